This design comes from an exercise in tuning for small area, a short achievable clock period and few clock cycles per item on the open sky130 flow, not from production work. The RTL was checked by simulation tests, not by an equivalence proof against the original design. Runs are listed by start time; runs that overlapped did not see each other's results, and the first one shown may already differ from the original design. The series may have gaps, and a smaller design here may also do less where the tests do not look.

==> flow/design.v <==
module JAM (
input CLK,
input RST,
output reg [2:0] W,
output reg [2:0] J,
input [6:0] Cost,
output reg [3:0] MatchCount,
output reg [9:0] MinCost,
output reg Valid );
parameter GETDATA = 3'b000;
parameter CALCULATE = 3'b001;
parameter NEXTORDER = 3'b010;
parameter NEXTORDER2 = 3'b011;
parameter NEXTORDER3 = 3'b100;
reg finish_getdata, finish_nextorder, start_getdata;
reg [2:0] state, nextState, step;
reg [2:0] order_pointer, exchange_position, start_pointer;
reg [9:0] adder1, adder2;
reg [2:0] order [0:7];
reg [6:0] tab [0:7];
wire order_less_than_post;
wire [2:0] aim_number;
wire [9:0] total_cost;
assign aim_number = order[start_pointer - 1];
assign order_less_than_post = order[order_pointer] < order[order_pointer + 1];
assign total_cost = adder1 + adder2;
always@(negedge CLK)begin
	finish_getdata <= 0;
	if(RST)begin
		W <= 0;
		J <= 0;
	end
	else if(state == GETDATA)begin
		if(W == 7 && J == 7)begin
			W <= 0;
			J <= 0;
			finish_getdata <= 1;
		end
		else begin
			J <= J + 1;
			W <= W + 1;
		end
		tab[J] <= Cost;
	end
	else if(state == NEXTORDER2 && order_pointer == 0)begin
		W <= start_pointer - 1;
		J <= order[exchange_position];
	end
	else if(start_getdata == 1)begin
		tab[W] <= Cost;
		W <= W + 1;
		J <= order[W + 1];
	end
	else begin
		W <= W;
		J <= J;
	end
end
always@(posedge CLK)begin
	if(RST)
		state <= 0;
	else
		state <= nextState;
end
always@(state, finish_getdata, finish_nextorder, order_pointer, start_pointer, step)begin
	case(state)
		GETDATA:
			if(finish_getdata)
				nextState = CALCULATE;
			else
				nextState = GETDATA;
		CALCULATE:
			if(step >= 6)
				nextState = NEXTORDER;
			else
				nextState = CALCULATE;
		NEXTORDER:
			if(finish_nextorder)
				nextState = NEXTORDER2;
			else
				nextState = NEXTORDER;
		NEXTORDER2:
			if(order_pointer == 0)
				nextState = NEXTORDER3;
			else
				nextState = NEXTORDER2;
		NEXTORDER3:
			if(start_pointer == 0)
				nextState = CALCULATE;
			else
				nextState = NEXTORDER3;
		default:
			nextState = 0;
	endcase
end
always@(posedge CLK)begin
	if(RST)begin
		step <= 0;
	end
	else if(state == CALCULATE ||((start_pointer != 1) && (step < (start_pointer - 2)) &&((state == NEXTORDER2) || (state == NEXTORDER3))))begin
		case(step)
			0:begin
				adder1 <= tab[0];
				adder2 <= tab[1];
			end
			1:begin
				adder1 <= total_cost;
				adder2 <= tab[2];
			end
			2:begin
				adder1 <= total_cost;
				adder2 <= tab[3];
			end
			3:begin
				adder1 <= total_cost;
				adder2 <= tab[4];
			end
			4:begin
				adder1 <= total_cost;
				adder2 <= tab[5];
			end
			5:begin
				adder1 <= total_cost;
				adder2 <= tab[6];
			end
			6:begin
				adder1 <= total_cost;
				adder2 <= tab[7];
			end
		endcase
		if(step == 7)begin
			step <= step;
		end
		else begin
			step <= step + 1;
		end
	end
	else if(finish_nextorder)
		step <= 0;
	else
		step <= step;
end
integer i;
always@(posedge CLK)begin
	start_getdata <= 0;
	finish_nextorder <= 0;
	if(RST)begin
		MinCost <= 1023;
		MatchCount <= 0;
		for(i = 0;i<8;i=i+1)
			order[i] <= i;
		order_pointer <= 6;
		exchange_position <= 7;
		Valid <= 0;
	end
	else
		case(state)
			NEXTORDER:begin
				if(!finish_nextorder)begin
					if(order_less_than_post)begin
						finish_nextorder <= 1;
						order_pointer <= order_pointer + 1;
					end
					else if(order_pointer == 0)begin
						if(!Valid)begin
							if(total_cost < MinCost)begin
								MinCost <= total_cost;
								MatchCount <= 1;
							end
							else if (total_cost == MinCost)begin
								MatchCount <= MatchCount + 1;
							end
						end
						Valid <= 1;
					end
					else
						order_pointer <= order_pointer - 1;
				end
				else begin
					if(total_cost < MinCost)begin
						MinCost <= total_cost;
						MatchCount <= 1;
					end
					else if (total_cost == MinCost)begin
						MatchCount <= MatchCount + 1;
					end
					start_pointer <= order_pointer;
					exchange_position <= order_pointer;
				end
			end
			NEXTORDER2:begin
				order_pointer <= order_pointer + 1;
				if(order_pointer != 0)begin
					if((order[order_pointer] > aim_number )&&( order[order_pointer] <= order[exchange_position]))
						exchange_position <= order_pointer;
					else
						exchange_position <= exchange_position;
				end
				else begin
					order_pointer <= 6;
					exchange_position <= 7;
					order[start_pointer - 1] <= order[exchange_position];
					order[exchange_position] <= order[(start_pointer - 1)];	
				end
			end
			NEXTORDER3:begin
				start_getdata <= 1;
				start_pointer <= start_pointer + 1;
				exchange_position <= exchange_position - 1;  
				if(start_pointer != 0)begin
					if(start_pointer < exchange_position)begin
						order[start_pointer] <= order[exchange_position];
						order[exchange_position] <= order[start_pointer];
					end
				end
				else begin
					start_pointer <= start_pointer;
					exchange_position <= exchange_position;
				end
			end
		endcase
end
endmodule
==> flow/run.sh <==
#!/bin/bash
# synth_recipe.tcl (not shown) runs the flow's synth.tcl, then flattens the netlist and writes it again
# the make line also repeats each setting of config.mk as NAME=value (left out here)
make -C /OpenROAD-flow-scripts/flow DESIGN_CONFIG=/design/flow/config.mk WORK_HOME=/design/flow/orfs CLKGATE_MAP_FILE= SYNTH_SCRIPT=/design/flow/synth_recipe.tcl finish
==> flow/config.mk <==
export PLATFORM = sky130hd
export DESIGN_NAME = JAM
export DESIGN_NICKNAME = JAM
export VERILOG_FILES = /design/flow/design.v
export SDC_FILE = /design/flow/constraint.sdc
export NUM_CORES = 4
export LEC_CHECK = 0
export CAP_MARGIN = 20
export CORE_MARGIN = 2
export CORE_UTILIZATION = 40
export SLEW_MARGIN = 20
==> flow/constraint.sdc <==
create_clock -name core_clock -period 10.0 [get_ports {CLK}]
set_input_delay 2.0000 -clock core_clock [delete_from_list [all_inputs] [get_ports {CLK}]]
set_output_delay 2.0000 -clock core_clock [all_outputs]
set_load 0.01 [all_outputs]
==> summary.txt, run 1 <==
status no timing/DRC/antenna violations; PostCTS Resize Cnt 0; Fin Clk Skew 0.04587 ns; total number of vias 6615; Synth Area in XOR/XNOR 1.030%; initial core utilization 40.58%; # IOs 30; root cell of the clock tree clkbuf_16; buffers and inverters on the worst path 1; Post-synth EDFFs 100; number of global-route vias before repair 6522; asr flop ratio synth 0%; H-tree depth 4; kind of path behind the tightest hold check flip-flop to flip-flop; Hold EP MatchCount[3]; row count 53; largest net degree at the start of global routing 33; Mapped Area 8503 µm²; max cap viols 0; Max Buffers Root-to-Sink 2; DP Wirelength 15.73 mm; drt total wl 21.58 mm; Synth Area in Adders 7.446%; Hold Buf Count CTS 0; Critical Path AT 6.79 ns; 1st-iter DRT viols 761; Compound-Gate Fraction of Synth Area 14.70%; worst relative slew slack 29.31%; DR DRC count 0; Netlist cell types 72; drt wl/cell 19.37 µm; post-synthesis mux area share 15.24%; grt ovf 0; Worst-Skew Late Latency 0.47 ns; FF-to-FF End tab[2][6]; Inserted Diodes 0; drt first pass iters 6; critical path class flip-flop to output port; hold path startpoint MatchCount[3]; CP max FO 12; die height 149.8 µm; CP max-delay cell dfxtp_1; Post-Syn Nets 804; initial antenna violation count 0; FF-to-FF Start order_pointer[0]; CTS Sinks 145; Setup TNS 0 ns; Final GP Congestion 0.8751; required time worst endpoint 8.00 ns; syn_area_per_cell 11.41 µm²; area delta synth->final 16.82%; Ys Warns 1; Hold Vio Cnt, Final 0; IO Port Bufs 29; slowest cell delay on critical path 0.67 ns; DIE WIDTH 149.8 µm; crit end category output port; R2R depth 8; final setup violating endpoints 0; nets@finish 885; CP Launch Type flip-flop; Worst-Margin Slew 1.053 ns; die area 22440 µm²; largest family of logic cells by synthesized area multiplexers; first-pass GRT wire length 34.51 mm; all-layer global routing usage 19.78%; final slew viol count 0; CTS tree done; cts bufs inserted 17; Main synth FF type edfxtp_1; RSZ-0062 raised after global routing false; Core ar. 20960 µm²; WHS Path Cells 2; reg-to-reg slack, setup 1.89 ns; CP delay by family, top flip-flops; critical-path cell list clkdlybuf4s50_1; #FFs+latches synth 145; Post-CTS Setup Repair Bufs 0; clock slew at reported path FFs 0.07 ns; ratio of cells with drive above 1 in the final layout 12.99%; final antenna-violating net count 0; register area share after synthesis 45.91%; Post-Synthesis Cells 745; routed vias/inst 5.938; Synth Area in Simple Gates 11.85%
[cell usage in the layout, fill, tap and decap left out, types with 17 or more instances in the layout]
cell             Yosys  final
inv_1               43    105
edfxtp_1           100    100
nand2_1             52     52
nor2_1              50     50
ha_1                49     49
dfxtp_1             45     45
mux4_2              30     30
a21oi_1             29     29
clkdlybuf4s50_1      0     29
o21ai_0             25     25
mux2_2              25     25
nand3_1             20     20
nor3_1              19     19
mux2i_1             17     17
clkbuf_16            0     17
[cell type report]
type,count,area [µm²]
inverter,43,161.4
fill,1906,11020
clock buffer,18,439.2
timing repair buffer,38,357.8
clock inverter,77,452.9
sequential,145,3904
multi-input combinational,518,4274
tap,275,344.1
[through the flow]
stage	std cells	hold slack (ns)	utilization [%]	setup WS, ns	cell area (µm²)
floorplan	745	0.5188	-	1.668	8503
global placement	1020	0.4943	43.16	0.9488	9045
detailed placement	1020	0.5105	43.16	0.8750	9045
CTS	1114	0.5205	47.40	1.221	9933
global route	1114	0.5517	47.40	1.154	9933
finish	1114	0.5151	47.40	1.214	9933
[state kept, by name, indices dropped and copies added (netlist names), named ones only]
name,count
finish_nextorder,1
W,3
adder1,10
start_getdata,1
adder2,7
step,3
exchange_position,3
state,3
order,24
order_pointer,3
tab,56
finish_getdata,1
MatchCount,4
J,3
MinCost,10
Valid,1
start_pointer,3
[synthesized netlist by cell type, types with 4 or more instances]
library cell | number | area share, %
o21ai_0 | 25 | 1.5
or3_1 | 9 | 0.66
a211oi_1 | 12 | 1.1
nor3_1 | 19 | 1.1
a21o_1 | 9 | 0.79
o211ai_1 | 13 | 1.1
o21ai_1 | 4 | 0.24
xnor2_1 | 6 | 0.62
nor2_1 | 50 | 2.2
nor4_1 | 5 | 0.37
nand2_1 | 52 | 2.3
nor2b_1 | 9 | 0.66
a221oi_1 | 5 | 0.51
a32oi_1 | 4 | 0.41
mux2_2 | 25 | 3.3
o22ai_1 | 10 | 0.74
nor3b_1 | 4 | 0.35
a22oi_1 | 13 | 1.1
mux4_2 | 30 | 7.9
a22o_1 | 4 | 0.41
mux2i_1 | 17 | 2.0
a21oi_1 | 29 | 1.7
or4_1 | 5 | 0.44
buf_2 | 5 | 0.29
a31oi_1 | 10 | 0.74
clkbuf_1 | 29 | 1.3
nand2b_1 | 6 | 0.44
nand3_1 | 20 | 1.2
ha_1 | 49 | 7.2
xor2_1 | 4 | 0.41
a222oi_1 | 6 | 0.71
dfxtp_1 | 45 | 11
inv_1 | 43 | 1.9
nand4_1 | 5 | 0.37
edfxtp_1 | 100 | 35
a211oi_2 | 4 | 0.59
mux4_1 | 6 | 1.9
[how the worst max path moves through the flow]
stage          start  slack [ns]  cells past startpoint        end
2_1_floorplan    RST        1.67                      5  tab[2][0]
3_3_place_gp     RST        0.95                      5  tab[0][5]
3_5_place_dp     RST        0.88                      6  tab[2][0]
4_1_cts         W[0]        1.22                      1       W[0]
5_1_grt         W[0]        1.15                      1       W[0]
6_report        W[0]        1.21                      1       W[0]
[cell families after synthesis]
kind of cell,count (synthesis)
simple gates,202
compound gates,177
flops,145
fa+ha+maj,50
mux,79
xor+xnor,10
buf+inv,82
[worst min-delay path, delay by kind of cell (launching register included)]
family / cells / cell delay, ns
DFF: 1 / 0.33
AOI/OAI and AO/OA: 1 / 0.07
and+or+nand+nor: 1 / 0.06
[per-layer routing]
| metal | global-route usage, % | up-vias | part of all wire, % |
|---|---|---|---|
| li1 | - | 3072 | - |
| met1 | 27.46 | 3205 | 44 |
| met2 | 30.27 | 310 | 46 |
| met3 | 4.482 | 28 | 7.8 |
| met4 | 7.406 | 0 | 1.6 |
| met5 | 0 | - | 0 |
Testbench counts, summed over its fixed seeds: cycles 9,826,512, items 24.
Power of run 1 is not shown: the default activity estimate is doubtful for this run.
==> run 2, diff against run 1 <==
==> flow/design.v (replaced) <==
module JAM (
input CLK,
input RST,
output reg [2:0] W,
output reg [2:0] J,
input [6:0] Cost,
output reg [3:0] MatchCount,
output reg [9:0] MinCost,
output reg Valid );
integer k;
reg        rst_q;
reg        iv, iv_d1;
reg [5:0]  wa_d1;
reg [6:0]  T [0:63];
reg [3:0]  rows_done;
always @(posedge CLK) begin
	rst_q <= RST;
	if (RST) begin
		W <= 3'd0;
		J <= 3'd0;
		iv <= 1'b1;
		iv_d1 <= 1'b0;
	end
	else begin
		iv_d1 <= iv;
		wa_d1 <= {W, J};
		if (iv) begin
			if ({W, J} == 6'd63)
				iv <= 1'b0;
			else
				{W, J} <= {W, J} + 6'd1;
		end
	end
end
always @(posedge CLK) begin
	if (!RST && iv_d1)
		T[wa_d1] <= Cost;
end
always @(posedge CLK) begin
	if (rst_q)
		rows_done <= 4'd0;
	else if (!RST && iv_d1 && wa_d1[2:0] == 3'd7)
		rows_done <= rows_done + 4'd1;
end
localparam H_WAIT = 3'd0, H_S2 = 3'd1, H_S3 = 3'd2, H_DEC = 3'd3,
           H_E = 3'd4, H_ELIM = 3'd5, H_DFS = 3'd6, H_DONE = 3'd7;
reg [2:0]  hs;
reg [2:0]  ph;                  
reg [10:0] nv [0:7];     
reg [11:0] NU [0:7];     
reg [9:0]  minv [0:7];
reg [3:0]  way [0:7];           
reg [2:0]  p [0:7];             
reg [7:0]  matched;
reg [7:0]  used;                
reg [7:0]  usedrow;             
reg [9:0]  D;
reg [2:0]  j1;
reg [9:0]  total;
reg [6:0]  Trow [0:7];
reg [11:0] Xr;
reg [3:0]  j0_r;
reg        s2_first;
reg [2:0]  erow;                
reg [2:0]  s2_erow;
reg        s2_e;                
reg        busy;
reg [2:0]  aug_j;
reg [2:0]  aug_row;
reg [7:0]  E [0:7];
reg [7:0]  AR, AC;
reg [2:0]  dl;
reg [2:0]  ch [0:7];
reg        rs;
reg [3:0]  cnt;
reg [12:0] val [0:7];
reg [9:0]  v10 [0:7];
always @* begin
	for (k = 0; k < 8; k = k + 1) begin
		val[k] = {6'd0, Trow[k]} + {3'd0, nv[k][9:0]} + {Xr[11], Xr};
		v10[k] = (val[k][12:10] != 3'd0) ? 10'h3ff : val[k][9:0];
	end
end
reg [10:0] key [0:7];
reg [10:0] m01, m23, m45, m67, m03, m47, m07;
reg [2:0]  i01, i23, i45, i67, i03, i47, i07;
always @* begin
	for (k = 0; k < 8; k = k + 1)
		key[k] = used[k] ? 11'h7ff : {1'b0, minv[k]};
	if (key[1] < key[0]) begin m01 = key[1]; i01 = 3'd1; end else begin m01 = key[0]; i01 = 3'd0; end
	if (key[3] < key[2]) begin m23 = key[3]; i23 = 3'd3; end else begin m23 = key[2]; i23 = 3'd2; end
	if (key[5] < key[4]) begin m45 = key[5]; i45 = 3'd5; end else begin m45 = key[4]; i45 = 3'd4; end
	if (key[7] < key[6]) begin m67 = key[7]; i67 = 3'd7; end else begin m67 = key[6]; i67 = 3'd6; end
	if (m23 < m01) begin m03 = m23; i03 = i23; end else begin m03 = m01; i03 = i01; end
	if (m67 < m45) begin m47 = m67; i47 = i67; end else begin m47 = m45; i47 = i45; end
	if (m47 < m03) begin m07 = m47; i07 = i47; end else begin m07 = m03; i07 = i03; end
end
wire       dec_m   = matched[j1];
wire [2:0] dec_row = p[j1];
wire [11:0] dec_X = {2'b00, D} + NU[dec_row];
wire [3:0] ph1 = {1'b0, ph} + 4'd1;
reg [7:0]  ecol [0:7];
reg [7:0]  rdeg1, cdeg1, rm_r, rm_c;
reg [7:0]  er, ec;
reg [7:0]  umask, above, cand, candlow, rowsabove, rowsbelow;
reg [2:0]  candidx, nextrow, prevrow;
reg        have_above, have_below;
function onehot8;
	input [7:0] x;
	begin
		onehot8 = (x != 8'd0) && ((x & (x - 8'd1)) == 8'd0);
	end
endfunction
always @* begin
	for (k = 0; k < 8; k = k + 1) begin
		ecol[k] = {E[7][k], E[6][k], E[5][k], E[4][k], E[3][k], E[2][k], E[1][k], E[0][k]};
	end
	for (k = 0; k < 8; k = k + 1) begin
		rdeg1[k] = AR[k] & onehot8(E[k] & AC);
		cdeg1[k] = AC[k] & onehot8(ecol[k] & AR);
	end
	for (k = 0; k < 8; k = k + 1) begin
		rm_r[k] = rdeg1[k] | (|(E[k] & cdeg1));
		rm_c[k] = cdeg1[k] | (|(ecol[k] & rdeg1));
	end
	umask = ~AC;
	for (k = 0; k < 8; k = k + 1)
		if (AR[k] && k < dl)
			umask = umask | (8'd1 << ch[k]);
	above = rs ? ~((8'd2 << ch[dl]) - 8'd1) : 8'hff;
	cand = E[dl] & ~umask & above;
	candidx = 3'd0;
	for (k = 7; k >= 0; k = k - 1)
		if (cand[k]) candidx = k;
	rowsabove = AR & ~((8'd2 << dl) - 8'd1);
	rowsbelow = AR & ((8'd1 << dl) - 8'd1);
	have_above = |rowsabove;
	have_below = |rowsbelow;
	nextrow = 3'd0;
	for (k = 7; k >= 0; k = k - 1)
		if (rowsabove[k]) nextrow = k;
	prevrow = 3'd0;
	for (k = 0; k < 8; k = k + 1)
		if (rowsbelow[k]) prevrow = k;
end
reg [2:0] firstrow;
always @* begin
	firstrow = 3'd0;
	for (k = 7; k >= 0; k = k - 1)
		if (AR[k]) firstrow = k;
end
wire elim_stable = ((rm_r & AR) == 8'd0) && ((rm_c & AC) == 8'd0);
wire done_now = (hs == H_ELIM && !s2_e && elim_stable && AR == 8'd0) ||
                (hs == H_DFS && cand == 8'd0 && !have_below);
always @(posedge CLK) begin
	if (rst_q) begin
		hs <= H_WAIT;
		ph <= 3'd0;
		for (k = 0; k < 8; k = k + 1) begin
			nv[k] <= 11'd0;
			way[k] <= 4'b1000;
		end
		matched <= 8'd0;
		used <= 8'd0;
		usedrow <= 8'd0;
		total <= 10'd0;
		busy <= 1'b0;
		s2_e <= 1'b0;
	end
	else begin
		if (busy) begin
			matched[aug_j] <= 1'b1;
			if (way[aug_j][3]) begin
				p[aug_j] <= aug_row;
				busy <= 1'b0;
				for (k = 0; k < 8; k = k + 1)
					way[k] <= 4'b1000;
			end
			else begin
				p[aug_j] <= p[way[aug_j][2:0]];
				aug_j <= way[aug_j][2:0];
			end
		end
		if (hs == H_S2) begin
			for (k = 0; k < 8; k = k + 1) begin
				if (s2_first) begin
					minv[k] <= v10[k];
				end
				else if (!used[k] && v10[k] < minv[k]) begin
					minv[k] <= v10[k];
					way[k] <= j0_r;
				end
			end
			hs <= H_S3;
		end
		if (s2_e) begin
			for (k = 0; k < 8; k = k + 1)
				E[s2_erow][k] <= (val[k] == 13'd0);
		end
		s2_e <= 1'b0;
		if (hs == H_S3) begin
			D <= m07[9:0];
			j1 <= i07;
			hs <= H_DEC;
		end
		if (hs == H_WAIT && rows_done > {1'b0, ph}) begin
			for (k = 0; k < 8; k = k + 1)
				Trow[k] <= T[ph*8+k];
			Xr <= 12'd0;
			NU[ph] <= 12'd0;
			usedrow <= 8'd1 << ph;
			j0_r <= 4'b1000;
			s2_first <= 1'b1;
			hs <= H_S2;
		end
		if (hs == H_DEC && !busy) begin
			if (dec_m) begin
				for (k = 0; k < 8; k = k + 1)
					Trow[k] <= T[dec_row*8+k];
				Xr <= dec_X;
				NU[dec_row] <= dec_X;
				used[j1] <= 1'b1;
				nv[j1] <= nv[j1] - {1'b0, D};
				usedrow[dec_row] <= 1'b1;
				j0_r <= {1'b0, j1};
				s2_first <= 1'b0;
				hs <= H_S2;
			end
			else begin
				for (k = 0; k < 8; k = k + 1) begin
					if (used[k])
						nv[k] <= nv[k] + {1'b0, D};
					if (usedrow[k])
						NU[k] <= NU[k] - {2'b00, D};
				end
				total <= total + D;
				used <= 8'd0;
				usedrow <= 8'd0;
				ph <= ph + 3'd1;
				if (ph == 3'd7) begin
					hs <= H_E;
					erow <= 3'd0;
				end
				else begin
					busy <= 1'b1;
					aug_j <= j1;
					aug_row <= ph;
					if (rows_done > ph1) begin
						for (k = 0; k < 8; k = k + 1)
							Trow[k] <= T[ph1[2:0]*8+k];
						Xr <= 12'd0;
						NU[ph1[2:0]] <= 12'd0;
						usedrow <= 8'd1 << ph1[2:0];
						j0_r <= 4'b1000;
						s2_first <= 1'b1;
						hs <= H_S2;
					end
					else
						hs <= H_WAIT;
				end
			end
		end
		if (hs == H_E) begin
			for (k = 0; k < 8; k = k + 1)
				Trow[k] <= T[erow*8+k];
			Xr <= NU[erow];
			s2_e <= 1'b1;
			s2_erow <= erow;
			erow <= erow + 3'd1;
			if (erow == 3'd7) begin
				hs <= H_ELIM;
				AR <= 8'hff;
				AC <= 8'hff;
			end
		end
		if (hs == H_ELIM && !s2_e) begin
			if (!elim_stable) begin
				AR <= AR & ~rm_r;
				AC <= AC & ~rm_c;
			end
			else begin
				hs <= H_DFS;
				dl <= firstrow;
				rs <= 1'b0;
				cnt <= 4'd0;
				if (AR == 8'd0) begin
					cnt <= 4'd1;
					hs <= H_DONE;
				end
			end
		end
		if (hs == H_DFS) begin
			if (cand != 8'd0) begin
				ch[dl] <= candidx;
				if (have_above) begin
					dl <= nextrow;
					rs <= 1'b0;
				end
				else begin
					cnt <= cnt + 4'd1;
					rs <= 1'b1;
				end
			end
			else begin
				if (have_below) begin
					dl <= prevrow;
					rs <= 1'b1;
				end
				else begin
					hs <= H_DONE;
				end
			end
		end
	end
end
always @(posedge CLK) begin
	if (RST || rst_q)
		Valid <= 1'b0;
	else if (done_now)
		Valid <= 1'b1;
end
always @(posedge CLK) begin
	if (done_now) begin
		MinCost <= total;
		MatchCount <= (AR == 8'd0) ? 4'd1 : cnt;
	end
end
endmodule
==> run 2 against run 1 <==
  * Still clean on timing, DRC and antenna
  * Via count grew to 9.4 times the previous value
  * Clock-buffer cell count grew 150
  * Core utilization shrank 3.4 points
  * Critical path depth grew 30
  * Synthesized area grew to 9.1 times the previous value
  * Sequential share of layout area shrank 2.9 points
  * Critical path type is now flip-flop to flip-flop
==> summary.txt, run 2 <==
Final GP Congestion 0.9539 (was 0.8751); R2R depth 31 (was 8); max cap viols 0 (unchanged); DP Wirelength 175.1 mm (was 15.73 mm); most common cell in the netlist nand2_1 (was edfxtp_1); RSZ-0062 raised after global routing false (unchanged); Hold Vio Cnt, Final 0 (unchanged); total number of vias 62057 (was 6615); Yosys top cell by area edfxtp_1 (unchanged); min cycle time layout 7.391 ns; CP max-delay cell dfxtp_1 (unchanged); # IOs 30 (unchanged); area share of the largest cell type after synthesis 37.33% (was 35.31%); most frequent CP cell a21o_1; number of global-route vias before repair 60232 (was 6522); slowest cell delay on critical path 0.92 ns (was 0.67 ns); Critical Path AT 8.07 ns (was 6.79 ns); Synth Area in XOR/XNOR 3.376% (was 1.030%); Synth Area in Adders 9.208% (was 7.446%); final core utilization 44.03% (was 47.40%); IO Port Bufs 29 (unchanged); max FFs per register 448 (was 56); Max Buffers Root-to-Sink 3 (was 2); CTS tree done (unchanged); Post-Syn Nets 8018 (was 804); CP startpoint used[3] (was W[0]); Hold Buf Count CTS 0 (unchanged); Placed Area 80050 µm² (was 9045 µm²); H-tree depth 4 (unchanged); PostCTS Resize Cnt 0 (unchanged); register area share after synthesis 39.93% (was 45.91%); crit end category flip-flop (was output port); Post-CTS Setup Repair Bufs 0 (unchanged); Synth Area in Simple Gates 14.39% (was 11.85%); highest clock rate 135.3 MHz; largest net degree at the start of global routing 154 (was 33); final worst slack 2.609 ns (was 1.214 ns); leading cell type in the layout, fill and taps excluded nand2_1 (was inv_1); post-synthesis mux area share 15.47% (was 15.24%); all-layer global routing usage 25.70% (was 19.78%); DIE WIDTH 442.9 µm (was 149.8 µm); commonest cells after routing, fill and taps aside 1070 x nand2_1, 958 x edfxtp_1, 513 x a21oi_1, 501 x ha_1, 451 x nor2_1 (was 105 x inv_1, 100 x edfxtp_1, 52 x nand2_1, 50 x nor2_1, 49 x ha_1); Netlist cell types 96 (was 72); asr flop ratio synth 0% (unchanged); Setup TNS 0 ns (unchanged); hold path startpoint iv (was MatchCount[3]); worst relative slew slack 20.42% (was 29.31%); CP Launch Type flip-flop (unchanged); cts bufs inserted 131 (was 17); die area 196200 µm² (was 22440 µm²); multi-input logic area 43430 µm² (was 4274 µm²); final antenna-violating net count 0 (unchanged); Most flops, register T (was tab); Compound-Gate Fraction of Synth Area 13.67% (was 14.70%); Post-Synthesis Cells 7471 (was 745); reg-to-reg slack, setup 2.61 ns (was 1.89 ns); nets@finish 7881 (was 885); ratio of cells with drive above 1 in the final layout 11.66% (was 12.99%); Main synth FF type edfxtp_1 (unchanged); drt first pass iters 8 (was 6); FF-to-FF Start used[3] (was order_pointer[0]); initial antenna violation count 12 (was 0); Mapped Area 77060 µm² (was 8503 µm²); Post-Layout Inst Area 84520 µm² (was 9933 µm²); filler cell count 17802 (was 1906); critical path class flip-flop to flip-flop (was flip-flop to output port); first-pass GRT wire length 385.4 mm (was 34.51 mm); drt total wl 257.2 mm (was 21.58 mm); Largest regs T (448), NU (96) (was tab (56), order (24)); Final Cycle Share 73.91%; Hold EP iv_d1 (was MatchCount[3]); syn_area_per_cell 10.31 µm² (was 11.41 µm²); Ys Warns 8 (was 1); die height 442.9 µm (was 149.8 µm); Fin Clk Skew 0.03557 ns (was 0.04587 ns); Core ar. 192000 µm² (was 20960 µm²); 1st-iter DRT viols 6980 (was 761); final slew viol count 0 (unchanged); Post-synth EDFFs 958 (was 100); CP max FO 19 (was 12); grt ovf 0 (unchanged); initial core utilization 40.14% (was 40.58%); required time worst endpoint 10.68 ns (was 8.00 ns); Worst-Margin Slew 1.185 ns (was 1.053 ns); top cells by count, synth 1072 x nand2_1, 958 x edfxtp_1, 514 x a21oi_1 (was 100 x edfxtp_1, 52 x nand2_1, 50 x nor2_1); final setup violating endpoints 0 (unchanged); WHS Path Cells 1 (was 2); #FFs+latches synth 1058 (was 145); CTS Sinks 1058 (was 145); register area 30780 µm² (was 3904 µm²); worst slack, placed 2.374 ns (was 0.8750 ns); drt wl/cell 25.79 µm (was 19.37 µm); routed vias/inst 6.223 (was 5.938); kind of path behind the tightest hold check flip-flop to flip-flop (unchanged); area delta synth->final 9.685% (was 16.82%); DR DRC count 0 (unchanged); root cell of the clock tree clkbuf_16 (unchanged); Worst-Skew Late Latency 0.82 ns (was 0.47 ns); synth top area cells edfxtp_1 37%, mux4_2 12%, ha_1 8.2% (was edfxtp_1 35%, dfxtp_1 11%, mux4_2 7.9%); largest family of logic cells by synthesized area multiplexers (unchanged); row count 161 (was 53); status no timing/DRC/antenna violations (unchanged); clock slew at reported path FFs 0.06 ns (was 0.07 ns)
[run 2: cell types whose count changed after synthesis, sizes merged, moves of 110 or more]
cell / change
a21o: +110
a21oi: +485
clkbuf: +293
edfxtp: +858
ha: +454
inv: +314
mux2i: +204
mux4: +372
nand2: +1020
nand3: +279
nor2: +404
o21ai: +295
xnor2: +200
[run 2: layout make-up]
class                      count  share of cell area, %
tap                         2526                  3.739
sequential                  1058                  36.42
clock buffer                 168                  4.198
inverter                     359                  1.612
timing repair buffer         168                  1.599
multi-input combinational   5616                  51.38
antenna                        3               0.008882
clock inverter                75                  1.047
[run 2: layer usage]
metal  global-route usage, %  share of wire, %  wire length (µm)
met3                   4.740               9.1             23410
met5                       0             0.019                50
met4                   10.57               4.1             10510
met1                   34.74                41            106400
met2                   40.60                45            116800
[run 2: worst max-delay path by stage]
stage	to	slack, ns	cells after the start
2_1_floorplan	D[0]	3.35	34
3_3_place_gp	flip-flop	2.33	31
3_5_place_dp	flip-flop	2.37	30
4_1_cts	flip-flop	2.34	30
5_1_grt	minv[6][9]	1.89	25
6_report	flip-flop	2.61	31
[run 2: cell families (layout without fill, tap and decap cells)]
| logic type | count (synthesis) | in the layout |
|---|---|---|
| simple gates | 2429 | 2429 |
| fa+ha+maj | 548 | 548 |
| flops | 1058 | 1058 |
| mux | 672 | 672 |
| other cells | 0 | 3 |
| compound gates | 1670 | 1670 |
| buf+inv | 797 | 770 |
| xor+xnor | 297 | 297 |
[run 2: worst max-delay path: cells and delay by family (launching register included)]
kind / cells / cell delay (ns)
mux: 2 / 0.55
flops: 1 / 0.92
simple gates: 4 / 0.34
fa+ha+maj: 3 / 0.79
buf+inv: 4 / 0.90
compound gates: 18 / 3.74
[run 2: per-stage QoR]
step	cells	hold slack [ns]
floorplan	7471	0.4223
global placement	9723	0.4446
detailed placement	9725	0.4594
CTS	9968	0.4718
global route	9971	0.4919
finish	9973	0.4707
Testbench counts for the RTL of run 2, summed over its fixed seeds: cycles 2,378, items 24.
Power of run 2 is not shown: the default activity estimate is doubtful for this run.
==> run 3, diff against run 2 <==
==> flow/design.v (replaced) <==
module JAM (
input CLK,
input RST,
output reg [2:0] W,
output reg [2:0] J,
input [6:0] Cost,
output reg [3:0] MatchCount,
output reg [9:0] MinCost,
output reg Valid );
integer k, m;
reg        rst_q;
reg        iv, iv_d1;
reg [5:0]  wa_d1;
reg [6:0]  T [0:63];
reg [3:0]  rows_done;
always @(posedge CLK) begin
	rst_q <= RST;
	if (RST) begin
		W <= 3'd0;
		J <= 3'd0;
		iv <= 1'b1;
		iv_d1 <= 1'b0;
	end
	else begin
		iv_d1 <= iv;
		wa_d1 <= {W, J};
		if (iv) begin
			if ({W, J} == 6'd63)
				iv <= 1'b0;
			else
				{W, J} <= {W, J} + 6'd1;
		end
	end
end
always @(posedge CLK) begin
	if (iv_d1)
		T[wa_d1] <= Cost;
end
always @(posedge CLK) begin
	if (rst_q)
		rows_done <= 4'd0;
	else if (iv_d1 && wa_d1[2:0] == 3'd7)
		rows_done <= rows_done + 4'd1;
end
localparam H_WAIT = 3'd0, H_S2 = 3'd1, H_S3 = 3'd2, H_E = 3'd3,
           H_ELIM = 3'd4, H_DFS = 3'd5, H_DONE = 3'd6;
reg [2:0]  hs;
reg [2:0]  ph;                  
reg [10:0] nv [0:7];            
reg [9:0]  minv [0:7];
reg [3:0]  way [0:7];           
reg [2:0]  p [0:7];             
reg [7:0]  matched;
reg [7:0]  used;                
reg [9:0]  total;
reg [6:0]  Trow [0:7];
reg [11:0] Kr;
reg [6:0]  tjr;
reg [3:0]  j0_r;
reg        s2_first;
reg        s2_e;
reg [2:0]  s2_erow;
reg [7:0]  epend;               
reg        busy;
reg [2:0]  aug_j;
reg [7:0]  E [0:7];
reg [7:0]  AR, AC;
reg [2:0]  dl;
reg [2:0]  ch [0:7];
reg        rs;
reg [3:0]  cnt;
reg [11:0] val [0:7];
reg [9:0]  v10 [0:7];
always @* begin
	for (k = 0; k < 8; k = k + 1) begin
		val[k] = {5'd0, Trow[k]} + {2'd0, nv[k][9:0]} + Kr - {5'd0, tjr};
		v10[k] = (val[k][11:10] != 2'd0) ? 10'h3ff : val[k][9:0];
	end
end
reg [7:0]  win;
reg [63:0] le;
reg [9:0]  Dn, nvsel;
reg [11:0] Kn;
reg [2:0]  i0n, j1n;
reg        mj;
always @* begin
	for (k = 0; k < 8; k = k + 1)
		for (m = k + 1; m < 8; m = m + 1)
			le[k*8+m] = (minv[k] <= minv[m]);
	for (k = 0; k < 8; k = k + 1) begin
		win[k] = !used[k];
		for (m = 0; m < 8; m = m + 1) begin
			if (m < k && !used[m] && le[m*8+k]) win[k] = 1'b0;
			if (m > k && !used[m] && !le[k*8+m]) win[k] = 1'b0;
		end
	end
	Dn = 10'd0;
	nvsel = 10'd0;
	i0n = 3'd0;
	j1n = 3'd0;
	mj = 1'b0;
	for (k = 0; k < 8; k = k + 1) begin
		Dn = Dn | ({10{win[k]}} & minv[k]);
		nvsel = nvsel | ({10{win[k]}} & nv[k][9:0]);
		i0n = i0n | ({3{win[k]}} & p[k]);
		j1n = j1n | ({3{win[k]}} & k[2:0]);
		mj = mj | (win[k] & matched[k]);
	end
	Kn = {2'd0, Dn} - {2'd0, nvsel};
end
wire [3:0] ph1 = {1'b0, ph} + 4'd1;
wire       s3_go      = (hs == H_S3) && !busy;
wire       s3_next    = s3_go && mj;                      
wire       s3_end     = s3_go && !mj;                     
wire       first_wait = (hs == H_WAIT) && (rows_done > {1'b0, ph});
wire       first_next = s3_end && (ph != 3'd7) && (rows_done > ph1);
reg  [2:0] ecnt;
always @* begin
	ecnt = 3'd0;
	for (k = 7; k >= 0; k = k - 1)
		if (epend[k]) ecnt = k;
end
reg [2:0]  s1_row;
always @* begin
	if (hs == H_E)
		s1_row = p[ecnt];
	else if (hs == H_S3)
		s1_row = mj ? i0n : (ph == 3'd7) ? 3'd7 : ph1[2:0];
	else
		s1_row = ph;
end
reg [6:0]  Trow_c [0:7];
reg [6:0]  tj_c;
always @* begin
	for (k = 0; k < 8; k = k + 1)
		Trow_c[k] = T[s1_row*8+k];
	tj_c = 7'd0;
	if (hs == H_E)
		tj_c = Trow_c[ecnt];
	else if (hs == H_S3) begin
		for (k = 0; k < 8; k = k + 1)
			tj_c = tj_c | ({7{win[k] & mj}} & Trow_c[k]);
	end
end
always @(posedge CLK) begin
	for (k = 0; k < 8; k = k + 1)
		Trow[k] <= Trow_c[k];
	tjr <= tj_c;
	if (hs == H_E)
		Kr <= 12'd0 - {1'b0, nv[ecnt]};
	else if (hs == H_S3 && mj)
		Kr <= Kn;
	else if (hs == H_S3 && ph == 3'd7)
		Kr <= 12'd0 - {2'd0, Dn};
	else
		Kr <= 12'd0;
	s2_erow <= s1_row;
end
reg [7:0]  ecol [0:7];
reg [7:0]  rdeg1, cdeg1, rm_r, rm_c;
reg [7:0]  umask, above, cand, rowsabove, rowsbelow;
reg [2:0]  candidx, nextrow, prevrow, firstrow;
reg        have_above, have_below;
function onehot8;
	input [7:0] x;
	begin
		onehot8 = (x != 8'd0) && ((x & (x - 8'd1)) == 8'd0);
	end
endfunction
always @* begin
	for (k = 0; k < 8; k = k + 1)
		for (m = 0; m < 8; m = m + 1)
			ecol[k][m] = E[m][k];
	for (k = 0; k < 8; k = k + 1) begin
		rdeg1[k] = AR[k] & onehot8(E[k] & AC);
		cdeg1[k] = AC[k] & onehot8(ecol[k] & AR);
	end
	for (k = 0; k < 8; k = k + 1) begin
		rm_r[k] = rdeg1[k] | (|(E[k] & cdeg1));
		rm_c[k] = cdeg1[k] | (|(ecol[k] & rdeg1));
	end
	umask = ~AC;
	for (k = 0; k < 8; k = k + 1)
		if (AR[k] && k < dl)
			umask = umask | (8'd1 << ch[k]);
	above = rs ? ~((8'd2 << ch[dl]) - 8'd1) : 8'hff;
	cand = E[dl] & ~umask & above;
	candidx = 3'd0;
	for (k = 7; k >= 0; k = k - 1)
		if (cand[k]) candidx = k;
	rowsabove = AR & ~((8'd2 << dl) - 8'd1);
	rowsbelow = AR & ((8'd1 << dl) - 8'd1);
	have_above = |rowsabove;
	have_below = |rowsbelow;
	nextrow = 3'd0;
	for (k = 7; k >= 0; k = k - 1)
		if (rowsabove[k]) nextrow = k;
	prevrow = 3'd0;
	for (k = 0; k < 8; k = k + 1)
		if (rowsbelow[k]) prevrow = k;
	firstrow = 3'd0;
	for (k = 7; k >= 0; k = k - 1)
		if (AR[k]) firstrow = k;
end
wire elim_stable = ((rm_r & AR) == 8'd0) && ((rm_c & AC) == 8'd0);
wire done_now = (hs == H_ELIM && !s2_e && (AR & ~rm_r) == 8'd0) ||
                (hs == H_DFS && cand == 8'd0 && !have_below);
wire       aug_go  = busy || (s3_end && ph != 3'd7);
wire [2:0] aug_cur = busy ? aug_j : j1n;
always @(posedge CLK) begin
	if (rst_q) begin
		hs <= H_WAIT;
		ph <= 3'd0;
		for (k = 0; k < 8; k = k + 1) begin
			nv[k] <= 11'd0;
			way[k] <= 4'b1000;
		end
		matched <= 8'd0;
		used <= 8'd0;
		total <= 10'd0;
		busy <= 1'b0;
		s2_e <= 1'b0;
	end
	else begin
		if (aug_go) begin
			matched[aug_cur] <= 1'b1;
			if (way[aug_cur][3]) begin
				p[aug_cur] <= busy ? ph - 3'd1 : ph;
				busy <= 1'b0;
				for (k = 0; k < 8; k = k + 1)
					way[k] <= 4'b1000;
			end
			else begin
				p[aug_cur] <= p[way[aug_cur][2:0]];
				aug_j <= way[aug_cur][2:0];
				busy <= 1'b1;
			end
		end
		if (hs == H_S2) begin
			for (k = 0; k < 8; k = k + 1) begin
				if (s2_first)
					minv[k] <= v10[k];
				else if (!used[k] && v10[k] < minv[k]) begin
					minv[k] <= v10[k];
					way[k] <= j0_r;
				end
			end
			hs <= H_S3;
		end
		if (s2_e) begin
			for (k = 0; k < 8; k = k + 1)
				E[s2_erow][k] <= (val[k] == 12'd0);
		end
		s2_e <= 1'b0;
		if (first_wait || first_next) begin
			j0_r <= 4'b1000;
			s2_first <= 1'b1;
			hs <= H_S2;
		end
		if (s3_next) begin
			used <= used | win;
			nv[j1n] <= 11'd0 - Kn[10:0];
			j0_r <= {1'b0, j1n};
			s2_first <= 1'b0;
			hs <= H_S2;
		end
		if (s3_end) begin
			for (k = 0; k < 8; k = k + 1)
				if (used[k])
					nv[k] <= nv[k] + {1'b0, Dn};
			total <= total + Dn;
			used <= 8'd0;
			ph <= ph + 3'd1;
			if (ph == 3'd7) begin
				hs <= H_E;
				epend <= matched;
				s2_e <= 1'b1;
			end
			else if (!first_next)
				hs <= H_WAIT;
		end
		if (hs == H_E) begin
			s2_e <= 1'b1;
			epend[ecnt] <= 1'b0;
			if ((epend & (epend - 8'd1)) == 8'd0) begin
				hs <= H_ELIM;
				AR <= 8'hff;
				AC <= 8'hff;
			end
		end
		if (hs == H_ELIM && !s2_e) begin
			if ((AR & ~rm_r) == 8'd0)
				hs <= H_DONE;
			else if (!elim_stable) begin
				AR <= AR & ~rm_r;
				AC <= AC & ~rm_c;
			end
			else begin
				hs <= H_DFS;
				dl <= firstrow;
				rs <= 1'b0;
				cnt <= 4'd0;
			end
		end
		if (hs == H_DFS) begin
			if (cand != 8'd0) begin
				ch[dl] <= candidx;
				if (have_above) begin
					dl <= nextrow;
					rs <= 1'b0;
				end
				else begin
					cnt <= cnt + 4'd1;
					rs <= 1'b1;
				end
			end
			else if (have_below) begin
				dl <= prevrow;
				rs <= 1'b1;
			end
			else
				hs <= H_DONE;
		end
	end
end
always @(posedge CLK) begin
	if (RST || rst_q)
		Valid <= 1'b0;
	else if (done_now)
		Valid <= 1'b1;
end
always @(posedge CLK) begin
	if (done_now) begin
		MinCost <= total;
		MatchCount <= (hs == H_ELIM) ? 4'd1 : cnt;
	end
end
endmodule
--- a/flow/config.mk
+++ b/flow/config.mk
@@ -7,5 +7,6 @@
 export LEC_CHECK = 0
 export CAP_MARGIN = 20
 export CORE_MARGIN = 2
-export CORE_UTILIZATION = 40
+export CORE_UTILIZATION = 55
+export SETUP_SLACK_MARGIN = 5
 export SLEW_MARGIN = 20
==> run 3 against run 2 <==
  * Still clean on timing, DRC and antenna
  * Hold slack got worse by 0.021 ns
  * Global-route usage is 22 points higher
  * Sequential share of layout area down 5.0 points
  * Flip-flop and latch count shrank 110
  * Final cell count shrank 11%
  * Synthesized area shrank 14%
  * Non-clock buffer count rose by 667
  * Synthesized cell count decreased by 14%
  * Design area increased by 1.3%
  * Critical path depth decreased by 6
  * Routed wire length grew 18%
  * Critical path type unchanged
  * Highest routed layer unchanged
==> summary.txt, run 3 <==
commonest cells after routing, fill and taps aside 787 x edfxtp_1, 565 x buf_4, 554 x ha_1, 520 x inv_1, 506 x nand2_1 (was 1070 x nand2_1, 958 x edfxtp_1, 513 x a21oi_1, 501 x ha_1, 451 x nor2_1); Hold Buf Count CTS 0 (unchanged); row count 127 (was 161); final setup violating endpoints 0 (unchanged); grt ovf 0 (unchanged); Hold Vio Cnt, Final 0 (unchanged); routed vias/inst 7.013 (was 6.223); Final Cycle Share 62.96% (was 73.91%); kind of path behind the tightest hold check flip-flop to flip-flop (unchanged); IO Port Bufs 29 (unchanged); Fin Clk Skew 0.06055 ns (was 0.03557 ns); RSZ-0062 raised after global routing true (was false); critical path class flip-flop to flip-flop (unchanged); Final GP Congestion 1.094 (was 0.9539); leading cell type in the layout, fill and taps excluded edfxtp_1 (was nand2_1); largest net degree at the start of global routing 82 (was 154); CTS Sinks 948 (was 1058); syn_area_per_cell 10.26 µm² (was 10.31 µm²); Core ar. 119500 µm² (was 192000 µm²); worst relative slew slack 17.89% (was 20.42%); synth top area cells edfxtp_1 36%, ha_1 12%, dfxtp_1 4.9% (was edfxtp_1 37%, mux4_2 12%, ha_1 8.2%); nets@finish 7880 (was 7881); #FFs+latches synth 948 (was 1058); Critical Path AT 6.77 ns (was 8.07 ns); slowest cell delay on critical path 0.57 ns (was 0.92 ns); all-layer global routing usage 47.43% (was 25.70%); CP max FO 11 (was 19); top cells by count, synth 787 x edfxtp_1, 625 x ha_1, 587 x inv_1 (was 1072 x nand2_1, 958 x edfxtp_1, 514 x a21oi_1); area share of the largest cell type after synthesis 35.79% (was 37.33%); Netlist cell types 101 (was 96); first-pass GRT wire length 414.7 mm (was 385.4 mm); Setup TNS 0 ns (unchanged); # IOs 30 (unchanged); ratio of cells with drive above 1 in the final layout 27.85% (was 11.66%); Yosys top cell by area edfxtp_1 (unchanged); CP Launch Type flip-flop (unchanged); required time worst endpoint 10.47 ns (was 10.68 ns); max cap viols 0 (unchanged); Post-synth EDFFs 787 (was 958); most common cell in the netlist edfxtp_1 (was nand2_1); root cell of the clock tree clkbuf_16 (unchanged); Worst-Margin Slew 1.229 ns (was 1.185 ns); CP delay by family, top simple AND/OR/NAND/NOR gates (was compound AO/OA/AOI/OAI gates); Max Buffers Root-to-Sink 3 (unchanged); Mapped Area 66030 µm² (was 77060 µm²); buffers and inverters on the worst path 5 (was 4); Main synth FF type edfxtp_1 (unchanged); register area share after synthesis 40.67% (was 39.93%); highest clock rate 158.8 MHz (was 135.3 MHz); drt total wl 302.9 mm (was 257.2 mm); min cycle time layout 6.296 ns (was 7.391 ns); die area 122800 µm² (was 196200 µm²); DIE WIDTH 350.5 µm (was 442.9 µm); total number of vias 61985 (was 62057); Most flops, register T (unchanged); initial antenna violation count 13 (was 12); area delta synth->final 29.71% (was 9.685%); initial core utilization 55.26% (was 40.14%); drt first pass iters 10 (was 8); final antenna-violating net count 0 (unchanged); Post-Syn Nets 7194 (was 8018); DP Wirelength 202.8 mm (was 175.1 mm); drt wl/cell 34.27 µm (was 25.79 µm); die height 350.5 µm (was 442.9 µm); Post-Synthesis Cells 6438 (was 7471); 1st-iter DRT viols 9923 (was 6980); H-tree depth 3 (was 4); CP max-delay cell or4b_4 (was dfxtp_1); final slew viol count 0 (unchanged); Ys Warns 8 (unchanged); status no timing/DRC/antenna violations (unchanged); max FFs per register 448 (unchanged); CTS tree done (unchanged); crit end category flip-flop (unchanged); cts bufs inserted 104 (was 131); most frequent CP cell a21o_1 (unchanged); asr flop ratio synth 0% (unchanged); Largest regs T (448), nv (88), minv (80) (was T (448), NU (96)); Worst-Skew Late Latency 0.77 ns (was 0.82 ns); number of global-route vias before repair 57495 (was 60232); DR DRC count 0 (unchanged); clock slew at reported path FFs 0.06 ns (about the same)
## run 3: worst min-delay path, delay by kind of cell (launching register included)
| family | cells | cell delay, ns |
|---|---|---|
| buf+inv | 1 | 0.06 |
| simple gates | 1 | 0.04 |
| flops | 1 | 0.30 |
## run 3: timing repair
| action | CTS | global route |
|---|---|---|
| gates resized for setup | 957 | 430 |
| setup endpoints to repair | 527 | 533 |
| pin swaps | 264 | 209 |
| setup buffers | 474 | 178 |
| gates cloned | 36 | 7 |
## run 3: kinds of logic (layout without fill, tap and decap cells)
family	Yosys count	after routing	share of synthesized area, %
flops	948	948	40.67
xor+xnor	205	205	2.719
mux	405	405	7.218
compound gates	1534	1542	15.87
other cells	0	10	0
buf+inv	862	1629	5.046
fa+ha+maj	759	759	15.72
simple gates	1725	1728	12.75
## run 3: cell type report
type                    instances  area, µm²
repair buffers                835       8494
repair inverters                5      82.58
multi-input cells            4639      42250
clock buffers                 138       2874
clock inverters                60      614.3
flip-flops and latches        948      26870
well taps                    1612       2017
fillers                      8538      33850
diodes                         10      25.02
inverters                     591       2425
## run 3: layer usage
| metal | track usage [%] | share of wire [%] | vias to the layer above | routed length (µm) |
|---|---|---|---|---|
| met3 | 17.96 | 15 | 1329 | 44610 |
| met5 | 0 | 0.046 | - | 138 |
| met1 | 60.43 | 36 | 30032 | 108700 |
| met2 | 66.74 | 41 | 5056 | 123600 |
| met4 | 32.10 | 8.5 | 10 | 25900 |
| li1 | - | - | 25558 | - |
## run 3: final timing paths
| check | slack (ns) | cells after the start | endpoint | startpoint |
|---|---|---|---|---|
| setup / recovery | 3.70 | 25 | nv[6][10] | minv[7][3] |
| hold / removal | 0.45 | 2 | iv_d1 | iv |
| setup reg to reg | 3.70 | 25 | nv[6][10] | minv[7][3] |
| hold reg to reg | 0.45 | 2 | iv_d1 | iv |
## run 3: through the flow
step | std cells | util, % | setup slack (ns) | hold WS (ns) | area (µm²)
6_report | 8838 | 71.68 | 3.704 | 0.4493 | 85650
4_1_cts | 8642 | 68.61 | 3.912 | 0.4381 | 81980
3_5_place_dp | 7934 | 57.64 | 2.012 | 0.4362 | 68880
5_1_grt | 8828 | 71.66 | 3.588 | 0.4706 | 85620
2_1_floorplan | 6438 | - | 4.336 | 0.4162 | 66700
3_3_place_gp | 7934 | 57.63 | 2.210 | 0.4353 | 68870
Testbench counts for the RTL of run 3, summed over its fixed seeds: cycles 2,139, items 24.
Power of run 3 is not shown: the default activity estimate is doubtful for this run.
==> run 4, diff against run 3 <==
--- a/flow/design.v
+++ b/flow/design.v
@@ -4,8 +4,8 @@
 output reg [2:0] W,
 output reg [2:0] J,
 input [6:0] Cost,
-output reg [3:0] MatchCount,
-output reg [9:0] MinCost,
+output [3:0] MatchCount,
+output [9:0] MinCost,
 output reg Valid );
 integer k, m;
 reg        rst_q;
@@ -13,28 +13,26 @@
 reg [5:0]  wa_d1;
 reg [6:0]  T [0:63];
 reg [3:0]  rows_done;
+wire       done_now;
 always @(posedge CLK) begin
 	rst_q <= RST;
+	iv_d1 <= iv;
+	wa_d1 <= {W, J};
 	if (RST) begin
-		W <= 3'd0;
-		J <= 3'd0;
+		{W, J} <= ({W, J} == 6'd0) ? 6'd1 : 6'd0;
 		iv <= 1'b1;
-		iv_d1 <= 1'b0;
 	end
-	else begin
-		iv_d1 <= iv;
-		wa_d1 <= {W, J};
-		if (iv) begin
-			if ({W, J} == 6'd63)
-				iv <= 1'b0;
-			else
-				{W, J} <= {W, J} + 6'd1;
-		end
+	else if (iv) begin
+		if ({W, J} == 6'd63)
+			iv <= 1'b0;
+		else
+			{W, J} <= {W, J} + 6'd1;
 	end
+	else if (done_now)
+		{W, J} <= 6'd0;
 end
 always @(posedge CLK) begin
-	if (iv_d1)
-		T[wa_d1] <= Cost;
+	T[wa_d1] <= Cost;
 end
 always @(posedge CLK) begin
 	if (rst_q)
@@ -203,8 +201,8 @@
 		if (AR[k]) firstrow = k;
 end
 wire elim_stable = ((rm_r & AR) == 8'd0) && ((rm_c & AC) == 8'd0);
-wire done_now = (hs == H_ELIM && !s2_e && (AR & ~rm_r) == 8'd0) ||
-                (hs == H_DFS && cand == 8'd0 && !have_below);
+assign done_now = (hs == H_ELIM && !s2_e && (AR & ~rm_r) == 8'd0) ||
+                  (hs == H_DFS && cand == 8'd0 && !have_below);
 wire       aug_go  = busy || (s3_end && ph != 3'd7);
 wire [2:0] aug_cur = busy ? aug_j : j1n;
 always @(posedge CLK) begin
@@ -289,8 +287,10 @@
 			end
 		end
 		if (hs == H_ELIM && !s2_e) begin
-			if ((AR & ~rm_r) == 8'd0)
+			if ((AR & ~rm_r) == 8'd0) begin
+				cnt <= 4'd1;
 				hs <= H_DONE;
+			end
 			else if (!elim_stable) begin
 				AR <= AR & ~rm_r;
 				AC <= AC & ~rm_c;
@@ -329,10 +329,6 @@
 	else if (done_now)
 		Valid <= 1'b1;
 end
-always @(posedge CLK) begin
-	if (done_now) begin
-		MinCost <= total;
-		MatchCount <= (hs == H_ELIM) ? 4'd1 : cnt;
-	end
-end
+assign MinCost = total;
+assign MatchCount = cnt;
 endmodule
--- a/flow/config.mk
+++ b/flow/config.mk
@@ -7,6 +7,7 @@
 export LEC_CHECK = 0
 export CAP_MARGIN = 20
 export CORE_MARGIN = 2
-export CORE_UTILIZATION = 55
+export CORE_UTILIZATION = 50
+export CTS_BUF_LIST = sky130_fd_sc_hd__clkbuf_4 sky130_fd_sc_hd__clkbuf_8
 export SETUP_SLACK_MARGIN = 5
 export SLEW_MARGIN = 20
==> run 4 against run 3 <==
  * Clock skew shrank 0.0041 ns
  * Via count decreased by 8.4%
  * Hold slack got worse by 0.018 ns
  * Core utilization decreased by 6.2 points
  * Synthesized area is 4.9% lower
  * Clock-buffer cell count rose by 87
  * Maximum frequency fell by 5.7%
  * Register-to-register slack lost 0.38 ns
  * Critical path depth increased by 4
  * Critical path type unchanged
  * First-iteration DRC count fell by 26%
  * Die area up 4.6%
==> summary.txt, run 4 <==
drt total wl 269.0 mm (was 302.9 mm); root cell of the clock tree clkbuf_8 (was clkbuf_16); drt wl/cell 31.08 µm (was 34.27 µm); Final Cycle Share 66.73% (was 62.96%); Final GP Congestion 1.018 (was 1.094); initial core utilization 50.23% (was 55.26%); top cells by count, synth 773 x edfxtp_1, 626 x ha_1, 601 x inv_1 (was 787 x edfxtp_1, 625 x ha_1, 587 x inv_1); CTS Sinks 934 (was 948); H-tree depth 4 (was 3); Setup TNS 0 ns (unchanged); Yosys top cell by area edfxtp_1 (unchanged); final antenna-violating net count 0 (unchanged); Ys Warns 8 (unchanged); IO Port Bufs 29 (unchanged); reg-to-reg slack, setup 3.33 ns (was 3.70 ns); nets@finish 7619 (was 7880); filler cell count 9614 (was 8538); FF-to-FF Start minv[4][8] (was minv[7][3]); CTS tree done (unchanged); worst relative slew slack 5.556% (was 17.89%); Most flops, register T (unchanged); largest net degree at the start of global routing 65 (was 82); initial antenna violation count 17 (was 13); min cycle time layout 6.673 ns (was 6.296 ns); die area 128500 µm² (was 122800 µm²); CP max-delay cell a222oi_1 (was or4b_4); final slew viol count 0 (unchanged); status no timing/DRC/antenna violations (unchanged); Post-Syn Nets 6843 (was 7194); slowest cell delay on critical path 1.05 ns (was 0.57 ns); Hold EP iv_d1 (unchanged); FF-to-FF End nv[3][10] (was nv[6][10]); max FFs per register 448 (unchanged); register area share after synthesis 42.08% (was 40.67%); # IOs 30 (unchanged); final setup violating endpoints 0 (unchanged); synth top area cells edfxtp_1 37%, ha_1 12%, dfxtp_1 5.1% (was edfxtp_1 36%, ha_1 12%, dfxtp_1 4.9%); cts bufs inserted 163 (was 104); Worst-Margin Slew 1.409 ns (was 1.229 ns); commonest cells after routing, fill and taps aside 773 x edfxtp_1, 574 x buf_4, 546 x ha_1, 530 x nand2_1, 526 x inv_1 (was 787 x edfxtp_1, 565 x buf_4, 554 x ha_1, 520 x inv_1, 506 x nand2_1); DR DRC count 0 (unchanged); leading cell type in the layout, fill and taps excluded edfxtp_1 (unchanged); hold path startpoint iv (unchanged); minimum hold slack 0.4318 ns (was 0.4493 ns); all-layer global routing usage 40.15% (was 47.43%); buffers and inverters on the worst path 7 (was 5); Max Buffers Root-to-Sink 3 (unchanged); number of global-route vias before repair 53500 (was 57495); most common cell in the netlist edfxtp_1 (unchanged); WHS Path Cells 0 (was 2); max cap viols 0 (unchanged); ratio of cells with drive above 1 in the final layout 28.69% (was 27.85%); CP max FO 5 (was 11); first-pass GRT wire length 372.4 mm (was 414.7 mm); syn_area_per_cell 10.32 µm² (was 10.26 µm²); required time worst endpoint 10.65 ns (was 10.47 ns); asr flop ratio synth 0% (unchanged); RSZ-0062 raised after global routing true (unchanged); Main synth FF type edfxtp_1 (unchanged); CP Launch Type flip-flop (unchanged); crit end category flip-flop (unchanged); Post-Synthesis Cells 6086 (was 6438); area delta synth->final 30.33% (was 29.71%); Post-synth EDFFs 773 (was 787); 1st-iter DRT viols 7392 (was 9923); #FFs+latches synth 934 (was 948); Core ar. 125100 µm² (was 119500 µm²); Fin Clk Skew 0.05641 ns (was 0.06055 ns); Worst-Skew Late Latency 0.95 ns (was 0.77 ns); Mapped Area 62830 µm² (was 66030 µm²); area share of the largest cell type after synthesis 36.95% (was 35.79%); DP Wirelength 178.3 mm (was 202.8 mm); kind of path behind the tightest hold check flip-flop to flip-flop (unchanged); grt ovf 0 (unchanged); clock slew at reported path FFs 0.06 ns (about the same); Critical Path AT 7.32 ns (was 6.77 ns); Largest regs T (448), nv (88), minv (80) (unchanged); die height 358.5 µm (was 350.5 µm); total number of vias 56774 (was 61985); highest clock rate 149.9 MHz (was 158.8 MHz); Hold Vio Cnt, Final 0 (unchanged); row count 130 (was 127); drt first pass iters 7 (was 10); most frequent CP cell nor2_4 (was a21o_1); Netlist cell types 101 (unchanged); critical path class flip-flop to flip-flop (unchanged); CP delay by family, top compound AO/OA/AOI/OAI gates (was simple AND/OR/NAND/NOR gates); R2R depth 29 (was 25); DIE WIDTH 358.5 µm (was 350.5 µm); routed vias/inst 6.559 (was 7.013)
-- run 4: changes by cell type after synthesis, sizes merged, moves of 15 or more --
cell and delta:
nor3 -21, o22ai -18, o211ai -24, a221oi +30
a2111oi +35, o21ai -41, mux4 -22, inv +18
mux2 -22, a21oi -15, and2 -27, mux2i -141
nand3 -46
-- run 4: area by class of cell --
type | count | area (µm²) | share of cell area (%)
Antenna cell | 8 | 20.02 | 0.02445
Tap cell | 1650 | 2064 | 2.521
Multi-Input combinational cell | 4300 | 38760 | 47.34
Timing Repair inverter | 5 | 71.32 | 0.08710
Inverter | 608 | 2496 | 3.049
Timing Repair Buffer | 850 | 8620 | 10.53
Clock buffer | 225 | 2753 | 3.362
Sequential cell | 934 | 26450 | 32.31
Clock inverter | 76 | 641.9 | 0.7839
-- run 4: through the flow --
stage	setup slack (ns)	std cells	utilization [%]	cell area [µm²]
global route	3.297	8654	65.46	81870
finish	3.327	8656	65.46	81880
CTS	4.030	8483	62.28	77910
global placement	2.114	7619	52.40	65550
detailed placement	2.480	7620	52.42	65570
floorplan	4.401	6086	-	63530
-- run 4: per-layer routing --
| layer | up-vias | global-route usage [%] | wire [µm] |
|---|---|---|---|
| met5 | - | 0 | 23 |
| met4 | 4 | 20.95 | 17570 |
| met3 | 880 | 11.64 | 34360 |
| met2 | 3753 | 58.72 | 113100 |
| met1 | 27735 | 53.95 | 103900 |
| li1 | 24402 | - | - |
-- run 4: repair_timing --
action / in CTS / in global routing
setup endpoints to repair: 580 / 489
gates cloned: 28 / 15
pin swaps: 247 / 268
hold buffers: 0 / 0
gates resized for setup: 772 / 483
buffers inserted: 534 / 150
-- run 4: cells by family after synthesis --
family | after synthesis | synth area share, %
AO/OA/AOI/OAI | 1499 | 16.67
XOR/XNOR | 202 | 2.816
adder cells (fa/ha/maj) | 755 | 16.47
buffers and inverters | 862 | 5.377
flip-flops | 934 | 42.08
multiplexers | 220 | 4.156
AND/OR/NAND/NOR | 1614 | 12.44
-- run 4: worst max path at each step --
stage,from,end,cells after the start
after global routing,minv[4][8],nv[3][10],29
final,minv[4][8],nv[3][10],29
after floorplan,Kr[2],minv[6][0],28
after CTS,minv[5][7],nv[2][10],30
after detailed placement,minv[6][7],tjr[4],19
after global placement,minv[3][8],tjr[4],19
Testbench counts for the RTL of run 4, summed over its fixed seeds: cycles 2,115, items 24.
Power of run 4 is not shown: the default activity estimate is doubtful for this run.
==> run 5, diff against run 4 <==
==> flow/design.v (replaced) <==
module JAM (
input CLK,
input RST,
output reg [2:0] W,
output reg [2:0] J,
input [6:0] Cost,
output [3:0] MatchCount,
output [9:0] MinCost,
output reg Valid );
integer k, m;
function [13:0] ks13;
	input [12:0] a, b;
	input cin;
	reg [12:0] pp, G, P, Gn, Pn;
	integer i, l;
	begin
		pp = a ^ b;
		G = a & b;
		P = pp;
		G[0] = G[0] | (pp[0] & cin);
		for (l = 0; l < 4; l = l + 1) begin
			Gn = G;
			Pn = P;
			for (i = (1 << l); i < 13; i = i + 1) begin
				Gn[i] = G[i] | (P[i] & G[i - (1 << l)]);
				Pn[i] = P[i] & P[i - (1 << l)];
			end
			G = Gn;
			P = Pn;
		end
		ks13[0] = pp[0] ^ cin;
		for (i = 1; i < 13; i = i + 1)
			ks13[i] = pp[i] ^ G[i - 1];
		ks13[13] = G[12];
	end
endfunction
reg        rst_q;
reg        iv, iv_d1;
reg [5:0]  wa_d1;
reg [6:0]  T [0:63];
reg [3:0]  rows_done;
wire       done_now;
always @(posedge CLK) begin
	rst_q <= RST;
	iv_d1 <= iv;
	wa_d1 <= {W, J};
	if (RST) begin
		{W, J} <= ({W, J} == 6'd0) ? 6'd1 : 6'd0;
		iv <= 1'b1;
	end
	else if (iv) begin
		if ({W, J} == 6'd63)
			iv <= 1'b0;
		else
			{W, J} <= {W, J} + 6'd1;
	end
	else if (done_now)
		{W, J} <= 6'd0;
end
always @(posedge CLK) begin
	T[wa_d1] <= Cost;
end
always @(posedge CLK) begin
	if (rst_q)
		rows_done <= 4'd0;
	else if (iv_d1 && wa_d1[2:0] == 3'd7)
		rows_done <= rows_done + 4'd1;
end
localparam H_WAIT = 3'd0, H_C = 3'd1, H_A = 3'd2, H_B = 3'd3, H_E = 3'd4,
           H_ELIM = 3'd5, H_DFS = 3'd6, H_DONE = 3'd7;
reg [2:0]  hs;
reg [2:0]  ph;                  
reg [10:0] nv [0:7];            
reg [9:0]  minv [0:7];
reg [3:0]  way [0:7];           
reg [2:0]  p [0:7];             
reg [7:0]  matched;
reg [7:0]  used;                
reg [9:0]  total;
reg [7:0]  win;                 
reg [6:0]  Trow [0:7];
reg [11:0] Kr;
reg [6:0]  tjr;
reg [3:0]  j0_r;
reg        c_first;
reg        c_e;
reg [2:0]  c_erow;
reg [7:0]  epend;               
reg [2:0]  ecur, erow;          
reg        busy;
reg [2:0]  aug_j;
reg [7:0]  E [0:7];
reg [7:0]  AR, AC;
reg [2:0]  dl;
reg [2:0]  ch [0:7];
reg        rs;
reg        dph;                 
reg        cand_r, have_above_r, have_below_r;
reg [2:0]  candidx_r, nextrow_r, prevrow_r;
reg [3:0]  cnt;
reg [12:0] s1, c1, s2, c2, s3, c3, o4, o5;
reg [12:0] val [0:7];
reg [13:0] dms;
reg        lt [0:7];
reg        ez [0:7];
reg [9:0]  v10 [0:7];
always @* begin
	for (k = 0; k < 8; k = k + 1) begin
		o4 = ~{6'd0, tjr};
		o5 = ~{3'd0, minv[k]};
		s1 = {6'd0, Trow[k]} ^ {3'd0, nv[k][9:0]} ^ {Kr[11], Kr};
		c1 = {(({6'd0, Trow[k]} & {3'd0, nv[k][9:0]}) | ({6'd0, Trow[k]} & {Kr[11], Kr}) | ({3'd0, nv[k][9:0]} & {Kr[11], Kr})), 1'b0};
		s2 = s1 ^ c1 ^ o4;
		c2 = {((s1 & c1) | (s1 & o4) | (c1 & o4)), 1'b1};
		s3 = s2 ^ c2 ^ o5;
		c3 = {((s2 & c2) | (s2 & o5) | (c2 & o5)), 1'b1};
		val[k] = ks13(s2, c2, 1'b0);
		dms = ks13(s3, c3, 1'b0);
		lt[k] = dms[12];
		ez[k] = ((s2 ^ c2) == {(s2[11:0] | c2[11:0]), 1'b0});
		v10[k] = (val[k][12:10] != 3'd0) ? 10'h3ff : val[k][9:0];
	end
end
reg [63:0] le;
reg [7:0]  win_c;
always @* begin
	for (k = 0; k < 8; k = k + 1)
		for (m = k + 1; m < 8; m = m + 1)
			le[k*8+m] = (minv[k] <= minv[m]);
	for (k = 0; k < 8; k = k + 1) begin
		win_c[k] = !used[k];
		for (m = 0; m < 8; m = m + 1) begin
			if (m < k && !used[m] && le[m*8+k]) win_c[k] = 1'b0;
			if (m > k && !used[m] && !le[k*8+m]) win_c[k] = 1'b0;
		end
	end
end
reg [9:0]  Dn, nvsel;
reg [2:0]  i0n, j1n;
reg        mj;
always @* begin
	Dn = 10'd0;
	nvsel = 10'd0;
	i0n = 3'd0;
	j1n = 3'd0;
	mj = 1'b0;
	for (k = 0; k < 8; k = k + 1) begin
		Dn = Dn | ({10{win[k]}} & minv[k]);
		nvsel = nvsel | ({10{win[k]}} & nv[k][9:0]);
		i0n = i0n | ({3{win[k]}} & p[k]);
		j1n = j1n | ({3{win[k]}} & k[2:0]);
		mj = mj | (win[k] & matched[k]);
	end
end
wire [13:0] Kn_f   = ks13({3'd0, Dn}, ~{3'd0, nvsel}, 1'b1);
wire [13:0] nvj1_f = ks13({3'd0, nvsel}, ~{3'd0, Dn}, 1'b1);
wire [11:0] Kn   = Kn_f[11:0];
wire [10:0] nvj1 = nvj1_f[10:0];
reg [10:0] nvc [0:7];
reg [13:0] nvc_f;
always @* begin
	for (k = 0; k < 8; k = k + 1) begin
		nvc_f = ks13({{2{nv[k][10]}}, nv[k]}, {3'd0, Dn}, 1'b0);
		nvc[k] = nvc_f[10:0];
	end
end
reg  [7:0] esrc, elow;
reg  [2:0] enext;
always @* begin
	esrc = (hs == H_E) ? epend : matched;
	elow = 8'd0;
	enext = 3'd0;
	for (k = 7; k >= 0; k = k - 1)
		if (esrc[k]) begin
			elow = 8'd0;
			elow[k] = 1'b1;
			enext = k;
		end
end
wire [3:0] ph1 = {1'b0, ph} + 4'd1;
wire       b_go       = (hs == H_B) && !busy;
wire       b_next     = b_go && mj;                       
wire       b_end      = b_go && !mj;                      
wire       first_wait = (hs == H_WAIT) && (rows_done > {1'b0, ph});
wire       first_next = b_end && (ph != 3'd7) && (rows_done > ph1);
reg [2:0]  s_row;
always @* begin
	if (hs == H_E)
		s_row = erow;
	else if (hs == H_B)
		s_row = mj ? i0n : (ph == 3'd7) ? 3'd7 : ph1[2:0];
	else
		s_row = ph;
end
reg [6:0]  Trow_c [0:7];
reg [6:0]  tj_c;
always @* begin
	for (k = 0; k < 8; k = k + 1)
		Trow_c[k] = T[s_row*8+k];
	tj_c = 7'd0;
	if (hs == H_E)
		tj_c = Trow_c[ecur];
	else if (hs == H_B) begin
		for (k = 0; k < 8; k = k + 1)
			tj_c = tj_c | ({7{win[k] & mj}} & Trow_c[k]);
	end
end
always @(posedge CLK) begin
	for (k = 0; k < 8; k = k + 1)
		Trow[k] <= Trow_c[k];
	tjr <= tj_c;
	if (hs == H_E)
		Kr <= 12'd0 - {1'b0, nv[ecur]};
	else if (hs == H_B && mj)
		Kr <= Kn;
	else if (hs == H_B && ph == 3'd7)
		Kr <= 12'd0 - {2'd0, Dn};
	else
		Kr <= 12'd0;
	c_erow <= s_row;
	win <= win_c;
end
reg [7:0]  ecol [0:7];
reg [7:0]  rdeg1, cdeg1, rm_r, rm_c;
reg [7:0]  umask, above, cand, rowsabove, rowsbelow;
reg [2:0]  candidx, nextrow, prevrow, firstrow;
reg        have_above, have_below;
function onehot4;
	input [3:0] y;
	begin
		onehot4 = ((y[0] ^ y[1]) & ~(y[2] | y[3])) | ((y[2] ^ y[3]) & ~(y[0] | y[1]));
	end
endfunction
function onehot8;
	input [7:0] x;
	begin
		onehot8 = (onehot4(x[3:0]) & ~(|x[7:4])) | (onehot4(x[7:4]) & ~(|x[3:0]));
	end
endfunction
always @* begin
	for (k = 0; k < 8; k = k + 1)
		for (m = 0; m < 8; m = m + 1)
			ecol[k][m] = E[m][k];
	for (k = 0; k < 8; k = k + 1) begin
		rdeg1[k] = AR[k] & onehot8(E[k] & AC);
		cdeg1[k] = AC[k] & onehot8(ecol[k] & AR);
	end
	for (k = 0; k < 8; k = k + 1) begin
		rm_r[k] = rdeg1[k] | (|(E[k] & cdeg1));
		rm_c[k] = cdeg1[k] | (|(ecol[k] & rdeg1));
	end
	umask = ~AC;
	for (k = 0; k < 8; k = k + 1)
		if (AR[k] && k < dl)
			umask = umask | (8'd1 << ch[k]);
	for (k = 0; k < 8; k = k + 1) begin
		above[k] = !rs || (k > ch[dl]);
		rowsabove[k] = AR[k] && (k > dl);
		rowsbelow[k] = AR[k] && (k < dl);
	end
	cand = E[dl] & ~umask & above;
	candidx = 3'd0;
	for (k = 7; k >= 0; k = k - 1)
		if (cand[k]) candidx = k;
	have_above = |rowsabove;
	have_below = |rowsbelow;
	nextrow = 3'd0;
	for (k = 7; k >= 0; k = k - 1)
		if (rowsabove[k]) nextrow = k;
	prevrow = 3'd0;
	for (k = 0; k < 8; k = k + 1)
		if (rowsbelow[k]) prevrow = k;
	firstrow = 3'd0;
	for (k = 7; k >= 0; k = k - 1)
		if (AR[k]) firstrow = k;
end
assign done_now = (hs == H_ELIM && !c_e && (AR & ~rm_r) == 8'd0) ||
                  (hs == H_DFS && dph && !cand_r && !have_below_r);
wire [2:0] aug_cur = aug_j;
always @(posedge CLK) begin
	if (rst_q) begin
		hs <= H_WAIT;
		ph <= 3'd0;
		for (k = 0; k < 8; k = k + 1) begin
			nv[k] <= 11'd0;
			way[k] <= 4'b1000;
		end
		matched <= 8'd0;
		used <= 8'd0;
		total <= 10'd0;
		busy <= 1'b0;
		c_e <= 1'b0;
	end
	else begin
		if (busy) begin
			matched[aug_cur] <= 1'b1;
			if (way[aug_cur][3]) begin
				p[aug_cur] <= ph - 3'd1;
				busy <= 1'b0;
				for (k = 0; k < 8; k = k + 1)
					way[k] <= 4'b1000;
			end
			else begin
				p[aug_cur] <= p[way[aug_cur][2:0]];
				aug_j <= way[aug_cur][2:0];
			end
		end
		if (hs == H_C) begin
			for (k = 0; k < 8; k = k + 1) begin
				if (c_first)
					minv[k] <= v10[k];
				else if (!used[k] && lt[k]) begin
					minv[k] <= val[k][9:0];
					way[k] <= j0_r;
				end
			end
			hs <= H_A;
		end
		if (hs == H_A)
			hs <= H_B;
		if (c_e) begin
			for (k = 0; k < 8; k = k + 1)
				E[c_erow][k] <= ez[k];
		end
		c_e <= 1'b0;
		if (first_wait || first_next) begin
			j0_r <= 4'b1000;
			c_first <= 1'b1;
			hs <= H_C;
		end
		if (b_next) begin
			used <= used | win;
			nv[j1n] <= nvj1;
			j0_r <= {1'b0, j1n};
			c_first <= 1'b0;
			hs <= H_C;
		end
		if (b_end) begin
			for (k = 0; k < 8; k = k + 1)
				if (used[k])
					nv[k] <= nvc[k];
			total <= total + Dn;
			used <= 8'd0;
			ph <= ph + 3'd1;
			if (ph == 3'd7) begin
				hs <= H_E;
				epend <= matched & ~elow;
				ecur <= enext;
				erow <= p[enext];
				c_e <= 1'b1;
			end
			else begin
				busy <= 1'b1;
				aug_j <= j1n;
				if (!first_next)
					hs <= H_WAIT;
			end
		end
		if (hs == H_E) begin
			c_e <= 1'b1;
			epend <= epend & ~elow;
			ecur <= enext;
			erow <= p[enext];
			if (epend == 8'd0) begin
				hs <= H_ELIM;
				AR <= 8'hff;
				AC <= 8'hff;
			end
		end
		if (hs == H_ELIM && !c_e) begin
			AR <= AR & ~rm_r;
			AC <= AC & ~rm_c;
			if ((AR & ~rm_r) == 8'd0) begin
				cnt <= 4'd1;
				hs <= H_DONE;
			end
			else if ((rm_r & AR) == 8'd0) begin
				hs <= H_DFS;
				dl <= firstrow;
				rs <= 1'b0;
				cnt <= 4'd0;
				dph <= 1'b0;
			end
		end
		if (hs == H_DFS) begin
			dph <= !dph;
			cand_r <= (cand != 8'd0);
			candidx_r <= candidx;
			nextrow_r <= nextrow;
			prevrow_r <= prevrow;
			have_above_r <= have_above;
			have_below_r <= have_below;
			if (dph) begin
				if (cand_r) begin
					ch[dl] <= candidx_r;
					if (have_above_r) begin
						dl <= nextrow_r;
						rs <= 1'b0;
					end
					else begin
						cnt <= cnt + 4'd1;
						rs <= 1'b1;
					end
				end
				else if (have_below_r) begin
					dl <= prevrow_r;
					rs <= 1'b1;
				end
				else
					hs <= H_DONE;
			end
		end
	end
end
always @(posedge CLK) begin
	if (RST || rst_q)
		Valid <= 1'b0;
	else if (done_now)
		Valid <= 1'b1;
end
assign MinCost = total;
assign MatchCount = cnt;
endmodule
--- a/flow/config.mk
+++ b/flow/config.mk
@@ -8,6 +8,5 @@
 export CAP_MARGIN = 20
 export CORE_MARGIN = 2
 export CORE_UTILIZATION = 50
-export CTS_BUF_LIST = sky130_fd_sc_hd__clkbuf_4 sky130_fd_sc_hd__clkbuf_8
 export SETUP_SLACK_MARGIN = 5
 export SLEW_MARGIN = 20
==> run 5 against run 4 <==
  * Routed wire length fell by 0.92%
  * Register-to-register slack better by 1.8 ns
  * Final cell count grew 0.58%
  * Hold slack got worse by 0.0099 ns
  * Synthesized cell count is 9.9% higher
  * Flip-flop and latch count up 29
  * Clock skew is 0.055 ns higher
  * Critical path type unchanged
  * Highest routed layer unchanged
==> summary.txt, run 5 <==
die area 142500 µm² (was 128500 µm²); Synth Area in XOR/XNOR 2.613% (was 2.816%); register area share after synthesis 39.00% (was 42.08%); most common cell in the netlist ha_1 (was edfxtp_1); clock slew at reported path FFs 0.06 ns (about the same); initial antenna violation count 7 (was 17); drt first pass iters 10 (was 7); Core ar. 139000 µm² (was 125100 µm²); Most flops, register T (unchanged); met2 usage 57.35% (was 58.72%); area delta synth->final 9.656% (was 30.33%); syn_area_per_cell 10.43 µm² (was 10.32 µm²); commonest cells after routing, fill and taps aside 828 x ha_1, 791 x edfxtp_1, 736 x inv_1, 480 x nand2_1, 313 x nor2_1 (was 773 x edfxtp_1, 574 x buf_4, 546 x ha_1, 530 x nand2_1, 526 x inv_1); drt total wl 266.5 mm (was 269.0 mm); filler cell count 12146 (was 9614); final setup violating endpoints 0 (unchanged); area share of the largest cell type after synthesis 34.07% (was 36.95%); max cap viols 0 (unchanged); largest net degree at the start of global routing 65 (unchanged); DR DRC count 0 (unchanged); post-synthesis mux area share 4.827% (was 4.156%); Ys Warns 11 (was 8); DP Wirelength 198.3 mm (was 178.3 mm); CP max FO 48 (was 5); top cells by count, synth 828 x ha_1, 791 x edfxtp_1, 737 x inv_1 (was 773 x edfxtp_1, 626 x ha_1, 601 x inv_1); CTS Sinks 963 (was 934); total number of vias 56253 (was 56774); crit end category flip-flop (unchanged); synth top area cells edfxtp_1 34%, ha_1 15%, fa_1 5.6% (was edfxtp_1 37%, ha_1 12%, dfxtp_1 5.1%); Setup TNS 0 ns (unchanged); H-tree depth 3 (was 4); # IOs 30 (unchanged); row count 137 (was 130); max FFs per register 448 (unchanged); final antenna-violating net count 0 (unchanged); first-pass GRT wire length 380.2 mm (was 372.4 mm); CP max-delay cell a311oi_1 (was a222oi_1); CTS tree done (unchanged); M1 GR Usage 47.31% (was 53.95%); Worst-Margin Slew 1.227 ns (was 1.409 ns); root cell of the clock tree clkbuf_16 (was clkbuf_8); Post-Syn Nets 7718 (was 6843); DIE WIDTH 377.4 µm (was 358.5 µm); #FFs+latches synth 963 (was 934); Compound-Gate Fraction of Synth Area 16.42% (was 16.67%); Main synth FF type edfxtp_1 (unchanged); Worst-Skew Late Latency 0.80 ns (was 0.95 ns); Yosys top cell by area edfxtp_1 (unchanged); ratio of cells with drive above 1 in the final layout 8.027% (was 28.69%); Synth Area in Adders 20.46% (was 16.47%); CP delay by family, top simple AND/OR/NAND/NOR gates (was compound AO/OA/AOI/OAI gates); die height 377.4 µm (was 358.5 µm); all-layer global routing usage 37.01% (was 40.15%); critical-path cell list buf_6 > a22o_1 > nor4_4 > buf_4 > buf_4 > nor4_2 > or2_4 > inv_8 > buf_8 > nand2_1 > nor3_1 > a311oi_1 > nand3_1 > nor4_1 > o22ai_1; Synth Area in Simple Gates 11.05% (was 12.44%); status no timing/DRC/antenna violations (unchanged); nets@finish 7765 (was 7619); number of global-route vias before repair 53994 (was 53500); slowest cell delay on critical path 0.56 ns (was 1.05 ns); GR peak layer met2 (unchanged); initial core utilization 50.16% (was 50.23%); min cycle time layout 4.835 ns (was 6.673 ns); IO Port Bufs 29 (unchanged); Largest regs T (448), nv (88), minv (80) (unchanged); Final GP Congestion 1.017 (was 1.018); Mapped Area 69730 µm² (was 62830 µm²); drt wl/cell 30.61 µm (was 31.08 µm); Post-Synthesis Cells 6686 (was 6086); highest clock rate 206.8 MHz (was 149.9 MHz); Critical Path AT 5.47 ns (was 7.32 ns); Hold Vio Cnt, Final 0 (unchanged); buffers and inverters on the worst path 5 (was 7); largest family of logic cells by synthesized area adder cells (was compound AO/OA/AOI/OAI gates); kind of path behind the tightest hold check flip-flop to flip-flop (unchanged); Netlist cell types 95 (was 101); grt ovf 0 (unchanged); Final Cycle Share 48.35% (was 66.73%); RSZ-0062 raised after global routing true (unchanged); asr flop ratio synth 0% (unchanged); leading cell type in the layout, fill and taps excluded ha_1 (was edfxtp_1); final slew viol count 0 (unchanged); routed vias/inst 6.461 (was 6.559); cts bufs inserted 106 (was 163); CP Launch Type flip-flop (unchanged); worst relative slew slack 18.03% (was 5.556%); most frequent CP cell buf_4 (was nor2_4); critical path class flip-flop to flip-flop (unchanged); Post-synth EDFFs 791 (was 773); 1st-iter DRT viols 6210 (was 7392); Max Buffers Root-to-Sink 3 (unchanged); Fin Clk Skew 0.1116 ns (was 0.05641 ns); required time worst endpoint 10.64 ns (was 10.65 ns); GR Util met3 7.617% (was 11.64%)
run 5: cell type report:
| cell class | count | area [µm²] | area share, % |
|---|---|---|---|
| diodes | 3 | 7.507 | 0.009819 |
| multi-input cells | 4726 | 38900 | 50.87 |
| flip-flops and latches | 963 | 27220 | 35.60 |
| inverters | 743 | 2811 | 3.677 |
| repair buffers | 193 | 1589 | 2.078 |
| well taps | 1876 | 2347 | 3.070 |
| clock inverters | 48 | 550.5 | 0.7200 |
| clock buffers | 154 | 3039 | 3.975 |
run 5: metal layers:
layer  wire (µm)  part of all wire (%)  up-vias
met5          65                 0.024        -
met4       20350                   7.6       10
met3       24890                   9.3      733
met2      117600                    44     3019
met1      103600                    39    27653
li1            -                     -    24838
run 5: worst paths after layout:
path,endpoint,from,cells after the start,slack [ns]
worst max-delay path,tjr[1],win[3],15,5.17
worst min-delay path,iv_d1,iv,0,0.42
worst max register to register,tjr[1],win[3],15,5.17
worst min register to register,iv_d1,iv,0,0.42
run 5: logic make-up (layout without fill, tap and decap cells):
group / Yosys count / in the layout
adder cells (fa/ha/maj): 1023 / 1023
buffers and inverters: 1000 / 1138
multiplexers: 270 / 270
XOR/XNOR: 208 / 208
other: 0 / 3
AND/OR/NAND/NOR: 1584 / 1585
flip-flops: 963 / 963
AO/OA/AOI/OAI: 1638 / 1640
run 5: timing repair:
item,CTS,global route
hold buffers,0,0
endpoints found under the setup margin,216,139
gates cloned,2,1
resized for setup,23,26
buffers inserted,4,22
pin swaps,4,5
run 5: stage by stage:
step / util [%] / std cells / cell area [µm²] / worst slack, ns / hold slack (ns)
floorplan: - / 6686 / 69730 / 5.324 / 0.3809
global placement: 52.05 / 8467 / 72350 / 4.211 / 0.4034
detailed placement: 52.07 / 8469 / 72380 / 4.111 / 0.4103
CTS: 54.74 / 8677 / 76100 / 4.994 / 0.4202
global route: 54.99 / 8703 / 76450 / 4.877 / 0.4416
finish: 55.00 / 8706 / 76460 / 5.165 / 0.4219
Testbench counts for the RTL of run 5, summed over its fixed seeds: cycles 2,352, items 24.
Power of run 5 is not shown: the default activity estimate is doubtful for this run.
==> run 6, diff against run 5 <==
--- a/flow/design.v
+++ b/flow/design.v
@@ -126,7 +126,7 @@
 always @* begin
 	for (k = 0; k < 8; k = k + 1)
 		for (m = k + 1; m < 8; m = m + 1)
-			le[k*8+m] = (minv[k] <= minv[m]);
+			le[k*8+m] = le10(minv[k], minv[m]);
 	for (k = 0; k < 8; k = k + 1) begin
 		win_c[k] = !used[k];
 		for (m = 0; m < 8; m = m + 1) begin
@@ -184,19 +184,31 @@
 wire       first_wait = (hs == H_WAIT) && (rows_done > {1'b0, ph});
 wire       first_next = b_end && (ph != 3'd7) && (rows_done > ph1);
 reg [2:0]  s_row;
+reg [7:0]  rsel;
 always @* begin
 	if (hs == H_E)
 		s_row = erow;
 	else if (hs == H_B)
-		s_row = mj ? i0n : (ph == 3'd7) ? 3'd7 : ph1[2:0];
+		s_row = (ph == 3'd7) ? 3'd7 : ph1[2:0];
 	else
 		s_row = ph;
+	rsel = 8'd0;
+	if (hs == H_B && mj) begin
+		for (k = 0; k < 8; k = k + 1)
+			for (m = 0; m < 8; m = m + 1)
+				if (win[k] && p[k] == m) rsel[m] = 1'b1;
+	end
+	else
+		rsel[s_row] = 1'b1;
 end
 reg [6:0]  Trow_c [0:7];
 reg [6:0]  tj_c;
 always @* begin
-	for (k = 0; k < 8; k = k + 1)
-		Trow_c[k] = T[s_row*8+k];
+	for (k = 0; k < 8; k = k + 1) begin
+		Trow_c[k] = 7'd0;
+		for (m = 0; m < 8; m = m + 1)
+			Trow_c[k] = Trow_c[k] | ({7{rsel[m]}} & T[m*8+k]);
+	end
 	tj_c = 7'd0;
 	if (hs == H_E)
 		tj_c = Trow_c[ecur];
@@ -217,7 +229,7 @@
 		Kr <= 12'd0 - {2'd0, Dn};
 	else
 		Kr <= 12'd0;
-	c_erow <= s_row;
+	c_erow <= s_row;    
 	win <= win_c;
 end
 reg [7:0]  ecol [0:7];
@@ -225,6 +237,31 @@
 reg [7:0]  umask, above, cand, rowsabove, rowsbelow;
 reg [2:0]  candidx, nextrow, prevrow, firstrow;
 reg        have_above, have_below;
+function le10;
+	input [9:0] a, b;
+	reg [9:0] g, e;
+	reg [4:0] g1, e1;
+	reg [2:0] g2, e2;
+	reg g3, e3;
+	integer i;
+	begin
+		g = a & ~b;
+		e = ~(a ^ b);
+		for (i = 0; i < 5; i = i + 1) begin
+			g1[i] = g[2*i+1] | (e[2*i+1] & g[2*i]);
+			e1[i] = e[2*i+1] & e[2*i];
+		end
+		g2[0] = g1[1] | (e1[1] & g1[0]);
+		e2[0] = e1[1] & e1[0];
+		g2[1] = g1[3] | (e1[3] & g1[2]);
+		e2[1] = e1[3] & e1[2];
+		g2[2] = g1[4];
+		e2[2] = e1[4];
+		g3 = g2[1] | (e2[1] & g2[0]);
+		e3 = e2[1] & e2[0];
+		le10 = ~(g2[2] | (e2[2] & g3));
+	end
+endfunction
 function onehot4;
 	input [3:0] y;
 	begin
==> run 6 against run 5 <==
  * Still clean on timing, DRC and antenna
  * Global-route usage fell by 2.3 points
  * First-iteration DRC count fell by 0.89%
  * Non-clock buffer count fell by 33
  * Synthesized cell count fell by 8.3%
  * Clock skew fell by 0.044 ns
==> summary.txt, run 6 <==
nets@finish 7167 (was 7765); routed vias/inst 6.440 (was 6.461); initial antenna violation count 7 (unchanged); initial core utilization 50.33% (was 50.16%); worst relative slew slack 20.22% (was 18.03%); CTS tree done (unchanged); final antenna-violating net count 0 (unchanged); Largest regs T (448), nv (88), minv (80) (unchanged); leading cell type in the layout, fill and taps excluded ha_1 (unchanged); max FFs per register 448 (unchanged); Netlist cell types 95 (unchanged); CTS Sinks 963 (unchanged); register area share after synthesis 41.11% (was 39.00%); first-pass GRT wire length 344.6 mm (was 380.2 mm); max cap viols 0 (unchanged); Worst-Skew Late Latency 0.77 ns (was 0.80 ns); Most flops, register T (unchanged); Max Buffers Root-to-Sink 3 (unchanged); crit end category flip-flop (unchanged); drt wl/cell 29.69 µm (was 30.61 µm); buffers and inverters on the worst path 1 (was 5); syn_area_per_cell 10.79 µm² (was 10.43 µm²); WHS Path Cells 0 (unchanged); Crit. path cell count 14 (was 15); Mapped Area 66160 µm² (was 69730 µm²); CP max FO 14 (was 48); R2R depth 14 (was 15); root cell of the clock tree clkbuf_16 (unchanged); Post-Synthesis Cells 6131 (was 6686); DP Wirelength 176.0 mm (was 198.3 mm); cell count after placement 7791 (was 8469); asr flop ratio synth 0% (unchanged); slowest cell delay on critical path 0.85 ns (was 0.56 ns); 1st-iter DRT viols 6155 (was 6210); final setup violating endpoints 0 (unchanged); cts bufs inserted 104 (was 106); top cells by count, synth 803 x ha_1, 791 x edfxtp_1, 720 x inv_1 (was 828 x ha_1, 791 x edfxtp_1, 737 x inv_1); all-layer global routing usage 34.71% (was 37.01%); Fin Clk Skew 0.06755 ns (was 0.1116 ns); Main synth FF type edfxtp_1 (unchanged); grt ovf 0 (unchanged); Hold Vio Cnt, Final 0 (unchanged); IO Port Bufs 29 (unchanged); # IOs 30 (unchanged); Final Cycle Share 48.50% (was 48.35%); DR DRC count 0 (unchanged); drt first pass iters 9 (was 10); status no timing/DRC/antenna violations (unchanged); drt total wl 237.8 mm (was 266.5 mm); #FFs+latches synth 963 (unchanged); row count 133 (was 137); Core ar. 131500 µm² (was 139000 µm²); area share of the largest cell type after synthesis 35.90% (was 34.07%); RSZ-0062 raised after global routing true (unchanged); Non-Filler Instances 8009 (was 8706); DIE WIDTH 367.8 µm (was 377.4 µm); Post-synth EDFFs 791 (unchanged); most common cell in the netlist ha_1 (unchanged); Yosys top cell by area edfxtp_1 (unchanged); critical path class flip-flop to flip-flop (unchanged); CP Launch Type flip-flop (unchanged); Worst-Margin Slew 1.188 ns (was 1.227 ns); final slew viol count 0 (unchanged); number of global-route vias before repair 50052 (was 53994); critical-path cell list nand2_1 > ha_1 > a22oi_1 > o22ai_1 > and2_1 > a221o_1 > a2111oi_1 > buf_4 > nand2b_1 > o2111ai_1 > nor3_4 > nand2_2 > and3_1 > a211o_1 (was buf_6 > a22o_1 > nor4_4 > buf_4 > buf_4 > nor4_2 > or2_4 > inv_8 > buf_8 > nand2_1 > nor3_1 > a311oi_1 > nand3_1 > nor4_1 > o22ai_1); highest clock rate 206.2 MHz (was 206.8 MHz); clock slew at reported path FFs 0.06 ns (about the same); Ys Warns 11 (unchanged); die area 135200 µm² (was 142500 µm²); kind of path behind the tightest hold check flip-flop to flip-flop (unchanged); filler cell count 11494 (was 12146); Final GP Congestion 1.011 (was 1.017); area delta synth->final 9.689% (was 9.656%); Setup TNS 0 ns (unchanged); CP delay by family, top compound AO/OA/AOI/OAI gates (was simple AND/OR/NAND/NOR gates); CP max-delay cell edfxtp_1 (was a311oi_1); required time worst endpoint 10.49 ns (was 10.64 ns); largest net degree at the start of global routing 65 (unchanged); ratio of cells with drive above 1 in the final layout 7.599% (was 8.027%); total number of vias 51580 (was 56253); min cycle time layout 4.850 ns (was 4.835 ns); H-tree depth 3 (unchanged); Critical Path AT 5.34 ns (was 5.47 ns); die height 367.8 µm (was 377.4 µm); commonest cells after routing, fill and taps aside 803 x ha_1, 791 x edfxtp_1, 719 x inv_1, 423 x nand2_1, 264 x nor2_1 (was 828 x ha_1, 791 x edfxtp_1, 736 x inv_1, 480 x nand2_1, 313 x nor2_1); Post-Syn Nets 7138 (was 7718); synth top area cells edfxtp_1 36%, ha_1 15%, fa_1 5.9% (was edfxtp_1 34%, ha_1 15%, fa_1 5.6%)
-- run 6: cell types whose count changed after synthesis, sizes merged, moves of 45 or more --
cell	change
mux2	-49
a222oi	+103
mux2i	-129
a221oi	-45
nor2	-46
a21o	-61
nand2	-57
-- run 6: layout make-up --
| type | count | area, µm² | area share, % |
|---|---|---|---|
| clock buffer | 129 | 2853 | 3.931 |
| tap | 1755 | 2196 | 3.026 |
| antenna | 3 | 7.507 | 0.01034 |
| sequential | 963 | 27220 | 37.52 |
| inverter | 723 | 2714 | 3.740 |
| clock inverter | 68 | 758.2 | 1.045 |
| timing repair buffer | 160 | 1328 | 1.829 |
| multi-input combinational | 4208 | 35490 | 48.90 |
-- run 6: what timing repair did --
item                       in CTS  in global routing
pin swaps                       0                  4
setup endpoints to repair     169                135
hold buffers                    0                  0
gates resized for setup         8                 36
buffers inserted                0                 16
-- run 6: logic make-up (layout without fill, tap and decap cells) --
| group | after synthesis | after routing | synth area share, % |
|---|---|---|---|
| compound gates | 1433 | 1433 | 15.51 |
| xor+xnor | 223 | 223 | 2.952 |
| fa+ha+maj | 998 | 998 | 21.09 |
| buf+inv | 960 | 1080 | 5.600 |
| flops | 963 | 963 | 41.11 |
| mux | 106 | 106 | 2.772 |
| other cells | 0 | 3 | 0 |
| simple gates | 1448 | 1448 | 10.97 |
-- run 6: per-layer routing --
layer	vias to the layer above	track usage, %	wire, µm
li1	22796	-	-
met1	25354	46.73	95800
met3	594	7.449	23310
met5	-	0	48
met4	8	16.75	13920
met2	2828	53.35	104700
-- run 6: final timing paths --
| path | from | end | slack [ns] |
|---|---|---|---|
| setup / recovery | AR[6] | dl[1] | 5.15 |
| setup reg to reg | AR[6] | dl[1] | 5.15 |
| hold reg to reg | iv | iv_d1 | 0.39 |
| hold / removal | iv | iv_d1 | 0.39 |
-- run 6: through the flow --
step	hold slack (ns)	util, %	area (µm²)	setup slack, ns
after detailed placement	0.3760	52.17	68590	4.585
final	0.3907	55.20	72570	5.150
after CTS	0.3962	54.93	72210	5.010
after global placement	0.3885	52.15	68550	4.708
after floorplan	0.3609	-	66160	5.512
after global routing	0.4113	55.20	72560	4.980
Testbench counts for the RTL of run 6, summed over its fixed seeds: cycles 2,352, items 24.
Power of run 6 is not shown: the default activity estimate is doubtful for this run.
==> run 7, diff against run 6 <==
--- a/flow/design.v
+++ b/flow/design.v
@@ -79,8 +79,9 @@
 reg [9:0]  total;
 reg [7:0]  win;                 
 reg [6:0]  Trow [0:7];
-reg [11:0] Kr;
-reg [6:0]  tjr;
+reg [11:0] Xr;                  
+reg [11:0] UC [0:7];            
+reg [11:0] NUnew;               
 reg [3:0]  j0_r;
 reg        c_first;
 reg        c_e;
@@ -95,6 +96,7 @@
 reg [2:0]  ch [0:7];
 reg        rs;
 reg        dph;                 
+reg        dinit;               
 reg        cand_r, have_above_r, have_below_r;
 reg [2:0]  candidx_r, nextrow_r, prevrow_r;
 reg [3:0]  cnt;
@@ -106,18 +108,15 @@
 reg [9:0]  v10 [0:7];
 always @* begin
 	for (k = 0; k < 8; k = k + 1) begin
-		o4 = ~{6'd0, tjr};
 		o5 = ~{3'd0, minv[k]};
-		s1 = {6'd0, Trow[k]} ^ {3'd0, nv[k][9:0]} ^ {Kr[11], Kr};
-		c1 = {(({6'd0, Trow[k]} & {3'd0, nv[k][9:0]}) | ({6'd0, Trow[k]} & {Kr[11], Kr}) | ({3'd0, nv[k][9:0]} & {Kr[11], Kr})), 1'b0};
-		s2 = s1 ^ c1 ^ o4;
-		c2 = {((s1 & c1) | (s1 & o4) | (c1 & o4)), 1'b1};
-		s3 = s2 ^ c2 ^ o5;
-		c3 = {((s2 & c2) | (s2 & o5) | (c2 & o5)), 1'b1};
-		val[k] = ks13(s2, c2, 1'b0);
+		s1 = {6'd0, Trow[k]} ^ {3'd0, nv[k][9:0]} ^ {Xr[11], Xr};
+		c1 = {(({6'd0, Trow[k]} & {3'd0, nv[k][9:0]}) | ({6'd0, Trow[k]} & {Xr[11], Xr}) | ({3'd0, nv[k][9:0]} & {Xr[11], Xr})), 1'b0};
+		s3 = s1 ^ c1 ^ o5;
+		c3 = {((s1 & c1) | (s1 & o5) | (c1 & o5)), 1'b1};
+		val[k] = ks13(s1, c1, 1'b0);
 		dms = ks13(s3, c3, 1'b0);
 		lt[k] = dms[12];
-		ez[k] = ((s2 ^ c2) == {(s2[11:0] | c2[11:0]), 1'b0});
+		ez[k] = ((s1 ^ c1) == {(s1[11:0] | c1[11:0]), 1'b0});
 		v10[k] = (val[k][12:10] != 3'd0) ? 10'h3ff : val[k][9:0];
 	end
 end
@@ -152,10 +151,25 @@
 		mj = mj | (win[k] & matched[k]);
 	end
 end
-wire [13:0] Kn_f   = ks13({3'd0, Dn}, ~{3'd0, nvsel}, 1'b1);
+reg  [11:0] ucsel;
+always @* begin
+	ucsel = 12'd0;
+	for (k = 0; k < 8; k = k + 1)
+		ucsel = ucsel | ({12{win[k]}} & UC[k]);
+end
+wire [13:0] Xn_f   = ks13({3'd0, Dn}, {ucsel[11], ucsel}, 1'b0);
 wire [13:0] nvj1_f = ks13({3'd0, nvsel}, ~{3'd0, Dn}, 1'b1);
-wire [11:0] Kn   = Kn_f[11:0];
+wire [11:0] Xn   = Xn_f[11:0];
 wire [10:0] nvj1 = nvj1_f[10:0];
+wire [13:0] ndn_f  = ks13(13'd0, ~{3'd0, Dn}, 1'b1);
+reg [11:0] ucc [0:7];
+reg [13:0] ucc_f;
+always @* begin
+	for (k = 0; k < 8; k = k + 1) begin
+		ucc_f = ks13({UC[k][11], UC[k]}, ~{3'd0, Dn}, 1'b1);
+		ucc[k] = ucc_f[11:0];
+	end
+end
 reg [10:0] nvc [0:7];
 reg [13:0] nvc_f;
 always @* begin
@@ -202,33 +216,24 @@
 		rsel[s_row] = 1'b1;
 end
 reg [6:0]  Trow_c [0:7];
-reg [6:0]  tj_c;
 always @* begin
 	for (k = 0; k < 8; k = k + 1) begin
 		Trow_c[k] = 7'd0;
 		for (m = 0; m < 8; m = m + 1)
 			Trow_c[k] = Trow_c[k] | ({7{rsel[m]}} & T[m*8+k]);
 	end
-	tj_c = 7'd0;
-	if (hs == H_E)
-		tj_c = Trow_c[ecur];
-	else if (hs == H_B) begin
-		for (k = 0; k < 8; k = k + 1)
-			tj_c = tj_c | ({7{win[k] & mj}} & Trow_c[k]);
-	end
 end
 always @(posedge CLK) begin
 	for (k = 0; k < 8; k = k + 1)
 		Trow[k] <= Trow_c[k];
-	tjr <= tj_c;
 	if (hs == H_E)
-		Kr <= 12'd0 - {1'b0, nv[ecur]};
+		Xr <= UC[ecur];
 	else if (hs == H_B && mj)
-		Kr <= Kn;
+		Xr <= Xn;
 	else if (hs == H_B && ph == 3'd7)
-		Kr <= 12'd0 - {2'd0, Dn};
+		Xr <= ndn_f[11:0];
 	else
-		Kr <= 12'd0;
+		Xr <= 12'd0;
 	c_erow <= s_row;    
 	win <= win_c;
 end
@@ -312,7 +317,7 @@
 		if (AR[k]) firstrow = k;
 end
 assign done_now = (hs == H_ELIM && !c_e && (AR & ~rm_r) == 8'd0) ||
-                  (hs == H_DFS && dph && !cand_r && !have_below_r);
+                  (hs == H_DFS && !dinit && dph && !cand_r && !have_below_r);
 wire [2:0] aug_cur = aug_j;
 always @(posedge CLK) begin
 	if (rst_q) begin
@@ -333,12 +338,14 @@
 			matched[aug_cur] <= 1'b1;
 			if (way[aug_cur][3]) begin
 				p[aug_cur] <= ph - 3'd1;
+				UC[aug_cur] <= NUnew;
 				busy <= 1'b0;
 				for (k = 0; k < 8; k = k + 1)
 					way[k] <= 4'b1000;
 			end
 			else begin
 				p[aug_cur] <= p[way[aug_cur][2:0]];
+				UC[aug_cur] <= UC[way[aug_cur][2:0]];
 				aug_j <= way[aug_cur][2:0];
 			end
 		end
@@ -368,15 +375,19 @@
 		if (b_next) begin
 			used <= used | win;
 			nv[j1n] <= nvj1;
+			UC[j1n] <= Xn;
 			j0_r <= {1'b0, j1n};
 			c_first <= 1'b0;
 			hs <= H_C;
 		end
 		if (b_end) begin
 			for (k = 0; k < 8; k = k + 1)
-				if (used[k])
+				if (used[k]) begin
 					nv[k] <= nvc[k];
+					UC[k] <= ucc[k];
+				end
 			total <= total + Dn;
+			NUnew <= ndn_f[11:0];
 			used <= 8'd0;
 			ph <= ph + 3'd1;
 			if (ph == 3'd7) begin
@@ -402,24 +413,27 @@
 				hs <= H_ELIM;
 				AR <= 8'hff;
 				AC <= 8'hff;
+				cnt <= 4'd1;
 			end
 		end
 		if (hs == H_ELIM && !c_e) begin
 			AR <= AR & ~rm_r;
 			AC <= AC & ~rm_c;
-			if ((AR & ~rm_r) == 8'd0) begin
-				cnt <= 4'd1;
+			if ((AR & ~rm_r) == 8'd0)
 				hs <= H_DONE;
-			end
 			else if ((rm_r & AR) == 8'd0) begin
 				hs <= H_DFS;
-				dl <= firstrow;
-				rs <= 1'b0;
-				cnt <= 4'd0;
-				dph <= 1'b0;
+				dinit <= 1'b1;
 			end
 		end
-		if (hs == H_DFS) begin
+		if (hs == H_DFS && dinit) begin
+			dinit <= 1'b0;
+			dl <= firstrow;
+			rs <= 1'b0;
+			cnt <= 4'd0;
+			dph <= 1'b0;
+		end
+		if (hs == H_DFS && !dinit) begin
 			dph <= !dph;
 			cand_r <= (cand != 8'd0);
 			candidx_r <= candidx;
--- a/flow/config.mk
+++ b/flow/config.mk
@@ -7,6 +7,5 @@
 export LEC_CHECK = 0
 export CAP_MARGIN = 20
 export CORE_MARGIN = 2
-export CORE_UTILIZATION = 50
-export SETUP_SLACK_MARGIN = 5
+export CORE_UTILIZATION = 40
 export SLEW_MARGIN = 20
==> run 7 against run 6 <==
  * Global-route usage down 6.7 points
  * Hold slack improved by 0.027 ns
  * Sequential share of layout area grew 0.34 points
  * Flip-flop and latch count increased by 94
  * Maximum frequency fell by 11%
  * Critical endpoint is now UC[7][11]
  * Design area up 9.6%
  * Register-to-register slack worse by 0.58 ns
  * Still clean
  * Worst setup slack lost 0.58 ns
  * Clock skew is 0.035 ns higher
  * Die area rose by 35%
  * Routed wire length is 11% higher
  * Core utilization is 11 points lower
==> summary.txt, run 7 <==
slowest cell delay on critical path 0.94 ns (was 0.85 ns); filler cell count 16652 (was 11494); max cap viols 0 (unchanged); Largest regs T (448), UC (96) (was T (448), nv (88), minv (80)); DIE WIDTH 427.8 µm (was 367.8 µm); final core utilization 44.57% (was 55.20%); crit end category flip-flop (unchanged); H-tree depth 3 (unchanged); die height 427.8 µm (was 367.8 µm); DR DRC count 0 (unchanged); leading cell type in the layout, fill and taps excluded edfxtp_1 (was ha_1); commonest cells after routing, fill and taps aside 892 x edfxtp_1, 800 x ha_1, 621 x nand2_1, 459 x inv_1, 382 x nor2_1 (was 803 x ha_1, 791 x edfxtp_1, 719 x inv_1, 423 x nand2_1, 264 x nor2_1); DP Wirelength 192.3 mm (was 176.0 mm); all-layer global routing usage 28.01% (was 34.71%); critical-path cell list buf_4 > a22oi_1 > and4_2 > inv_1 > ha_1 > o21ai_0 > o21ai_0 > a21o_1 > a31o_2 > a31oi_1 > mux2i_1 > nor2_1 > a22oi_1 (was nand2_1 > ha_1 > a22oi_1 > o22ai_1 > and2_1 > a221o_1 > a2111oi_1 > buf_4 > nand2b_1 > o2111ai_1 > nor3_4 > nand2_2 > and3_1 > a211o_1); 1st-iter DRT viols 7020 (was 6155); number of global-route vias before repair 54866 (was 50052); Post-Syn Nets 7680 (was 7138); register area share after synthesis 41.88% (was 41.11%); final slew viol count 0 (unchanged); min cycle time layout 5.429 ns (was 4.850 ns); CP Launch Type flip-flop (unchanged); asr flop ratio synth 0% (unchanged); ratio of cells with drive above 1 in the final layout 8.086% (was 7.599%); Netlist cell types 109 (was 95); largest net degree at the start of global routing 65 (unchanged); most common cell in the netlist edfxtp_1 (was ha_1); area share of the largest cell type after synthesis 37.28% (was 35.90%); Mapped Area 71850 µm² (was 66160 µm²); Setup TNS 0 ns (unchanged); Fin Clk Skew 0.1029 ns (was 0.06755 ns); first-pass GRT wire length 381.7 mm (was 344.6 mm); PostCTS Resize Cnt 0 (was 8); cell count after placement 8971 (was 7791); Post-CTS Setup Repair Bufs 0 (unchanged); Post-Synthesis Cells 6716 (was 6131); Critical Path AT 6.00 ns (was 5.34 ns); # IOs 30 (unchanged); CTS Sinks 1057 (was 963); Ys Warns 12 (was 11); RSZ-0062 raised after global routing false (was true); top cells by count, synth 892 x edfxtp_1, 800 x ha_1, 621 x nand2_1 (was 803 x ha_1, 791 x edfxtp_1, 720 x inv_1); total number of vias 57856 (was 51580); CP max FO 25 (was 14); worst relative slew slack 22.77% (was 20.22%); required time worst endpoint 10.57 ns (was 10.49 ns); drt wl/cell 28.70 µm (was 29.69 µm); Yosys top cell by area edfxtp_1 (unchanged); status no timing/DRC/antenna violations (unchanged); critical path class flip-flop to flip-flop (unchanged); #FFs+latches synth 1057 (was 963); Hold Buf Count CTS 0 (unchanged); initial core utilization 40.27% (was 50.33%); root cell of the clock tree clkbuf_16 (unchanged); final antenna-violating net count 0 (unchanged); final setup violating endpoints 0 (unchanged); nets@finish 7699 (was 7167); highest clock rate 184.2 MHz (was 206.2 MHz); routed vias/inst 6.289 (was 6.440); max FFs per register 448 (unchanged); Final Cycle Share 54.29% (was 48.50%); initial antenna violation count 9 (was 7); row count 155 (was 133); Post-synth EDFFs 892 (was 791); area delta synth->final 10.68% (was 9.689%); CP delay by family, top compound AO/OA/AOI/OAI gates (unchanged); die area 183000 µm² (was 135200 µm²); Hold Vio Cnt, Final 0 (unchanged); buffers and inverters on the worst path 2 (was 1); CTS tree done (unchanged); clock slew at reported path FFs 0.06 ns (about the same); CP max-delay cell mux2i_1 (was edfxtp_1); drt total wl 264.0 mm (was 237.8 mm); reg-to-reg slack, setup 4.57 ns (was 5.15 ns); grt ovf 0 (unchanged); IO Port Bufs 29 (unchanged); cts bufs inserted 116 (was 104); Final GP Congestion 0.9707 (was 1.011); Core ar. 178400 µm² (was 131500 µm²); drt first pass iters 7 (was 9); Max Buffers Root-to-Sink 3 (unchanged); Worst-Skew Late Latency 0.80 ns (was 0.77 ns); Most flops, register T (unchanged); Worst-Margin Slew 1.153 ns (was 1.188 ns); synth top area cells edfxtp_1 37%, ha_1 14%, dfxtp_1 4.6% (was edfxtp_1 36%, ha_1 15%, fa_1 5.9%); Non-Filler Instances 9200 (was 8009); syn_area_per_cell 10.70 µm² (was 10.79 µm²); Main synth FF type edfxtp_1 (unchanged); kind of path behind the tightest hold check flip-flop to flip-flop (unchanged)
run 7: stage by stage:
| step | area [µm²] | hold WS (ns) | setup slack (ns) |
|---|---|---|---|
| after CTS | 79480 | 0.4347 | 4.832 |
| after global placement | 75150 | 0.4219 | 4.791 |
| final | 79520 | 0.4176 | 4.571 |
| after detailed placement | 75150 | 0.4238 | 4.837 |
| after global routing | 79510 | 0.4419 | 4.577 |
| after floorplan | 71850 | 0.3726 | 6.080 |
run 7: final timing paths:
path | startpoint | cells after the start | endpoint
worst max-delay path | win[4] | 13 | UC[7][11]
worst min register to register | iv | 0 | iv_d1
worst max register to register | win[4] | 13 | UC[7][11]
worst min-delay path | iv | 0 | iv_d1
run 7: kinds of logic after synthesis:
group	Yosys count	synth area share, %
simple gates	1832	12.32
compound gates	1675	16.71
flops	1057	41.88
fa+ha+maj	955	18.25
buf+inv	739	4.099
xor+xnor	283	3.476
mux	175	3.270
run 7: cell type report:
type	instances	area [µm²]	share of cell area, %
antenna	6	15.01	0.01888
timing repair buffer	173	1344	1.690
clock inverter	96	1340	1.685
multi-input combinational	4920	39030	49.08
clock buffer	126	2990	3.760
inverter	467	1753	2.204
tap	2355	2947	3.705
sequential	1057	30100	37.86
run 7: worst register-to-register path, stage by stage, from the launching register on:
cell and delay, ns:
dfxtp_2 0.74, buf_4 0.51, a22oi_1 0.15, and4_2 0.42, inv_1 0.75, ha_1 0.43, o21ai_0 0.12, o21ai_0 0.11
a21o_1 0.19, a31o_2 0.26, a31oi_1 0.31, mux2i_1 0.94, nor2_1 0.10, a22oi_1 0.23
run 7: per-layer routing:
layer	global-route usage, %	up-vias	wire [µm]
met3	5.578	672	24940
met1	38.10	28517	109500
met2	42.85	3124	115000
met4	13.13	4	14460
met5	0	-	27
li1	-	25539	-
Testbench counts for the RTL of run 7, summed over its fixed seeds: cycles 2,354, items 24.
Power of run 7 is not shown: the default activity estimate is doubtful for this run.
==> run 8, diff against run 7 <==
--- a/flow/design.v
+++ b/flow/design.v
@@ -90,6 +90,9 @@
 reg [2:0]  ecur, erow;          
 reg        busy;
 reg [2:0]  aug_j;
+reg [3:0]  aug_n;               
+reg [7:0]  ph_oh;               
+reg [7:0]  erow_oh;             
 reg [7:0]  E [0:7];
 reg [7:0]  AR, AC;
 reg [2:0]  dl;
@@ -152,10 +155,14 @@
 	end
 end
 reg  [11:0] ucsel;
+reg  [3:0]  waysel;
 always @* begin
 	ucsel = 12'd0;
-	for (k = 0; k < 8; k = k + 1)
+	waysel = 4'd0;
+	for (k = 0; k < 8; k = k + 1) begin
 		ucsel = ucsel | ({12{win[k]}} & UC[k]);
+		waysel = waysel | ({4{win[k]}} & way[k]);
+	end
 end
 wire [13:0] Xn_f   = ks13({3'd0, Dn}, {ucsel[11], ucsel}, 1'b0);
 wire [13:0] nvj1_f = ks13({3'd0, nvsel}, ~{3'd0, Dn}, 1'b1);
@@ -212,8 +219,12 @@
 			for (m = 0; m < 8; m = m + 1)
 				if (win[k] && p[k] == m) rsel[m] = 1'b1;
 	end
+	else if (hs == H_E)
+		rsel = erow_oh;
+	else if (hs == H_B)
+		rsel = (ph == 3'd7) ? 8'h80 : {ph_oh[6:0], 1'b0};
 	else
-		rsel[s_row] = 1'b1;
+		rsel = ph_oh;
 end
 reg [6:0]  Trow_c [0:7];
 always @* begin
@@ -323,6 +334,7 @@
 	if (rst_q) begin
 		hs <= H_WAIT;
 		ph <= 3'd0;
+		ph_oh <= 8'd1;
 		for (k = 0; k < 8; k = k + 1) begin
 			nv[k] <= 11'd0;
 			way[k] <= 4'b1000;
@@ -336,7 +348,7 @@
 	else begin
 		if (busy) begin
 			matched[aug_cur] <= 1'b1;
-			if (way[aug_cur][3]) begin
+			if (aug_n[3]) begin
 				p[aug_cur] <= ph - 3'd1;
 				UC[aug_cur] <= NUnew;
 				busy <= 1'b0;
@@ -344,9 +356,10 @@
 					way[k] <= 4'b1000;
 			end
 			else begin
-				p[aug_cur] <= p[way[aug_cur][2:0]];
-				UC[aug_cur] <= UC[way[aug_cur][2:0]];
-				aug_j <= way[aug_cur][2:0];
+				p[aug_cur] <= p[aug_n[2:0]];
+				UC[aug_cur] <= UC[aug_n[2:0]];
+				aug_j <= aug_n[2:0];
+				aug_n <= way[aug_n[2:0]];
 			end
 		end
 		if (hs == H_C) begin
@@ -390,16 +403,19 @@
 			NUnew <= ndn_f[11:0];
 			used <= 8'd0;
 			ph <= ph + 3'd1;
+			ph_oh <= {ph_oh[6:0], ph_oh[7]};
 			if (ph == 3'd7) begin
 				hs <= H_E;
 				epend <= matched & ~elow;
 				ecur <= enext;
 				erow <= p[enext];
+			erow_oh <= 8'd1 << p[enext];
 				c_e <= 1'b1;
 			end
 			else begin
 				busy <= 1'b1;
 				aug_j <= j1n;
+				aug_n <= waysel;
 				if (!first_next)
 					hs <= H_WAIT;
 			end
@@ -409,6 +425,7 @@
 			epend <= epend & ~elow;
 			ecur <= enext;
 			erow <= p[enext];
+			erow_oh <= 8'd1 << p[enext];
 			if (epend == 8'd0) begin
 				hs <= H_ELIM;
 				AR <= 8'hff;
--- a/flow/config.mk
+++ b/flow/config.mk
@@ -7,5 +7,6 @@
 export LEC_CHECK = 0
 export CAP_MARGIN = 20
 export CORE_MARGIN = 2
-export CORE_UTILIZATION = 40
+export CORE_UTILIZATION = 50
+export SETUP_SLACK_MARGIN = 5
 export SLEW_MARGIN = 20
==> run 8 against run 7 <==
  * Synthesized cell count shrank 1.1%
  * Synthesized area up 0.44%
  * First-iteration DRC count up 4.1%
  * Via count shrank 1.2%
  * Non-clock buffer count shrank 10
  * Design area decreased by 0.49%
  * Maximum frequency grew 12%
  * Final cell count decreased by 5.8%
  * Clock-buffer cell count grew 19
  * Die area shrank 19%
==> summary.txt, run 8 <==
register area share after synthesis 42.50% (was 41.88%); multi-input logic area 39040 µm² (was 39030 µm²); Fin Clk Skew 0.07708 ns (was 0.1029 ns); Hold EP iv_d1 (unchanged); Mapped Area 72160 µm² (was 71850 µm²); drt total wl 256.8 mm (was 264.0 mm); CP max-delay cell edfxtp_1 (was mux2i_1); top cells by count, synth 904 x edfxtp_1, 795 x ha_1, 505 x nand2_1 (was 892 x edfxtp_1, 800 x ha_1, 621 x nand2_1); DIE WIDTH 383.9 µm (was 427.8 µm); syn_area_per_cell 10.86 µm² (was 10.70 µm²); CTS Sinks 1080 (was 1057); initial antenna violation count 10 (was 9); CTS tree done (unchanged); RSZ-0062 raised after global routing false (unchanged); Final Cycle Share 48.61% (was 54.29%); drt first pass iters 9 (was 7); # IOs 30 (unchanged); final antenna-violating net count 0 (unchanged); leading cell type in the layout, fill and taps excluded edfxtp_1 (unchanged); min cycle time layout 4.861 ns (was 5.429 ns); required time worst endpoint 10.42 ns (was 10.57 ns); first-pass GRT wire length 371.5 mm (was 381.7 mm); kind of path behind the tightest hold check flip-flop to flip-flop (unchanged); FF-to-FF Start AR[5] (was win[4]); highest clock rate 205.7 MHz (was 184.2 MHz); critical-path cell list nand2_1 > ha_1 > a22oi_1 > o32ai_1 > nor4_1 > nand2_1 > o21ai_0 > nor4_1 > a21oi_1 > buf_4 > o21bai_1 (was buf_4 > a22oi_1 > and4_2 > inv_1 > ha_1 > o21ai_0 > o21ai_0 > a21o_1 > a31o_2 > a31oi_1 > mux2i_1 > nor2_1 > a22oi_1); row count 139 (was 155); Ys Warns 12 (unchanged); Hold Vio Cnt, Final 0 (unchanged); CP Launch Type flip-flop (unchanged); R2R depth 11 (was 13); #FFs+latches synth 1080 (was 1057); Hold Buf Count CTS 0 (unchanged); 1st-iter DRT viols 7310 (was 7020); area share of the largest cell type after synthesis 37.62% (was 37.28%); ratio of cells with drive above 1 in the final layout 7.772% (was 8.086%); Critical Path AT 5.29 ns (was 6.00 ns); final core utilization 55.15% (was 44.57%); worst relative slew slack 15.85% (was 22.77%); CP startpoint AR[5] (was win[4]); hold path startpoint iv (unchanged); Worst-Margin Slew 1.262 ns (was 1.153 ns); Post-Syn Nets 7603 (was 7680); final setup violating endpoints 0 (unchanged); die area 147400 µm² (was 183000 µm²); DP Wirelength 185.7 mm (was 192.3 mm); drt wl/cell 29.65 µm (was 28.70 µm); Largest regs T (448), UC (96) (unchanged); nets@finish 7612 (was 7699); cts bufs inserted 114 (was 116); H-tree depth 3 (unchanged); Max Buffers Root-to-Sink 3 (unchanged); clock slew at reported path FFs 0.07 ns (was 0.06 ns); filler cell count 12361 (was 16652); CP max FO 16 (was 25); slowest cell delay on critical path 0.91 ns (was 0.94 ns); minimum hold slack 0.3350 ns (was 0.4176 ns); register area 30690 µm² (was 30100 µm²); most common cell in the netlist edfxtp_1 (unchanged); final slew viol count 0 (unchanged); critical path class flip-flop to flip-flop (unchanged); Worst-Skew Late Latency 0.79 ns (was 0.80 ns); initial core utilization 50.30% (was 40.27%); Post-Synthesis Cells 6644 (was 6716); DR DRC count 0 (unchanged); grt ovf 0 (unchanged); asr flop ratio synth 0% (unchanged); max cap viols 0 (unchanged); Setup TNS 0 ns (unchanged); die height 383.9 µm (was 427.8 µm); reg-to-reg slack, setup 5.14 ns (was 4.57 ns); Yosys top cell by area edfxtp_1 (unchanged); Netlist cell types 92 (was 109); area delta synth->final 9.656% (was 10.68%); number of global-route vias before repair 54017 (was 54866); commonest cells after routing, fill and taps aside 904 x edfxtp_1, 795 x ha_1, 505 x nand2_1, 429 x inv_1, 329 x nor2_1 (was 892 x edfxtp_1, 800 x ha_1, 621 x nand2_1, 459 x inv_1, 382 x nor2_1); FF-to-FF End W[1] (was UC[7][11]); largest net degree at the start of global routing 65 (unchanged); all-layer global routing usage 34.33% (was 28.01%); root cell of the clock tree clkbuf_16 (unchanged); Main synth FF type edfxtp_1 (unchanged); cell count after placement 8433 (was 8971); max FFs per register 448 (unchanged); Post-synth EDFFs 904 (was 892); Core ar. 143500 µm² (was 178400 µm²); total number of vias 57154 (was 57856); Most flops, register T (unchanged); crit end category flip-flop (unchanged); routed vias/inst 6.598 (was 6.289); WHS Path Cells 0 (unchanged); status no timing/DRC/antenna violations (unchanged); IO Port Bufs 29 (unchanged); synth top area cells edfxtp_1 38%, ha_1 14%, dfxtp_1 4.9% (was edfxtp_1 37%, ha_1 14%, dfxtp_1 4.6%); Non-Filler Instances 8662 (was 9200); Final GP Congestion 1.009 (was 0.9707)
## run 8: cell types whose count changed after synthesis, moves of 33 or more
cell	before	now
a21oi_1	255	299
a22oi_1	193	294
a221oi_1	44	77
nand2_1	621	505
nor2_1	384	333
nand4_1	142	96
clkbuf_1	168	215
a22o_1	14	67
a222oi_1	107	11
o21ai_0	243	172
o21ai_1	4	99
## run 8: cells by family (layout without fill, tap and decap cells)
family | after synthesis | after routing | synth area share (%)
DFF | 1080 | 1080 | 42.50
and+or+nand+nor | 1619 | 1619 | 10.76
xor gates and xnor gates | 285 | 285 | 3.459
AOI/OAI and AO/OA | 1778 | 1778 | 17.00
buffers and inverters | 714 | 825 | 3.759
adders and majority gates | 950 | 950 | 18.08
muxes | 218 | 218 | 4.435
other | 0 | 4 | 0
## run 8: worst max-delay path by stage
stage | slack, ns | cells after the start | end
finish | 5.14 | 11 | W[1]
global route | 5.00 | 11 | W[1]
CTS | 5.09 | 10 | nv[0][8]
detailed placement | 4.92 | 15 | UC[7][10]
global placement | 5.01 | 15 | UC[5][10]
floorplan | 5.83 | 14 | UC[5][11]
## run 8: timing repair
item | CTS | global route
endpoints found under the setup margin | 8 | 103
hold endpoints to repair | 0 | 0
buffers inserted | 1 | 5
gates resized for setup | 0 | 2
pin swaps | 1 | 0
## run 8: stage by stage
step | instance area (µm²) | setup WS [ns]
5_1_grt | 79120 | 5.002
3_5_place_dp | 74980 | 4.920
6_report | 79130 | 5.139
2_1_floorplan | 72160 | 5.834
4_1_cts | 79050 | 5.088
3_3_place_gp | 74960 | 5.015
## run 8: worst max-delay path: cells and delay by family, from the launching register on
| kind | cells | cell delay, ns |
|---|---|---|
| AND/OR/NAND/NOR | 4 | 1.24 |
| flip-flops | 1 | 0.91 |
| adder cells (fa/ha/maj) | 1 | 0.33 |
| AO/OA/AOI/OAI | 5 | 1.77 |
| buffers and inverters | 1 | 0.25 |
## run 8: cell type report
cell class | count | share of cell area (%)
inverter | 444 | 2.106
tap | 1903 | 3.009
timing repair buffer | 163 | 1.616
antenna | 4 | 0.01265
clock buffer | 145 | 3.920
multi-input combinational | 4850 | 49.34
sequential | 1080 | 38.79
clock inverter | 73 | 1.213
## run 8: metal layers
| metal | routed length [µm] | part of all wire, % | track usage, % |
|---|---|---|---|
| met5 | 62 | 0.024 | 0 |
| met1 | 107900 | 42 | 48.38 |
| met4 | 12430 | 4.8 | 14.83 |
| met3 | 24000 | 9.3 | 5.890 |
| met2 | 112500 | 44 | 52.13 |
Testbench counts for the RTL of run 8, summed over its fixed seeds: cycles 2,354, items 24.
Power of run 8 is not shown: the default activity estimate is doubtful for this run.
==> run 9, diff against run 8 <==
--- a/flow/design.v
+++ b/flow/design.v
@@ -137,23 +137,28 @@
 		end
 	end
 end
-reg [9:0]  Dn, nvsel;
+reg [9:0]  Dn, nvsel;           
+reg [9:0]  Dn_c, nvsel_c;
 reg [2:0]  i0n, j1n;
 reg        mj;
 always @* begin
-	Dn = 10'd0;
-	nvsel = 10'd0;
 	i0n = 3'd0;
 	j1n = 3'd0;
 	mj = 1'b0;
 	for (k = 0; k < 8; k = k + 1) begin
-		Dn = Dn | ({10{win[k]}} & minv[k]);
-		nvsel = nvsel | ({10{win[k]}} & nv[k][9:0]);
 		i0n = i0n | ({3{win[k]}} & p[k]);
 		j1n = j1n | ({3{win[k]}} & k[2:0]);
 		mj = mj | (win[k] & matched[k]);
 	end
 end
+always @* begin
+	Dn_c = 10'd0;
+	nvsel_c = 10'd0;
+	for (k = 0; k < 8; k = k + 1) begin
+		Dn_c = Dn_c | ({10{win_c[k]}} & minv[k]);
+		nvsel_c = nvsel_c | ({10{win_c[k]}} & nv[k][9:0]);
+	end
+end
 reg  [11:0] ucsel;
 reg  [3:0]  waysel;
 always @* begin
@@ -247,6 +252,8 @@
 		Xr <= 12'd0;
 	c_erow <= s_row;    
 	win <= win_c;
+	Dn <= Dn_c;
+	nvsel <= nvsel_c;
 end
 reg [7:0]  ecol [0:7];
 reg [7:0]  rdeg1, cdeg1, rm_r, rm_c;
==> run 9 against run 8 <==
  * Clock-buffer cell count increased by 11
  * Routed wire length increased by 2.7%
  * Worst setup slack improved by 0.21 ns
  * Flip-flop and latch count increased by 20
  * Synthesized area increased by 1.2%
  * Critical path type unchanged
  * Via count increased by 2.4%
==> summary.txt, run 9 <==
leading cell type in the layout, fill and taps excluded edfxtp_1 (unchanged); ratio of cells with drive above 1 in the final layout 7.588% (was 7.772%); filler cell count 12639 (was 12361); clock slew at reported path FFs 0.07 ns (about the same); DIE WIDTH 386.1 µm (was 383.9 µm); Hold Buf Count CTS 0 (unchanged); total number of vias 58507 (was 57154); final slew viol count 0 (unchanged); # IOs 30 (unchanged); drt first pass iters 8 (was 9); register area share after synthesis 42.56% (was 42.50%); initial antenna violation count 10 (unchanged); Worst-Margin Slew 1.138 ns (was 1.262 ns); FF-to-FF Start Xr[1] (was AR[5]); highest clock rate 215.2 MHz (was 205.7 MHz); worst relative slew slack 24.00% (was 15.85%); Mapped Area 73000 µm² (was 72160 µm²); Post-CTS Setup Repair Bufs 0 (was 1); number of global-route vias before repair 54890 (was 54017); multi-input logic area 39370 µm² (was 39040 µm²); max FFs per register 448 (unchanged); final setup violating endpoints 0 (unchanged); area share of the largest cell type after synthesis 37.18% (was 37.62%); critical path class flip-flop to flip-flop (unchanged); Most flops, register T (unchanged); RSZ-0062 raised after global routing false (unchanged); die height 386.1 µm (was 383.9 µm); crit end category flip-flop (unchanged); Setup TNS 0 ns (unchanged); 1st-iter DRT viols 7602 (was 7310); Setup crit end minv[2][8] (was W[1]); most common cell in the netlist edfxtp_1 (unchanged); cell count after placement 8593 (was 8433); top cells by count, synth 904 x edfxtp_1, 795 x ha_1, 549 x nand2_1 (was 904 x edfxtp_1, 795 x ha_1, 505 x nand2_1); Post-synth EDFFs 904 (unchanged); CP max FO 10 (was 16); Crit. path cell count 13 (was 11); R2R depth 13 (was 11); kind of path behind the tightest hold check flip-flop to flip-flop (unchanged); die area 149100 µm² (was 147400 µm²); CP delay by family, top compound AO/OA/AOI/OAI gates (unchanged); drt total wl 263.7 mm (was 256.8 mm); syn_area_per_cell 10.76 µm² (was 10.86 µm²); Worst-Skew Late Latency 0.78 ns (was 0.79 ns); buffers and inverters on the worst path 2 (was 1); Yosys top cell by area edfxtp_1 (unchanged); Final GP Congestion 0.9980 (was 1.009); CP max-delay cell dfxtp_1 (was edfxtp_1); grt ovf 0 (unchanged); final antenna-violating net count 0 (unchanged); CP startpoint Xr[1] (was AR[5]); #FFs+latches synth 1100 (was 1080); CP Launch Type flip-flop (unchanged); H-tree depth 3 (unchanged); slowest cell delay on critical path 0.88 ns (was 0.91 ns); CTS Sinks 1100 (was 1080); FF-to-FF End minv[2][8] (was W[1]); row count 140 (was 139); commonest cells after routing, fill and taps aside 904 x edfxtp_1, 795 x ha_1, 549 x nand2_1, 471 x inv_1, 366 x nor2_1 (was 904 x edfxtp_1, 795 x ha_1, 505 x nand2_1, 429 x inv_1, 329 x nor2_1); area delta synth->final 9.680% (was 9.656%); Non-Filler Instances 8826 (was 8662); critical-path cell list fa_1 > inv_1 > fa_1 > inv_1 > ha_1 > a21o_1 > a21o_1 > a21o_1 > a21o_1 > a21o_1 > a21oi_1 > o31ai_1 > a21oi_1 (was nand2_1 > ha_1 > a22oi_1 > o32ai_1 > nor4_1 > nand2_1 > o21ai_0 > nor4_1 > a21oi_1 > buf_4 > o21bai_1); Final Cycle Share 46.47% (was 48.61%); largest net degree at the start of global routing 65 (unchanged); asr flop ratio synth 0% (unchanged); register area 31080 µm² (was 30690 µm²); routed vias/inst 6.629 (was 6.598); synth top area cells edfxtp_1 37%, ha_1 14%, dfxtp_1 5.4% (was edfxtp_1 38%, ha_1 14%, dfxtp_1 4.9%); max cap viols 0 (unchanged); IO Port Bufs 29 (unchanged); CTS tree done (unchanged); DP Wirelength 191.6 mm (was 185.7 mm); Post-Synthesis Cells 6782 (was 6644); most frequent CP cell a21o_1; root cell of the clock tree clkbuf_16 (unchanged); Fin Clk Skew 0.07668 ns (was 0.07708 ns); status no timing/DRC/antenna violations (unchanged); Largest regs T (448), UC (96) (unchanged); cts bufs inserted 118 (was 114); nets@finish 7760 (was 7612); first-pass GRT wire length 380.0 mm (was 371.5 mm); Core ar. 145400 µm² (was 143500 µm²); Hold Vio Cnt, Final 0 (unchanged); Ys Warns 12 (unchanged); all-layer global routing usage 34.82% (was 34.33%); Critical Path AT 5.03 ns (was 5.29 ns); required time worst endpoint 10.39 ns (was 10.42 ns); Post-Syn Nets 7741 (was 7603); DR DRC count 0 (unchanged); Netlist cell types 90 (was 92); Max Buffers Root-to-Sink 3 (unchanged); drt wl/cell 29.88 µm (was 29.65 µm); reg-to-reg slack, setup 5.35 ns (was 5.14 ns); initial core utilization 50.21% (was 50.30%); Main synth FF type edfxtp_1 (unchanged); PostCTS Resize Cnt 0 (unchanged); min cycle time layout 4.647 ns (was 4.861 ns)
-- run 9: cell count changes after synthesis, sizes merged, moves of 25 or more --
cell and change:
a21oi +46, nand2 +44, nor2 +38, o21a -38, inv +34, nand3 +32, o32ai -26, or3 +26
a22oi -25
-- run 9: routing by layer --
layer,share of wire (%),wire [µm],global-route usage (%)
met3,10,27430,6.723
met2,43,112400,51.43
met1,42,111700,50.12
met5,0.015,40,0
met4,4.6,12140,14.30
-- run 9: final cells by class --
class	instances	share of cell area, %
Multi-Input combinational cell	4942	49.17
Sequential cell	1100	38.82
Clock buffer	156	4.018
Tap cell	1917	2.996
Inverter	477	2.236
Timing Repair Buffer	162	1.588
Clock inverter	69	1.170
Antenna cell	3	0.009376
-- run 9: cell families (layout without fill, tap and decap cells) --
| kind of cell | Yosys count | count (layout) | synth area share (%) |
|---|---|---|---|
| buffers and inverters | 740 | 864 | 3.873 |
| AO/OA/AOI/OAI | 1764 | 1764 | 16.64 |
| adder cells (fa/ha/maj) | 950 | 950 | 17.88 |
| XOR/XNOR | 283 | 283 | 3.395 |
| flip-flops | 1100 | 1100 | 42.56 |
| AND/OR/NAND/NOR | 1749 | 1749 | 11.54 |
| other | 0 | 3 | 0 |
| multiplexers | 196 | 196 | 4.118 |
-- run 9: stage by stage --
| stage | hold slack, ns | worst slack [ns] | utilization (%) | area [µm²] |
|---|---|---|---|---|
| floorplan | 0.3609 | 5.896 | - | 73000 |
| global placement | 0.3834 | 5.394 | 52.16 | 75830 |
| detailed placement | 0.3841 | 5.337 | 52.17 | 75850 |
| CTS | 0.3929 | 5.297 | 55.03 | 80010 |
| global route | 0.4026 | 5.128 | 55.07 | 80060 |
| finish | 0.3919 | 5.353 | 55.07 | 80070 |
-- run 9: worst min-delay path by stage --
stage	start	endpoint	slack, ns	cells after the start
finish	iv	iv_d1	0.39	0
CTS	iv	iv_d1	0.39	0
floorplan	iv	iv_d1	0.36	0
global route	iv	iv_d1	0.40	0
global placement	iv	iv_d1	0.38	0
detailed placement	iv	iv_d1	0.38	0
Testbench counts for the RTL of run 9, summed over its fixed seeds: cycles 2,354, items 24.
Power of run 9 is not shown: the default activity estimate is doubtful for this run.
==> run 10, diff against run 9 <==
--- a/flow/design.v
+++ b/flow/design.v
@@ -79,9 +79,8 @@
 reg [9:0]  total;
 reg [7:0]  win;                 
 reg [6:0]  Trow [0:7];
-reg [11:0] Xr;                  
-reg [11:0] UC [0:7];            
-reg [11:0] NUnew;               
+reg [11:0] Kr;
+reg [6:0]  tjr;
 reg [3:0]  j0_r;
 reg        c_first;
 reg        c_e;
@@ -111,15 +110,18 @@
 reg [9:0]  v10 [0:7];
 always @* begin
 	for (k = 0; k < 8; k = k + 1) begin
+		o4 = ~{6'd0, tjr};
 		o5 = ~{3'd0, minv[k]};
-		s1 = {6'd0, Trow[k]} ^ {3'd0, nv[k][9:0]} ^ {Xr[11], Xr};
-		c1 = {(({6'd0, Trow[k]} & {3'd0, nv[k][9:0]}) | ({6'd0, Trow[k]} & {Xr[11], Xr}) | ({3'd0, nv[k][9:0]} & {Xr[11], Xr})), 1'b0};
-		s3 = s1 ^ c1 ^ o5;
-		c3 = {((s1 & c1) | (s1 & o5) | (c1 & o5)), 1'b1};
-		val[k] = ks13(s1, c1, 1'b0);
+		s1 = {6'd0, Trow[k]} ^ {3'd0, nv[k][9:0]} ^ {Kr[11], Kr};
+		c1 = {(({6'd0, Trow[k]} & {3'd0, nv[k][9:0]}) | ({6'd0, Trow[k]} & {Kr[11], Kr}) | ({3'd0, nv[k][9:0]} & {Kr[11], Kr})), 1'b0};
+		s2 = s1 ^ c1 ^ o4;
+		c2 = {((s1 & c1) | (s1 & o4) | (c1 & o4)), 1'b1};
+		s3 = s2 ^ c2 ^ o5;
+		c3 = {((s2 & c2) | (s2 & o5) | (c2 & o5)), 1'b1};
+		val[k] = ks13(s2, c2, 1'b0);
 		dms = ks13(s3, c3, 1'b0);
 		lt[k] = dms[12];
-		ez[k] = ((s1 ^ c1) == {(s1[11:0] | c1[11:0]), 1'b0});
+		ez[k] = ((s2 ^ c2) == {(s2[11:0] | c2[11:0]), 1'b0});
 		v10[k] = (val[k][12:10] != 3'd0) ? 10'h3ff : val[k][9:0];
 	end
 end
@@ -139,13 +141,16 @@
 end
 reg [9:0]  Dn, nvsel;           
 reg [9:0]  Dn_c, nvsel_c;
+reg [3:0]  waysel;
 reg [2:0]  i0n, j1n;
 reg        mj;
 always @* begin
+	waysel = 4'd0;
 	i0n = 3'd0;
 	j1n = 3'd0;
 	mj = 1'b0;
 	for (k = 0; k < 8; k = k + 1) begin
+		waysel = waysel | ({4{win[k]}} & way[k]);
 		i0n = i0n | ({3{win[k]}} & p[k]);
 		j1n = j1n | ({3{win[k]}} & k[2:0]);
 		mj = mj | (win[k] & matched[k]);
@@ -159,29 +164,10 @@
 		nvsel_c = nvsel_c | ({10{win_c[k]}} & nv[k][9:0]);
 	end
 end
-reg  [11:0] ucsel;
-reg  [3:0]  waysel;
-always @* begin
-	ucsel = 12'd0;
-	waysel = 4'd0;
-	for (k = 0; k < 8; k = k + 1) begin
-		ucsel = ucsel | ({12{win[k]}} & UC[k]);
-		waysel = waysel | ({4{win[k]}} & way[k]);
-	end
-end
-wire [13:0] Xn_f   = ks13({3'd0, Dn}, {ucsel[11], ucsel}, 1'b0);
+wire [13:0] Kn_f   = ks13({3'd0, Dn}, ~{3'd0, nvsel}, 1'b1);
 wire [13:0] nvj1_f = ks13({3'd0, nvsel}, ~{3'd0, Dn}, 1'b1);
-wire [11:0] Xn   = Xn_f[11:0];
+wire [11:0] Kn   = Kn_f[11:0];
 wire [10:0] nvj1 = nvj1_f[10:0];
-wire [13:0] ndn_f  = ks13(13'd0, ~{3'd0, Dn}, 1'b1);
-reg [11:0] ucc [0:7];
-reg [13:0] ucc_f;
-always @* begin
-	for (k = 0; k < 8; k = k + 1) begin
-		ucc_f = ks13({UC[k][11], UC[k]}, ~{3'd0, Dn}, 1'b1);
-		ucc[k] = ucc_f[11:0];
-	end
-end
 reg [10:0] nvc [0:7];
 reg [13:0] nvc_f;
 always @* begin
@@ -232,24 +218,33 @@
 		rsel = ph_oh;
 end
 reg [6:0]  Trow_c [0:7];
+reg [6:0]  tj_c;
 always @* begin
 	for (k = 0; k < 8; k = k + 1) begin
 		Trow_c[k] = 7'd0;
 		for (m = 0; m < 8; m = m + 1)
 			Trow_c[k] = Trow_c[k] | ({7{rsel[m]}} & T[m*8+k]);
 	end
+	tj_c = 7'd0;
+	if (hs == H_E)
+		tj_c = Trow_c[ecur];
+	else if (hs == H_B) begin
+		for (k = 0; k < 8; k = k + 1)
+			tj_c = tj_c | ({7{win[k] & mj}} & Trow_c[k]);
+	end
 end
 always @(posedge CLK) begin
 	for (k = 0; k < 8; k = k + 1)
 		Trow[k] <= Trow_c[k];
+	tjr <= tj_c;
 	if (hs == H_E)
-		Xr <= UC[ecur];
+		Kr <= 12'd0 - {1'b0, nv[ecur]};
 	else if (hs == H_B && mj)
-		Xr <= Xn;
+		Kr <= Kn;
 	else if (hs == H_B && ph == 3'd7)
-		Xr <= ndn_f[11:0];
+		Kr <= 12'd0 - {2'd0, Dn};
 	else
-		Xr <= 12'd0;
+		Kr <= 12'd0;
 	c_erow <= s_row;    
 	win <= win_c;
 	Dn <= Dn_c;
@@ -357,14 +352,12 @@
 			matched[aug_cur] <= 1'b1;
 			if (aug_n[3]) begin
 				p[aug_cur] <= ph - 3'd1;
-				UC[aug_cur] <= NUnew;
 				busy <= 1'b0;
 				for (k = 0; k < 8; k = k + 1)
 					way[k] <= 4'b1000;
 			end
 			else begin
 				p[aug_cur] <= p[aug_n[2:0]];
-				UC[aug_cur] <= UC[aug_n[2:0]];
 				aug_j <= aug_n[2:0];
 				aug_n <= way[aug_n[2:0]];
 			end
@@ -395,19 +388,15 @@
 		if (b_next) begin
 			used <= used | win;
 			nv[j1n] <= nvj1;
-			UC[j1n] <= Xn;
 			j0_r <= {1'b0, j1n};
 			c_first <= 1'b0;
 			hs <= H_C;
 		end
 		if (b_end) begin
 			for (k = 0; k < 8; k = k + 1)
-				if (used[k]) begin
+				if (used[k])
 					nv[k] <= nvc[k];
-					UC[k] <= ucc[k];
-				end
 			total <= total + Dn;
-			NUnew <= ndn_f[11:0];
 			used <= 8'd0;
 			ph <= ph + 3'd1;
 			ph_oh <= {ph_oh[6:0], ph_oh[7]};
==> run 10 against run 9 <==
  * Core utilization grew 0.25 points
  * Largest cell class unchanged
  * Worst setup slack worse by 0.25 ns
  * Still clean
  * Sequential share of layout area fell by 1.2 points
==> summary.txt, run 10 <==
RSZ-0062 raised after global routing true (was false); Final GP Congestion 1.015 (was 0.9980); Post-Syn Nets 7491 (was 7741); Core ar. 135800 µm² (was 145400 µm²); CP Launch Type flip-flop (unchanged); CTS tree done (unchanged); WHS Path Cells 0 (unchanged); Synth Area in Simple Gates 11.98% (was 11.54%); final slew viol count 0 (unchanged); Setup TNS 0 ns (unchanged); DIE WIDTH 374.5 µm (was 386.1 µm); Fin Clk Skew 0.08512 ns (was 0.07668 ns); Post-Synthesis Cells 6489 (was 6782); Final Cycle Share 48.98% (was 46.47%); Largest regs T (448), nv (88), minv (80) (was T (448), UC (96)); drt first pass iters 12 (was 8); DR DRC count 0 (unchanged); clock slew at reported path FFs 0.06 ns (was 0.07 ns); register area share after synthesis 41.10% (was 42.56%); Ys Warns 11 (was 12); min cycle time layout 4.898 ns (was 4.647 ns); drt wl/cell 30.23 µm (was 29.88 µm); Synth Area in XOR/XNOR 2.770% (was 3.395%); Synth Area in Adders 20.24% (was 17.88%); Netlist cell types 97 (was 90); filler cell count 11812 (was 12639); CP max FO 10 (unchanged); die height 374.5 µm (was 386.1 µm); row count 135 (was 140); leading cell type in the layout, fill and taps excluded edfxtp_1 (unchanged); Worst-Skew Late Latency 0.77 ns (was 0.78 ns); top cells by count, synth 804 x edfxtp_1, 798 x ha_1, 743 x inv_1 (was 904 x edfxtp_1, 795 x ha_1, 549 x nand2_1); status no timing/DRC/antenna violations (unchanged); number of global-route vias before repair 51911 (was 54890); die area 140200 µm² (was 149100 µm²); grt ovf 0 (unchanged); final antenna-violating net count 0 (unchanged); Post-synth EDFFs 804 (was 904); Mapped Area 68620 µm² (was 73000 µm²); syn_area_per_cell 10.58 µm² (was 10.76 µm²); DP Wirelength 185.5 mm (was 191.6 mm); drt total wl 253.8 mm (was 263.7 mm); max FFs per register 448 (unchanged); R2R depth 16 (was 13); asr flop ratio synth 0% (unchanged); Critical Path AT 5.29 ns (was 5.03 ns); CTS Sinks 1007 (was 1100); final setup violating endpoints 0 (unchanged); H-tree depth 3 (unchanged); kind of path behind the tightest hold check flip-flop to flip-flop (unchanged); root cell of the clock tree clkbuf_16 (unchanged); #FFs+latches synth 1007 (was 1100); FF-to-FF End minv[6][5] (was minv[2][8]); post-synthesis mux area share 2.954% (was 4.118%); worst relative slew slack 13.27% (was 24.00%); largest net degree at the start of global routing 65 (unchanged); ratio of cells with drive above 1 in the final layout 7.732% (was 7.588%); Hold Vio Cnt, Final 0 (unchanged); largest family of logic cells by synthesized area adder cells (unchanged); crit end category flip-flop (unchanged); area delta synth->final 9.490% (was 9.680%); Most flops, register T (unchanged); critical path class flip-flop to flip-flop (unchanged); initial antenna violation count 5 (was 10); Compound-Gate Fraction of Synth Area 15.33% (was 16.64%); hold path startpoint iv (unchanged); area share of the largest cell type after synthesis 35.18% (was 37.18%); total number of vias 54349 (was 58507); all-layer global routing usage 35.46% (was 34.82%); routed vias/inst 6.475 (was 6.629); reg-to-reg slack, setup 5.10 ns (was 5.35 ns); FF-to-FF Start nv[6][1] (was Xr[1]); most common cell in the netlist edfxtp_1 (unchanged); nets@finish 7516 (was 7760); IO Port Bufs 29 (unchanged); commonest cells after routing, fill and taps aside 804 x edfxtp_1, 798 x ha_1, 742 x inv_1, 465 x nand2_1, 304 x nor2_1 (was 904 x edfxtp_1, 795 x ha_1, 549 x nand2_1, 471 x inv_1, 366 x nor2_1); Worst-Margin Slew 1.295 ns (was 1.138 ns); Hold Buf Count CTS 0 (unchanged); 1st-iter DRT viols 6797 (was 7602); Yosys top cell by area edfxtp_1 (unchanged); highest clock rate 204.2 MHz (was 215.2 MHz); Main synth FF type edfxtp_1 (unchanged); cts bufs inserted 108 (was 118); initial core utilization 50.53% (was 50.21%); first-pass GRT wire length 363.1 mm (was 380.0 mm); required time worst endpoint 10.39 ns (about the same); # IOs 30 (unchanged); synth top area cells edfxtp_1 35%, ha_1 15%, dfxtp_1 5.9% (was edfxtp_1 37%, ha_1 14%, dfxtp_1 5.4%); Hold EP iv_d1 (unchanged); Max Buffers Root-to-Sink 3 (unchanged); max cap viols 0 (unchanged)
==> run 10: cell count changes after synthesis, moves of 45 or more <==
cell | previous run | this run
inv_1 | 472 | 743
a21o_1 | 162 | 60
edfxtp_1 | 904 | 804
nand2_1 | 549 | 465
a22oi_1 | 269 | 196
nor2_1 | 370 | 308
a21oi_1 | 345 | 290
nor3_1 | 130 | 76
xor2_1 | 154 | 105
mux2i_1 | 99 | 54
==> run 10: final cells by class <==
class / instances / area (µm²) / share of cell area (%)
Clock buffer: 153 / 3017 / 4.015
Clock inverter: 52 / 585.6 / 0.7793
Inverter: 745 / 2796 / 3.722
Timing Repair Buffer: 170 / 1366 / 1.818
Sequential cell: 1007 / 28230 / 37.57
Antenna cell: 4 / 10.01 / 0.01332
Multi-Input combinational cell: 4482 / 36910 / 49.12
Tap cell: 1781 / 2228 / 2.966
==> run 10: cells by family (layout without fill, tap and decap cells) <==
kind of cell               Yosys count  count (layout)
AOI/OAI and AO/OA                 1521            1521
DFF                               1007            1007
and+or+nand+nor                   1619            1619
muxes                              132             132
buffers and inverters             1000            1120
adders and majority gates          993             993
other                                0               4
xor gates and xnor gates           217             217
==> run 10: through the flow <==
stage / cell area, µm² / utilization, % / hold slack [ns] / setup WS, ns / instances
final: 75140 / 55.33 / 0.3905 / 5.102 / 8394
after global routing: 75130 / 55.32 / 0.3980 / 4.990 / 8390
after CTS: 74850 / 55.12 / 0.3903 / 5.012 / 8377
after detailed placement: 71190 / 52.42 / 0.3825 / 4.489 / 8172
after global placement: 71170 / 52.40 / 0.3758 / 4.477 / 8171
after floorplan: 68620 / - / 0.3648 / 5.522 / 6489
==> run 10: what timing repair did <==
item                       CTS  global route
setup endpoints to repair  158           141
setup buffers                0            11
pin swaps                    0             1
resized for setup           18            23
==> run 10: worst max path at each step <==
| stage | depth (start not counted) | endpoint | startpoint |
|---|---|---|---|
| global route | 16 | minv[4][9] | nv[4][1] |
| detailed placement | 16 | minv[1][8] | Kr[1] |
| floorplan | 16 | minv[2][0] | Kr[1] |
| finish | 16 | minv[6][5] | nv[6][1] |
| global placement | 16 | minv[0][5] | Kr[1] |
| CTS | 13 | tjr[6] | ph[0] |
==> run 10: per-layer routing <==
metal | GRT usage [%] | up-vias | part of all wire [%]
li1 | - | 23952 | -
met1 | 47.23 | 26743 | 40
met2 | 54.83 | 2932 | 44
met3 | 7.774 | 716 | 10
met4 | 17.24 | 6 | 6.0
met5 | 0 | - | 0.014
==> run 10: critical path, stage by stage (launching register included) <==
cell and delay [ns]:
edfxtp_1 0.58, fa_1 0.56, inv_1 0.05, fa_1 0.56, inv_1 0.10, fa_1 0.44, ha_1 0.27, nor2b_1 0.13
o21a_1 0.17, o21a_1 0.17, o21a_1 0.15, o21ai_0 0.15, nand2b_1 0.08, a21oi_1 0.22, o31a_1 0.22, mux2i_2 0.40
o21a_2 0.33
Testbench counts for the RTL of run 10, summed over its fixed seeds: cycles 2,354, items 24.
Power of run 10 is not shown: the default activity estimate is doubtful for this run.
==> run 11, diff against run 10 <==
--- a/flow/design.v
+++ b/flow/design.v
@@ -45,7 +45,7 @@
 	iv_d1 <= iv;
 	wa_d1 <= {W, J};
 	if (RST) begin
-		{W, J} <= ({W, J} == 6'd0) ? 6'd1 : 6'd0;
+		{W, J} <= ({W, J} == 6'd0 && !rst_q) ? 6'd1 : 6'd0;
 		iv <= 1'b1;
 	end
 	else if (iv) begin
@@ -89,16 +89,12 @@
 reg [2:0]  ecur, erow;          
 reg        busy;
 reg [2:0]  aug_j;
-reg [3:0]  aug_n;               
-reg [7:0]  ph_oh;               
-reg [7:0]  erow_oh;             
 reg [7:0]  E [0:7];
 reg [7:0]  AR, AC;
 reg [2:0]  dl;
 reg [2:0]  ch [0:7];
 reg        rs;
 reg        dph;                 
-reg        dinit;               
 reg        cand_r, have_above_r, have_below_r;
 reg [2:0]  candidx_r, nextrow_r, prevrow_r;
 reg [3:0]  cnt;
@@ -139,31 +135,23 @@
 		end
 	end
 end
-reg [9:0]  Dn, nvsel;           
-reg [9:0]  Dn_c, nvsel_c;
-reg [3:0]  waysel;
+reg [9:0]  Dn, nvsel;
 reg [2:0]  i0n, j1n;
 reg        mj;
 always @* begin
-	waysel = 4'd0;
+	Dn = 10'd0;
+	nvsel = 10'd0;
 	i0n = 3'd0;
 	j1n = 3'd0;
 	mj = 1'b0;
 	for (k = 0; k < 8; k = k + 1) begin
-		waysel = waysel | ({4{win[k]}} & way[k]);
+		Dn = Dn | ({10{win[k]}} & minv[k]);
+		nvsel = nvsel | ({10{win[k]}} & nv[k][9:0]);
 		i0n = i0n | ({3{win[k]}} & p[k]);
 		j1n = j1n | ({3{win[k]}} & k[2:0]);
 		mj = mj | (win[k] & matched[k]);
 	end
 end
-always @* begin
-	Dn_c = 10'd0;
-	nvsel_c = 10'd0;
-	for (k = 0; k < 8; k = k + 1) begin
-		Dn_c = Dn_c | ({10{win_c[k]}} & minv[k]);
-		nvsel_c = nvsel_c | ({10{win_c[k]}} & nv[k][9:0]);
-	end
-end
 wire [13:0] Kn_f   = ks13({3'd0, Dn}, ~{3'd0, nvsel}, 1'b1);
 wire [13:0] nvj1_f = ks13({3'd0, nvsel}, ~{3'd0, Dn}, 1'b1);
 wire [11:0] Kn   = Kn_f[11:0];
@@ -210,12 +198,8 @@
 			for (m = 0; m < 8; m = m + 1)
 				if (win[k] && p[k] == m) rsel[m] = 1'b1;
 	end
-	else if (hs == H_E)
-		rsel = erow_oh;
-	else if (hs == H_B)
-		rsel = (ph == 3'd7) ? 8'h80 : {ph_oh[6:0], 1'b0};
 	else
-		rsel = ph_oh;
+		rsel[s_row] = 1'b1;
 end
 reg [6:0]  Trow_c [0:7];
 reg [6:0]  tj_c;
@@ -247,8 +231,6 @@
 		Kr <= 12'd0;
 	c_erow <= s_row;    
 	win <= win_c;
-	Dn <= Dn_c;
-	nvsel <= nvsel_c;
 end
 reg [7:0]  ecol [0:7];
 reg [7:0]  rdeg1, cdeg1, rm_r, rm_c;
@@ -330,13 +312,12 @@
 		if (AR[k]) firstrow = k;
 end
 assign done_now = (hs == H_ELIM && !c_e && (AR & ~rm_r) == 8'd0) ||
-                  (hs == H_DFS && !dinit && dph && !cand_r && !have_below_r);
+                  (hs == H_DFS && dph && !cand_r && !have_below_r);
 wire [2:0] aug_cur = aug_j;
 always @(posedge CLK) begin
 	if (rst_q) begin
 		hs <= H_WAIT;
 		ph <= 3'd0;
-		ph_oh <= 8'd1;
 		for (k = 0; k < 8; k = k + 1) begin
 			nv[k] <= 11'd0;
 			way[k] <= 4'b1000;
@@ -350,16 +331,15 @@
 	else begin
 		if (busy) begin
 			matched[aug_cur] <= 1'b1;
-			if (aug_n[3]) begin
+			if (way[aug_cur][3]) begin
 				p[aug_cur] <= ph - 3'd1;
 				busy <= 1'b0;
 				for (k = 0; k < 8; k = k + 1)
 					way[k] <= 4'b1000;
 			end
 			else begin
-				p[aug_cur] <= p[aug_n[2:0]];
-				aug_j <= aug_n[2:0];
-				aug_n <= way[aug_n[2:0]];
+				p[aug_cur] <= p[way[aug_cur][2:0]];
+				aug_j <= way[aug_cur][2:0];
 			end
 		end
 		if (hs == H_C) begin
@@ -399,19 +379,16 @@
 			total <= total + Dn;
 			used <= 8'd0;
 			ph <= ph + 3'd1;
-			ph_oh <= {ph_oh[6:0], ph_oh[7]};
 			if (ph == 3'd7) begin
 				hs <= H_E;
 				epend <= matched & ~elow;
 				ecur <= enext;
 				erow <= p[enext];
-			erow_oh <= 8'd1 << p[enext];
 				c_e <= 1'b1;
 			end
 			else begin
 				busy <= 1'b1;
 				aug_j <= j1n;
-				aug_n <= waysel;
 				if (!first_next)
 					hs <= H_WAIT;
 			end
@@ -421,32 +398,28 @@
 			epend <= epend & ~elow;
 			ecur <= enext;
 			erow <= p[enext];
-			erow_oh <= 8'd1 << p[enext];
 			if (epend == 8'd0) begin
 				hs <= H_ELIM;
 				AR <= 8'hff;
 				AC <= 8'hff;
-				cnt <= 4'd1;
 			end
 		end
 		if (hs == H_ELIM && !c_e) begin
 			AR <= AR & ~rm_r;
 			AC <= AC & ~rm_c;
-			if ((AR & ~rm_r) == 8'd0)
+			if ((AR & ~rm_r) == 8'd0) begin
+				cnt <= 4'd1;
 				hs <= H_DONE;
+			end
 			else if ((rm_r & AR) == 8'd0) begin
 				hs <= H_DFS;
-				dinit <= 1'b1;
+				dl <= firstrow;
+				rs <= 1'b0;
+				cnt <= 4'd0;
+				dph <= 1'b0;
 			end
 		end
-		if (hs == H_DFS && dinit) begin
-			dinit <= 1'b0;
-			dl <= firstrow;
-			rs <= 1'b0;
-			cnt <= 4'd0;
-			dph <= 1'b0;
-		end
-		if (hs == H_DFS && !dinit) begin
+		if (hs == H_DFS) begin
 			dph <= !dph;
 			cand_r <= (cand != 8'd0);
 			candidx_r <= candidx;
==> run 11 against run 10 <==
  * Worst setup slack got worse by 0.13 ns
  * Critical path depth decreased by 5
  * Highest routed layer unchanged
  * Synthesized cell count increased by 4.2%
  * Non-clock buffer count increased by 29
  * Critical path type unchanged
  * Routed wire length increased by 9.1%
  * Maximum frequency decreased by 2.6%
  * Core utilization increased by 0.11 points
  * Final cell count increased by 4.4%
==> summary.txt, run 11 <==
Routed met3 length 36.09 mm (was 25.27 mm); FF-to-FF Start AR[1] (was nv[6][1]); commonest cells after routing, fill and taps aside 802 x ha_1, 791 x edfxtp_1, 717 x inv_1, 520 x nand2_1, 273 x nor2_1 (was 804 x edfxtp_1, 798 x ha_1, 742 x inv_1, 465 x nand2_1, 304 x nor2_1); Netlist cell types 103 (was 97); final slew viol count 0 (unchanged); final setup violating endpoints 0 (unchanged); #FFs+latches synth 963 (was 1007); Yosys top cell by area edfxtp_1 (unchanged); initial core utilization 50.30% (was 50.53%); leading cell type in the layout, fill and taps excluded ha_1 (was edfxtp_1); final antenna-violating net count 0 (unchanged); FF-to-FF End J[1] (was minv[6][5]); routed vias/inst 6.668 (was 6.475); drt first pass iters 8 (was 12); max cap viols 0 (unchanged); row count 137 (was 135); reg-to-reg slack, setup 4.97 ns (was 5.10 ns); Critical Path AT 5.45 ns (was 5.29 ns); Hold EP iv_d1 (unchanged); Most flops, register T (unchanged); # IOs 30 (unchanged); root cell of the clock tree clkbuf_16 (unchanged); routed wl met2 115.8 mm (was 111.5 mm); Final GP Congestion 1.022 (was 1.015); top cells by count, synth 803 x ha_1, 791 x edfxtp_1, 719 x inv_1 (was 804 x edfxtp_1, 798 x ha_1, 743 x inv_1); nets@finish 7793 (was 7516); most common cell in the netlist ha_1 (was edfxtp_1); H-tree depth 3 (unchanged); filler cell count 12149 (was 11812); kind of path behind the tightest hold check flip-flop to flip-flop (unchanged); critical path class flip-flop to flip-flop (unchanged); first-pass GRT wire length 390.9 mm (was 363.1 mm); total number of vias 58447 (was 54349); Non-Filler Instances 8765 (was 8394); area delta synth->final 10.21% (was 9.490%); register area share after synthesis 38.80% (was 41.10%); DR DRC count 0 (unchanged); drt wl/cell 31.57 µm (was 30.23 µm); initial antenna violation count 16 (was 5); Max Buffers Root-to-Sink 3 (unchanged); buffers and inverters on the worst path 0 (was 2); required time worst endpoint 10.42 ns (was 10.39 ns); largest net degree at the start of global routing 65 (unchanged); Final Cycle Share 50.30% (was 48.98%); multi-input logic area 39420 µm² (was 36910 µm²); minimum hold slack 0.4065 ns (was 0.3905 ns); area share of the largest cell type after synthesis 33.89% (was 35.18%); ratio of cells with drive above 1 in the final layout 8.148% (was 7.732%); synth top area cells edfxtp_1 34%, ha_1 14%, fa_1 5.6% (was edfxtp_1 35%, ha_1 15%, dfxtp_1 5.9%); IO Port Bufs 29 (unchanged); highest clock rate 198.8 MHz (was 204.2 MHz); slowest cell delay on critical path 0.88 ns (was 0.58 ns); Hold Vio Cnt, Final 0 (unchanged); WHS Path Cells 0 (unchanged); register area 27240 µm² (was 28230 µm²); CP delay by family, top compound AO/OA/AOI/OAI gates (was adder cells); CP max FO 12 (was 10); clock slew at reported path FFs 0.06 ns (about the same); Fin Clk Skew 0.06372 ns (was 0.08512 ns); Post-Synthesis Cells 6762 (was 6489); Largest regs T (448), nv (88), minv (80) (unchanged); hold path startpoint iv (unchanged); cts bufs inserted 107 (was 108); Setup TNS 0 ns (unchanged); CP max-delay cell edfxtp_1 (unchanged); syn_area_per_cell 10.37 µm² (was 10.58 µm²); min cycle time layout 5.030 ns (was 4.898 ns); CP Launch Type flip-flop (unchanged); cell count after placement 8511 (was 8172); worst relative slew slack 17.63% (was 13.27%); DIE WIDTH 378.4 µm (was 374.5 µm); DP Wirelength 203.5 mm (was 185.5 mm); Worst-Margin Slew 1.234 ns (was 1.295 ns); asr flop ratio synth 0% (unchanged); Main synth FF type edfxtp_1 (unchanged); final core utilization 55.43% (was 55.33%); die area 143200 µm² (was 140200 µm²); Crit. path cell count 11 (was 16); all-layer global routing usage 37.87% (was 35.46%); M1 WL 110.8 mm (was 101.7 mm); CTS Sinks 963 (was 1007); Post-synth EDFFs 791 (was 804); critical-path cell list nand2_1 > ha_1 > a22oi_1 > o22ai_1 > a222oi_1 > nand4_1 > or2_2 > and4_1 > and3_1 > a21oi_1 > o21bai_1 (was fa_1 > inv_1 > fa_1 > inv_1 > fa_1 > ha_1 > nor2b_1 > o21a_1 > o21a_1 > o21a_1 > o21ai_0 > nand2b_1 > a21oi_1 > o31a_1 > mux2i_2 > o21a_2); crit end category flip-flop (unchanged); drt total wl 276.7 mm (was 253.8 mm); CTS tree done (unchanged); Ys Warns 11 (unchanged); grt ovf 0 (unchanged); status no timing/DRC/antenna violations (unchanged); R2R depth 11 (was 16); Worst-Skew Late Latency 0.76 ns (was 0.77 ns); die height 378.4 µm (was 374.5 µm); 1st-iter DRT viols 8399 (was 6797); Core ar. 139400 µm² (was 135800 µm²); max FFs per register 448 (unchanged); number of global-route vias before repair 54664 (was 51911); Mapped Area 70090 µm² (was 68620 µm²); Post-Syn Nets 7769 (was 7491); RSZ-0062 raised after global routing true (unchanged); top routing layer in use met5 (unchanged)
==> run 11: cell types whose count changed after synthesis, moves of 31 or more <==
cell | previous run | this run
nand4_1 | 84 | 130
a22oi_1 | 196 | 265
o2bb2ai_1 | 35 | 3
buf_2 | 39 | 71
o21bai_1 | 55 | 22
nand2b_1 | 65 | 117
nand3_1 | 233 | 159
mux2i_1 | 54 | 89
dfxtp_1 | 203 | 172
nand2_1 | 465 | 521
==> run 11: cell families (layout without fill, tap and decap cells) <==
kind of cell / after synthesis / in the layout / synth area share [%]
other: 0 / 16 / 0
buffers and inverters: 1011 / 1122 / 5.673
AOI/OAI and AO/OA: 1657 / 1657 / 16.65
muxes: 150 / 150 / 3.086
and+or+nand+nor: 1768 / 1768 / 13.20
DFF: 963 / 963 / 38.80
xor gates and xnor gates: 215 / 215 / 2.686
adders and majority gates: 998 / 998 / 19.90
==> run 11: layout make-up <==
type / instances / share of cell area (%)
antenna: 16 / 0.05183
multi-input combinational: 4788 / 51.03
clock inverter: 65 / 1.007
sequential: 963 / 35.27
clock buffer: 131 / 3.743
inverter: 727 / 3.539
timing repair buffer: 199 / 2.326
tap: 1876 / 3.038
==> run 11: metal layers <==
layer  up-vias  GRT usage, %
met5         -             0
met3       694         10.94
met4         6         16.30
met2      3820         55.17
li1      25267             -
met1     28660         52.33
==> run 11: worst max path at each step <==
stage | from | end
floorplan | Kr[1] | minv[0][0]
global placement | ph[0] | tjr[6]
detailed placement | hs[0] | tjr[6]
CTS | nv[6][1] | minv[6][5]
global route | nv[4][1] | minv[4][8]
finish | AR[1] | J[1]
==> run 11: repair_timing <==
item / 4_1_cts / 5_1_grt
hold buffers: 0 / 0
pin swaps: 6 / 13
gates cloned: 0 / 1
setup buffers: 13 / 28
setup endpoints to repair: 175 / 172
hold endpoints to repair: 0 / 0
resized for setup: 40 / 60
==> run 11: metrics by stage <==
stage	instance area, µm²	worst slack [ns]
after floorplan	70090	5.157
after global placement	72640	4.271
after detailed placement	72640	4.171
after CTS	76660	5.012
after global routing	77210	4.824
final	77250	4.970
Testbench counts for the RTL of run 11, summed over its fixed seeds: cycles 2,360, items 24.
Power of run 11 is not shown: the default activity estimate is doubtful for this run.

[afterwards: timing with drivers on the ports]
How much do the figures lean on ideal ports? The routed layouts below were timed once more, with nothing changed but the port constraints. Step 1 assumes that a clkbuf_16 drives the clock port and a buf_2 every other input. Step 2 also shifts input and output timing later by t, the mid clock arrival at the registers, as if the neighbouring blocks saw the same clock. a / b / c = ideal / step 1 / step 2; a / b = the first two.
run | t (ns) | slack for setup (ns) | worst setup path at the end | latest minus earliest clock arrival (ns) | worst slew at a driven data input, ns
run 2 | 0.883 | 2.609 / 2.609 / 2.609 | register to register | 0.039 / 0.039 | 0.04
run 3 | 0.837 | 3.704 / 3.704 / 3.704 | register to register | 0.068 / 0.068 | 0.03
run 4 | 1.007 | 3.327 / 3.327 / 3.327 | register to register | 0.070 / 0.070 | 0.12
run 5 | 0.826 | 5.165 / 5.165 / 5.165 | register to register | 0.114 / 0.114 | 0.06
run 6 | 0.819 | 5.150 / 5.150 / 5.150 | register to register | 0.072 / 0.071 | 0.08
run 7 | 0.836 | 4.571 / 4.571 / 4.571 | register to register | 0.105 / 0.104 | 0.03
run 8 | 0.841 | 5.139 / 5.139 / 5.139 | register to register | 0.077 / 0.077 | 0.03
run 9 | 0.830 | 5.353 / 5.353 / 5.353 | register to register | 0.079 / 0.079 | 0.03
run 10 | 0.807 | 5.102 / 5.102 / 5.102 | register to register | 0.086 / 0.086 | 0.03
run 11 | 0.820 | 4.970 / 4.970 / 4.970 | register to register | 0.068 / 0.069 | 0.04
After both steps setup and hold are still met in every run listed.
